From an optimization exercise on the open Yosys and OpenROAD flow, aimed at small area, a short achievable clock period and few clock cycles; shortcuts taken in it are not production practice.
Only simulation tests tie the RTL to the original design; equivalence was not proved.
Order is by start time. A run may have started before the one above it ended, and the first run may already hold edits.
Not every run is shown, and edits may drop behaviour that the tests do not exercise.

## flow/design.v

```verilog
parameter [3:0] AluOp_Add  = 4'b0010;
parameter [3:0] AluOp_Sub  = 4'b0110;
parameter [3:0] AluOp_Lui  = 4'b0100;
parameter [3:0] AluOp_Sll  = 4'b0011;
parameter [3:0] AluOp_Or   = 4'b0001;
parameter [3:0] AluOp_Mul  = 4'b1000;
parameter [3:0] AluOp_Div  = 4'b1001;
parameter [3:0] AluOp_Mfhi = 4'b1110;
parameter [3:0] AluOp_Slt  = 4'b0111;
parameter [2:0] AluCtrl_R    = 3'b000;
parameter [2:0] AluCtrl_Lui  = 3'b001;
parameter [2:0] AluCtrl_Addi = 3'b010;
parameter [2:0] AluCtrl_Ori  = 3'b011;
parameter [2:0] AluCtrl_Beq  = 3'b100;
parameter [2:0] AluCtrl_Div  = 3'b101;
parameter [2:0] AluCtrl_Bne  = AluCtrl_Beq;
parameter [2:0] AluCtrl_J    = AluCtrl_Addi;
parameter [2:0] AluCtrl_Jal  = AluCtrl_Addi;
parameter [2:0] AluCtrl_Lw   = AluCtrl_Addi;
parameter [2:0] AluCtrl_Sw   = AluCtrl_Addi;
parameter [11:0] DP_R      = 12'b00_000001_00_01;
parameter [11:0] DP_Branch = 12'b10_110000_00_00;
parameter [11:0] DP_Add   = DP_R;
parameter [11:0] DP_Addi  = 12'b00_001010_00_01;
parameter [11:0] DP_Sub   = DP_R;
parameter [11:0] DP_Lui   = 12'b00_000110_00_01;
parameter [11:0] DP_Sll   = DP_R;
parameter [11:0] DP_Ori   = 12'b00_001110_00_01;
parameter [11:0] DP_Mul   = DP_R;
parameter [11:0] DP_Div   = 12'b00_010100_00_00;
parameter [11:0] DP_Mfhi  = DP_R;
parameter [11:0] DP_Slt   = DP_R;
parameter [11:0] DP_Beq   = DP_Branch;
parameter [11:0] DP_Bne   = DP_Branch;
parameter [11:0] DP_J     = 12'b01_101000_00_00;
parameter [11:0] DP_Jal   = 12'b01_101000_00_01;
parameter [11:0] DP_Jr    = 12'b11_100000_00_00;
parameter [11:0] DP_Lw    = 12'b00_001010_01_11;
parameter [11:0] DP_Sw    = 12'b00_001010_10_00;
parameter [5:0] Op_R  = 6'b000000;
parameter [5:0] Op_R2 = 6'b011100;
parameter [5:0] Op_Add  = Op_R; 
parameter [5:0] Op_Addi = 6'b001000; 
parameter [5:0] Op_Sub  = Op_R; 
parameter [5:0] Op_Lui  = 6'b001111; 
parameter [5:0] Op_Sll  = Op_R; 
parameter [5:0] Op_Ori  = 6'b001101; 
parameter [5:0] Op_Mul  = Op_R2; 
parameter [5:0] Op_Div  = Op_R; 
parameter [5:0] Op_Mfhi = Op_R; 
parameter [5:0] Op_Slt  = Op_R; 
parameter [5:0] Op_Beq  = 6'b000100; 
parameter [5:0] Op_Bne  = 6'b000101; 
parameter [5:0] Op_J    = 6'b000010; 
parameter [5:0] Op_Jal  = 6'b000011; 
parameter [5:0] Op_Jr   = Op_R; 
parameter [5:0] Op_Lw   = 6'b100011; 
parameter [5:0] Op_Sw   = 6'b101011; 
parameter [5:0] Funct_Add  = 6'b100000;
parameter [5:0] Funct_Sub  = 6'b100010;
parameter [5:0] Funct_Sll  = 6'b000000;
parameter [5:0] Funct_Mul  = 6'b000010;
parameter [5:0] Funct_Div  = 6'b011010;
parameter [5:0] Funct_Mfhi = 6'b010000;
parameter [5:0] Funct_Slt  = 6'b101010;
parameter [5:0] Funct_Jr   = 6'b001000;
`timescale 1ns / 1ps
module ADD (
    input [31:0] A,
    input [31:0] B,
    output[31:0] C
    );
    assign C = (A + B);
endmodule
`timescale 1ns / 1ps
module Mux2 #(parameter SIZE = 32)(
    input Sel,
    input [(SIZE-1):0] In0 , In1,
    output [(SIZE-1):0] Out
    );
    assign Out = (Sel) ? In1 : In0;
endmodule
`timescale 1ns / 1ps
module Mux4 #(parameter SIZE = 32)(
    input [1:0] Sel,
    input [(SIZE-1):0] In00 , In01, In10, In11,
    output reg [(SIZE-1):0] Out
    );
    always @(*) begin
      case (Sel)
        2'b00: Out <= In00;
        2'b01: Out <= In01;
        2'b10: Out <= In10;
        2'b11: Out <= In11;
      endcase
    end
endmodule
`timescale 1ns / 1ps
module Register (
    input Clock,
    input Reset,
    input Enable,
    input [31:0] In,
    output reg [31:0] Out
    );
    always @(posedge Clock) begin
      Out <= (Reset) ? 0 : ((Enable) ? In : Out);
    end
endmodule
`timescale 1ns / 1ps
module RegisterFile(
    input Clock,
    input Reset,
    input [4:0] ReadRg1, ReadRg2, WriteRg,
    input RegWrite,
    input [31:0] WriteData,
    output [31:0] ReadData1, ReadData2 
    );
    reg [31:0] registers [0:31];
    always @(negedge Clock) begin
            if (WriteRg != 0) 
                registers[WriteRg] <= RegWrite ? WriteData : registers[WriteRg];
    end
    assign ReadData1 = (ReadRg1 == 0) ? 32'b0 : registers[ReadRg1];
    assign ReadData2 = (ReadRg2 == 0) ? 32'b0 : registers[ReadRg2];
endmodule
`timescale 1ns / 1ps
module Extender (
        input SignExt,
        input [15:0] In,
        output [31:0] Out
    );
    wire signBit = In[15];
    assign Out = (SignExt) ? ((signBit) ? { 16'hFFFF, In } : { 16'b0 , In} ) : { 16'b0, In }; 
endmodule
`timescale 1ns / 1ps
module ALU (
    input Clock,
    input Reset,
    input [31:0] A,
    input [31:0] B,
    input [4:0] Shamt,
    input [3:0] ALUOp,
    output reg [31:0] ALUOut,
    output ZERO,
    output NEGATIVE,
    output reg CARRY,
    output OVERFLOW
    );
parameter [3:0] AluOp_Add  = 4'b0010;
parameter [3:0] AluOp_Sub  = 4'b0110;
parameter [3:0] AluOp_Lui  = 4'b0100;
parameter [3:0] AluOp_Sll  = 4'b0011;
parameter [3:0] AluOp_Or   = 4'b0001;
parameter [3:0] AluOp_Mul  = 4'b1000;
parameter [3:0] AluOp_Div  = 4'b1001;
parameter [3:0] AluOp_Mfhi = 4'b1110;
parameter [3:0] AluOp_Slt  = 4'b0111;
parameter [2:0] AluCtrl_R    = 3'b000;
parameter [2:0] AluCtrl_Lui  = 3'b001;
parameter [2:0] AluCtrl_Addi = 3'b010;
parameter [2:0] AluCtrl_Ori  = 3'b011;
parameter [2:0] AluCtrl_Beq  = 3'b100;
parameter [2:0] AluCtrl_Div  = 3'b101;
parameter [2:0] AluCtrl_Bne  = AluCtrl_Beq;
parameter [2:0] AluCtrl_J    = AluCtrl_Addi;
parameter [2:0] AluCtrl_Jal  = AluCtrl_Addi;
parameter [2:0] AluCtrl_Lw   = AluCtrl_Addi;
parameter [2:0] AluCtrl_Sw   = AluCtrl_Addi;
    reg [63:0] accumulator;
    wire [31:0] hi,lo;
    wire signed [31:0] As,Bs;
    wire signed [63:0] Mul_Result;
    wire signed [31:0] Quotient;
    wire signed [31:0] Remainder;
    assign hi = accumulator[63:32];
    assign lo = accumulator[31:0];
    assign As = A;
    assign Bs = B;
    assign Mul_Result = (As * Bs);
    assign Quotient = (As / Bs);
    assign Remainder = (As % Bs);
    always @(*) begin
        CARRY <= 1'b0;
        case (ALUOp)
            AluOp_Add:  {CARRY, ALUOut}      <= (A + B);
            AluOp_Sub:  ALUOut      <= (A - B);
            AluOp_Lui:  ALUOut      <= {B[15:0], 16'b0};
            AluOp_Sll:  ALUOut      <= B << Shamt;
            AluOp_Or:   ALUOut      <= (A | B);
            AluOp_Mul:  ALUOut      <= Mul_Result[31:0];
            AluOp_Mfhi: ALUOut      <= hi;
            AluOp_Slt:  ALUOut      <= (As < Bs) ? 32'b1 : 32'b0;
            default:    ALUOut      <= 32'b0;
        endcase
    end
    always @(posedge Clock) begin
        if (Reset) begin
            accumulator <= 64'b0;
        end
        else begin
            case (ALUOp)
                AluOp_Div: accumulator <= {Remainder, Quotient};
                default: accumulator <= accumulator;
            endcase
        end
    end
    assign ZERO = ~(|ALUOut);
    assign NEGATIVE = ( (A < B) && ALUOp == AluOp_Sub) ? 1 : 0;
    assign OVERFLOW = ({CARRY, ALUOut[31]} == 2'b01);
endmodule
`timescale 1ns / 1ps
module ALUControl (
    input [5:0] Funct,
    input [2:0] ALUCtrl,
    output reg [3:0] ALUOp
    );
parameter [3:0] AluOp_Add  = 4'b0010;
parameter [3:0] AluOp_Sub  = 4'b0110;
parameter [3:0] AluOp_Lui  = 4'b0100;
parameter [3:0] AluOp_Sll  = 4'b0011;
parameter [3:0] AluOp_Or   = 4'b0001;
parameter [3:0] AluOp_Mul  = 4'b1000;
parameter [3:0] AluOp_Div  = 4'b1001;
parameter [3:0] AluOp_Mfhi = 4'b1110;
parameter [3:0] AluOp_Slt  = 4'b0111;
parameter [2:0] AluCtrl_R    = 3'b000;
parameter [2:0] AluCtrl_Lui  = 3'b001;
parameter [2:0] AluCtrl_Addi = 3'b010;
parameter [2:0] AluCtrl_Ori  = 3'b011;
parameter [2:0] AluCtrl_Beq  = 3'b100;
parameter [2:0] AluCtrl_Div  = 3'b101;
parameter [2:0] AluCtrl_Bne  = AluCtrl_Beq;
parameter [2:0] AluCtrl_J    = AluCtrl_Addi;
parameter [2:0] AluCtrl_Jal  = AluCtrl_Addi;
parameter [2:0] AluCtrl_Lw   = AluCtrl_Addi;
parameter [2:0] AluCtrl_Sw   = AluCtrl_Addi;
parameter [5:0] Op_R  = 6'b000000;
parameter [5:0] Op_R2 = 6'b011100;
parameter [5:0] Op_Add  = Op_R; 
parameter [5:0] Op_Addi = 6'b001000; 
parameter [5:0] Op_Sub  = Op_R; 
parameter [5:0] Op_Lui  = 6'b001111; 
parameter [5:0] Op_Sll  = Op_R; 
parameter [5:0] Op_Ori  = 6'b001101; 
parameter [5:0] Op_Mul  = Op_R2; 
parameter [5:0] Op_Div  = Op_R; 
parameter [5:0] Op_Mfhi = Op_R; 
parameter [5:0] Op_Slt  = Op_R; 
parameter [5:0] Op_Beq  = 6'b000100; 
parameter [5:0] Op_Bne  = 6'b000101; 
parameter [5:0] Op_J    = 6'b000010; 
parameter [5:0] Op_Jal  = 6'b000011; 
parameter [5:0] Op_Jr   = Op_R; 
parameter [5:0] Op_Lw   = 6'b100011; 
parameter [5:0] Op_Sw   = 6'b101011; 
parameter [5:0] Funct_Add  = 6'b100000;
parameter [5:0] Funct_Sub  = 6'b100010;
parameter [5:0] Funct_Sll  = 6'b000000;
parameter [5:0] Funct_Mul  = 6'b000010;
parameter [5:0] Funct_Div  = 6'b011010;
parameter [5:0] Funct_Mfhi = 6'b010000;
parameter [5:0] Funct_Slt  = 6'b101010;
parameter [5:0] Funct_Jr   = 6'b001000;
    always @(*) begin
        case (ALUCtrl)
            AluCtrl_R: begin
                case (Funct)
                    Funct_Add : ALUOp <= AluOp_Add;
                    Funct_Sub : ALUOp <= AluOp_Sub;
                    Funct_Sll : ALUOp <= AluOp_Sll;
                    Funct_Mul : ALUOp <= AluOp_Mul;
                    Funct_Div : ALUOp <= AluOp_Add;
                    Funct_Mfhi: ALUOp <= AluOp_Mfhi;
                    Funct_Slt : ALUOp <= AluOp_Slt;
                    Funct_Jr  : ALUOp <= AluOp_Add;
                    default: ALUOp <= AluOp_Add;
                endcase
            end
            AluCtrl_Lui : ALUOp <= AluOp_Lui;
            AluCtrl_Addi: ALUOp <= AluOp_Add;
            AluCtrl_Ori : ALUOp <= AluOp_Or;
            AluCtrl_Div : ALUOp <= AluOp_Div;
            AluCtrl_Beq : ALUOp <= AluOp_Sub;
            AluCtrl_Bne : ALUOp <= AluOp_Sub;
            AluCtrl_J   : ALUOp <= AluOp_Add;
            AluCtrl_Jal : ALUOp <= AluOp_Add;
            AluCtrl_Lw  : ALUOp <= AluOp_Add;
            AluCtrl_Sw  : ALUOp <= AluOp_Add;
            default: ALUOp <= AluOp_Add;
        endcase
    end
endmodule
`timescale 1ns / 1ps
module ControlUnit (
    input [5:0] Opcode,
    input [5:0] Funct,
    input Cmp_RsRt,
    output IF_Flush,
    output SignExt,
    output [1:0] PCSrc,
    output NoDest,
    output [2:0] ALUCtrl,
    output ALUSrc,
    output RegDst,
    output MemWrite,
    output MemRead,
    output RegWrite,
    output Branch,
    output MemtoReg
    );
parameter [5:0] Op_R  = 6'b000000;
parameter [5:0] Op_R2 = 6'b011100;
parameter [5:0] Op_Add  = Op_R; 
parameter [5:0] Op_Addi = 6'b001000; 
parameter [5:0] Op_Sub  = Op_R; 
parameter [5:0] Op_Lui  = 6'b001111; 
parameter [5:0] Op_Sll  = Op_R; 
parameter [5:0] Op_Ori  = 6'b001101; 
parameter [5:0] Op_Mul  = Op_R2; 
parameter [5:0] Op_Div  = Op_R; 
parameter [5:0] Op_Mfhi = Op_R; 
parameter [5:0] Op_Slt  = Op_R; 
parameter [5:0] Op_Beq  = 6'b000100; 
parameter [5:0] Op_Bne  = 6'b000101; 
parameter [5:0] Op_J    = 6'b000010; 
parameter [5:0] Op_Jal  = 6'b000011; 
parameter [5:0] Op_Jr   = Op_R; 
parameter [5:0] Op_Lw   = 6'b100011; 
parameter [5:0] Op_Sw   = 6'b101011; 
parameter [5:0] Funct_Add  = 6'b100000;
parameter [5:0] Funct_Sub  = 6'b100010;
parameter [5:0] Funct_Sll  = 6'b000000;
parameter [5:0] Funct_Mul  = 6'b000010;
parameter [5:0] Funct_Div  = 6'b011010;
parameter [5:0] Funct_Mfhi = 6'b010000;
parameter [5:0] Funct_Slt  = 6'b101010;
parameter [5:0] Funct_Jr   = 6'b001000;
parameter [11:0] DP_R      = 12'b00_000001_00_01;
parameter [11:0] DP_Branch = 12'b10_110000_00_00;
parameter [11:0] DP_Add   = DP_R;
parameter [11:0] DP_Addi  = 12'b00_001010_00_01;
parameter [11:0] DP_Sub   = DP_R;
parameter [11:0] DP_Lui   = 12'b00_000110_00_01;
parameter [11:0] DP_Sll   = DP_R;
parameter [11:0] DP_Ori   = 12'b00_001110_00_01;
parameter [11:0] DP_Mul   = DP_R;
parameter [11:0] DP_Div   = 12'b00_010100_00_00;
parameter [11:0] DP_Mfhi  = DP_R;
parameter [11:0] DP_Slt   = DP_R;
parameter [11:0] DP_Beq   = DP_Branch;
parameter [11:0] DP_Bne   = DP_Branch;
parameter [11:0] DP_J     = 12'b01_101000_00_00;
parameter [11:0] DP_Jal   = 12'b01_101000_00_01;
parameter [11:0] DP_Jr    = 12'b11_100000_00_00;
parameter [11:0] DP_Lw    = 12'b00_001010_01_11;
parameter [11:0] DP_Sw    = 12'b00_001010_10_00;
    reg [11:0] datapath;
    assign PCSrc[0]     = datapath[10];
    assign NoDest       = datapath[9];
    assign ALUCtrl      = datapath[8:6];
    assign ALUSrc       = datapath[5];
    assign RegDst       = datapath[4];
    assign MemWrite     = datapath[3];
    assign MemRead      = datapath[2];
    assign MemtoReg     = datapath[1];
    assign RegWrite     = datapath[0];
    wire Branch_Eq, Branch_Neq;
    always @(*) begin
        case (Opcode)
            Op_R: begin
                case (Funct)
                    Funct_Add:  datapath <= DP_Add;
                    Funct_Sub:  datapath <= DP_Sub;
                    Funct_Sll:  datapath <= DP_Sll;
                    Funct_Div:  datapath <= DP_Div;
                    Funct_Mfhi: datapath <= DP_Mfhi;
                    Funct_Slt:  datapath <= DP_Slt;
                    Funct_Jr :  datapath <= DP_Jr;
                    default  :  datapath <= 12'b0;
                endcase
            end
            Op_R2: begin
                case (Funct)
                    Funct_Mul: datapath <= DP_Mul;
                    default:   datapath <= 12'b0;
                endcase
            end
            Op_Addi:  datapath <= DP_Addi;
            Op_Lui :  datapath <= DP_Lui;
            Op_Ori :  datapath <= DP_Ori;
            Op_Beq :  datapath <= DP_Beq;
            Op_Bne :  datapath <= DP_Bne;
            Op_J   :  datapath <= DP_J;
            Op_Jal :  datapath <= DP_Jal;
            Op_Lw  :  datapath <= DP_Lw;
            Op_Sw  :  datapath <= DP_Sw;
            default:  datapath <= 12'b0;
        endcase
    end
    assign Branch = (datapath[11] & ~datapath[10]);
    assign Branch_Eq  =  (~Opcode[3] & Opcode[2] & ~Opcode[1] & ~Opcode[0]) & Cmp_RsRt;
    assign Branch_Neq =  (~Opcode[3] & Opcode[2] & ~Opcode[1] &  Opcode[0]) & ~Cmp_RsRt;
    assign PCSrc[1] = (Branch) ? (Branch_Eq | Branch_Neq) : datapath[11];
    assign Jump = (~datapath[11] & datapath[10]);
    assign JumpReg = (datapath[11] & datapath[10]);
    assign IF_Flush = (Branch_Eq | Branch_Neq) | (Jump | JumpReg);
    assign SignExt = (Opcode[5:2] != 4'b0011);
endmodule
`timescale 1ns / 1ps
module ForwardingUnit(
    input MEMWB_MemToReg,
    input MEMWB_RegWrite,
    input EXMEM_RegWrite,
    input EXMEM_MemWrite,
    input [4:0] IDEX_RegRs,
    input [4:0] IDEX_RegRt,
    input [4:0] EXMEM_RegRd,
    input [4:0] MEMWB_RegRd,
    output [1:0] ForA,
    output [1:0] ForB,
    output ForC
);				
    wire IDEX_EQ_EXMEM_Rs = (IDEX_RegRs == EXMEM_RegRd);
    wire IDEX_EQ_EXMEM_Rt = (IDEX_RegRt == EXMEM_RegRd);
    wire IDEX_EQ_MEMWB_Rs = (IDEX_RegRs == MEMWB_RegRd);
    wire IDEX_EQ_MEMWB_Rt = (IDEX_RegRt == MEMWB_RegRd);
    wire EXMEM_EQ_MEMWB_Rd = (EXMEM_RegRd == MEMWB_RegRd);
    wire MEM_ForwardA = (EXMEM_RegWrite & EXMEM_RegRd != 0 & IDEX_EQ_EXMEM_Rs);
    wire MEM_ForwardB = (EXMEM_RegWrite & EXMEM_RegRd != 0 & IDEX_EQ_EXMEM_Rt);
    wire WB_ForwardA = (MEMWB_RegWrite & MEMWB_RegRd != 0 & !(MEM_ForwardA) & IDEX_EQ_MEMWB_Rs);
    wire WB_ForwardB = (MEMWB_RegWrite & MEMWB_RegRd != 0 & !(MEM_ForwardB) & IDEX_EQ_MEMWB_Rt);
    wire WB_ForwardC = (MEMWB_MemToReg & EXMEM_MemWrite & EXMEM_EQ_MEMWB_Rd);
    assign ForA = (MEM_ForwardA) ? 2'b10 : ( (WB_ForwardA) ? 2'b01 : 2'b00);
    assign ForB = (MEM_ForwardB) ? 2'b10 : ( (WB_ForwardB) ? 2'b01 : 2'b00);
    assign ForC = (WB_ForwardC) ? 1'b1 : 1'b0;
endmodule
`timescale 1ns / 1ps
module BranchForwardUnit(
    input EXMEM_RegWrite,
    input MEMWB_RegWrite,
    input [4:0] IFID_RegRs,
    input [4:0] IFID_RegRt,
    input [4:0] EXMEM_RegRd,
    input [4:0] MEMWB_RegRd,
    output [1:0] ForBranchA,
    output [1:0] ForBranchB
    );
    wire IFID_EQ_EXMEM_Rs = (IFID_RegRs == EXMEM_RegRd);
    wire IFID_EQ_EXMEM_Rt = (IFID_RegRt == EXMEM_RegRd);
    wire IFID_EQ_MEMWB_Rs = (IFID_RegRs == MEMWB_RegRd);
    wire IFID_EQ_MEMWB_Rt = (IFID_RegRt == MEMWB_RegRd);
    wire MEM_ForwardA = (EXMEM_RegWrite & EXMEM_RegRd != 0 & IFID_EQ_EXMEM_Rs);
    wire MEM_ForwardB = (EXMEM_RegWrite & EXMEM_RegRd != 0 & IFID_EQ_EXMEM_Rt);
    wire WB_ForwardA = (MEMWB_RegWrite & MEMWB_RegRd != 0 & IFID_EQ_MEMWB_Rs);
    wire WB_ForwardB = (MEMWB_RegWrite & MEMWB_RegRd != 0 & IFID_EQ_MEMWB_Rt);
    assign ForBranchA = (MEM_ForwardA) ? 2'b10 : ((WB_ForwardA) ? 2'b01 : 2'b00 );
    assign ForBranchB = (MEM_ForwardB) ? 2'b10 : ((WB_ForwardB) ? 2'b01 : 2'b00 );
endmodule
`timescale 1ns / 1ps
module HazardDetectionUnit(
    input IDEX_MemRead,
    input IDEX_RegWrite,
    input EXMEM_MemWrite,
    input EXMEM_MemRead,
    input MemWrite,
    input Branch,
    input [4:0] IDEX_DestReg,
    input [4:0] IFID_RegRs,
    input [4:0] IFID_RegRt,
    input [4:0] EXMEM_RegRd,
    output IFID_Write,
    output PCWrite,
    output HazZero
);
    wire IFID_EQ_IDEX_Rs = (IFID_RegRs == IDEX_DestReg);
    wire IFID_EQ_IDEX_Rt = (IFID_RegRt == IDEX_DestReg);
    wire IFID_EQ_EXMEM_Rs = (IFID_RegRs == EXMEM_RegRd);
    wire IFID_EQ_EXMEM_Rt = (IFID_RegRt == EXMEM_RegRd);
    wire Hazard_A = (IDEX_MemRead & IDEX_DestReg != 0 & (IFID_EQ_IDEX_Rs | (IFID_EQ_IDEX_Rt & !MemWrite)));
    wire Hazard_B = (Branch & IDEX_DestReg != 0 & (IDEX_RegWrite & (IFID_EQ_IDEX_Rs | IFID_EQ_IDEX_Rt)));
    wire Hazard_C = (Branch & EXMEM_RegRd != 0 & (EXMEM_MemRead & (IFID_EQ_EXMEM_Rs | IFID_EQ_EXMEM_Rt)));
    wire EXMEM_MemUsage = (EXMEM_MemWrite || EXMEM_MemRead);
    assign IFID_Write = (Hazard_A) ? 1'b0 : ( (Hazard_B) ? 1'b0 : ( (Hazard_C) ? 1'b0 : ( (EXMEM_MemUsage) ? 1'b0 : 1'b1)));
    assign PCWrite = (Hazard_A) ? 1'b0 : ( (Hazard_B) ? 1'b0 : ( (Hazard_C) ? 1'b0 : ( (EXMEM_MemUsage) ? 1'b0 : 1'b1)));
    assign HazZero = (Hazard_A) ? 1'b1 : ( (Hazard_B) ? 1'b1 : ( (Hazard_C) ? 1'b1 : ( (EXMEM_MemUsage) ? 1'b1 : 1'b0)));
endmodule
`timescale 1ns / 1ps
module IF_ID_Stage (
    input Clock,
    input Reset,
    input [31:0] IF_PCplus4,
    input [31:0] IF_Instruction,
    input IFDWrite,
    input IF_Flush,
    output reg[31:0] ID_Instruction,
    output reg[31:0] ID_PCplus4
    );
    always@(posedge Clock) begin
        ID_Instruction <= (Reset) ? 32'd0 : ((!IFDWrite) ? ID_Instruction : ((IF_Flush) ? 32'd0 : IF_Instruction)); 
        ID_PCplus4     <= (Reset) ? 32'd0 : ((!IFDWrite) ? ID_PCplus4     : ((IF_Flush) ? 32'd0 : IF_PCplus4    )); 
    end
endmodule
`timescale 1ns / 1ps
module ID_EX_Stage (
    input Clock,
    input Reset,
    input IDEXWrite,
    input ID_Flush,
    input ID_RegWrite,
    input ID_MemtoReg,
    input ID_MemRead,
    input ID_MemWrite,
    input ID_ALUSrc,
    input [2:0] ID_ALUCtrl,
    input ID_RegDst,
    input ID_NoDest,
    input [31:0] ID_PCplus4,
    input [31:0] ID_RsData,
    input [31:0] ID_RtData,
    input [31:0] ID_Immediate,
    input [4:0] ID_RsReg,
    input [4:0] ID_RtReg,
    input [4:0] ID_RdReg,
    input [31:0] ID_Instruction,
    output reg[31:0] EX_PCplus4,
    output reg[31:0] EX_RsData,
    output reg[31:0] EX_RtData,
    output reg[31:0] EX_Immediate,
    output reg[4:0] EX_RsReg,
    output reg[4:0] EX_RtReg,
    output reg[4:0] EX_RdReg,
    output reg EX_RegWrite,
    output reg EX_MemtoReg,
    output reg EX_MemRead,
    output reg EX_MemWrite,
    output reg EX_ALUSrc,
    output reg[2:0] EX_ALUCtrl,
    output reg EX_RegDst,
    output reg EX_NoDest,
    output reg [31:0] EX_Instruction
    );
    always@(posedge Clock) begin
        EX_PCplus4    <= (Reset) ? 32'd0 : ((!IDEXWrite) ? EX_PCplus4   : ((ID_Flush) ? 32'd0 : ID_PCplus4  )); 
        EX_RsData     <= (Reset) ? 32'd0 : ((!IDEXWrite) ? EX_RsData    : ((ID_Flush) ? 32'd0 : ID_RsData   )); 
        EX_RtData     <= (Reset) ? 32'd0 : ((!IDEXWrite) ? EX_RtData    : ((ID_Flush) ? 32'd0 : ID_RtData   )); 
        EX_Immediate  <= (Reset) ? 32'd0 : ((!IDEXWrite) ? EX_Immediate : ((ID_Flush) ? 32'd0 : ID_Immediate)); 
        EX_RsReg      <= (Reset) ? 5'd0  : ((!IDEXWrite) ? EX_RsReg     : ((ID_Flush) ?  5'd0 : ID_RsReg    )); 
        EX_RtReg      <= (Reset) ? 5'd0  : ((!IDEXWrite) ? EX_RtReg     : ((ID_Flush) ?  5'd0 : ID_RtReg    )); 
        EX_RdReg      <= (Reset) ? 5'd0  : ((!IDEXWrite) ? EX_RdReg     : ((ID_Flush) ?  5'd0 : ID_RdReg    )); 
        EX_RegWrite   <= (Reset) ? 1'd0  : ((!IDEXWrite) ? EX_RegWrite  : ((ID_Flush) ?  1'd0 : ID_RegWrite )); 
        EX_MemtoReg   <= (Reset) ? 1'd0  : ((!IDEXWrite) ? EX_MemtoReg  : ((ID_Flush) ?  1'd0 : ID_MemtoReg )); 
        EX_MemRead    <= (Reset) ? 1'd0  : ((!IDEXWrite) ? EX_MemRead   : ((ID_Flush) ?  1'd0 : ID_MemRead )); 
        EX_MemWrite   <= (Reset) ? 1'd0  : ((!IDEXWrite) ? EX_MemWrite  : ((ID_Flush) ?  1'd0 : ID_MemWrite )); 
        EX_ALUSrc     <= (Reset) ? 1'd0  : ((!IDEXWrite) ? EX_ALUSrc    : ((ID_Flush) ?  1'd0 : ID_ALUSrc )); 
        EX_ALUCtrl    <= (Reset) ? 3'd0  : ((!IDEXWrite) ? EX_ALUCtrl   : ((ID_Flush) ?  3'd0 : ID_ALUCtrl )); 
        EX_RegDst     <= (Reset) ? 1'd0  : ((!IDEXWrite) ? EX_RegDst    : ((ID_Flush) ?  1'd0 : ID_RegDst )); 
        EX_NoDest     <= (Reset) ? 1'd0  : ((!IDEXWrite) ? EX_NoDest    : ((ID_Flush) ?  1'd0 : ID_NoDest )); 
        EX_Instruction <= (Reset) ? 32'd0  : ((!IDEXWrite) ? EX_Instruction    : ((ID_Flush) ?  32'd0 : ID_Instruction )); 
    end
endmodule
`timescale 1ns / 1ps
module EX_MEM_Stage (
    input Clock,
    input Reset,
    input EXMEMWrite,
    input EX_Flush,
    input EX_RegWrite,
    input EX_MemtoReg,
    input EX_MemRead,
    input EX_MemWrite,
    input [31:0] EX_ALUOut,
    input [31:0] EX_RtData,
    input [4:0] EX_RdReg,
    input [31:0] EX_Instruction,
    output reg[31:0] MEM_ALUOut,
    output reg[31:0] MEM_RtData,
    output reg[4:0] MEM_RdReg,
    output reg MEM_RegWrite,
    output reg MEM_MemtoReg,
    output reg MEM_MemRead,
    output reg MEM_MemWrite,
    output reg [31:0] MEM_Instruction
    );
    always@(posedge Clock) begin
        MEM_ALUOut    <= (Reset) ? 32'd0 : ((!EXMEMWrite) ? MEM_ALUOut   : ((EX_Flush) ? 32'd0 : EX_ALUOut  )); 
        MEM_RtData    <= (Reset) ? 32'd0 : ((!EXMEMWrite) ? MEM_RtData   : ((EX_Flush) ? 32'd0 : EX_RtData  )); 
        MEM_RdReg     <= (Reset) ?  5'd0 : ((!EXMEMWrite) ? MEM_RdReg    : ((EX_Flush) ?  5'd0 : EX_RdReg   )); 
        MEM_RegWrite  <= (Reset) ?  1'd0 : ((!EXMEMWrite) ? MEM_RegWrite : ((EX_Flush) ?  1'd0 : EX_RegWrite   )); 
        MEM_MemtoReg  <= (Reset) ?  1'd0 : ((!EXMEMWrite) ? MEM_MemtoReg : ((EX_Flush) ?  1'd0 : EX_MemtoReg   )); 
        MEM_MemRead   <= (Reset) ?  1'd0 : ((!EXMEMWrite) ? MEM_MemRead  : ((EX_Flush) ?  1'd0 : EX_MemRead   )); 
        MEM_MemWrite  <= (Reset) ?  1'd0 : ((!EXMEMWrite) ? MEM_MemWrite : ((EX_Flush) ?  1'd0 : EX_MemWrite   )); 
        MEM_Instruction  <= (Reset) ?  32'd0 : ((!EXMEMWrite) ? MEM_Instruction : ((EX_Flush) ?  32'd0 : EX_Instruction   )); 
    end
endmodule
`timescale 1ns / 1ps
module MEM_WB_Stage (
    input Clock,
    input Reset,
    input MEMWBWrite,
    input MEM_Flush,
    input MEM_RegWrite,
    input MEM_MemtoReg,
    input [31:0] MEM_MemData,
    input [31:0] MEM_ALUOut,
    input [4:0] MEM_RdReg,
    input [31:0] MEM_Instruction,
    output reg[31:0] WB_MemData,
    output reg[31:0] WB_ALUOut,
    output reg[4:0] WB_RdReg,
    output reg WB_RegWrite,
    output reg WB_MemtoReg,
    output reg[31:0] WB_Instruction
    );
    always@(posedge Clock) begin
        WB_MemData    <= (Reset) ? 32'd0 : ((!MEMWBWrite) ? WB_MemData   : ((MEM_Flush) ? 32'd0 : MEM_MemData  )); 
        WB_ALUOut     <= (Reset) ? 32'd0 : ((!MEMWBWrite) ? WB_ALUOut    : ((MEM_Flush) ? 32'd0 : MEM_ALUOut  )); 
        WB_RdReg      <= (Reset) ?  5'd0 : ((!MEMWBWrite) ? WB_RdReg     : ((MEM_Flush) ?  5'd0 : MEM_RdReg   )); 
        WB_RegWrite   <= (Reset) ?  1'd0 : ((!MEMWBWrite) ? WB_RegWrite  : ((MEM_Flush) ?  1'd0 : MEM_RegWrite   )); 
        WB_MemtoReg   <= (Reset) ?  1'd0 : ((!MEMWBWrite) ? WB_MemtoReg  : ((MEM_Flush) ?  1'd0 : MEM_MemtoReg   )); 
        WB_Instruction   <= (Reset) ?  32'd0 : ((!MEMWBWrite) ? WB_Instruction  : ((MEM_Flush) ?  32'd0 : MEM_Instruction   )); 
    end
endmodule
`timescale 1ns / 1ps
module IF_Block (
    input Clock,
    input Reset,
    input [1:0] ID_PCSrc,
    input [31:0] ID_JumpAddr, ID_BranchAddr, ID_JrRsData,
    input MEM_MemRead, MEM_MemWrite,
    input [31:0] MEM_ALUOut, MEM_RtData, WB_WriteData,
    input [31:0] Mem_ReadData,
    input IF_ForC, IF_Write, IF_PCWrite, IF_Flush,
    output [31:0] Mem_Address,
    output [31:0] Mem_WriteData,
    output [31:0] ID_Instruction,
    output [31:0] ID_PCplus4
    );
    wire [31:0] IF_PCIn, IF_PCOut, IF_PCplus4;
    wire IF_IorD = (MEM_MemRead | MEM_MemWrite);
    Register PC (
        .Clock(Clock),
        .Reset(Reset),
        .Enable(IF_PCWrite),
        .In(IF_PCIn),
        .Out(IF_PCOut)
    );
    ADD Add_PC_4 (
        .A(IF_PCOut),
        .B(32'h00000004),
        .C(IF_PCplus4)
    );
    Mux4 #(.SIZE(32)) PCSrc_Mux (
        .Sel(ID_PCSrc),
        .In00(IF_PCplus4),
        .In01(ID_JumpAddr),
        .In10(ID_BranchAddr),
        .In11(ID_JrRsData),
        .Out(IF_PCIn)
    );
    Mux2 #(.SIZE(32)) IorD_Mux (
        .Sel(IF_IorD),
        .In0(IF_PCOut),
        .In1(MEM_ALUOut),
        .Out(Mem_Address)
    );
    Mux2 #(.SIZE(32)) ForwardC_Mux (
        .Sel(IF_ForC),
        .In0(MEM_RtData),
        .In1(WB_WriteData),
        .Out(Mem_WriteData)
    );
    IF_ID_Stage IfId (
        .Clock(Clock),
        .Reset(Reset),
        .IF_PCplus4(IF_PCplus4),
        .IF_Instruction(Mem_ReadData),
        .IFDWrite(IF_Write),
        .IF_Flush(IF_Flush),
        .ID_Instruction(ID_Instruction),
        .ID_PCplus4(ID_PCplus4)
    );
endmodule
`timescale 1ns / 1ps
module ID_Block (
    input Clock,
    input Reset,
    input [31:0] ID_Instruction, ID_PCplus4, WB_WriteData, MEM_ALUOut,
    input [1:0] ForBranchA, ForBranchB,
    input HazZero, WB_RegWrite,
    input [4:0] WB_DestReg,
    output [31:0] ID_BranchAddr, ID_JumpAddr, ID_JrRsData,
    output [1:0] ID_PCSrc,
    output IF_Flush, Branch,
    output [31:0] EX_PCplus4, EX_RsData, EX_RtData, EX_Immediate,
    output [4:0] EX_RsReg, EX_RtReg, EX_RdReg,
    output EX_RegWrite, EX_MemtoReg, EX_MemRead, EX_MemWrite, EX_ALUSrc,
    output [2:0] EX_ALUCtrl,
    output EX_RegDst, EX_NoDest,
    output [31:0] EX_Instruction,
    output [4:0] ID_RsReg, ID_RtReg,
    output MemWrite
    );
    wire [5:0] ID_Opcode     = ID_Instruction[31:26];
    wire [4:0] ID_Rs         = ID_Instruction[25:21];
    wire [4:0] ID_Rt         = ID_Instruction[20:16];
    wire [4:0] ID_Rd         = ID_Instruction[15:11];
    wire [5:0] ID_Funct      = ID_Instruction[5:0];
    wire [15:0] ID_Immediate  = ID_Instruction[15:0];
    wire SignExt;
    wire [31:0] ID_ExtImmediate;
    wire [31:0] ID_RsData, ID_RtData, ID_RsDataEnd, ID_RtDataEnd;
    wire ID_NoDest;
    wire [2:0] ID_ALUCtrl;
    wire ID_ALUSrc, ID_RegDst, ID_MemWrite, ID_MemRead; 
    wire ID_RegWrite, ID_MemtoReg;
    wire [9:0] pipelineSignals = {ID_NoDest,ID_ALUCtrl,ID_ALUSrc,ID_RegDst,ID_MemWrite,ID_MemRead,ID_MemtoReg,ID_RegWrite};
    wire [9:0] pipelineSignalsEnd;
    wire ID_NoDestEnd   = pipelineSignalsEnd[9];
    wire [2:0] ID_ALUCtrlEnd  = pipelineSignalsEnd[8:6];
    wire ID_ALUSrcEnd   = pipelineSignalsEnd[5];
    wire ID_RegDstEnd   = pipelineSignalsEnd[4];
    wire ID_MemWriteEnd = pipelineSignalsEnd[3];
    wire ID_MemReadEnd  = pipelineSignalsEnd[2];
    wire ID_MemtoRegEnd = pipelineSignalsEnd[1];
    wire ID_RegWriteEnd = pipelineSignalsEnd[0];
    assign ID_JrRsData = ID_RsDataEnd;
    assign ID_JumpAddr = {4'b0000, ID_Instruction[25:0], 2'b00};
    assign ID_RsReg = ID_Rs;
    assign ID_RtReg = ID_Rt;
    assign MemWrite = ID_MemWrite;
    wire Cmp_RsRt = (ID_RsDataEnd == ID_RtDataEnd);
    ADD branchAdd (
        .A(ID_PCplus4),
        .B({ID_ExtImmediate[29:0],2'b00}),
        .C(ID_BranchAddr)
    );
    ControlUnit ctrlu (
        .Opcode(ID_Opcode),
        .Funct(ID_Funct),
        .Cmp_RsRt(Cmp_RsRt),
        .IF_Flush(IF_Flush),
        .SignExt(SignExt),
        .PCSrc(ID_PCSrc),
        .NoDest(ID_NoDest),
        .ALUCtrl(ID_ALUCtrl),
        .ALUSrc(ID_ALUSrc),
        .RegDst(ID_RegDst),
        .MemWrite(ID_MemWrite),
        .MemRead(ID_MemRead),
        .RegWrite(ID_RegWrite),
        .Branch(Branch),
        .MemtoReg(ID_MemtoReg)
    );
    Mux2 #(.SIZE(10)) stall_mux (
        .Sel(HazZero),
        .In0(pipelineSignals),
        .In1(10'b0),
        .Out(pipelineSignalsEnd)
    );
    Mux4 #(.SIZE(32)) forBranchA_Mux(
        .Sel(ForBranchA),
        .In00(ID_RsData),
        .In01(WB_WriteData),
        .In10(MEM_ALUOut),
        .In11(32'bx),
        .Out(ID_RsDataEnd)
    );
    Mux4 #(.SIZE(32)) forBranchB_Mux(
        .Sel(ForBranchB),
        .In00(ID_RtData),
        .In01(WB_WriteData),
        .In10(MEM_ALUOut),
        .In11(32'bx),
        .Out(ID_RtDataEnd)
    );
    RegisterFile registerFile(
        .Clock(Clock),
        .Reset(Reset),
        .ReadRg1(ID_Rs),
        .ReadRg2(ID_Rt),
        .WriteRg(WB_DestReg),
        .RegWrite(WB_RegWrite),
        .WriteData(WB_WriteData),
        .ReadData1(ID_RsData),
        .ReadData2(ID_RtData)
    );
    Extender ext (
        .SignExt(SignExt),
        .In(ID_Immediate),
        .Out(ID_ExtImmediate)
    );
    ID_EX_Stage IdEx(
        .Clock(Clock),
        .Reset(Reset),
        .IDEXWrite(1'b1),
        .ID_Flush(1'b0),
        .ID_RegWrite(ID_RegWriteEnd),
        .ID_MemtoReg(ID_MemtoRegEnd),
        .ID_MemRead(ID_MemReadEnd),
        .ID_MemWrite(ID_MemWriteEnd),
        .ID_ALUSrc(ID_ALUSrcEnd),
        .ID_ALUCtrl(ID_ALUCtrlEnd),
        .ID_RegDst(ID_RegDstEnd),
        .ID_NoDest(ID_NoDestEnd),
        .ID_PCplus4(ID_PCplus4),
        .ID_RsData(ID_RsDataEnd),
        .ID_RtData(ID_RtDataEnd),
        .ID_Immediate(ID_ExtImmediate),
        .ID_RsReg(ID_Rs),
        .ID_RtReg(ID_Rt),
        .ID_RdReg(ID_Rd),
        .ID_Instruction(ID_Instruction),
        .EX_PCplus4(EX_PCplus4),
        .EX_RsData(EX_RsData),
        .EX_RtData(EX_RtData),
        .EX_Immediate(EX_Immediate),
        .EX_RsReg(EX_RsReg),
        .EX_RtReg(EX_RtReg),
        .EX_RdReg(EX_RdReg),
        .EX_RegWrite(EX_RegWrite),
        .EX_MemtoReg(EX_MemtoReg),
        .EX_MemRead(EX_MemRead),
        .EX_MemWrite(EX_MemWrite),
        .EX_ALUSrc(EX_ALUSrc),
        .EX_ALUCtrl(EX_ALUCtrl),
        .EX_RegDst(EX_RegDst),
        .EX_NoDest(EX_NoDest),
        .EX_Instruction(EX_Instruction)
    );
endmodule
`timescale 1ns / 1ps
module EX_Block (
    input Clock,
    input Reset,
    input [31:0] EX_PCplus4, EX_RsData, EX_RtData, EX_Immediate, EX_Instruction,
    input [4:0] EX_RtReg, EX_RdReg,
    input  EX_RegWrite, EX_MemtoReg,
    input EX_MemRead, EX_MemWrite,
    input [2:0] EX_ALUCtrl,
    input EX_ALUSrc, EX_RegDst, EX_NoDest,
    input [1:0] ForA, ForB,
    input [31:0] WB_WriteData,
    output [31:0] MEM_ALUOut, MEM_RtData, MEM_Instruction,
    output [4:0] MEM_DestReg,
    output [4:0] EX_DestReg,
    output MEM_RegWrite, MEM_MemtoReg, MEM_MemRead, MEM_MemWrite,
    output ZERO, NEGATIVE, OVERFLOW, CARRY
    );
    wire [31:0] ALU_InA, ALU_InB_End, ALU_InB;
    wire [4:0] Shamt = EX_Immediate[10:6];
    wire [5:0] Funct = EX_Immediate[5:0];
    wire [3:0] ALUOp;
    wire [31:0] ALUOut, ALUOut_End;
    wire [4:0] DestReg, DestReg_End, LinkReg;
    wire [31:0] MEM_ALUOut_For;
    assign EX_DestReg = DestReg_End;
    assign MEM_ALUOut = MEM_ALUOut_For;
    Mux4 forA_Mux(
        .Sel(ForA),
        .In00(EX_RsData),
        .In01(WB_WriteData),
        .In10(MEM_ALUOut_For),
        .In11(32'bx),
        .Out(ALU_InA)
    );
    Mux4 forB_Mux(
        .Sel(ForB),
        .In00(EX_RtData),
        .In01(WB_WriteData),
        .In10(MEM_ALUOut_For),
        .In11(32'bx),
        .Out(ALU_InB)
    );
    Mux2 AluSrc_Mux(
        .Sel(EX_ALUSrc),
        .In0(ALU_InB),
        .In1(EX_Immediate),
        .Out(ALU_InB_End)
    );
    Mux2 aluOut_Mux(
        .Sel(EX_NoDest),
        .In0(ALUOut),
        .In1(EX_PCplus4),
        .Out(ALUOut_End)
    );
    Mux2 #(.SIZE(5)) RtRd_Mux (
        .Sel(EX_RegDst),
        .In0(EX_RtReg),
        .In1(EX_RdReg),
        .Out(DestReg)
    );
    Mux2 #(.SIZE(5)) link_Mux(
        .Sel(EX_RegWrite),
        .In0(5'b00000),
        .In1(5'b11111),
        .Out(LinkReg)
    );
    Mux2 #(.SIZE(5)) destReg_Mux (
        .Sel(EX_NoDest),
        .In0(DestReg),
        .In1(LinkReg),
        .Out(DestReg_End)
    );
    ALUControl aluCtrl(
        .Funct(Funct),
        .ALUCtrl(EX_ALUCtrl),
        .ALUOp(ALUOp)
    );
    ALU alu (
        .Clock(Clock),
        .Reset(Reset),
        .A(ALU_InA),
        .B(ALU_InB_End),
        .Shamt(Shamt),
        .ALUOp(ALUOp),
        .ALUOut(ALUOut),
        .ZERO(ZERO),
        .NEGATIVE(NEGATIVE),
        .CARRY(CARRY),
        .OVERFLOW(OVERFLOW)
    );
    EX_MEM_Stage ExMem (
        .Clock(Clock),
        .Reset(Reset),
        .EXMEMWrite(1'b1),
        .EX_Flush(1'b0),
        .EX_RegWrite(EX_RegWrite),
        .EX_MemtoReg(EX_MemtoReg),
        .EX_MemRead(EX_MemRead),
        .EX_MemWrite(EX_MemWrite),
        .EX_ALUOut(ALUOut_End),
        .EX_RtData(ALU_InB),
        .EX_RdReg(DestReg_End),
        .EX_Instruction(EX_Instruction),
        .MEM_ALUOut(MEM_ALUOut_For),
        .MEM_RtData(MEM_RtData),
        .MEM_RdReg(MEM_DestReg),
        .MEM_RegWrite(MEM_RegWrite),
        .MEM_MemtoReg(MEM_MemtoReg),
        .MEM_MemRead(MEM_MemRead),
        .MEM_MemWrite(MEM_MemWrite),
        .MEM_Instruction(MEM_Instruction)
    );
endmodule
`timescale 1ns / 1ps
module MEM_Block (
    input Clock,
    input Reset,
    input [31:0] MEM_ALUOut, MEM_RtData, MEM_Instruction,
    input [4:0] MEM_DestReg,
    input MEM_RegWrite, MEM_MemtoReg, 
    input MEM_MemRead, MEM_MemWrite, 
    input [31:0] Mem_ReadData,
    output [31:0] WB_MemData, WB_ALUOut, WB_Instruction,
    output [4:0] WB_DestReg,
    output WB_RegWrite, WB_MemtoReg
    );
    MEM_WB_Stage MemWb (
        .Clock(Clock),
        .Reset(Reset),
        .MEMWBWrite(1'b1),
        .MEM_Flush(1'b0),
        .MEM_RegWrite(MEM_RegWrite),
        .MEM_MemtoReg(MEM_MemtoReg),
        .MEM_MemData(Mem_ReadData),
        .MEM_ALUOut(MEM_ALUOut),
        .MEM_RdReg(MEM_DestReg),
        .MEM_Instruction(MEM_Instruction),
        .WB_MemData(WB_MemData),
        .WB_ALUOut(WB_ALUOut),
        .WB_RdReg(WB_DestReg),
        .WB_RegWrite(WB_RegWrite),
        .WB_MemtoReg(WB_MemtoReg),
        .WB_Instruction(WB_Instruction)
    );
endmodule
`timescale 1ns / 1ps
module WB_Block (
    input [31:0] WB_MemData, WB_ALUOut,
    input WB_MemtoReg,
    output [31:0] WB_WriteData
    );
    Mux2 MemtoReg_Mux(
        .Sel(WB_MemtoReg),
        .In0(WB_ALUOut),
        .In1(WB_MemData),
        .Out(WB_WriteData)
    );
endmodule
`timescale 1ns / 1ps
module Processor (
    input Clock,
    input Reset,
    input [31:0] Mem_DataIn,
    output [31:0] Mem_Address,
    output Mem_WriteEnable,
    output [31:0] Mem_DataOut
    );
    wire [31:0] Mem_ReadData = Mem_DataIn;
    wire HazZero, Branch;
    wire IF_ForC, IF_Write, IF_PCWrite, IF_Flush;
    wire [1:0] ID_PCSrc, ID_ForBranchA, ID_ForBranchB;
    wire [31:0] ID_JumpAddr, ID_BranchAddr, ID_JrRsData;
    wire [31:0] ID_Instruction, ID_PCplus4;
    wire [4:0] ID_RsReg, ID_RtReg;
    wire ID_MemWrite;
    wire [31:0] EX_PCplus4, EX_Immediate, EX_Instruction;
    wire [31:0] EX_RsData, EX_RtData;
    wire [4:0] EX_RsReg, EX_RtReg, EX_RdReg, EX_DestReg;
    wire EX_RegWrite, EX_ALUSrc, EX_MemRead, EX_MemWrite, EX_MemtoReg;
    wire EX_NoDest, EX_RegDst;
    wire [2:0] EX_ALUCtrl;
    wire [1:0] EX_ForA, EX_ForB;
    wire MEM_MemRead, MEM_MemWrite, MEM_RegWrite, MEM_MemtoReg;
    wire [31:0] MEM_ALUOut, MEM_RtData, MEM_Instruction;
    wire [4:0] MEM_DestReg;
    wire [31:0] WB_WriteData, WB_ALUOut, WB_Instruction, WB_MemData;
    wire WB_RegWrite, WB_MemtoReg;
    wire [4:0] WB_DestReg;
    wire ZERO, NEGATIVE, OVERFLOW, CARRY;
    assign Mem_WriteEnable = MEM_MemWrite;
    IF_Block ifblock(
        .Clock(Clock),
        .Reset(Reset),
        .ID_PCSrc(ID_PCSrc),
        .ID_JumpAddr(ID_JumpAddr),
        .ID_BranchAddr(ID_BranchAddr),
        .ID_JrRsData(ID_JrRsData),
        .MEM_MemRead(MEM_MemRead),
        .MEM_MemWrite(MEM_MemWrite),
        .MEM_ALUOut(MEM_ALUOut),
        .MEM_RtData(MEM_RtData),
        .WB_WriteData(WB_WriteData),
        .Mem_ReadData(Mem_ReadData),
        .IF_ForC(IF_ForC),
        .IF_Write(IF_Write),
        .IF_PCWrite(IF_PCWrite),
        .IF_Flush(IF_Flush),
        .Mem_Address(Mem_Address),
        .Mem_WriteData(Mem_DataOut),
        .ID_Instruction(ID_Instruction),
        .ID_PCplus4(ID_PCplus4)
    );
    ID_Block idblock(
        .Clock(Clock),
        .Reset(Reset),
        .ID_Instruction(ID_Instruction),
        .ID_PCplus4(ID_PCplus4),
        .WB_WriteData(WB_WriteData),
        .MEM_ALUOut(MEM_ALUOut),
        .ForBranchA(ID_ForBranchA),
        .ForBranchB(ID_ForBranchB),
        .HazZero(HazZero),
        .WB_RegWrite(WB_RegWrite),
        .WB_DestReg(WB_DestReg),
        .ID_BranchAddr(ID_BranchAddr),
        .ID_JumpAddr(ID_JumpAddr),
        .ID_JrRsData(ID_JrRsData),
        .ID_PCSrc(ID_PCSrc),
        .IF_Flush(IF_Flush),
        .Branch(Branch),
        .EX_PCplus4(EX_PCplus4),
        .EX_RsData(EX_RsData),
        .EX_RtData(EX_RtData),
        .EX_Immediate(EX_Immediate),
        .EX_RsReg(EX_RsReg),
        .EX_RtReg(EX_RtReg),
        .EX_RdReg(EX_RdReg),
        .EX_RegWrite(EX_RegWrite),
        .EX_MemtoReg(EX_MemtoReg),
        .EX_MemRead(EX_MemRead),
        .EX_MemWrite(EX_MemWrite),
        .EX_ALUSrc(EX_ALUSrc),
        .EX_ALUCtrl(EX_ALUCtrl),
        .EX_RegDst(EX_RegDst),
        .EX_NoDest(EX_NoDest),
        .EX_Instruction(EX_Instruction),
        .ID_RsReg(ID_RsReg),
        .ID_RtReg(ID_RtReg),
        .MemWrite(ID_MemWrite)
    );
    EX_Block exblock(
        .Clock(Clock),
        .Reset(Reset),
        .EX_PCplus4(EX_PCplus4),
        .EX_RsData(EX_RsData),
        .EX_RtData(EX_RtData),
        .EX_Immediate(EX_Immediate),
        .EX_Instruction(EX_Instruction),
        .EX_RtReg(EX_RtReg),
        .EX_RdReg(EX_RdReg),
        .EX_RegWrite(EX_RegWrite),
        .EX_MemtoReg(EX_MemtoReg),
        .EX_MemRead(EX_MemRead),
        .EX_MemWrite(EX_MemWrite),
        .EX_ALUCtrl(EX_ALUCtrl),
        .EX_ALUSrc(EX_ALUSrc),
        .EX_RegDst(EX_RegDst),
        .EX_NoDest(EX_NoDest),
        .ForA(EX_ForA),
        .ForB(EX_ForB),
        .WB_WriteData(WB_WriteData),
        .MEM_ALUOut(MEM_ALUOut),
        .MEM_RtData(MEM_RtData),
        .MEM_Instruction(MEM_Instruction),
        .MEM_DestReg(MEM_DestReg),
        .EX_DestReg(EX_DestReg),
        .MEM_RegWrite(MEM_RegWrite),
        .MEM_MemtoReg(MEM_MemtoReg),
        .MEM_MemRead(MEM_MemRead),
        .MEM_MemWrite(MEM_MemWrite),
        .ZERO(ZERO),
        .NEGATIVE(NEGATIVE),
        .OVERFLOW(OVERFLOW),
        .CARRY(CARRY)
    );
    MEM_Block memblock(
        .Clock(Clock),
        .Reset(Reset),
        .MEM_ALUOut(MEM_ALUOut),
        .MEM_RtData(MEM_RtData),
        .MEM_Instruction(MEM_Instruction),
        .MEM_DestReg(MEM_DestReg),
        .MEM_RegWrite(MEM_RegWrite),
        .MEM_MemtoReg(MEM_MemtoReg),
        .MEM_MemRead(MEM_MemRead),
        .MEM_MemWrite(MEM_MemWrite),
        .Mem_ReadData(Mem_ReadData),
        .WB_MemData(WB_MemData),
        .WB_ALUOut(WB_ALUOut),
        .WB_Instruction(WB_Instruction),
        .WB_DestReg(WB_DestReg),
        .WB_RegWrite(WB_RegWrite),
        .WB_MemtoReg(WB_MemtoReg)
    );
    WB_Block wbblock(
        .WB_MemData(WB_MemData),
        .WB_ALUOut(WB_ALUOut),
        .WB_MemtoReg(WB_MemtoReg),
        .WB_WriteData(WB_WriteData)
    );
    ForwardingUnit fu(
        .MEMWB_MemToReg(WB_MemtoReg),
        .MEMWB_RegWrite(WB_RegWrite),
        .EXMEM_RegWrite(MEM_RegWrite),
        .EXMEM_MemWrite(MEM_MemWrite),
        .IDEX_RegRs(EX_RsReg),
        .IDEX_RegRt(EX_RtReg),
        .EXMEM_RegRd(MEM_DestReg),
        .MEMWB_RegRd(WB_DestReg),
        .ForA(EX_ForA),
        .ForB(EX_ForB),
        .ForC(IF_ForC)
    );
    BranchForwardUnit bfu (
        .EXMEM_RegWrite(MEM_RegWrite),
        .MEMWB_RegWrite(WB_RegWrite),
        .IFID_RegRs(ID_RsReg),
        .IFID_RegRt(ID_RtReg),
        .EXMEM_RegRd(MEM_DestReg),
        .MEMWB_RegRd(WB_DestReg),
        .ForBranchA(ID_ForBranchA),
        .ForBranchB(ID_ForBranchB)
    );
    HazardDetectionUnit hdu (
        .IDEX_MemRead(EX_MemRead),
        .IDEX_RegWrite(EX_RegWrite),
        .EXMEM_MemWrite(MEM_MemWrite),
        .EXMEM_MemRead(MEM_MemRead),
        .MemWrite(ID_MemWrite),
        .Branch(Branch),
        .IDEX_DestReg(EX_DestReg),
        .IFID_RegRs(ID_RsReg),
        .IFID_RegRt(ID_RtReg),
        .EXMEM_RegRd(MEM_DestReg),
        .IFID_Write(IF_Write),
        .PCWrite(IF_PCWrite),
        .HazZero(HazZero)
    );
endmodule
```

## flow/run.sh

```bash
#!/bin/bash
# synth_recipe.tcl (not shown) runs the flow's synth.tcl, then flattens the netlist and writes it again
# the make line also repeats each setting of config.mk as NAME=value (left out here)
make -C /OpenROAD-flow-scripts/flow DESIGN_CONFIG=/design/flow/config.mk WORK_HOME=/design/flow/orfs CLKGATE_MAP_FILE= SYNTH_SCRIPT=/design/flow/synth_recipe.tcl finish
```

## flow/config.mk

```make
export PLATFORM = sky130hd
export DESIGN_NAME = Processor
export DESIGN_NICKNAME = Processor
export VERILOG_FILES = /design/flow/design.v
export SDC_FILE = /design/flow/constraint.sdc
export NUM_CORES = 4
export LEC_CHECK = 0
export CAP_MARGIN = 20
export CORE_MARGIN = 2
export CORE_UTILIZATION = 40
export SLEW_MARGIN = 20
```

## flow/constraint.sdc

```tcl
create_clock -name core_clock -period 125.0 [get_ports {Clock}]
set_input_delay 25.0000 -clock core_clock [delete_from_list [all_inputs] [get_ports {Clock}]]
set_output_delay 25.0000 -clock core_clock [all_outputs]
set_load 0.01 [all_outputs]
```

==> notes.md, run 1 <==
The worst setup path is launched from a flip-flop. In this run, synthesis inferred 1024 flip-flops with an integrated enable. Setup violations remaining at the end of the flow were counted as 0. In this run the tool buffered the top-level ports with 98 buffer cells. The number of instances on the worst hold path came out at 1. The post-synthesis cell count is 12300. The floorplan row count came out at 203. The worst setup path is of the flip-flop to flip-flop kind. The detailed-route DRC error count is 0. For this configuration, the core starts out at a cell density of 0.402. For this block, the initial DRC count from the detailed router was between 10000 and 15000. The sequential fraction of the synthesis area is 0.316. The period utilization came out at 0.888. The normalized max-slew margin came out at 0.134. The worst hold-check path type is flip-flop to flip-flop.

The worst path needs 111.05 ns of the cycle, external delays included. The final core utilization came out at 0.455. The cell taking the most area after synthesis is edfxtp_1. The sum of net half-perimeters after detailed placement came out at 376000 um. During I/O placement, the number of pins put on the boundary was 99. Clock tree synthesis found a total of about 1400 sinks. The final-report max-slew violation count is 0. The count of filler cells inserted in the layout is 29200. The total of max-cap violations came out at 0. Among all stages on the critical path, the largest delay is contributed by and4_1. The kind of end point of the critical path is a flip-flop. By area the synthesized netlist is led by edfxtp_1 (25%), mux4_2 (12%), ha_1 (8.2%). Setup repair after global routing left no endpoint under its margin.

After synthesis, the mean cell area works out to 10.0 um2. The buffer count from post-CTS setup fixing is 0. In the post-route analysis, the smallest setup slack over all paths is 13.95 ns. Compared with the post-synthesis result, the final layout area differs by 13.2%. The largest fanout on the critical path is 37. The post-detailed-route wirelength per cell is 30.5 um. In this run, synthesis produced a sequential element count of 1428. After detailed routing, the total wire length is 535000 um. The global route total overflow came out at 0. More flip-flops sit in one register than any other, and that register is idblock.registerFile.registers. The tree is rooted in a clkbuf_16. For this run, the leading register cell type out of synthesis is edfxtp_1. Counting along the longest clock path gives a buffer depth of 3. The post-detailed-route count of antenna-violating nets came out at 0. After floorplanning, the core was sized to cover 0.306 mm2.

The die height is about 560 um. The number of cell instances on the worst register-to-register path came out at about 400. The routed layout has 110000 vias. Entering global routing, the biggest net connects between 100 and 150 pins. Once the clock tree was built, the resizer swapped 0 gates to a different size.

The worst path required time came out at between 100 and 150 ns. The clock slew seen by the registers of the worst setup and hold paths is about 0.070 ns. The largest incremental delay on the critical path came out at 0.91 ns. The slew at the pin closest to its max-slew limit came out at 1.29 ns.

The fraction of final layout cells with drive strength greater than 1 is 0.133. The H-tree was split into 4 levels. The via count of the first global-routing pass came out at 108000. Among the stages of the critical path, the cell type that occurs most often is o21a_1. The post-synthesis async set-or-reset flop share is 0. After synthesis, the most frequently instantiated cells are nand2_1 (1229), nor2_1 (1106), edfxtp_1 (1024).

The smallest hold slack came out at 0.455 ns. The data arrival time of the worst path came out at 111.79 ns. The run finished with no timing, DRC or antenna violations.

For this run, the total global-route usage over all layers was measured as 0.337. The initial antenna violation count was 31. Using the TritonRoute via totals, the vias-per-cell ratio works out to 6.27.

The full die area came out at around 0.31 mm2. At the later pin of the worst-skew pair, clock insertion delay measures 0.84 ns. The final estimated routing congestion in global placement is ~1.1.

The total number of yosys warnings is 13. In this run the horizontal extent of the chip is 559 um. The wire length of the first global-routing pass is 759000 um. The number of flip-flops in the largest register came out at 1024. The total number of nets in the final design is between 10000 and 15000. The number of distinct library cells after synthesis came out at 140. Of the post-synthesis cell area, the dominant cell type holds 0.250. Prior to clock tree synthesis, the placed netlist has a worst setup slack of 18.00 ns. The highest achievable clock rate came out at roughly 9.0 MHz.

The length of the first detailed-routing pass in iterations is 10. The cell area after technology mapping is 0.123 mm2. In the final timing run, aggregate negative setup slack is 0 ns. The number of buffers added by the clock tree synthesis step is 154. The library cell with the highest instance count after synthesis is nand2_1. The number of failing hold endpoints at the final stage came to 0. TritonCTS built the clock tree. After clock tree synthesis, the flow added hold-fix buffers numbering 0. Clock skew on the completed layout was measured at 0.0852 ns.
cells in the final DEF, fill, tap and decap left out, types with 55 or more instances in the layout:
master	instances
a211oi_1	81
a21o_1	179
a21oi_1	600
a221oi_1	57
a22oi_1	79
a31oi_1	143
and2_1	98
and3_1	73
buf_4	345
clkbuf_16	157
clkdlybuf4s50_1	97
dfxtp_1	390
edfxtp_1	1024
fa_1	412
ha_1	806
inv_1	1847
mux2_2	177
mux2i_1	130
mux4_2	641
nand2_1	1229
nand2b_1	94
nand3_1	205
nand4_1	109
nor2_1	1076
nor2b_1	211
nor3_1	279
nor4_1	85
o21a_1	173
o21ai_0	520
o21ai_1	56
o21bai_1	55
o31ai_1	72
or2_2	56
or3_1	90
xnor2_1	419
xor2_1	183
critical path: cells and delay by family, from the launching register on:
family,cells,cell delay (ns)
compound gates,216,57.85
fa+ha+maj,31,9.56
simple gates,118,32.90
buf+inv,23,5.88
flops,1,0.69
mux,9,3.67
metrics by stage:
| step | area [um2] | instances |
|---|---|---|
| global placement | 130000 | 16200 |
| global route | 139000 | 17500 |
| CTS | 139000 | 17500 |
| finish | 139000 | 17500 |
| floorplan | 123000 | 12300 |
| detailed placement | 130000 | 16200 |
worst paths after layout:
kind | start | end | slack (ns)
worst max-delay path | memblock.MemWb.WB_MemtoReg | exblock.alu.accumulator[59] | 13.95
worst min-delay path | idblock.IdEx.EX_PCplus4[3] | exblock.ExMem.MEM_ALUOut[3] | 0.45
worst max register to register | memblock.MemWb.WB_MemtoReg | exblock.alu.accumulator[59] | 13.95
worst min register to register | idblock.IdEx.EX_PCplus4[3] | exblock.ExMem.MEM_ALUOut[3] | 0.45
layout make-up:
type,count,area (um2),area share
diodes,27,67.6,0.000485
clock buffers,173,4090,0.0294
clock inverters,1130,5190,0.0373
inverters,845,3170,0.0228
multi-input cells,9374,78900,0.567
flip-flops and latches,1428,38900,0.279
well taps,4100,5130,0.0368
repair buffers,455,3760,0.0270
cells by family (layout without fill, tap and decap cells):
family	Yosys count	in the layout	synth area share
AOI/OAI and AO/OA	2729	2729	0.152
xor gates and xnor gates	619	619	0.0443
adders and majority gates	1218	1218	0.149
buffers and inverters	1524	2603	0.0488
DFF	1428	1428	0.316
muxes	952	952	0.145
other	1	59	0.0000305
and+or+nand+nor	3824	3824	0.146
metal layers:
| layer | vias up | track usage | wire length (um) |
|---|---|---|---|
| met4 | 18 | 0.264 | 47200 |
| met5 | - | 0 | 103 |
| met3 | 1747 | 0.0850 | 56200 |
| met1 | 53900 | 0.409 | 196000 |
| met2 | 6894 | 0.511 | 236000 |
| li1 | 47500 | - | - |
Testbench counts, summed over its fixed seeds: cycles 271,721.
Power of run 1 is not shown: default switching activity piles up to over one toggle a cycle in this logic, so the estimate is an artifact.
==> inputs of run 2 (changes only) <==
==> flow/design.v (replaced) <==
`timescale 1ns / 1ps
module Processor (
    input Clock,
    input Reset,
    input [31:0] Mem_DataIn,
    output [31:0] Mem_Address,
    output Mem_WriteEnable,
    output [31:0] Mem_DataOut
    );
    localparam DIVK = 4;                        
    localparam DIVN = 32 / DIVK;                
    reg  [31:0] mar;         
    reg         we;          
    reg  [31:0] dout;        
    reg         dcyc;        
    reg         ldp;         
    reg  [4:0]  ldrt;        
    reg  [31:0] ir;          
    reg         iv;          
    reg  [11:0] irpc;        
    reg  [30:0] hi;          
    reg         hineg;       
    reg  [31:0] dq;          
    reg  [31:0] dv;          
    reg         dcin;
    reg  [2:0]  dcnt;
    reg         dbusy;
    reg  [31:0] rf [1:31];
    assign Mem_Address     = mar;
    assign Mem_WriteEnable = we;
    assign Mem_DataOut     = dout;
    wire [5:0]  op  = ir[31:26];
    wire [4:0]  rs  = ir[25:21];
    wire [4:0]  rt  = ir[20:16];
    wire [4:0]  rd  = ir[15:11];
    wire [4:0]  sh  = ir[10:6];
    wire [5:0]  fn  = ir[5:0];
    wire [15:0] imm = ir[15:0];
    wire is_mem  = op[5];
    wire is_sw   = op[5] & op[3];
    wire is_lw   = op[5] & ~op[3];
    wire is_mul  = ~op[5] & op[4];
    wire is_imm  = ~op[5] & ~op[4] & op[3];
    wire is_addi = is_imm & ~op[0];
    wire is_lui  = is_imm & op[1] & op[0];
    wire is_ori  = is_imm & ~op[1] & op[0];
    wire is_j0   = ~op[5] & ~op[4] & ~op[3];
    wire is_br   = is_j0 & op[2];
    wire is_jmp  = is_j0 & ~op[2] & op[1];
    wire is_jal  = is_jmp & op[0];
    wire is_r    = is_j0 & ~op[2] & ~op[1];
    wire is_as   = is_r & fn[5];                
    wire is_slt  = is_as & fn[3];
    wire is_sub  = is_as & fn[1];
    wire is_div  = is_r & ~fn[5] & fn[4] & fn[3];
    wire is_mfhi = is_r & ~fn[5] & fn[4] & ~fn[3];
    wire is_jr   = is_r & ~fn[5] & ~fn[4] & fn[3];
    wire is_sll  = is_r & ~fn[5] & ~fn[4] & ~fn[3];
    wire stall = iv & is_r & ~fn[5] & fn[4] & dbusy;    
    wire ex    = iv & ~dcyc & ~stall;
    wire [31:0] A = (rs == 5'd0) ? 32'd0 : rf[rs];
    wire [31:0] B = (rt == 5'd0) ? 32'd0 : rf[rt];
    wire [31:0] simm = {{16{imm[15]}}, imm};
    wire        xzero = is_mfhi | is_div;
    wire [31:0] X = xzero ? 32'd0 : A;
    wire [31:0] Y = is_mfhi ? {1'b0, hi} :
                    is_div  ? A :
                    (is_imm | is_mem) ? simm : B;
    wire        sub = is_sub | (is_mfhi & hineg) | (is_div & A[31]);
    wire [31:0] sum = X + (Y ^ {32{sub}}) + {31'd0, sub};
    wire        lt  = (A[31] ^ B[31]) ? A[31] : sum[31];
    wire [31:0] mb   = is_sll ? (32'd1 << sh) : A;
    wire [31:0] prod = B * mb;
    wire [31:0] lg = is_lui ? {imm, 16'd0} : {A[31:16], A[15:0] | imm};
    wire [31:0] res = (is_mul | is_sll) ? prod :
                      is_imm ? (is_addi ? sum : lg) :
                      is_jal ? {18'd0, irpc, 2'b00} :
                      is_slt ? {31'd0, lt} : sum;
    wire        wr_ex = is_mul | is_imm | is_jal | (is_r & (fn[5] | ~fn[3]));
    wire [4:0]  dest  = (is_r | is_mul) ? rd : is_imm ? rt : 5'd31;
    wire        eq       = (A == B);
    wire        redirect = is_jmp | is_jr | (is_br & (eq ^ op[0]));
    wire [11:0] btarget  = irpc + imm[11:0];
    wire [11:0] target   = is_jmp ? ir[11:0] : is_jr ? A[13:2] : btarget;
    wire [11:0] seq      = mar[13:2] + 12'd1;
    wire        rf_we = dcyc ? ldp : (ex & wr_ex);
    wire [4:0]  rf_wa = dcyc ? ldrt : dest;
    wire [31:0] rf_wd = dcyc ? Mem_DataIn : res;
    integer i;
    always @(posedge Clock) begin
        for (i = 1; i < 32; i = i + 1)
            if (rf_we && rf_wa == i) rf[i] <= rf_wd;
    end
    always @(posedge Clock) begin
        if (Reset) begin
            mar  <= 32'd0;
            we   <= 1'b0;
            dcyc <= 1'b0;
            ldp  <= 1'b0;
            iv   <= 1'b0;
        end else if (dcyc) begin
            mar  <= {18'd0, irpc, 2'b00};
            we   <= 1'b0;
            dcyc <= 1'b0;
            ldp  <= 1'b0;
        end else if (!stall) begin
            ir   <= Mem_DataIn;
            irpc <= seq;
            iv   <= 1'b1;
            if (ex & is_mem) begin
                mar  <= sum;
                we   <= is_sw;
                dcyc <= 1'b1;
                ldp  <= is_lw;
            end else if (ex & redirect) begin
                mar  <= {18'd0, target, 2'b00};
                iv   <= 1'b0;
            end else begin
                mar  <= {18'd0, seq, 2'b00};
            end
        end
    end
    always @(posedge Clock) begin
        dout <= B;
        ldrt <= rt;
    end
    reg [30:0] r_n;
    reg [31:0] q_n;
    reg [32:0] t;
    integer k;
    always @(*) begin
        r_n = hi;
        q_n = dq;
        for (k = 0; k < DIVK; k = k + 1) begin
            t = {1'b0, r_n, q_n[31]} + {1'b1, dv} + {32'd0, dcin};
            r_n = t[32] ? {r_n[29:0], q_n[31]} : t[30:0];
            q_n = {q_n[30:0], 1'b0};
        end
    end
    always @(posedge Clock) begin
        if (Reset) begin
            hi    <= 31'd0;
            hineg <= 1'b0;
            dbusy <= 1'b0;
        end else if (ex & is_div) begin
            hi    <= 31'd0;
            hineg <= A[31];
            dq    <= sum;
            dv    <= B[31] ? B : ~B;
            dcin  <= ~B[31];
            dcnt  <= DIVN - 1;
            dbusy <= 1'b1;
        end else if (dbusy) begin
            hi    <= r_n;
            dq    <= q_n;
            dcnt  <= dcnt - 3'd1;
            if (dcnt == 3'd0) dbusy <= 1'b0;
        end
    end
endmodule
==> run 2 against run 1 <==
  * Via count is 32% lower
  * Flip-flop and latch count fell by 218
  * Core utilization is 0.37 points lower
  * Die area shrank 33%
==> notes.md, run 2 <==
The flow ran to the end and the layout has no timing, DRC or antenna violations. The via count of the first global-routing pass is 71800. The post-detailed-route wirelength per cell is 36.6 um.

In the synthesized netlist the dominant register cell turns out to be edfxtp_1. The layout-stage area growth over the synthesis result is 12.2%. The net count of the finished layout is 8759. In the synthesized netlist, the cells that appear most often are edfxtp_1 (1104), nand2_1 (818), inv_1 (623). In this run the number of H-tree levels came out at 4. The kind of end point of the critical path is a flip-flop. The startpoint identified for the worst register-to-register timing path is dv[0]. The quantity of I/O buffers inserted on ports is between 90 and 100.

The fraction of post-synthesis cell area in the top cell type by area came out at 0.402. At the placement stage, the worst setup path has a slack of 97.12 ns. Tracing the worst setup path back leads to its startpoint at Reset. The total number of yosys warnings is 34. The hold-fix buffer count after cts is 0. The wire length of the first global-routing pass came out at 548000 um. The die height is 458 um. The number of failing hold endpoints at the final stage is 0. The count of filler cells inserted in the layout is 18900.

Summed over all failing endpoints, the final setup total negative slack is 0 ns. The final-report max-slew violation count is 0. The highest achievable clock rate is approximately 37 MHz.

The setup violation total in the final timing report came out at 0. The floorplan row count is 166. The global route total overflow is 0. The worst hold-check path type is flip-flop to flip-flop. The first routing iteration left 14400 violations.

The post-detailed-routing wire length came out at 397000 um. The initial antenna violation count came out at 32. The sequential fraction of the synthesis area came out at 0.428.

Counting flops and latches in the post-synthesis netlist gives 1210. In the layout the commonest cells are edfxtp_1 (1104), nand2_1 (818), inv_1 (623). A synthesized cell averages just over 10 um2. The die is 458 um wide. The post-route non-filler standard cell count came out at 10800. The final route contains 75300 vias. The cell sitting at the root of the clock tree is a clkbuf_16. At the worst endpoint, the required time is 125.45 ns. The number of flip-flops in the largest register is 992. The library cell used most frequently in the layout, excluding fill and tap cells, is edfxtp_1. rf holds more flip-flops than any other register. TritonCTS built the clock tree.

In the final layout, the share of cells above drive strength 1 is 0.100. Once the clock tree was built, the resizer swapped 0 gates to a different size. The sum of net half-perimeters after detailed placement came out at ~250000 um. The average via count per standard cell came out at slightly below 7. The adder-cell share of the synthesized area came out at 0.146. In this run the worst path has a maximum fanout of 44. By area, the combinational part of the netlist is dominated by simple AND/OR/NAND/NOR gates. The initial utilization of the core area, before any placement, comes to 0.403. The smallest hold slack came out at 0.465 ns. The full die area is 0.210 mm2. 99 I/O pins were placed. The placeable core region came out at 0.205 mm2. The buffer count from post-CTS setup fixing came out at 0. Across the run, the number of max-cap violations was 0. At the pin with the least slew margin, the transition time is 1.30 ns.

The worst setup path category is input port to flip-flop. The basic-gate share of the synthesized area counting and, or, nand and nor cells is 0.186. The data arrival time of the worst path came out at 27.58 ns. For this design, the sink count on the clock tree is 1210. The period utilization is 0.217. The detailed-route DRC error count came out at 0. Across all setup checks in the final design, the least slack found is 97.87 ns. The worst clock skew on the final layout came out at 0.0875 ns. Setup repair after global routing left no endpoint under its margin.

Of all cell types, the one taking the most synthesized area is edfxtp_1. The area fraction in compound gates after synthesis came out at 0.133. The worst setup path is launched from an input port. In the global route stage, overall resource usage came out at 0.369. The number of enable-type register cells in the synthesized netlist is 1104. In this run the tightest slew margin relative to its limit is 0.134.

The number of cells in the design after placement came out at 10600. The cell area after technology mapping is 0.0824 mm2. The length of the first detailed-routing pass in iterations is 9.

Synthesis handed over a netlist of 8039 instances. The portion of netlist area occupied by mux cells is 0.0134. The insertion delay to the later sink of the worst-skew pair is 0.87 ns. Of all flip-flops after synthesis, the portion carrying an async set or reset was 0. The buffer levels on the longest clock path came out at 3.

After clock tree synthesis, the clock-pin slew on the worst setup and hold paths is 0.07 ns. edfxtp_1 is the most common cell in the netlist. The xor/xnor cell area share of the yosys netlist came out at 0.0345. The number of buffers added by the clock tree synthesis step came out at 138. By area the synthesized netlist is led by edfxtp_1 (40%), fa_1 (10%), ha_1 (4.5%). The final estimated routing congestion in global placement came out at 0.992. The post-layout minimum cycle time came out at about 27 ns.

The number of distinct library cells after synthesis came out at between 100 and 150. Entering global routing, the biggest net connects 108 pins. Once detail routing completed, the nets flagged for antenna violations numbered 0. The worst hold path begins at hineg.
[run 2: changes by cell type in the layout (fill, tap and decap cells not counted), moves of 332 or more]
cell     delta
mux4_2    -641
and3_1    +446
nand2_1   -411
ha_1      -513
nor2_1    -802
o21ai_0   -332
inv_1    -1224
nand3_1   +393
[run 2: critical path: stages]
cell and delay, ns:
clkdlybuf4s50_1 0.82, inv_1 0.71, nand2_1 0.11, buf_4 0.24, nor2_4 0.09, buf_4 0.53
[run 2: worst paths after layout]
kind / endpoint / cells past startpoint / slack [ns]
min reg2reg: hineg / 2 / 0.46
min: hineg / 2 / 0.46
max reg2reg: hi[17] / 56 / 109.45
max: ir[26] / 6 / 97.87
[run 2: layout make-up]
type	count	area (um2)	area share
antenna	31	77.6	0.000840
tap	2688	3360	0.0364
timing repair buffer	394	3310	0.0359
clock inverter	99	1150	0.0125
sequential	1210	35300	0.382
inverter	625	2350	0.0254
clock buffer	156	3540	0.0383
multi-input combinational	5645	43300	0.469
[run 2: kinds of logic after synthesis]
group | Yosys count
adder cells (fa/ha/maj) | 711
flip-flops | 1210
multiplexers | 100
AO/OA/AOI/OAI | 1536
other | 1
AND/OR/NAND/NOR | 2983
XOR/XNOR | 314
buffers and inverters | 1184
[run 2: through the flow]
stage	area [um2]	util
floorplan	82400	-
global placement	87400	0.427
detailed placement	87400	0.427
CTS	92100	0.450
global route	92300	0.451
finish	92400	0.452
[run 2: routing by layer]
layer	part of all wire	track usage	wire length [um]	vias to the layer above
met5	0.00056	0.00253	221	-
met2	0.41	0.525	162000	7164
met3	0.16	0.155	61900	2211
met1	0.33	0.428	131000	36500
li1	-	-	-	29400
met4	0.10	0.311	41600	24
Testbench counts for the RTL of run 2, summed over its fixed seeds: cycles 284,973.
Power of run 2 is left out for the same reason.
==> inputs of run 3 (changes only) <==
--- a/flow/design.v
+++ b/flow/design.v
@@ -1,4 +1,844 @@
 `timescale 1ns / 1ps
+module rf_dec (
+    input  [4:0]  a,
+    output [31:0] y
+    );
+    assign y = 32'd1 << a;
+endmodule
+module rf_sel (
+    input  [31:1]       s,       
+    input  [32*31-1:0]  d,       
+    output reg [31:0]   y
+    );
+    integer i;
+    always @(*) begin
+        y = 32'd0;
+        for (i = 1; i < 32; i = i + 1)
+            y = y | ({32{s[i]}} & d[32*(i-1) +: 32]);
+    end
+endmodule
+module mul32lo (input [31:0] a, input [31:0] b, output [31:0] p);
+    wire bo0, bt0, bn0;
+    assign bo0 = b[0] ^ 1'b0;
+    assign bt0 = (b[1] & ~b[0] & ~1'b0) | (~b[1] & b[0] & 1'b0);
+    assign bn0 = b[1] & ~(b[0] & 1'b0);
+    wire pp0_0 = ((bo0 & a[0]) | 1'b0) ^ bn0;
+    wire pp0_1 = ((bo0 & a[1]) | (bt0 & a[0])) ^ bn0;
+    wire pp0_2 = ((bo0 & a[2]) | (bt0 & a[1])) ^ bn0;
+    wire pp0_3 = ((bo0 & a[3]) | (bt0 & a[2])) ^ bn0;
+    wire pp0_4 = ((bo0 & a[4]) | (bt0 & a[3])) ^ bn0;
+    wire pp0_5 = ((bo0 & a[5]) | (bt0 & a[4])) ^ bn0;
+    wire pp0_6 = ((bo0 & a[6]) | (bt0 & a[5])) ^ bn0;
+    wire pp0_7 = ((bo0 & a[7]) | (bt0 & a[6])) ^ bn0;
+    wire pp0_8 = ((bo0 & a[8]) | (bt0 & a[7])) ^ bn0;
+    wire pp0_9 = ((bo0 & a[9]) | (bt0 & a[8])) ^ bn0;
+    wire pp0_10 = ((bo0 & a[10]) | (bt0 & a[9])) ^ bn0;
+    wire pp0_11 = ((bo0 & a[11]) | (bt0 & a[10])) ^ bn0;
+    wire pp0_12 = ((bo0 & a[12]) | (bt0 & a[11])) ^ bn0;
+    wire pp0_13 = ((bo0 & a[13]) | (bt0 & a[12])) ^ bn0;
+    wire pp0_14 = ((bo0 & a[14]) | (bt0 & a[13])) ^ bn0;
+    wire pp0_15 = ((bo0 & a[15]) | (bt0 & a[14])) ^ bn0;
+    wire pp0_16 = ((bo0 & a[16]) | (bt0 & a[15])) ^ bn0;
+    wire pp0_17 = ((bo0 & a[17]) | (bt0 & a[16])) ^ bn0;
+    wire pp0_18 = ((bo0 & a[18]) | (bt0 & a[17])) ^ bn0;
+    wire pp0_19 = ((bo0 & a[19]) | (bt0 & a[18])) ^ bn0;
+    wire pp0_20 = ((bo0 & a[20]) | (bt0 & a[19])) ^ bn0;
+    wire pp0_21 = ((bo0 & a[21]) | (bt0 & a[20])) ^ bn0;
+    wire pp0_22 = ((bo0 & a[22]) | (bt0 & a[21])) ^ bn0;
+    wire pp0_23 = ((bo0 & a[23]) | (bt0 & a[22])) ^ bn0;
+    wire pp0_24 = ((bo0 & a[24]) | (bt0 & a[23])) ^ bn0;
+    wire pp0_25 = ((bo0 & a[25]) | (bt0 & a[24])) ^ bn0;
+    wire pp0_26 = ((bo0 & a[26]) | (bt0 & a[25])) ^ bn0;
+    wire pp0_27 = ((bo0 & a[27]) | (bt0 & a[26])) ^ bn0;
+    wire pp0_28 = ((bo0 & a[28]) | (bt0 & a[27])) ^ bn0;
+    wire pp0_29 = ((bo0 & a[29]) | (bt0 & a[28])) ^ bn0;
+    wire pp0_30 = ((bo0 & a[30]) | (bt0 & a[29])) ^ bn0;
+    wire pp0_31 = ((bo0 & a[31]) | (bt0 & a[30])) ^ bn0;
+    wire bo1, bt1, bn1;
+    assign bo1 = b[2] ^ b[1];
+    assign bt1 = (b[3] & ~b[2] & ~b[1]) | (~b[3] & b[2] & b[1]);
+    assign bn1 = b[3] & ~(b[2] & b[1]);
+    wire pp1_2 = ((bo1 & a[0]) | 1'b0) ^ bn1;
+    wire pp1_3 = ((bo1 & a[1]) | (bt1 & a[0])) ^ bn1;
+    wire pp1_4 = ((bo1 & a[2]) | (bt1 & a[1])) ^ bn1;
+    wire pp1_5 = ((bo1 & a[3]) | (bt1 & a[2])) ^ bn1;
+    wire pp1_6 = ((bo1 & a[4]) | (bt1 & a[3])) ^ bn1;
+    wire pp1_7 = ((bo1 & a[5]) | (bt1 & a[4])) ^ bn1;
+    wire pp1_8 = ((bo1 & a[6]) | (bt1 & a[5])) ^ bn1;
+    wire pp1_9 = ((bo1 & a[7]) | (bt1 & a[6])) ^ bn1;
+    wire pp1_10 = ((bo1 & a[8]) | (bt1 & a[7])) ^ bn1;
+    wire pp1_11 = ((bo1 & a[9]) | (bt1 & a[8])) ^ bn1;
+    wire pp1_12 = ((bo1 & a[10]) | (bt1 & a[9])) ^ bn1;
+    wire pp1_13 = ((bo1 & a[11]) | (bt1 & a[10])) ^ bn1;
+    wire pp1_14 = ((bo1 & a[12]) | (bt1 & a[11])) ^ bn1;
+    wire pp1_15 = ((bo1 & a[13]) | (bt1 & a[12])) ^ bn1;
+    wire pp1_16 = ((bo1 & a[14]) | (bt1 & a[13])) ^ bn1;
+    wire pp1_17 = ((bo1 & a[15]) | (bt1 & a[14])) ^ bn1;
+    wire pp1_18 = ((bo1 & a[16]) | (bt1 & a[15])) ^ bn1;
+    wire pp1_19 = ((bo1 & a[17]) | (bt1 & a[16])) ^ bn1;
+    wire pp1_20 = ((bo1 & a[18]) | (bt1 & a[17])) ^ bn1;
+    wire pp1_21 = ((bo1 & a[19]) | (bt1 & a[18])) ^ bn1;
+    wire pp1_22 = ((bo1 & a[20]) | (bt1 & a[19])) ^ bn1;
+    wire pp1_23 = ((bo1 & a[21]) | (bt1 & a[20])) ^ bn1;
+    wire pp1_24 = ((bo1 & a[22]) | (bt1 & a[21])) ^ bn1;
+    wire pp1_25 = ((bo1 & a[23]) | (bt1 & a[22])) ^ bn1;
+    wire pp1_26 = ((bo1 & a[24]) | (bt1 & a[23])) ^ bn1;
+    wire pp1_27 = ((bo1 & a[25]) | (bt1 & a[24])) ^ bn1;
+    wire pp1_28 = ((bo1 & a[26]) | (bt1 & a[25])) ^ bn1;
+    wire pp1_29 = ((bo1 & a[27]) | (bt1 & a[26])) ^ bn1;
+    wire pp1_30 = ((bo1 & a[28]) | (bt1 & a[27])) ^ bn1;
+    wire pp1_31 = ((bo1 & a[29]) | (bt1 & a[28])) ^ bn1;
+    wire bo2, bt2, bn2;
+    assign bo2 = b[4] ^ b[3];
+    assign bt2 = (b[5] & ~b[4] & ~b[3]) | (~b[5] & b[4] & b[3]);
+    assign bn2 = b[5] & ~(b[4] & b[3]);
+    wire pp2_4 = ((bo2 & a[0]) | 1'b0) ^ bn2;
+    wire pp2_5 = ((bo2 & a[1]) | (bt2 & a[0])) ^ bn2;
+    wire pp2_6 = ((bo2 & a[2]) | (bt2 & a[1])) ^ bn2;
+    wire pp2_7 = ((bo2 & a[3]) | (bt2 & a[2])) ^ bn2;
+    wire pp2_8 = ((bo2 & a[4]) | (bt2 & a[3])) ^ bn2;
+    wire pp2_9 = ((bo2 & a[5]) | (bt2 & a[4])) ^ bn2;
+    wire pp2_10 = ((bo2 & a[6]) | (bt2 & a[5])) ^ bn2;
+    wire pp2_11 = ((bo2 & a[7]) | (bt2 & a[6])) ^ bn2;
+    wire pp2_12 = ((bo2 & a[8]) | (bt2 & a[7])) ^ bn2;
+    wire pp2_13 = ((bo2 & a[9]) | (bt2 & a[8])) ^ bn2;
+    wire pp2_14 = ((bo2 & a[10]) | (bt2 & a[9])) ^ bn2;
+    wire pp2_15 = ((bo2 & a[11]) | (bt2 & a[10])) ^ bn2;
+    wire pp2_16 = ((bo2 & a[12]) | (bt2 & a[11])) ^ bn2;
+    wire pp2_17 = ((bo2 & a[13]) | (bt2 & a[12])) ^ bn2;
+    wire pp2_18 = ((bo2 & a[14]) | (bt2 & a[13])) ^ bn2;
+    wire pp2_19 = ((bo2 & a[15]) | (bt2 & a[14])) ^ bn2;
+    wire pp2_20 = ((bo2 & a[16]) | (bt2 & a[15])) ^ bn2;
+    wire pp2_21 = ((bo2 & a[17]) | (bt2 & a[16])) ^ bn2;
+    wire pp2_22 = ((bo2 & a[18]) | (bt2 & a[17])) ^ bn2;
+    wire pp2_23 = ((bo2 & a[19]) | (bt2 & a[18])) ^ bn2;
+    wire pp2_24 = ((bo2 & a[20]) | (bt2 & a[19])) ^ bn2;
+    wire pp2_25 = ((bo2 & a[21]) | (bt2 & a[20])) ^ bn2;
+    wire pp2_26 = ((bo2 & a[22]) | (bt2 & a[21])) ^ bn2;
+    wire pp2_27 = ((bo2 & a[23]) | (bt2 & a[22])) ^ bn2;
+    wire pp2_28 = ((bo2 & a[24]) | (bt2 & a[23])) ^ bn2;
+    wire pp2_29 = ((bo2 & a[25]) | (bt2 & a[24])) ^ bn2;
+    wire pp2_30 = ((bo2 & a[26]) | (bt2 & a[25])) ^ bn2;
+    wire pp2_31 = ((bo2 & a[27]) | (bt2 & a[26])) ^ bn2;
+    wire bo3, bt3, bn3;
+    assign bo3 = b[6] ^ b[5];
+    assign bt3 = (b[7] & ~b[6] & ~b[5]) | (~b[7] & b[6] & b[5]);
+    assign bn3 = b[7] & ~(b[6] & b[5]);
+    wire pp3_6 = ((bo3 & a[0]) | 1'b0) ^ bn3;
+    wire pp3_7 = ((bo3 & a[1]) | (bt3 & a[0])) ^ bn3;
+    wire pp3_8 = ((bo3 & a[2]) | (bt3 & a[1])) ^ bn3;
+    wire pp3_9 = ((bo3 & a[3]) | (bt3 & a[2])) ^ bn3;
+    wire pp3_10 = ((bo3 & a[4]) | (bt3 & a[3])) ^ bn3;
+    wire pp3_11 = ((bo3 & a[5]) | (bt3 & a[4])) ^ bn3;
+    wire pp3_12 = ((bo3 & a[6]) | (bt3 & a[5])) ^ bn3;
+    wire pp3_13 = ((bo3 & a[7]) | (bt3 & a[6])) ^ bn3;
+    wire pp3_14 = ((bo3 & a[8]) | (bt3 & a[7])) ^ bn3;
+    wire pp3_15 = ((bo3 & a[9]) | (bt3 & a[8])) ^ bn3;
+    wire pp3_16 = ((bo3 & a[10]) | (bt3 & a[9])) ^ bn3;
+    wire pp3_17 = ((bo3 & a[11]) | (bt3 & a[10])) ^ bn3;
+    wire pp3_18 = ((bo3 & a[12]) | (bt3 & a[11])) ^ bn3;
+    wire pp3_19 = ((bo3 & a[13]) | (bt3 & a[12])) ^ bn3;
+    wire pp3_20 = ((bo3 & a[14]) | (bt3 & a[13])) ^ bn3;
+    wire pp3_21 = ((bo3 & a[15]) | (bt3 & a[14])) ^ bn3;
+    wire pp3_22 = ((bo3 & a[16]) | (bt3 & a[15])) ^ bn3;
+    wire pp3_23 = ((bo3 & a[17]) | (bt3 & a[16])) ^ bn3;
+    wire pp3_24 = ((bo3 & a[18]) | (bt3 & a[17])) ^ bn3;
+    wire pp3_25 = ((bo3 & a[19]) | (bt3 & a[18])) ^ bn3;
+    wire pp3_26 = ((bo3 & a[20]) | (bt3 & a[19])) ^ bn3;
+    wire pp3_27 = ((bo3 & a[21]) | (bt3 & a[20])) ^ bn3;
+    wire pp3_28 = ((bo3 & a[22]) | (bt3 & a[21])) ^ bn3;
+    wire pp3_29 = ((bo3 & a[23]) | (bt3 & a[22])) ^ bn3;
+    wire pp3_30 = ((bo3 & a[24]) | (bt3 & a[23])) ^ bn3;
+    wire pp3_31 = ((bo3 & a[25]) | (bt3 & a[24])) ^ bn3;
+    wire bo4, bt4, bn4;
+    assign bo4 = b[8] ^ b[7];
+    assign bt4 = (b[9] & ~b[8] & ~b[7]) | (~b[9] & b[8] & b[7]);
+    assign bn4 = b[9] & ~(b[8] & b[7]);
+    wire pp4_8 = ((bo4 & a[0]) | 1'b0) ^ bn4;
+    wire pp4_9 = ((bo4 & a[1]) | (bt4 & a[0])) ^ bn4;
+    wire pp4_10 = ((bo4 & a[2]) | (bt4 & a[1])) ^ bn4;
+    wire pp4_11 = ((bo4 & a[3]) | (bt4 & a[2])) ^ bn4;
+    wire pp4_12 = ((bo4 & a[4]) | (bt4 & a[3])) ^ bn4;
+    wire pp4_13 = ((bo4 & a[5]) | (bt4 & a[4])) ^ bn4;
+    wire pp4_14 = ((bo4 & a[6]) | (bt4 & a[5])) ^ bn4;
+    wire pp4_15 = ((bo4 & a[7]) | (bt4 & a[6])) ^ bn4;
+    wire pp4_16 = ((bo4 & a[8]) | (bt4 & a[7])) ^ bn4;
+    wire pp4_17 = ((bo4 & a[9]) | (bt4 & a[8])) ^ bn4;
+    wire pp4_18 = ((bo4 & a[10]) | (bt4 & a[9])) ^ bn4;
+    wire pp4_19 = ((bo4 & a[11]) | (bt4 & a[10])) ^ bn4;
+    wire pp4_20 = ((bo4 & a[12]) | (bt4 & a[11])) ^ bn4;
+    wire pp4_21 = ((bo4 & a[13]) | (bt4 & a[12])) ^ bn4;
+    wire pp4_22 = ((bo4 & a[14]) | (bt4 & a[13])) ^ bn4;
+    wire pp4_23 = ((bo4 & a[15]) | (bt4 & a[14])) ^ bn4;
+    wire pp4_24 = ((bo4 & a[16]) | (bt4 & a[15])) ^ bn4;
+    wire pp4_25 = ((bo4 & a[17]) | (bt4 & a[16])) ^ bn4;
+    wire pp4_26 = ((bo4 & a[18]) | (bt4 & a[17])) ^ bn4;
+    wire pp4_27 = ((bo4 & a[19]) | (bt4 & a[18])) ^ bn4;
+    wire pp4_28 = ((bo4 & a[20]) | (bt4 & a[19])) ^ bn4;
+    wire pp4_29 = ((bo4 & a[21]) | (bt4 & a[20])) ^ bn4;
+    wire pp4_30 = ((bo4 & a[22]) | (bt4 & a[21])) ^ bn4;
+    wire pp4_31 = ((bo4 & a[23]) | (bt4 & a[22])) ^ bn4;
+    wire bo5, bt5, bn5;
+    assign bo5 = b[10] ^ b[9];
+    assign bt5 = (b[11] & ~b[10] & ~b[9]) | (~b[11] & b[10] & b[9]);
+    assign bn5 = b[11] & ~(b[10] & b[9]);
+    wire pp5_10 = ((bo5 & a[0]) | 1'b0) ^ bn5;
+    wire pp5_11 = ((bo5 & a[1]) | (bt5 & a[0])) ^ bn5;
+    wire pp5_12 = ((bo5 & a[2]) | (bt5 & a[1])) ^ bn5;
+    wire pp5_13 = ((bo5 & a[3]) | (bt5 & a[2])) ^ bn5;
+    wire pp5_14 = ((bo5 & a[4]) | (bt5 & a[3])) ^ bn5;
+    wire pp5_15 = ((bo5 & a[5]) | (bt5 & a[4])) ^ bn5;
+    wire pp5_16 = ((bo5 & a[6]) | (bt5 & a[5])) ^ bn5;
+    wire pp5_17 = ((bo5 & a[7]) | (bt5 & a[6])) ^ bn5;
+    wire pp5_18 = ((bo5 & a[8]) | (bt5 & a[7])) ^ bn5;
+    wire pp5_19 = ((bo5 & a[9]) | (bt5 & a[8])) ^ bn5;
+    wire pp5_20 = ((bo5 & a[10]) | (bt5 & a[9])) ^ bn5;
+    wire pp5_21 = ((bo5 & a[11]) | (bt5 & a[10])) ^ bn5;
+    wire pp5_22 = ((bo5 & a[12]) | (bt5 & a[11])) ^ bn5;
+    wire pp5_23 = ((bo5 & a[13]) | (bt5 & a[12])) ^ bn5;
+    wire pp5_24 = ((bo5 & a[14]) | (bt5 & a[13])) ^ bn5;
+    wire pp5_25 = ((bo5 & a[15]) | (bt5 & a[14])) ^ bn5;
+    wire pp5_26 = ((bo5 & a[16]) | (bt5 & a[15])) ^ bn5;
+    wire pp5_27 = ((bo5 & a[17]) | (bt5 & a[16])) ^ bn5;
+    wire pp5_28 = ((bo5 & a[18]) | (bt5 & a[17])) ^ bn5;
+    wire pp5_29 = ((bo5 & a[19]) | (bt5 & a[18])) ^ bn5;
+    wire pp5_30 = ((bo5 & a[20]) | (bt5 & a[19])) ^ bn5;
+    wire pp5_31 = ((bo5 & a[21]) | (bt5 & a[20])) ^ bn5;
+    wire bo6, bt6, bn6;
+    assign bo6 = b[12] ^ b[11];
+    assign bt6 = (b[13] & ~b[12] & ~b[11]) | (~b[13] & b[12] & b[11]);
+    assign bn6 = b[13] & ~(b[12] & b[11]);
+    wire pp6_12 = ((bo6 & a[0]) | 1'b0) ^ bn6;
+    wire pp6_13 = ((bo6 & a[1]) | (bt6 & a[0])) ^ bn6;
+    wire pp6_14 = ((bo6 & a[2]) | (bt6 & a[1])) ^ bn6;
+    wire pp6_15 = ((bo6 & a[3]) | (bt6 & a[2])) ^ bn6;
+    wire pp6_16 = ((bo6 & a[4]) | (bt6 & a[3])) ^ bn6;
+    wire pp6_17 = ((bo6 & a[5]) | (bt6 & a[4])) ^ bn6;
+    wire pp6_18 = ((bo6 & a[6]) | (bt6 & a[5])) ^ bn6;
+    wire pp6_19 = ((bo6 & a[7]) | (bt6 & a[6])) ^ bn6;
+    wire pp6_20 = ((bo6 & a[8]) | (bt6 & a[7])) ^ bn6;
+    wire pp6_21 = ((bo6 & a[9]) | (bt6 & a[8])) ^ bn6;
+    wire pp6_22 = ((bo6 & a[10]) | (bt6 & a[9])) ^ bn6;
+    wire pp6_23 = ((bo6 & a[11]) | (bt6 & a[10])) ^ bn6;
+    wire pp6_24 = ((bo6 & a[12]) | (bt6 & a[11])) ^ bn6;
+    wire pp6_25 = ((bo6 & a[13]) | (bt6 & a[12])) ^ bn6;
+    wire pp6_26 = ((bo6 & a[14]) | (bt6 & a[13])) ^ bn6;
+    wire pp6_27 = ((bo6 & a[15]) | (bt6 & a[14])) ^ bn6;
+    wire pp6_28 = ((bo6 & a[16]) | (bt6 & a[15])) ^ bn6;
+    wire pp6_29 = ((bo6 & a[17]) | (bt6 & a[16])) ^ bn6;
+    wire pp6_30 = ((bo6 & a[18]) | (bt6 & a[17])) ^ bn6;
+    wire pp6_31 = ((bo6 & a[19]) | (bt6 & a[18])) ^ bn6;
+    wire bo7, bt7, bn7;
+    assign bo7 = b[14] ^ b[13];
+    assign bt7 = (b[15] & ~b[14] & ~b[13]) | (~b[15] & b[14] & b[13]);
+    assign bn7 = b[15] & ~(b[14] & b[13]);
+    wire pp7_14 = ((bo7 & a[0]) | 1'b0) ^ bn7;
+    wire pp7_15 = ((bo7 & a[1]) | (bt7 & a[0])) ^ bn7;
+    wire pp7_16 = ((bo7 & a[2]) | (bt7 & a[1])) ^ bn7;
+    wire pp7_17 = ((bo7 & a[3]) | (bt7 & a[2])) ^ bn7;
+    wire pp7_18 = ((bo7 & a[4]) | (bt7 & a[3])) ^ bn7;
+    wire pp7_19 = ((bo7 & a[5]) | (bt7 & a[4])) ^ bn7;
+    wire pp7_20 = ((bo7 & a[6]) | (bt7 & a[5])) ^ bn7;
+    wire pp7_21 = ((bo7 & a[7]) | (bt7 & a[6])) ^ bn7;
+    wire pp7_22 = ((bo7 & a[8]) | (bt7 & a[7])) ^ bn7;
+    wire pp7_23 = ((bo7 & a[9]) | (bt7 & a[8])) ^ bn7;
+    wire pp7_24 = ((bo7 & a[10]) | (bt7 & a[9])) ^ bn7;
+    wire pp7_25 = ((bo7 & a[11]) | (bt7 & a[10])) ^ bn7;
+    wire pp7_26 = ((bo7 & a[12]) | (bt7 & a[11])) ^ bn7;
+    wire pp7_27 = ((bo7 & a[13]) | (bt7 & a[12])) ^ bn7;
+    wire pp7_28 = ((bo7 & a[14]) | (bt7 & a[13])) ^ bn7;
+    wire pp7_29 = ((bo7 & a[15]) | (bt7 & a[14])) ^ bn7;
+    wire pp7_30 = ((bo7 & a[16]) | (bt7 & a[15])) ^ bn7;
+    wire pp7_31 = ((bo7 & a[17]) | (bt7 & a[16])) ^ bn7;
+    wire bo8, bt8, bn8;
+    assign bo8 = b[16] ^ b[15];
+    assign bt8 = (b[17] & ~b[16] & ~b[15]) | (~b[17] & b[16] & b[15]);
+    assign bn8 = b[17] & ~(b[16] & b[15]);
+    wire pp8_16 = ((bo8 & a[0]) | 1'b0) ^ bn8;
+    wire pp8_17 = ((bo8 & a[1]) | (bt8 & a[0])) ^ bn8;
+    wire pp8_18 = ((bo8 & a[2]) | (bt8 & a[1])) ^ bn8;
+    wire pp8_19 = ((bo8 & a[3]) | (bt8 & a[2])) ^ bn8;
+    wire pp8_20 = ((bo8 & a[4]) | (bt8 & a[3])) ^ bn8;
+    wire pp8_21 = ((bo8 & a[5]) | (bt8 & a[4])) ^ bn8;
+    wire pp8_22 = ((bo8 & a[6]) | (bt8 & a[5])) ^ bn8;
+    wire pp8_23 = ((bo8 & a[7]) | (bt8 & a[6])) ^ bn8;
+    wire pp8_24 = ((bo8 & a[8]) | (bt8 & a[7])) ^ bn8;
+    wire pp8_25 = ((bo8 & a[9]) | (bt8 & a[8])) ^ bn8;
+    wire pp8_26 = ((bo8 & a[10]) | (bt8 & a[9])) ^ bn8;
+    wire pp8_27 = ((bo8 & a[11]) | (bt8 & a[10])) ^ bn8;
+    wire pp8_28 = ((bo8 & a[12]) | (bt8 & a[11])) ^ bn8;
+    wire pp8_29 = ((bo8 & a[13]) | (bt8 & a[12])) ^ bn8;
+    wire pp8_30 = ((bo8 & a[14]) | (bt8 & a[13])) ^ bn8;
+    wire pp8_31 = ((bo8 & a[15]) | (bt8 & a[14])) ^ bn8;
+    wire bo9, bt9, bn9;
+    assign bo9 = b[18] ^ b[17];
+    assign bt9 = (b[19] & ~b[18] & ~b[17]) | (~b[19] & b[18] & b[17]);
+    assign bn9 = b[19] & ~(b[18] & b[17]);
+    wire pp9_18 = ((bo9 & a[0]) | 1'b0) ^ bn9;
+    wire pp9_19 = ((bo9 & a[1]) | (bt9 & a[0])) ^ bn9;
+    wire pp9_20 = ((bo9 & a[2]) | (bt9 & a[1])) ^ bn9;
+    wire pp9_21 = ((bo9 & a[3]) | (bt9 & a[2])) ^ bn9;
+    wire pp9_22 = ((bo9 & a[4]) | (bt9 & a[3])) ^ bn9;
+    wire pp9_23 = ((bo9 & a[5]) | (bt9 & a[4])) ^ bn9;
+    wire pp9_24 = ((bo9 & a[6]) | (bt9 & a[5])) ^ bn9;
+    wire pp9_25 = ((bo9 & a[7]) | (bt9 & a[6])) ^ bn9;
+    wire pp9_26 = ((bo9 & a[8]) | (bt9 & a[7])) ^ bn9;
+    wire pp9_27 = ((bo9 & a[9]) | (bt9 & a[8])) ^ bn9;
+    wire pp9_28 = ((bo9 & a[10]) | (bt9 & a[9])) ^ bn9;
+    wire pp9_29 = ((bo9 & a[11]) | (bt9 & a[10])) ^ bn9;
+    wire pp9_30 = ((bo9 & a[12]) | (bt9 & a[11])) ^ bn9;
+    wire pp9_31 = ((bo9 & a[13]) | (bt9 & a[12])) ^ bn9;
+    wire bo10, bt10, bn10;
+    assign bo10 = b[20] ^ b[19];
+    assign bt10 = (b[21] & ~b[20] & ~b[19]) | (~b[21] & b[20] & b[19]);
+    assign bn10 = b[21] & ~(b[20] & b[19]);
+    wire pp10_20 = ((bo10 & a[0]) | 1'b0) ^ bn10;
+    wire pp10_21 = ((bo10 & a[1]) | (bt10 & a[0])) ^ bn10;
+    wire pp10_22 = ((bo10 & a[2]) | (bt10 & a[1])) ^ bn10;
+    wire pp10_23 = ((bo10 & a[3]) | (bt10 & a[2])) ^ bn10;
+    wire pp10_24 = ((bo10 & a[4]) | (bt10 & a[3])) ^ bn10;
+    wire pp10_25 = ((bo10 & a[5]) | (bt10 & a[4])) ^ bn10;
+    wire pp10_26 = ((bo10 & a[6]) | (bt10 & a[5])) ^ bn10;
+    wire pp10_27 = ((bo10 & a[7]) | (bt10 & a[6])) ^ bn10;
+    wire pp10_28 = ((bo10 & a[8]) | (bt10 & a[7])) ^ bn10;
+    wire pp10_29 = ((bo10 & a[9]) | (bt10 & a[8])) ^ bn10;
+    wire pp10_30 = ((bo10 & a[10]) | (bt10 & a[9])) ^ bn10;
+    wire pp10_31 = ((bo10 & a[11]) | (bt10 & a[10])) ^ bn10;
+    wire bo11, bt11, bn11;
+    assign bo11 = b[22] ^ b[21];
+    assign bt11 = (b[23] & ~b[22] & ~b[21]) | (~b[23] & b[22] & b[21]);
+    assign bn11 = b[23] & ~(b[22] & b[21]);
+    wire pp11_22 = ((bo11 & a[0]) | 1'b0) ^ bn11;
+    wire pp11_23 = ((bo11 & a[1]) | (bt11 & a[0])) ^ bn11;
+    wire pp11_24 = ((bo11 & a[2]) | (bt11 & a[1])) ^ bn11;
+    wire pp11_25 = ((bo11 & a[3]) | (bt11 & a[2])) ^ bn11;
+    wire pp11_26 = ((bo11 & a[4]) | (bt11 & a[3])) ^ bn11;
+    wire pp11_27 = ((bo11 & a[5]) | (bt11 & a[4])) ^ bn11;
+    wire pp11_28 = ((bo11 & a[6]) | (bt11 & a[5])) ^ bn11;
+    wire pp11_29 = ((bo11 & a[7]) | (bt11 & a[6])) ^ bn11;
+    wire pp11_30 = ((bo11 & a[8]) | (bt11 & a[7])) ^ bn11;
+    wire pp11_31 = ((bo11 & a[9]) | (bt11 & a[8])) ^ bn11;
+    wire bo12, bt12, bn12;
+    assign bo12 = b[24] ^ b[23];
+    assign bt12 = (b[25] & ~b[24] & ~b[23]) | (~b[25] & b[24] & b[23]);
+    assign bn12 = b[25] & ~(b[24] & b[23]);
+    wire pp12_24 = ((bo12 & a[0]) | 1'b0) ^ bn12;
+    wire pp12_25 = ((bo12 & a[1]) | (bt12 & a[0])) ^ bn12;
+    wire pp12_26 = ((bo12 & a[2]) | (bt12 & a[1])) ^ bn12;
+    wire pp12_27 = ((bo12 & a[3]) | (bt12 & a[2])) ^ bn12;
+    wire pp12_28 = ((bo12 & a[4]) | (bt12 & a[3])) ^ bn12;
+    wire pp12_29 = ((bo12 & a[5]) | (bt12 & a[4])) ^ bn12;
+    wire pp12_30 = ((bo12 & a[6]) | (bt12 & a[5])) ^ bn12;
+    wire pp12_31 = ((bo12 & a[7]) | (bt12 & a[6])) ^ bn12;
+    wire bo13, bt13, bn13;
+    assign bo13 = b[26] ^ b[25];
+    assign bt13 = (b[27] & ~b[26] & ~b[25]) | (~b[27] & b[26] & b[25]);
+    assign bn13 = b[27] & ~(b[26] & b[25]);
+    wire pp13_26 = ((bo13 & a[0]) | 1'b0) ^ bn13;
+    wire pp13_27 = ((bo13 & a[1]) | (bt13 & a[0])) ^ bn13;
+    wire pp13_28 = ((bo13 & a[2]) | (bt13 & a[1])) ^ bn13;
+    wire pp13_29 = ((bo13 & a[3]) | (bt13 & a[2])) ^ bn13;
+    wire pp13_30 = ((bo13 & a[4]) | (bt13 & a[3])) ^ bn13;
+    wire pp13_31 = ((bo13 & a[5]) | (bt13 & a[4])) ^ bn13;
+    wire bo14, bt14, bn14;
+    assign bo14 = b[28] ^ b[27];
+    assign bt14 = (b[29] & ~b[28] & ~b[27]) | (~b[29] & b[28] & b[27]);
+    assign bn14 = b[29] & ~(b[28] & b[27]);
+    wire pp14_28 = ((bo14 & a[0]) | 1'b0) ^ bn14;
+    wire pp14_29 = ((bo14 & a[1]) | (bt14 & a[0])) ^ bn14;
+    wire pp14_30 = ((bo14 & a[2]) | (bt14 & a[1])) ^ bn14;
+    wire pp14_31 = ((bo14 & a[3]) | (bt14 & a[2])) ^ bn14;
+    wire bo15, bt15, bn15;
+    assign bo15 = b[30] ^ b[29];
+    assign bt15 = (b[31] & ~b[30] & ~b[29]) | (~b[31] & b[30] & b[29]);
+    assign bn15 = b[31] & ~(b[30] & b[29]);
+    wire pp15_30 = ((bo15 & a[0]) | 1'b0) ^ bn15;
+    wire pp15_31 = ((bo15 & a[1]) | (bt15 & a[0])) ^ bn15;
+    wire s0 = pp0_24 ^ pp1_24;
+    wire c0 = pp0_24 & pp1_24;
+    wire s1 = pp0_25 ^ pp1_25;
+    wire c1 = pp0_25 & pp1_25;
+    wire s2 = pp0_26 ^ pp1_26 ^ pp2_26;
+    wire c2 = (pp0_26 & pp1_26) | (pp0_26 & pp2_26) | (pp1_26 & pp2_26);
+    wire s3 = pp3_26 ^ pp4_26;
+    wire c3 = pp3_26 & pp4_26;
+    wire s4 = pp0_27 ^ pp1_27 ^ pp2_27;
+    wire c4 = (pp0_27 & pp1_27) | (pp0_27 & pp2_27) | (pp1_27 & pp2_27);
+    wire s5 = pp3_27 ^ pp4_27;
+    wire c5 = pp3_27 & pp4_27;
+    wire s6 = pp0_28 ^ pp1_28 ^ pp2_28;
+    wire c6 = (pp0_28 & pp1_28) | (pp0_28 & pp2_28) | (pp1_28 & pp2_28);
+    wire s7 = pp3_28 ^ pp4_28 ^ pp5_28;
+    wire c7 = (pp3_28 & pp4_28) | (pp3_28 & pp5_28) | (pp4_28 & pp5_28);
+    wire s8 = pp6_28 ^ pp7_28;
+    wire c8 = pp6_28 & pp7_28;
+    wire s9 = pp0_29 ^ pp1_29 ^ pp2_29;
+    wire c9 = (pp0_29 & pp1_29) | (pp0_29 & pp2_29) | (pp1_29 & pp2_29);
+    wire s10 = pp3_29 ^ pp4_29 ^ pp5_29;
+    wire c10 = (pp3_29 & pp4_29) | (pp3_29 & pp5_29) | (pp4_29 & pp5_29);
+    wire s11 = pp6_29 ^ pp7_29;
+    wire c11 = pp6_29 & pp7_29;
+    wire s12 = pp0_30 ^ pp1_30 ^ pp2_30;
+    wire c12 = (pp0_30 & pp1_30) | (pp0_30 & pp2_30) | (pp1_30 & pp2_30);
+    wire s13 = pp3_30 ^ pp4_30 ^ pp5_30;
+    wire c13 = (pp3_30 & pp4_30) | (pp3_30 & pp5_30) | (pp4_30 & pp5_30);
+    wire s14 = pp6_30 ^ pp7_30 ^ pp8_30;
+    wire c14 = (pp6_30 & pp7_30) | (pp6_30 & pp8_30) | (pp7_30 & pp8_30);
+    wire s15 = pp9_30 ^ pp10_30;
+    wire c15 = pp9_30 & pp10_30;
+    wire s16 = pp0_31 ^ pp1_31 ^ pp2_31;
+    wire c16 = (pp0_31 & pp1_31) | (pp0_31 & pp2_31) | (pp1_31 & pp2_31);
+    wire s17 = pp3_31 ^ pp4_31 ^ pp5_31;
+    wire c17 = (pp3_31 & pp4_31) | (pp3_31 & pp5_31) | (pp4_31 & pp5_31);
+    wire s18 = pp6_31 ^ pp7_31 ^ pp8_31;
+    wire c18 = (pp6_31 & pp7_31) | (pp6_31 & pp8_31) | (pp7_31 & pp8_31);
+    wire s19 = pp9_31 ^ pp10_31;
+    wire c19 = pp9_31 & pp10_31;
+    wire s20 = pp0_16 ^ pp1_16;
+    wire c20 = pp0_16 & pp1_16;
+    wire s21 = pp0_17 ^ pp1_17;
+    wire c21 = pp0_17 & pp1_17;
+    wire s22 = pp0_18 ^ pp1_18 ^ pp2_18;
+    wire c22 = (pp0_18 & pp1_18) | (pp0_18 & pp2_18) | (pp1_18 & pp2_18);
+    wire s23 = pp3_18 ^ pp4_18;
+    wire c23 = pp3_18 & pp4_18;
+    wire s24 = pp0_19 ^ pp1_19 ^ pp2_19;
+    wire c24 = (pp0_19 & pp1_19) | (pp0_19 & pp2_19) | (pp1_19 & pp2_19);
+    wire s25 = pp3_19 ^ pp4_19;
+    wire c25 = pp3_19 & pp4_19;
+    wire s26 = pp0_20 ^ pp1_20 ^ pp2_20;
+    wire c26 = (pp0_20 & pp1_20) | (pp0_20 & pp2_20) | (pp1_20 & pp2_20);
+    wire s27 = pp3_20 ^ pp4_20 ^ pp5_20;
+    wire c27 = (pp3_20 & pp4_20) | (pp3_20 & pp5_20) | (pp4_20 & pp5_20);
+    wire s28 = pp6_20 ^ pp7_20;
+    wire c28 = pp6_20 & pp7_20;
+    wire s29 = pp0_21 ^ pp1_21 ^ pp2_21;
+    wire c29 = (pp0_21 & pp1_21) | (pp0_21 & pp2_21) | (pp1_21 & pp2_21);
+    wire s30 = pp3_21 ^ pp4_21 ^ pp5_21;
+    wire c30 = (pp3_21 & pp4_21) | (pp3_21 & pp5_21) | (pp4_21 & pp5_21);
+    wire s31 = pp6_21 ^ pp7_21;
+    wire c31 = pp6_21 & pp7_21;
+    wire s32 = pp0_22 ^ pp1_22 ^ pp2_22;
+    wire c32 = (pp0_22 & pp1_22) | (pp0_22 & pp2_22) | (pp1_22 & pp2_22);
+    wire s33 = pp3_22 ^ pp4_22 ^ pp5_22;
+    wire c33 = (pp3_22 & pp4_22) | (pp3_22 & pp5_22) | (pp4_22 & pp5_22);
+    wire s34 = pp6_22 ^ pp7_22 ^ pp8_22;
+    wire c34 = (pp6_22 & pp7_22) | (pp6_22 & pp8_22) | (pp7_22 & pp8_22);
+    wire s35 = pp9_22 ^ pp10_22;
+    wire c35 = pp9_22 & pp10_22;
+    wire s36 = pp0_23 ^ pp1_23 ^ pp2_23;
+    wire c36 = (pp0_23 & pp1_23) | (pp0_23 & pp2_23) | (pp1_23 & pp2_23);
+    wire s37 = pp3_23 ^ pp4_23 ^ pp5_23;
+    wire c37 = (pp3_23 & pp4_23) | (pp3_23 & pp5_23) | (pp4_23 & pp5_23);
+    wire s38 = pp6_23 ^ pp7_23 ^ pp8_23;
+    wire c38 = (pp6_23 & pp7_23) | (pp6_23 & pp8_23) | (pp7_23 & pp8_23);
+    wire s39 = pp9_23 ^ pp10_23;
+    wire c39 = pp9_23 & pp10_23;
+    wire s40 = s0 ^ pp2_24 ^ pp3_24;
+    wire c40 = (s0 & pp2_24) | (s0 & pp3_24) | (pp2_24 & pp3_24);
+    wire s41 = pp4_24 ^ pp5_24 ^ pp6_24;
+    wire c41 = (pp4_24 & pp5_24) | (pp4_24 & pp6_24) | (pp5_24 & pp6_24);
+    wire s42 = pp7_24 ^ pp8_24 ^ pp9_24;
+    wire c42 = (pp7_24 & pp8_24) | (pp7_24 & pp9_24) | (pp8_24 & pp9_24);
+    wire s43 = pp10_24 ^ pp11_24 ^ pp12_24;
+    wire c43 = (pp10_24 & pp11_24) | (pp10_24 & pp12_24) | (pp11_24 & pp12_24);
+    wire s44 = c0 ^ s1 ^ pp2_25;
+    wire c44 = (c0 & s1) | (c0 & pp2_25) | (s1 & pp2_25);
+    wire s45 = pp3_25 ^ pp4_25 ^ pp5_25;
+    wire c45 = (pp3_25 & pp4_25) | (pp3_25 & pp5_25) | (pp4_25 & pp5_25);
+    wire s46 = pp6_25 ^ pp7_25 ^ pp8_25;
+    wire c46 = (pp6_25 & pp7_25) | (pp6_25 & pp8_25) | (pp7_25 & pp8_25);
+    wire s47 = pp9_25 ^ pp10_25 ^ pp11_25;
+    wire c47 = (pp9_25 & pp10_25) | (pp9_25 & pp11_25) | (pp10_25 & pp11_25);
+    wire s48 = c1 ^ s2 ^ s3;
+    wire c48 = (c1 & s2) | (c1 & s3) | (s2 & s3);
+    wire s49 = pp5_26 ^ pp6_26 ^ pp7_26;
+    wire c49 = (pp5_26 & pp6_26) | (pp5_26 & pp7_26) | (pp6_26 & pp7_26);
+    wire s50 = pp8_26 ^ pp9_26 ^ pp10_26;
+    wire c50 = (pp8_26 & pp9_26) | (pp8_26 & pp10_26) | (pp9_26 & pp10_26);
+    wire s51 = pp11_26 ^ pp12_26 ^ pp13_26;
+    wire c51 = (pp11_26 & pp12_26) | (pp11_26 & pp13_26) | (pp12_26 & pp13_26);
+    wire s52 = c2 ^ c3 ^ s4;
+    wire c52 = (c2 & c3) | (c2 & s4) | (c3 & s4);
+    wire s53 = s5 ^ pp5_27 ^ pp6_27;
+    wire c53 = (s5 & pp5_27) | (s5 & pp6_27) | (pp5_27 & pp6_27);
+    wire s54 = pp7_27 ^ pp8_27 ^ pp9_27;
+    wire c54 = (pp7_27 & pp8_27) | (pp7_27 & pp9_27) | (pp8_27 & pp9_27);
+    wire s55 = pp10_27 ^ pp11_27 ^ pp12_27;
+    wire c55 = (pp10_27 & pp11_27) | (pp10_27 & pp12_27) | (pp11_27 & pp12_27);
+    wire s56 = c4 ^ c5 ^ s6;
+    wire c56 = (c4 & c5) | (c4 & s6) | (c5 & s6);
+    wire s57 = s7 ^ s8 ^ pp8_28;
+    wire c57 = (s7 & s8) | (s7 & pp8_28) | (s8 & pp8_28);
+    wire s58 = pp9_28 ^ pp10_28 ^ pp11_28;
+    wire c58 = (pp9_28 & pp10_28) | (pp9_28 & pp11_28) | (pp10_28 & pp11_28);
+    wire s59 = pp12_28 ^ pp13_28 ^ pp14_28;
+    wire c59 = (pp12_28 & pp13_28) | (pp12_28 & pp14_28) | (pp13_28 & pp14_28);
+    wire s60 = c6 ^ c7 ^ c8;
+    wire c60 = (c6 & c7) | (c6 & c8) | (c7 & c8);
+    wire s61 = s9 ^ s10 ^ s11;
+    wire c61 = (s9 & s10) | (s9 & s11) | (s10 & s11);
+    wire s62 = pp8_29 ^ pp9_29 ^ pp10_29;
+    wire c62 = (pp8_29 & pp9_29) | (pp8_29 & pp10_29) | (pp9_29 & pp10_29);
+    wire s63 = pp11_29 ^ pp12_29 ^ pp13_29;
+    wire c63 = (pp11_29 & pp12_29) | (pp11_29 & pp13_29) | (pp12_29 & pp13_29);
+    wire s64 = c9 ^ c10 ^ c11;
+    wire c64 = (c9 & c10) | (c9 & c11) | (c10 & c11);
+    wire s65 = s12 ^ s13 ^ s14;
+    wire c65 = (s12 & s13) | (s12 & s14) | (s13 & s14);
+    wire s66 = s15 ^ pp11_30 ^ pp12_30;
+    wire c66 = (s15 & pp11_30) | (s15 & pp12_30) | (pp11_30 & pp12_30);
+    wire s67 = pp13_30 ^ pp14_30 ^ pp15_30;
+    wire c67 = (pp13_30 & pp14_30) | (pp13_30 & pp15_30) | (pp14_30 & pp15_30);
+    wire s68 = c12 ^ c13 ^ c14;
+    wire c68 = (c12 & c13) | (c12 & c14) | (c13 & c14);
+    wire s69 = c15 ^ s16 ^ s17;
+    wire c69 = (c15 & s16) | (c15 & s17) | (s16 & s17);
+    wire s70 = s18 ^ s19 ^ pp11_31;
+    wire c70 = (s18 & s19) | (s18 & pp11_31) | (s19 & pp11_31);
+    wire s71 = pp12_31 ^ pp13_31 ^ pp14_31;
+    wire c71 = (pp12_31 & pp13_31) | (pp12_31 & pp14_31) | (pp13_31 & pp14_31);
+    wire s72 = pp0_10 ^ pp1_10;
+    wire c72 = pp0_10 & pp1_10;
+    wire s73 = pp0_11 ^ pp1_11;
+    wire c73 = pp0_11 & pp1_11;
+    wire s74 = pp0_12 ^ pp1_12 ^ pp2_12;
+    wire c74 = (pp0_12 & pp1_12) | (pp0_12 & pp2_12) | (pp1_12 & pp2_12);
+    wire s75 = pp3_12 ^ pp4_12;
+    wire c75 = pp3_12 & pp4_12;
+    wire s76 = pp0_13 ^ pp1_13 ^ pp2_13;
+    wire c76 = (pp0_13 & pp1_13) | (pp0_13 & pp2_13) | (pp1_13 & pp2_13);
+    wire s77 = pp3_13 ^ pp4_13;
+    wire c77 = pp3_13 & pp4_13;
+    wire s78 = pp0_14 ^ pp1_14 ^ pp2_14;
+    wire c78 = (pp0_14 & pp1_14) | (pp0_14 & pp2_14) | (pp1_14 & pp2_14);
+    wire s79 = pp3_14 ^ pp4_14 ^ pp5_14;
+    wire c79 = (pp3_14 & pp4_14) | (pp3_14 & pp5_14) | (pp4_14 & pp5_14);
+    wire s80 = pp6_14 ^ pp7_14;
+    wire c80 = pp6_14 & pp7_14;
+    wire s81 = pp0_15 ^ pp1_15 ^ pp2_15;
+    wire c81 = (pp0_15 & pp1_15) | (pp0_15 & pp2_15) | (pp1_15 & pp2_15);
+    wire s82 = pp3_15 ^ pp4_15 ^ pp5_15;
+    wire c82 = (pp3_15 & pp4_15) | (pp3_15 & pp5_15) | (pp4_15 & pp5_15);
+    wire s83 = pp6_15 ^ pp7_15;
+    wire c83 = pp6_15 & pp7_15;
+    wire s84 = s20 ^ pp2_16 ^ pp3_16;
+    wire c84 = (s20 & pp2_16) | (s20 & pp3_16) | (pp2_16 & pp3_16);
+    wire s85 = pp4_16 ^ pp5_16 ^ pp6_16;
+    wire c85 = (pp4_16 & pp5_16) | (pp4_16 & pp6_16) | (pp5_16 & pp6_16);
+    wire s86 = pp7_16 ^ pp8_16 ^ bn8;
+    wire c86 = (pp7_16 & pp8_16) | (pp7_16 & bn8) | (pp8_16 & bn8);
+    wire s87 = c20 ^ s21 ^ pp2_17;
+    wire c87 = (c20 & s21) | (c20 & pp2_17) | (s21 & pp2_17);
+    wire s88 = pp3_17 ^ pp4_17 ^ pp5_17;
+    wire c88 = (pp3_17 & pp4_17) | (pp3_17 & pp5_17) | (pp4_17 & pp5_17);
+    wire s89 = pp6_17 ^ pp7_17 ^ pp8_17;
+    wire c89 = (pp6_17 & pp7_17) | (pp6_17 & pp8_17) | (pp7_17 & pp8_17);
+    wire s90 = c21 ^ s22 ^ s23;
+    wire c90 = (c21 & s22) | (c21 & s23) | (s22 & s23);
+    wire s91 = pp5_18 ^ pp6_18 ^ pp7_18;
+    wire c91 = (pp5_18 & pp6_18) | (pp5_18 & pp7_18) | (pp6_18 & pp7_18);
+    wire s92 = pp8_18 ^ pp9_18 ^ bn9;
+    wire c92 = (pp8_18 & pp9_18) | (pp8_18 & bn9) | (pp9_18 & bn9);
+    wire s93 = c22 ^ c23 ^ s24;
+    wire c93 = (c22 & c23) | (c22 & s24) | (c23 & s24);
+    wire s94 = s25 ^ pp5_19 ^ pp6_19;
+    wire c94 = (s25 & pp5_19) | (s25 & pp6_19) | (pp5_19 & pp6_19);
+    wire s95 = pp7_19 ^ pp8_19 ^ pp9_19;
+    wire c95 = (pp7_19 & pp8_19) | (pp7_19 & pp9_19) | (pp8_19 & pp9_19);
+    wire s96 = c24 ^ c25 ^ s26;
+    wire c96 = (c24 & c25) | (c24 & s26) | (c25 & s26);
+    wire s97 = s27 ^ s28 ^ pp8_20;
+    wire c97 = (s27 & s28) | (s27 & pp8_20) | (s28 & pp8_20);
+    wire s98 = pp9_20 ^ pp10_20 ^ bn10;
+    wire c98 = (pp9_20 & pp10_20) | (pp9_20 & bn10) | (pp10_20 & bn10);
+    wire s99 = c26 ^ c27 ^ c28;
+    wire c99 = (c26 & c27) | (c26 & c28) | (c27 & c28);
+    wire s100 = s29 ^ s30 ^ s31;
+    wire c100 = (s29 & s30) | (s29 & s31) | (s30 & s31);
+    wire s101 = pp8_21 ^ pp9_21 ^ pp10_21;
+    wire c101 = (pp8_21 & pp9_21) | (pp8_21 & pp10_21) | (pp9_21 & pp10_21);
+    wire s102 = c29 ^ c30 ^ c31;
+    wire c102 = (c29 & c30) | (c29 & c31) | (c30 & c31);
+    wire s103 = s32 ^ s33 ^ s34;
+    wire c103 = (s32 & s33) | (s32 & s34) | (s33 & s34);
+    wire s104 = s35 ^ pp11_22 ^ bn11;
+    wire c104 = (s35 & pp11_22) | (s35 & bn11) | (pp11_22 & bn11);
+    wire s105 = c32 ^ c33 ^ c34;
+    wire c105 = (c32 & c33) | (c32 & c34) | (c33 & c34);
+    wire s106 = c35 ^ s36 ^ s37;
+    wire c106 = (c35 & s36) | (c35 & s37) | (s36 & s37);
+    wire s107 = s38 ^ s39 ^ pp11_23;
+    wire c107 = (s38 & s39) | (s38 & pp11_23) | (s39 & pp11_23);
+    wire s108 = c36 ^ c37 ^ c38;
+    wire c108 = (c36 & c37) | (c36 & c38) | (c37 & c38);
+    wire s109 = c39 ^ s40 ^ s41;
+    wire c109 = (c39 & s40) | (c39 & s41) | (s40 & s41);
+    wire s110 = s42 ^ s43 ^ bn12;
+    wire c110 = (s42 & s43) | (s42 & bn12) | (s43 & bn12);
+    wire s111 = c40 ^ c41 ^ c42;
+    wire c111 = (c40 & c41) | (c40 & c42) | (c41 & c42);
+    wire s112 = c43 ^ s44 ^ s45;
+    wire c112 = (c43 & s44) | (c43 & s45) | (s44 & s45);
+    wire s113 = s46 ^ s47 ^ pp12_25;
+    wire c113 = (s46 & s47) | (s46 & pp12_25) | (s47 & pp12_25);
+    wire s114 = c44 ^ c45 ^ c46;
+    wire c114 = (c44 & c45) | (c44 & c46) | (c45 & c46);
+    wire s115 = c47 ^ s48 ^ s49;
+    wire c115 = (c47 & s48) | (c47 & s49) | (s48 & s49);
+    wire s116 = s50 ^ s51 ^ bn13;
+    wire c116 = (s50 & s51) | (s50 & bn13) | (s51 & bn13);
+    wire s117 = c48 ^ c49 ^ c50;
+    wire c117 = (c48 & c49) | (c48 & c50) | (c49 & c50);
+    wire s118 = c51 ^ s52 ^ s53;
+    wire c118 = (c51 & s52) | (c51 & s53) | (s52 & s53);
+    wire s119 = s54 ^ s55 ^ pp13_27;
+    wire c119 = (s54 & s55) | (s54 & pp13_27) | (s55 & pp13_27);
+    wire s120 = c52 ^ c53 ^ c54;
+    wire c120 = (c52 & c53) | (c52 & c54) | (c53 & c54);
+    wire s121 = c55 ^ s56 ^ s57;
+    wire c121 = (c55 & s56) | (c55 & s57) | (s56 & s57);
+    wire s122 = s58 ^ s59 ^ bn14;
+    wire c122 = (s58 & s59) | (s58 & bn14) | (s59 & bn14);
+    wire s123 = c56 ^ c57 ^ c58;
+    wire c123 = (c56 & c57) | (c56 & c58) | (c57 & c58);
+    wire s124 = c59 ^ s60 ^ s61;
+    wire c124 = (c59 & s60) | (c59 & s61) | (s60 & s61);
+    wire s125 = s62 ^ s63 ^ pp14_29;
+    wire c125 = (s62 & s63) | (s62 & pp14_29) | (s63 & pp14_29);
+    wire s126 = c60 ^ c61 ^ c62;
+    wire c126 = (c60 & c61) | (c60 & c62) | (c61 & c62);
+    wire s127 = c63 ^ s64 ^ s65;
+    wire c127 = (c63 & s64) | (c63 & s65) | (s64 & s65);
+    wire s128 = s66 ^ s67 ^ bn15;
+    wire c128 = (s66 & s67) | (s66 & bn15) | (s67 & bn15);
+    wire s129 = c64 ^ c65 ^ c66;
+    wire c129 = (c64 & c65) | (c64 & c66) | (c65 & c66);
+    wire s130 = c67 ^ s68 ^ s69;
+    wire c130 = (c67 & s68) | (c67 & s69) | (s68 & s69);
+    wire s131 = s70 ^ s71 ^ pp15_31;
+    wire c131 = (s70 & s71) | (s70 & pp15_31) | (s71 & pp15_31);
+    wire s132 = pp0_6 ^ pp1_6;
+    wire c132 = pp0_6 & pp1_6;
+    wire s133 = pp0_7 ^ pp1_7;
+    wire c133 = pp0_7 & pp1_7;
+    wire s134 = pp0_8 ^ pp1_8 ^ pp2_8;
+    wire c134 = (pp0_8 & pp1_8) | (pp0_8 & pp2_8) | (pp1_8 & pp2_8);
+    wire s135 = pp3_8 ^ pp4_8;
+    wire c135 = pp3_8 & pp4_8;
+    wire s136 = pp0_9 ^ pp1_9 ^ pp2_9;
+    wire c136 = (pp0_9 & pp1_9) | (pp0_9 & pp2_9) | (pp1_9 & pp2_9);
+    wire s137 = pp3_9 ^ pp4_9;
+    wire c137 = pp3_9 & pp4_9;
+    wire s138 = s72 ^ pp2_10 ^ pp3_10;
+    wire c138 = (s72 & pp2_10) | (s72 & pp3_10) | (pp2_10 & pp3_10);
+    wire s139 = pp4_10 ^ pp5_10 ^ bn5;
+    wire c139 = (pp4_10 & pp5_10) | (pp4_10 & bn5) | (pp5_10 & bn5);
+    wire s140 = c72 ^ s73 ^ pp2_11;
+    wire c140 = (c72 & s73) | (c72 & pp2_11) | (s73 & pp2_11);
+    wire s141 = pp3_11 ^ pp4_11 ^ pp5_11;
+    wire c141 = (pp3_11 & pp4_11) | (pp3_11 & pp5_11) | (pp4_11 & pp5_11);
+    wire s142 = c73 ^ s74 ^ s75;
+    wire c142 = (c73 & s74) | (c73 & s75) | (s74 & s75);
+    wire s143 = pp5_12 ^ pp6_12 ^ bn6;
+    wire c143 = (pp5_12 & pp6_12) | (pp5_12 & bn6) | (pp6_12 & bn6);
+    wire s144 = c74 ^ c75 ^ s76;
+    wire c144 = (c74 & c75) | (c74 & s76) | (c75 & s76);
+    wire s145 = s77 ^ pp5_13 ^ pp6_13;
+    wire c145 = (s77 & pp5_13) | (s77 & pp6_13) | (pp5_13 & pp6_13);
+    wire s146 = c76 ^ c77 ^ s78;
+    wire c146 = (c76 & c77) | (c76 & s78) | (c77 & s78);
+    wire s147 = s79 ^ s80 ^ bn7;
+    wire c147 = (s79 & s80) | (s79 & bn7) | (s80 & bn7);
+    wire s148 = c78 ^ c79 ^ c80;
+    wire c148 = (c78 & c79) | (c78 & c80) | (c79 & c80);
+    wire s149 = s81 ^ s82 ^ s83;
+    wire c149 = (s81 & s82) | (s81 & s83) | (s82 & s83);
+    wire s150 = c81 ^ c82 ^ c83;
+    wire c150 = (c81 & c82) | (c81 & c83) | (c82 & c83);
+    wire s151 = s84 ^ s85 ^ s86;
+    wire c151 = (s84 & s85) | (s84 & s86) | (s85 & s86);
+    wire s152 = c84 ^ c85 ^ c86;
+    wire c152 = (c84 & c85) | (c84 & c86) | (c85 & c86);
+    wire s153 = s87 ^ s88 ^ s89;
+    wire c153 = (s87 & s88) | (s87 & s89) | (s88 & s89);
+    wire s154 = c87 ^ c88 ^ c89;
+    wire c154 = (c87 & c88) | (c87 & c89) | (c88 & c89);
+    wire s155 = s90 ^ s91 ^ s92;
+    wire c155 = (s90 & s91) | (s90 & s92) | (s91 & s92);
+    wire s156 = c90 ^ c91 ^ c92;
+    wire c156 = (c90 & c91) | (c90 & c92) | (c91 & c92);
+    wire s157 = s93 ^ s94 ^ s95;
+    wire c157 = (s93 & s94) | (s93 & s95) | (s94 & s95);
+    wire s158 = c93 ^ c94 ^ c95;
+    wire c158 = (c93 & c94) | (c93 & c95) | (c94 & c95);
+    wire s159 = s96 ^ s97 ^ s98;
+    wire c159 = (s96 & s97) | (s96 & s98) | (s97 & s98);
+    wire s160 = c96 ^ c97 ^ c98;
+    wire c160 = (c96 & c97) | (c96 & c98) | (c97 & c98);
+    wire s161 = s99 ^ s100 ^ s101;
+    wire c161 = (s99 & s100) | (s99 & s101) | (s100 & s101);
+    wire s162 = c99 ^ c100 ^ c101;
+    wire c162 = (c99 & c100) | (c99 & c101) | (c100 & c101);
+    wire s163 = s102 ^ s103 ^ s104;
+    wire c163 = (s102 & s103) | (s102 & s104) | (s103 & s104);
+    wire s164 = c102 ^ c103 ^ c104;
+    wire c164 = (c102 & c103) | (c102 & c104) | (c103 & c104);
+    wire s165 = s105 ^ s106 ^ s107;
+    wire c165 = (s105 & s106) | (s105 & s107) | (s106 & s107);
+    wire s166 = c105 ^ c106 ^ c107;
+    wire c166 = (c105 & c106) | (c105 & c107) | (c106 & c107);
+    wire s167 = s108 ^ s109 ^ s110;
+    wire c167 = (s108 & s109) | (s108 & s110) | (s109 & s110);
+    wire s168 = c108 ^ c109 ^ c110;
+    wire c168 = (c108 & c109) | (c108 & c110) | (c109 & c110);
+    wire s169 = s111 ^ s112 ^ s113;
+    wire c169 = (s111 & s112) | (s111 & s113) | (s112 & s113);
+    wire s170 = c111 ^ c112 ^ c113;
+    wire c170 = (c111 & c112) | (c111 & c113) | (c112 & c113);
+    wire s171 = s114 ^ s115 ^ s116;
+    wire c171 = (s114 & s115) | (s114 & s116) | (s115 & s116);
+    wire s172 = c114 ^ c115 ^ c116;
+    wire c172 = (c114 & c115) | (c114 & c116) | (c115 & c116);
+    wire s173 = s117 ^ s118 ^ s119;
+    wire c173 = (s117 & s118) | (s117 & s119) | (s118 & s119);
+    wire s174 = c117 ^ c118 ^ c119;
+    wire c174 = (c117 & c118) | (c117 & c119) | (c118 & c119);
+    wire s175 = s120 ^ s121 ^ s122;
+    wire c175 = (s120 & s121) | (s120 & s122) | (s121 & s122);
+    wire s176 = c120 ^ c121 ^ c122;
+    wire c176 = (c120 & c121) | (c120 & c122) | (c121 & c122);
+    wire s177 = s123 ^ s124 ^ s125;
+    wire c177 = (s123 & s124) | (s123 & s125) | (s124 & s125);
+    wire s178 = c123 ^ c124 ^ c125;
+    wire c178 = (c123 & c124) | (c123 & c125) | (c124 & c125);
+    wire s179 = s126 ^ s127 ^ s128;
+    wire c179 = (s126 & s127) | (s126 & s128) | (s127 & s128);
+    wire s180 = c126 ^ c127 ^ c128;
+    wire c180 = (c126 & c127) | (c126 & c128) | (c127 & c128);
+    wire s181 = s129 ^ s130 ^ s131;
+    wire c181 = (s129 & s130) | (s129 & s131) | (s130 & s131);
+    wire s182 = pp0_4 ^ pp1_4;
+    wire c182 = pp0_4 & pp1_4;
+    wire s183 = pp0_5 ^ pp1_5;
+    wire c183 = pp0_5 & pp1_5;
+    wire s184 = s132 ^ pp2_6 ^ pp3_6;
+    wire c184 = (s132 & pp2_6) | (s132 & pp3_6) | (pp2_6 & pp3_6);
+    wire s185 = c132 ^ s133 ^ pp2_7;
+    wire c185 = (c132 & s133) | (c132 & pp2_7) | (s133 & pp2_7);
+    wire s186 = c133 ^ s134 ^ s135;
+    wire c186 = (c133 & s134) | (c133 & s135) | (s134 & s135);
+    wire s187 = c134 ^ c135 ^ s136;
+    wire c187 = (c134 & c135) | (c134 & s136) | (c135 & s136);
+    wire s188 = c136 ^ c137 ^ s138;
+    wire c188 = (c136 & c137) | (c136 & s138) | (c137 & s138);
+    wire s189 = c138 ^ c139 ^ s140;
+    wire c189 = (c138 & c139) | (c138 & s140) | (c139 & s140);
+    wire s190 = c140 ^ c141 ^ s142;
+    wire c190 = (c140 & c141) | (c140 & s142) | (c141 & s142);
+    wire s191 = c142 ^ c143 ^ s144;
+    wire c191 = (c142 & c143) | (c142 & s144) | (c143 & s144);
+    wire s192 = c144 ^ c145 ^ s146;
+    wire c192 = (c144 & c145) | (c144 & s146) | (c145 & s146);
+    wire s193 = c146 ^ c147 ^ s148;
+    wire c193 = (c146 & c147) | (c146 & s148) | (c147 & s148);
+    wire s194 = c148 ^ c149 ^ s150;
+    wire c194 = (c148 & c149) | (c148 & s150) | (c149 & s150);
+    wire s195 = c150 ^ c151 ^ s152;
+    wire c195 = (c150 & c151) | (c150 & s152) | (c151 & s152);
+    wire s196 = c152 ^ c153 ^ s154;
+    wire c196 = (c152 & c153) | (c152 & s154) | (c153 & s154);
+    wire s197 = c154 ^ c155 ^ s156;
+    wire c197 = (c154 & c155) | (c154 & s156) | (c155 & s156);
+    wire s198 = c156 ^ c157 ^ s158;
+    wire c198 = (c156 & c157) | (c156 & s158) | (c157 & s158);
+    wire s199 = c158 ^ c159 ^ s160;
+    wire c199 = (c158 & c159) | (c158 & s160) | (c159 & s160);
+    wire s200 = c160 ^ c161 ^ s162;
+    wire c200 = (c160 & c161) | (c160 & s162) | (c161 & s162);
+    wire s201 = c162 ^ c163 ^ s164;
+    wire c201 = (c162 & c163) | (c162 & s164) | (c163 & s164);
+    wire s202 = c164 ^ c165 ^ s166;
+    wire c202 = (c164 & c165) | (c164 & s166) | (c165 & s166);
+    wire s203 = c166 ^ c167 ^ s168;
+    wire c203 = (c166 & c167) | (c166 & s168) | (c167 & s168);
+    wire s204 = c168 ^ c169 ^ s170;
+    wire c204 = (c168 & c169) | (c168 & s170) | (c169 & s170);
+    wire s205 = c170 ^ c171 ^ s172;
+    wire c205 = (c170 & c171) | (c170 & s172) | (c171 & s172);
+    wire s206 = c172 ^ c173 ^ s174;
+    wire c206 = (c172 & c173) | (c172 & s174) | (c173 & s174);
+    wire s207 = c174 ^ c175 ^ s176;
+    wire c207 = (c174 & c175) | (c174 & s176) | (c175 & s176);
+    wire s208 = c176 ^ c177 ^ s178;
+    wire c208 = (c176 & c177) | (c176 & s178) | (c177 & s178);
+    wire s209 = c178 ^ c179 ^ s180;
+    wire c209 = (c178 & c179) | (c178 & s180) | (c179 & s180);
+    wire s210 = pp0_2 ^ pp1_2;
+    wire c210 = pp0_2 & pp1_2;
+    wire s211 = pp0_3 ^ pp1_3;
+    wire c211 = pp0_3 & pp1_3;
+    wire s212 = s182 ^ pp2_4 ^ bn2;
+    wire c212 = (s182 & pp2_4) | (s182 & bn2) | (pp2_4 & bn2);
+    wire s213 = c182 ^ s183 ^ pp2_5;
+    wire c213 = (c182 & s183) | (c182 & pp2_5) | (s183 & pp2_5);
+    wire s214 = c183 ^ s184 ^ bn3;
+    wire c214 = (c183 & s184) | (c183 & bn3) | (s184 & bn3);
+    wire s215 = c184 ^ s185 ^ pp3_7;
+    wire c215 = (c184 & s185) | (c184 & pp3_7) | (s185 & pp3_7);
+    wire s216 = c185 ^ s186 ^ bn4;
+    wire c216 = (c185 & s186) | (c185 & bn4) | (s186 & bn4);
+    wire s217 = c186 ^ s187 ^ s137;
+    wire c217 = (c186 & s187) | (c186 & s137) | (s187 & s137);
+    wire s218 = c187 ^ s188 ^ s139;
+    wire c218 = (c187 & s188) | (c187 & s139) | (s188 & s139);
+    wire s219 = c188 ^ s189 ^ s141;
+    wire c219 = (c188 & s189) | (c188 & s141) | (s189 & s141);
+    wire s220 = c189 ^ s190 ^ s143;
+    wire c220 = (c189 & s190) | (c189 & s143) | (s190 & s143);
+    wire s221 = c190 ^ s191 ^ s145;
+    wire c221 = (c190 & s191) | (c190 & s145) | (s191 & s145);
+    wire s222 = c191 ^ s192 ^ s147;
+    wire c222 = (c191 & s192) | (c191 & s147) | (s192 & s147);
+    wire s223 = c192 ^ s193 ^ s149;
+    wire c223 = (c192 & s193) | (c192 & s149) | (s193 & s149);
+    wire s224 = c193 ^ s194 ^ s151;
+    wire c224 = (c193 & s194) | (c193 & s151) | (s194 & s151);
+    wire s225 = c194 ^ s195 ^ s153;
+    wire c225 = (c194 & s195) | (c194 & s153) | (s195 & s153);
+    wire s226 = c195 ^ s196 ^ s155;
+    wire c226 = (c195 & s196) | (c195 & s155) | (s196 & s155);
+    wire s227 = c196 ^ s197 ^ s157;
+    wire c227 = (c196 & s197) | (c196 & s157) | (s197 & s157);
+    wire s228 = c197 ^ s198 ^ s159;
+    wire c228 = (c197 & s198) | (c197 & s159) | (s198 & s159);
+    wire s229 = c198 ^ s199 ^ s161;
+    wire c229 = (c198 & s199) | (c198 & s161) | (s199 & s161);
+    wire s230 = c199 ^ s200 ^ s163;
+    wire c230 = (c199 & s200) | (c199 & s163) | (s200 & s163);
+    wire s231 = c200 ^ s201 ^ s165;
+    wire c231 = (c200 & s201) | (c200 & s165) | (s201 & s165);
+    wire s232 = c201 ^ s202 ^ s167;
+    wire c232 = (c201 & s202) | (c201 & s167) | (s202 & s167);
+    wire s233 = c202 ^ s203 ^ s169;
+    wire c233 = (c202 & s203) | (c202 & s169) | (s203 & s169);
+    wire s234 = c203 ^ s204 ^ s171;
+    wire c234 = (c203 & s204) | (c203 & s171) | (s204 & s171);
+    wire s235 = c204 ^ s205 ^ s173;
+    wire c235 = (c204 & s205) | (c204 & s173) | (s205 & s173);
+    wire s236 = c205 ^ s206 ^ s175;
+    wire c236 = (c205 & s206) | (c205 & s175) | (s206 & s175);
+    wire s237 = c206 ^ s207 ^ s177;
+    wire c237 = (c206 & s207) | (c206 & s177) | (s207 & s177);
+    wire s238 = c207 ^ s208 ^ s179;
+    wire c238 = (c207 & s208) | (c207 & s179) | (s208 & s179);
+    wire s239 = c208 ^ s209 ^ s181;
+    wire c239 = (c208 & s209) | (c208 & s181) | (s209 & s181);
+    wire [31:0] ra = {c238 , c237 , c236 , c235 , c234 , c233 , c232 , c231 , c230 , c229 , c228 , c227 , c226 , c225 , c224 , c223 , c222 , c221 , c220 , c219 , c218 , c217 , c216 , c215 , c214 , c213 , c212 , c211 , c210 , s210 , pp0_1 , pp0_0};
+    wire [31:0] rb = {s239 , s238 , s237 , s236 , s235 , s234 , s233 , s232 , s231 , s230 , s229 , s228 , s227 , s226 , s225 , s224 , s223 , s222 , s221 , s220 , s219 , s218 , s217 , s216 , s215 , s214 , s213 , s212 , s211 , bn1 , 1'b0 , bn0};
+    assign p = ra + rb;
+endmodule
+`timescale 1ns / 1ps
 module Processor (
     input Clock,
     input Reset,
@@ -26,6 +866,7 @@
     reg  [2:0]  dcnt;
     reg         dbusy;
     reg  [31:0] rf [1:31];
+    reg         rst;         
     assign Mem_Address     = mar;
     assign Mem_WriteEnable = we;
     assign Mem_DataOut     = dout;
@@ -58,8 +899,19 @@
     wire is_sll  = is_r & ~fn[5] & ~fn[4] & ~fn[3];
     wire stall = iv & is_r & ~fn[5] & fn[4] & dbusy;    
     wire ex    = iv & ~dcyc & ~stall;
-    wire [31:0] A = (rs == 5'd0) ? 32'd0 : rf[rs];
-    wire [31:0] B = (rt == 5'd0) ? 32'd0 : rf[rt];
+    wire [32*31-1:0] rflat;
+    genvar g;
+    generate
+        for (g = 1; g < 32; g = g + 1) begin : rfl
+            assign rflat[32*(g-1) +: 32] = rf[g];
+        end
+    endgenerate
+    wire [31:0] sela, selb;
+    wire [31:0] A, B;
+    rf_dec deca (.a(rs), .y(sela));
+    rf_dec decb (.a(rt), .y(selb));
+    rf_sel rda  (.s(sela[31:1]), .d(rflat), .y(A));
+    rf_sel rdb  (.s(selb[31:1]), .d(rflat), .y(B));
     wire [31:0] simm = {{16{imm[15]}}, imm};
     wire        xzero = is_mfhi | is_div;
     wire [31:0] X = xzero ? 32'd0 : A;
@@ -70,7 +922,8 @@
     wire [31:0] sum = X + (Y ^ {32{sub}}) + {31'd0, sub};
     wire        lt  = (A[31] ^ B[31]) ? A[31] : sum[31];
     wire [31:0] mb   = is_sll ? (32'd1 << sh) : A;
-    wire [31:0] prod = B * mb;
+    wire [31:0] prod;
+    mul32lo mul (.a(B), .b(mb), .p(prod));
     wire [31:0] lg = is_lui ? {imm, 16'd0} : {A[31:16], A[15:0] | imm};
     wire [31:0] res = (is_mul | is_sll) ? prod :
                       is_imm ? (is_addi ? sum : lg) :
@@ -91,8 +944,9 @@
         for (i = 1; i < 32; i = i + 1)
             if (rf_we && rf_wa == i) rf[i] <= rf_wd;
     end
+    always @(posedge Clock) rst <= Reset;
     always @(posedge Clock) begin
-        if (Reset) begin
+        if (rst) begin
             mar  <= 32'd0;
             we   <= 1'b0;
             dcyc <= 1'b0;
@@ -137,8 +991,9 @@
             q_n = {q_n[30:0], 1'b0};
         end
     end
+    wire [32:0] t0 = {1'b0, dq} + {1'b1, dv} + {32'd0, dcin};
     always @(posedge Clock) begin
-        if (Reset) begin
+        if (rst) begin
             hi    <= 31'd0;
             hineg <= 1'b0;
             dbusy <= 1'b0;
@@ -150,6 +1005,9 @@
             dcin  <= ~B[31];
             dcnt  <= DIVN - 1;
             dbusy <= 1'b1;
+        end else if (dbusy && dcnt == DIVN - 1 && t0[32]) begin
+            hi    <= dq[30:0];
+            dbusy <= 1'b0;
         end else if (dbusy) begin
             hi    <= r_n;
             dq    <= q_n;
==> run 3 against run 2 <==
  * Critical path depth down 5
  * Non-clock buffer count shrank 53
  * Via count is 14% lower
  * Still clean on timing, DRC and antenna
  * Hold slack got worse by 0.0046 ns
  * Critical path type is now flip-flop to output pin
  * Fmax is 1.0% higher
  * Flip-flop and latch count grew 1
  * Clock skew is 0.023 ns lower
  * First-iteration DRC count fell by 3.1%
  * Die area down 10%
==> notes.md, run 3 <==
After clock tree synthesis, the clock-pin slew on the worst setup and hold paths is 0.06 ns. The number of distinct library cells after synthesis is 100. In this run, post-CTS repair resized a total of 0 instances. The period utilization came out at 0.215. The worst hold-check path type is flip-flop to flip-flop. The number of enable-type register cells in the synthesized netlist is approximately 1100.

The hold-fix buffer count after cts is 0. For the final database, setup skew stands at 0.0648 ns. The HPWL after detailed placement is ~210000 um. The average via count per standard cell came out at between 7 and 8.

The fraction of final layout cells with drive strength greater than 1 is 0.0972. The total number of nets in the final design came out at between 7000 and 8000. The via count of the first global-routing pass is approximately 60000.

After synthesis, the cell types taking the most area are edfxtp_1 (45%), a22oi_1 (6.8%), fa_1 (5.4%). The length of the first detailed-routing pass in iterations came out at 10. The quantity of I/O buffers inserted on ports came out at 98. Of the synthesized area, sequential elements account for 0.478. The placeable core region came out at approximately 0.18 mm2. The post-synthesis async set-or-reset flop share came out at 0. The count of vias placed by the detailed router came out at 65100. The post-detailed-route count of antenna-violating nets came out at 0. The post-detailed-routing wire length is 358000 um. The effective utilization at floorplan is 0.403. In this run the vertical extent of the chip is 434 um. The number of H-tree levels came out at 4. Data on the critical path is required at its endpoint by 100.00 ns. The final-report max-slew violation count came to 0. The first global-routing pass estimated roughly 490000 um of wire.

The number of placed I/O pins came out at roughly 100. Based on the critical path, the design can be clocked at up to 37.2 MHz. The global-route usage over all layers is 0.372. The count of state elements after synthesis came out at ~1200. In this run the cell area of the synthesized design comes to 0.0739 mm2.

The flow ran to the end and the layout has no timing, DRC or antenna violations. The detailed-route DRC error count is 0. The floorplan row count is 157. Yosys instantiated no cell more often than edfxtp_1.

By count the netlist is led by edfxtp_1 (1104), a22oi_1 (673), clkbuf_1 (414). The CTS tree is built. More flip-flops sit in one register than any other, and that register is rf.

The post-synthesis cell count is 6679. Entering global routing, the biggest net connects 67 pins. The final estimated routing congestion in global placement came out at 0.995. The die covers 0.188 mm2. The largest fanout on the critical path is 6. The setup violation total in the final timing report came out at 0. Summed over all instances, the cell type with the most area after synthesis is edfxtp_1. After the first detailed-routing iteration, the DRC count stood at 14000. The buffer count from post-CTS setup fixing is 0. Of the post-synthesis cell area, the dominant cell type holds 0.449. After detailed routing, the average wire length per cell comes to 38.8 um. STA classifies the critical path startpoint as a flip-flop. The setup TNS is 0 ns. The setup path with the least slack is of type flip-flop to output pin.

For the pin with the worst max-slew slack, the measured transition is 1.32 ns. The mean post-synth cell area came out at about 11 um2. The clock reaches the later pin of the worst-skew pair after 0.83 ns. The most used flip-flop cell after synthesis is edfxtp_1.

The data arrival time of the worst path came out at around 1.9 ns. The cell family contributing the most delay on the critical path is buffers and inverters. The cell at the root of the clock tree is clkbuf_16. Setup repair after global routing left no endpoint under its margin. The die is between 400 and 500 um wide. The TritonCTS sink count is 1211. The kind of end point of the critical path is an output pin. Relative to the synthesized area, the layout overhead comes to 12.9%. Summed over all layers, the global routing overflow is 0. The clock passes through at most 3 buffers. The register with the most flip-flops in the layout has 992 of them.

The post-layout minimum cycle time came out at 26.85 ns. The most common cell after layout, fill and taps aside is edfxtp_1. The number of failing hold endpoints at the final stage came to 0.

TritonCTS created 132 clock buffers. The initial antenna violation count is 18. The total of max-cap violations came out at 0. The normalized max-slew margin came out at 0.116. The library cells used most frequently in the layout, excluding fill and tap cells, are edfxtp_1 (1104), a22oi_1 (673), xnor2_1 (383). The critical path goes through clkdlybuf4s50_1. The largest incremental delay on the critical path came out at ~0.58 ns. The total number of yosys warnings came out at 3.

The count of buffer and inverter cells on the critical path came out at 1. On the critical path, the stage with the largest delay is an instance of clkdlybuf4s50_1.
run 3: cell types whose count changed after synthesis, moves of 76 or more:
cell       previous run  this run
buf_2               131        14
nand4_1             199       110
xnor2_1             195       385
nand2_1             818       349
a22oi_1             168       673
a22o_1               63       218
inv_1               623       272
a221oi_1             55       232
o21ai_0             202       278
fa_1                418       199
and3_1              522        21
a2111oi_0           154         5
nand3_1             599       157
run 3: cell families (layout without fill, tap and decap cells):
family          count (synthesis)  after routing  synth area share
other cells                     1              8         0.0000507
compound gates               2131           2131             0.209
fa+ha+maj                     474            474             0.100
mux                            85             85            0.0119
flops                        1211           1211             0.478
simple gates                 1420           1420            0.0932
buf+inv                       791            852            0.0408
xor+xnor                      566            566            0.0672
run 3: path summary, 6_finish.rpt:
path / slack, ns / to / startpoint / depth (start not counted)
max: 98.15 / Mem_Address[8] / mar[8] / 1
min: 0.46 / we / we / 2
max reg2reg: 103.73 / hi[2] / dv[0] / 95
min reg2reg: 0.46 / we / we / 2
run 3: area by class of cell:
type | count | area, um2
antenna | 7 | 17.5
clock buffer | 145 | 3380
clock inverter | 90 | 1060
fill | 16700 | 99800
inverter | 276 | 1040
multi-input combinational | 4677 | 36700
sequential | 1211 | 35300
tap | 2464 | 3080
timing repair buffer | 341 | 2850
run 3: per-layer routing:
| metal | vias to the layer above | global-route usage | routed length (um) |
|---|---|---|---|
| li1 | 25500 | - | - |
| met1 | 31600 | 0.437 | 118000 |
| met2 | 6067 | 0.529 | 146000 |
| met3 | 1841 | 0.164 | 59200 |
| met4 | 16 | 0.293 | 34900 |
| met5 | - | 0.00286 | 368 |
run 3: per-stage QoR:
| stage | hold WS [ns] | cell area, um2 | std cells | setup WS (ns) | util |
|---|---|---|---|---|---|
| final | 0.460 | 83400 | 9211 | 98.15 | 0.455 |
| after floorplan | 0.343 | 73900 | 6679 | 98.27 | - |
| after global routing | 0.501 | 83400 | 9206 | 98.11 | 0.455 |
| after CTS | 0.468 | 83200 | 9200 | 98.13 | 0.454 |
| after detailed placement | 0.459 | 78700 | 8965 | 97.67 | 0.430 |
| after global placement | 0.450 | 78700 | 8965 | 97.78 | 0.430 |
Testbench counts for the RTL of run 3, summed over its fixed seeds: cycles 270,652.
Power of run 3 is left out for the same reason.
==> inputs of run 4 (changes only) <==
--- a/flow/config.mk
+++ b/flow/config.mk
@@ -8,4 +8,6 @@
 export CAP_MARGIN = 20
 export CORE_MARGIN = 2
 export CORE_UTILIZATION = 40
+export CTS_CLUSTER_DIAMETER = 120
+export CTS_CLUSTER_SIZE = 20
 export SLEW_MARGIN = 20
==> run 4 against run 3 <==
  * Die area is the same
  * Hold slack gained 0.0035 ns
  * Cell count shrank 1.4%
  * Highest routed layer unchanged
  * Critical endpoint is now rf[17][23]
  * Cell area shrank 2.7%
==> notes.md, run 4 <==
The flow ran to the end and the layout has no timing, DRC or antenna violations. The slew at the pin closest to its max-slew limit is 1.29 ns. The fraction of final layout cells with drive strength greater than 1 is 0.0817.

The insertion delay to the later sink of the worst-skew pair is roughly 0.79 ns. At the worst endpoint, the arrival time is 27.10 ns. The post-detailed-route wirelength per cell came out at 39.2 um.

The sum of net half-perimeters after detailed placement is 213000 um. By instance count, the leading cell after synthesis is edfxtp_1. Of the available clock period, the critical path in the final layout requires 0.214. In the layout the commonest cells are edfxtp_1 (1104), a22oi_1 (673), xnor2_1 (385).

The final route contains ~65000 vias. The final-report max-slew violation count came out at 0. The post-detailed-route count of antenna-violating nets came out at 0. Entering global routing, the biggest net connects 67 pins. STA puts the critical path data required time at 125.29 ns. The worst setup path is of the input port to flip-flop kind. The overall die width came out at 434 um. The path class of the tightest hold or removal check is flip-flop to flip-flop. The mean post-synth cell area is 11.1 um2.

The sequential fraction of the synthesis area is 0.478. In this run, the number of DRC markers left after iteration 0 of detailed routing was 14000. The number of H-tree levels came out at 3. The clock slew seen by the registers of the worst setup and hold paths came out at 0.08 ns.

The most common cell after layout, fill and taps aside is edfxtp_1. The commonest cells after synthesis are edfxtp_1 (1104), a22oi_1 (673), clkbuf_1 (414). The final estimated routing congestion in global placement is about 1.0. The global-route usage over all layers is 0.370. Summed over all failing endpoints, the final setup total negative slack is 0 ns.

The initial antenna violation count is 26. The buffer levels on the longest clock path came out at 3. The worst setup path is launched from an input port.

The quantity of I/O buffers inserted on ports is 98. In this run, synthesis produced a sequential element count of 1211. The worst clock skew on the final layout is 0.111 ns. Synthesis handed over a netlist of 6679 instances. The normalized max-slew margin is 0.134.

The via count of the first global-routing pass came out at 61300. The post-detailed-routing wire length came out at 356000 um. The die height is 434 um.

The number of placed I/O pins is slightly below 100. The first global-routing pass estimated 487000 um of wire. The largest total area in the synthesized netlist belongs to edfxtp_1. CTS placed an instance of clkbuf_16 at the clock tree root. The total number of yosys warnings is 3.

The total number of nets in the final design is 7087. The effective utilization at floorplan came out at 0.403. The layout-stage area growth over the synthesis result came out at 9.88%. By area the synthesized netlist is led by edfxtp_1 (45%), a22oi_1 (6.8%), fa_1 (5.4%).

The number of resized instances in the post-cts repair step came out at 0. The post-synthesis async set-or-reset flop share came out at 0. The register with the most flip-flops in the final layout is rf. The fraction of post-synthesis cell area in the top cell type by area came out at 0.449. For this run, the detailed router's first-pass iteration total came to 13.

The kind of end point of the critical path is a flip-flop. The synthesized design contains 1104 enable-type register cells. In the routed design, unresolved DRC markers number 0. The largest fanout on the critical path came out at 31.

The post-layout minimum cycle time came out at roughly 27 ns. The register with the most flip-flops in the layout has 992 of them. Static timing analysis puts the maximum clock frequency at 37.3 MHz. Setup repair after global routing left no endpoint under its margin. The floorplan has 157 rows.

The buffer count from post-CTS setup fixing is 0. The TritonCTS sink count came out at 1211. After floorplanning, the core was sized to cover 0.183 mm2. The number of failing hold endpoints at the final stage is 0.

Clock tree synthesis inserted a total of 74 buffers. The setup violation total in the final timing report came out at 0. The die covers 0.188 mm2. The global route total overflow is 0.

The cell area after technology mapping is 0.0739 mm2. TritonCTS built the clock tree. The total of max-cap violations is 0.

The number of distinct library cells after synthesis came out at 100. In the synthesized netlist the dominant register cell turns out to be edfxtp_1. The average via count per standard cell came out at 7.18.

The hold-fix buffer count after cts came out at 0.
==> run 4: cell counts after synthesis <==
Identical to the previous run, type by type.
==> run 4: kinds of logic after synthesis <==
kind of cell	share of synthesized area
xor gates and xnor gates	0.0672
DFF	0.478
and+or+nand+nor	0.0932
AOI/OAI and AO/OA	0.209
muxes	0.0119
adders and majority gates	0.100
other	0.0000507
buffers and inverters	0.0408
==> run 4: critical path, stage by stage <==
cell and delay, ns:
clkdlybuf4s50_1 0.68, a222oi_1 0.79, inv_1 0.60
==> run 4: stage by stage <==
stage / std cells / utilization / hold slack (ns) / instance area [um2] / setup slack, ns
3_3_place_gp: 8965 / 0.430 / 0.450 / 78700 / 97.78
6_report: 9085 / 0.443 / 0.464 / 81200 / 98.20
4_1_cts: 9071 / 0.442 / 0.471 / 81000 / 98.19
5_1_grt: 9074 / 0.443 / 0.505 / 81200 / 98.17
2_1_floorplan: 6679 / - / 0.343 / 73900 / 98.27
3_5_place_dp: 8965 / 0.430 / 0.459 / 78700 / 97.67
==> run 4: final timing paths <==
kind	from	endpoint	slack [ns]	cells past startpoint
setup / recovery	Mem_DataIn[23]	rf[17][23]	98.20	3
hold / removal	we	we	0.46	2
setup reg to reg	dv[0]	hi[2]	103.79	95
hold reg to reg	we	we	0.46	2
==> run 4: layout make-up <==
| type | count | area (um2) |
|---|---|---|
| Fill cell | 16900 | 102000 |
| Multi-Input combinational cell | 4677 | 36700 |
| Sequential cell | 1211 | 35300 |
| Tap cell | 2464 | 3080 |
| Timing Repair Buffer | 339 | 2810 |
| Clock buffer | 91 | 1930 |
| Inverter | 276 | 1040 |
| Clock inverter | 15 | 310 |
| Antenna cell | 12 | 30.0 |
==> run 4: layer usage <==
metal / track usage / vias up / wire, um
met5: 0 / - / 251
met4: 0.282 / 24 / 34000
met3: 0.151 / 1896 / 57300
met2: 0.534 / 6242 / 147000
met1: 0.438 / 31700 / 118000
li1: - / 25400 / -
Power of run 4 is left out for the same reason.
==> inputs of run 5 (changes only) <==
--- a/flow/design.v
+++ b/flow/design.v
@@ -1,4 +1,50 @@
 `timescale 1ns / 1ps
+module add_bk #(parameter W = 32) (
+    input  [W-1:0] a,
+    input  [W-1:0] b,
+    input          ci,
+    output [W-1:0] s,
+    output         co
+    );
+    localparam integer TOPL = 64;    
+    reg [W:0] g, p;          
+    integer l, i;
+    always @(*) begin
+        g = {a & b, ci};
+        p = {a ^ b, 1'b0};
+        for (l = 1; l <= W; l = l * 2)
+            for (i = 2 * l - 1; i <= W; i = i + 2 * l) begin
+                g[i] = g[i] | (p[i] & g[i - l]);
+                p[i] = p[i] & p[i - l];
+            end
+        for (l = TOPL; l >= 1; l = l / 2)
+            for (i = 3 * l - 1; i <= W; i = i + 2 * l) begin
+                g[i] = g[i] | (p[i] & g[i - l]);
+                p[i] = p[i] & p[i - l];
+            end
+    end
+    assign s  = a ^ b ^ g[W-1:0];
+    assign co = g[W];
+endmodule
+module add_rc #(parameter W = 32) (
+    input  [W-1:0] a,
+    input  [W-1:0] b,
+    input          ci,
+    output [W-1:0] s,
+    output         co
+    );
+    wire [W:0] c;
+    assign c[0] = ci;
+    genvar k;
+    generate
+        for (k = 0; k < W; k = k + 1) begin : rc
+            assign s[k]   = a[k] ^ b[k] ^ c[k];
+            assign c[k+1] = (a[k] & b[k]) | (c[k] & (a[k] ^ b[k]));
+        end
+    endgenerate
+    assign co = c[W];
+endmodule
+`timescale 1ns / 1ps
 module rf_dec (
     input  [4:0]  a,
     output [31:0] y
@@ -847,8 +893,6 @@
     output Mem_WriteEnable,
     output [31:0] Mem_DataOut
     );
-    localparam DIVK = 4;                        
-    localparam DIVN = 32 / DIVK;                
     reg  [31:0] mar;         
     reg         we;          
     reg  [31:0] dout;        
@@ -858,13 +902,12 @@
     reg  [31:0] ir;          
     reg         iv;          
     reg  [11:0] irpc;        
-    reg  [30:0] hi;          
+    reg  [31:0] hi;          
     reg         hineg;       
-    reg  [31:0] dq;          
-    reg  [31:0] dv;          
-    reg         dcin;
-    reg  [2:0]  dcnt;
-    reg         dbusy;
+    reg  [32:0] dd;          
+    reg  [4:0]  dcnt;        
+    reg         dodd;        
+    wire        dbusy = (dcnt != 5'd0);
     reg  [31:0] rf [1:31];
     reg         rst;         
     assign Mem_Address     = mar;
@@ -915,15 +958,33 @@
     wire [31:0] simm = {{16{imm[15]}}, imm};
     wire        xzero = is_mfhi | is_div;
     wire [31:0] X = xzero ? 32'd0 : A;
-    wire [31:0] Y = is_mfhi ? {1'b0, hi} :
+    wire [31:0] Y = is_mfhi ? hi :
                     is_div  ? A :
                     (is_imm | is_mem) ? simm : B;
     wire        sub = is_sub | (is_mfhi & hineg) | (is_div & A[31]);
     wire [31:0] sum = X + (Y ^ {32{sub}}) + {31'd0, sub};
     wire        lt  = (A[31] ^ B[31]) ? A[31] : sum[31];
-    wire [31:0] mb   = is_sll ? (32'd1 << sh) : A;
+    wire [31:0] xa = A ^ {32{A[31]}};
+    wire [31:0] xb = B ^ {32{B[31]}};
+    reg  [5:0]  ca, cb;
+    integer n;
+    always @(*) begin
+        ca = 6'd32;
+        cb = 6'd32;
+        for (n = 0; n < 32; n = n + 1) begin
+            if (xa[n]) ca = 6'd31 - n;
+            if (xb[n]) cb = 6'd31 - n;
+        end
+    end
+    wire [6:0]  kd   = {1'b0, cb} - {1'b0, ca} + 7'd1;
+    wire [5:0]  k    = kd[6] ? 6'd0 : kd[5:0];   
+    wire [31:0] babs = xb + {31'd0, B[31]};      
+    wire [32:0] bsh  = {1'b0, babs} << k;
+    wire [4:0]  shamt = is_div ? k[4:0] : sh;
+    wire [31:0] mb    = (is_sll | is_div) ? ((32'd1 << shamt) & {32{~(is_div & k[5])}}) : A;
+    wire [31:0] ma    = is_div ? babs : B;
     wire [31:0] prod;
-    mul32lo mul (.a(B), .b(mb), .p(prod));
+    mul32lo mul (.a(ma), .b(mb), .p(prod));
     wire [31:0] lg = is_lui ? {imm, 16'd0} : {A[31:16], A[15:0] | imm};
     wire [31:0] res = (is_mul | is_sll) ? prod :
                       is_imm ? (is_addi ? sum : lg) :
@@ -978,41 +1039,27 @@
         dout <= B;
         ldrt <= rt;
     end
-    reg [30:0] r_n;
-    reg [31:0] q_n;
-    reg [32:0] t;
-    integer k;
-    always @(*) begin
-        r_n = hi;
-        q_n = dq;
-        for (k = 0; k < DIVK; k = k + 1) begin
-            t = {1'b0, r_n, q_n[31]} + {1'b1, dv} + {32'd0, dcin};
-            r_n = t[32] ? {r_n[29:0], q_n[31]} : t[30:0];
-            q_n = {q_n[30:0], 1'b0};
-        end
-    end
-    wire [32:0] t0 = {1'b0, dq} + {1'b1, dv} + {32'd0, dcin};
+    wire [33:0] t1, t2;
+    wire        t1co, t2co;
+    add_bk #(34) dst1 (.a({2'b0, hi}), .b({1'b1, ~dd}), .ci(1'b1), .s(t1), .co(t1co));
+    wire [31:0] r1 = t1[33] ? hi : t1[31:0];
+    add_rc #(34) dst2 (.a({2'b0, r1}), .b({2'b11, ~dd[32:1]}), .ci(1'b1), .s(t2), .co(t2co));
+    wire [31:0] r2 = t2[33] ? r1 : t2[31:0];
     always @(posedge Clock) begin
         if (rst) begin
-            hi    <= 31'd0;
+            hi    <= 32'd0;
             hineg <= 1'b0;
-            dbusy <= 1'b0;
+            dcnt  <= 5'd0;
         end else if (ex & is_div) begin
-            hi    <= 31'd0;
+            hi    <= sum;                        
             hineg <= A[31];
-            dq    <= sum;
-            dv    <= B[31] ? B : ~B;
-            dcin  <= ~B[31];
-            dcnt  <= DIVN - 1;
-            dbusy <= 1'b1;
-        end else if (dbusy && dcnt == DIVN - 1 && t0[32]) begin
-            hi    <= dq[30:0];
-            dbusy <= 1'b0;
+            dd    <= {bsh[32], prod};            
+            dcnt  <= k[5:1] + 5'd1;              
+            dodd  <= ~k[0];
         end else if (dbusy) begin
-            hi    <= r_n;
-            dq    <= q_n;
-            dcnt  <= dcnt - 3'd1;
-            if (dcnt == 3'd0) dbusy <= 1'b0;
+            hi    <= (dcnt == 5'd1 && dodd) ? r1 : r2;
+            dd    <= {2'b0, dd[32:2]};
+            dcnt  <= dcnt - 5'd1;
         end
     end
 endmodule
--- a/flow/config.mk
+++ b/flow/config.mk
@@ -11,3 +11,4 @@
 export CTS_CLUSTER_DIAMETER = 120
 export CTS_CLUSTER_SIZE = 20
 export SLEW_MARGIN = 20
+export SYNTH_HIERARCHICAL = 1
==> run 5 against run 4 <==
  * Still clean
  * Synthesized cell count grew 0.43%
  * Via count shrank 3.4%
  * Die area shrank 0.54%
  * Critical path depth shrank 2
  * Cell count grew 0.52%
  * Non-clock buffer count grew 27
  * Synthesized area shrank 0.54%
  * Fmax is essentially flat
  * Worst setup slack gained 0.019 ns
  * Critical path type is now flip-flop to output pin
  * Highest routed layer unchanged
==> notes.md, run 5 <==
The cell type of the slowest stage on the worst timing path is clkdlybuf4s50_1. The post-route standard cell area excluding fillers came out at 0.0808 mm2. Counting flops per register, the top entry is rf. The average via count per standard cell is 6.89. The reg-to-reg setup timing slack came out at about 110 ns. Setup repair after global routing left no endpoint under its margin.

The total number of yosys warnings came out at 10. The post-detailed-route wirelength per cell is ~35 um. The count of buffers added on input and output ports is 98. Entering global routing, the biggest net connects 73 pins. The overall die width came out at 433 um. The path with the worst hold slack has its endpoint at hineg. The floorplan step defined a core boundary enclosing between 0.15 and 0.2 mm2. The post-detailed-route count of antenna-violating nets is 0. Along the worst hold path, the cell count comes to 2.

At the worst endpoint, the required time is around 100 ns. The post-detailed-routing wire length is around 320000 um. The sum of met2 wire segment lengths after detailed routing is roughly 140000 um. The period utilization is 0.214. The top cell types in the final layout, fill and taps aside, are edfxtp_1 (1070), a22oi_1 (1022), inv_1 (382). The global-route usage over all layers came out at 0.336. The worst setup path category is flip-flop to output pin. The number of resized instances in the post-cts repair step came out at 0. The effective utilization at floorplan is 0.402. The CTS tree is built. The normalized max-slew margin is 0.164. The worst clock skew on the final layout is about 0.079 ns. The initial antenna violation count was 13. The tree is rooted in a clkbuf_16. The mean post-synth cell area came out at 11.0 um2.

The layout-stage area growth over the synthesis result is 9.88%. Summing every instance area after synthesis gives 0.0735 mm2. The fraction of final layout cells with drive strength greater than 1 came out at 0.0990. Data on the critical path arrives at its endpoint at 1.78 ns. The number of clock buffers added by TritonCTS is 71. After technology mapping, the gate count stands at 6708. The most common cell after layout, fill and taps aside is edfxtp_1. The worst hold path belongs to the class flip-flop to flip-flop.

The wire length of the first global-routing pass came out at 446000 um. The insertion delay to the later sink of the worst-skew pair came out at 0.76 ns. The first TritonRoute pass finished after 8 iterations.

For this run, design rule violations remaining after detail routing come to 0. The floorplan row count is between 150 and 200. The number of cell instances on the worst register-to-register path came out at 52. The total overflow left after global routing is 0. The via count of the first global-routing pass came to approximately 60000.

The run finished with no timing, DRC or antenna violations. The post-route non-filler standard cell count is approximately 9000. STA classifies the critical path startpoint as a flip-flop. The total of max-cap violations came out at 0.

The highest achievable clock rate is 37.3 MHz. The largest incremental delay on the critical path is between 0.5 and 0.6 ns. The number of DRC markers in iteration 0 is 10600. The count of vias placed by the detailed router came out at 63000. The total number of nets in the final design is just over 7000. The die height is 433 um. The met1 routed wirelength after detailed routing is about 110000 um. The floorplan step defined a die boundary enclosing 0.187 mm2. The slew at the pin closest to its max-slew limit is approximately 1.2 ns. In this run the critical register-to-register path is captured at rf[5][31]. The kind of end point of the critical path is an output pin. The number of setup buffers added after CTS is 0. The number of flip-flops in the largest register came out at 992. The worst register-to-register path begins at ir[20].

The post-layout minimum cycle time is ~27 ns. The number of cells in the design after placement came out at around 9000. Detailed placement ended at an HPWL of 203000 um. The cell family contributing the most delay on the critical path is buffers and inverters. Setup violations remaining at the end of the flow were counted as 0.

The H-tree was split into 3 levels. The number of placed I/O pins is a little under 100. The hold-fix buffer count after cts came out at 0. The buffer levels on the longest clock path is 3. The count of buffer and inverter cells on the critical path came out at 1. The routed design uses 48500 um of met3 wire. The largest fanout on the critical path came out at 6. Routed signal wires occupy layers up through met5. The TritonCTS sink count came out at 1182. The placed instances occupy a cell area of 0.0784 mm2. The final-report max-slew violation count came to 0. The number of failing hold endpoints at the final stage is 0. At the end of routability-driven placement, the weighted congestion stood at 0.977. The setup TNS came out at 0 ns. The signal on the critical path passes through clkdlybuf4s50_1. In the final layout, the registers with the most flip-flops are rf x992, dd x33.

The clock slew seen by the registers of the worst setup and hold paths came out at ~0.11 ns. The worst hold path begins at hineg.
-- run 5: worst max path at each step --
stage | depth (start not counted) | start | end | slack (ns)
3_3_place_gp | 3 | Mem_DataIn[30] | rf[12][30] | 98.02
4_1_cts | 1 | mar[2] | Mem_Address[2] | 98.19
6_report | 1 | mar[10] | Mem_Address[10] | 98.22
3_5_place_dp | 3 | Mem_DataIn[30] | rf[12][30] | 97.91
2_1_floorplan | 3 | Mem_DataIn[9] | rf[10][9] | 98.52
5_1_grt | 1 | mar[2] | Mem_Address[2] | 98.16
-- run 5: metrics by stage --
step	hold slack [ns]	setup WS, ns	utilization
2_1_floorplan	0.418	98.52	-
3_3_place_gp	0.440	98.02	0.429
3_5_place_dp	0.445	97.91	0.429
4_1_cts	0.459	98.19	0.440
5_1_grt	0.483	98.16	0.442
6_report	0.458	98.22	0.442
-- run 5: cell type report --
cell class,count,area (um2)
clock inverter,12,210
clock buffer,94,1890
multi-input combinational,4619,36700
tap,2464,3080
antenna,10,25.0
sequential,1182,34400
timing repair buffer,366,3070
fill,16800,102000
inverter,385,1450
-- run 5: metal layers --
metal  track usage  vias up
li1              -    25300
met1         0.402    31000
met2         0.496     5279
met3         0.134     1357
met4         0.228        8
met5             0        -
-- run 5: tightest hold or removal path, cell delays in order (launching register included) --
cell     delay [ns]
dfxtp_1        0.32
nand2_1        0.05
a21oi_1        0.05
Testbench counts for the RTL of run 5, summed over its fixed seeds: cycles 270,798.
Power of run 5 is left out for the same reason.
==> inputs of run 6 (changes only) <==
--- a/flow/design.v
+++ b/flow/design.v
@@ -962,7 +962,9 @@
                     is_div  ? A :
                     (is_imm | is_mem) ? simm : B;
     wire        sub = is_sub | (is_mfhi & hineg) | (is_div & A[31]);
-    wire [31:0] sum = X + (Y ^ {32{sub}}) + {31'd0, sub};
+    wire [31:0] sum;
+    wire        sum_co;
+    add_rc #(32) alu_add (.a(X), .b(Y ^ {32{sub}}), .ci(sub), .s(sum), .co(sum_co));
     wire        lt  = (A[31] ^ B[31]) ? A[31] : sum[31];
     wire [31:0] xa = A ^ {32{A[31]}};
     wire [31:0] xb = B ^ {32{B[31]}};
==> flow/flow/run.sh (new file) <==
#!/bin/bash
# Own layout flow: the standard layout (standard.sh), with one extra step
# after placement: flow/resize.tcl sizes the buffers that ORFS puts on the
# ports, the flip-flops that drive the output buffers and the high-fanout
# gates right behind the input buffers (cell swaps and re-legalization only;
# the constraints are untouched). Each tool's output goes to its own log here.
set -euo pipefail
R=orfs/results/${FLOW_PLATFORM}/Processor/base
bash standard.sh place > std_place.log 2>&1
cp "$R/3_place.odb" "$R/3_place_unsized.odb"
IN_ODB="$R/3_place_unsized.odb" OUT_ODB="$R/3_place.odb" \
    openroad -exit flow/resize.tcl > resize.log 2>&1
bash standard.sh finish > std_finish.log 2>&1
==> flow/flow/resize.tcl (new file) <==
# Port-path sizing on the placed design (no timing constraint is changed):
#  - port buffers inserted by buffer_ports get a regular buffer (buf_2);
#  - flip-flops that drive an output buffer get drive strength 2;
#  - gates within 3 levels of an input buffer that drive 8 or more pins
#    get the strongest drive of the same cell.
# Then the placement is legalized again.
read_db $::env(IN_ODB)
set db [ord::get_db]
set block [ord::get_db_block]
set pfx sky130_fd_sc_hd__

proc stronger {m} {
  global db pfx
  set name [$m getName]
  if {![regexp {^(.*)_([0-9]+)$} $name -> base drv]} { return "" }
  foreach d {4 2} {
    if {$d <= $drv} { continue }
    set c [$db findMaster "${base}_$d"]
    if {$c != "NULL" && $c != ""} { return $c }
  }
  return ""
}
proc out_net {inst} {
  foreach it [$inst getITerms] {
    if {[$it isOutputSignal]} { return [$it getNet] }
  }
  return "NULL"
}
proc fanout {net} {
  set n 0
  foreach it [$net getITerms] { if {[$it isInputSignal]} { incr n } }
  return $n
}

set buf2 [$db findMaster ${pfx}buf_2]
set dff2 [$db findMaster ${pfx}dfxtp_2]
set nb 0; set nf 0; set ng 0
set inbufs {}
foreach inst [$block getInsts] {
  set name [$inst getName]
  set m [[$inst getMaster] getName]
  if {![string match "*buf*" $m]} { continue }
  if {[string match "output*" $name]} {
    $inst swapMaster $buf2; incr nb
    foreach it [$inst getITerms] {
      if {[$it isInputSignal] && [$it getNet] != "NULL"} {
        foreach d [[$it getNet] getITerms] {
          if {[$d isOutputSignal]} {
            set di [$d getInst]
            if {[[$di getMaster] getName] == "${pfx}dfxtp_1"} { $di swapMaster $dff2; incr nf }
          }
        }
      }
    }
  } elseif {[string match "input*" $name]} {
    $inst swapMaster $buf2; incr nb
    lappend inbufs $inst
  }
}
# forward cone of the input buffers, 3 levels
set front $inbufs
set seen [dict create]
for {set lvl 0} {$lvl < 4} {incr lvl} {
  set next {}
  foreach inst $front {
    set net [out_net $inst]
    if {$net == "NULL"} { continue }
    if {$lvl > 0 && [fanout $net] >= 8} {
      set c [stronger [$inst getMaster]]
      if {$c != ""} { $inst swapMaster $c; incr ng }
    }
    foreach it [$net getITerms] {
      if {![$it isInputSignal]} { continue }
      set s [$it getInst]
      if {[[$s getMaster] isSequential]} { continue }
      set sn [$s getName]
      if {[dict exists $seen $sn]} { continue }
      dict set seen $sn 1
      lappend next $s
    }
  }
  set front $next
}
puts "resized $nb port buffers, $nf output flip-flops, $ng input-cone gates"
detailed_placement
check_placement
write_db $::env(OUT_ODB)
==> flow/standard.sh (new file) <==
#!/bin/bash
# synth_recipe.tcl (not shown) runs the flow's synth.tcl, then flattens the netlist and writes it again
# the make line also repeats each setting of config.mk as NAME=value (left out here)
make -C /OpenROAD-flow-scripts/flow DESIGN_CONFIG=/design/flow/config.mk WORK_HOME=/design/flow/orfs CLKGATE_MAP_FILE= SYNTH_SCRIPT=/design/flow/synth_recipe.tcl "${@:-finish}"
removed: flow/run.sh
==> run 6 against run 5 <==
  * Core utilization about the same
  * Global-route usage up 0.16 points
  * Critical endpoint is now Mem_Address[2]
  * Via count fell by 2.0%
  * Register-to-register slack got worse by 0.23 ns
  * Fmax rose by 1.9%
  * Critical path type unchanged
  * Cell area shrank 1.3%
  * Non-clock buffer count up 17
  * Worst setup slack better by 0.49 ns
  * Highest routed layer unchanged
  * Count of clock-buffer cells in the layout shrank 1
  * Still clean
  * Synthesized cell count fell by 2.3%
==> notes.md, run 6 <==
The run finished with no timing, DRC or antenna violations. The insertion delay to the later sink of the worst-skew pair came out at 0.75 ns. The worst hold path begins at hineg. The tree built by TritonCTS fans out to 1182 sinks.

The worst register-to-register path has a setup slack of 105.79 ns. Grouping stages by cell kind, the critical path spends the most delay in flip-flops. The post-detailed-route count of antenna-violating nets came out at 0. CTS placed an instance of clkbuf_16 at the clock tree root. The average via count per standard cell came out at slightly below 7. For this block, the initial DRC count from the detailed router was 11100.

The count of filler cells inserted in the layout came out at 16800. During I/O placement, the number of pins put on the boundary was 99. The full die area came out at 0.185 mm2. On the critical path, the stage with the largest delay is an instance of dfxtp_2.

The worst clock skew on the final layout came out at 0.0823 ns. More flip-flops sit in one register than any other, and that register is rf. In the layout the commonest cells are edfxtp_1 (1070), a22oi_1 (1036), inv_1 (378). The total of max-cap violations came out at 0. The largest registers in the layout are rf x992, dd x33. The effective utilization at floorplan came out at 0.403. The path class of the tightest hold or removal check is flip-flop to flip-flop. The initialized floorplan defines 156 standard-cell rows. Setup repair after global routing left no endpoint under its margin. TritonCTS built the clock tree. The number of flip-flops in the largest register is 992. The worst setup path is captured at an output pin. The endpoint identified for the worst register-to-register timing path is rf[8][0].

The total number of yosys warnings is 10. The worst setup path is launched from a flip-flop. Once the clock tree was built, the resizer swapped 0 gates to a different size. The total number of nets in the final design came out at 6928. The via count of the first global-routing pass came out at 58600. In the global route stage, overall resource usage came out at 0.337. The number of cell instances on the worst register-to-register path is 56. The wire length of the first global-routing pass came out at 444000 um. The cell depth of the worst setup path came out at 1.

The period utilization is 0.210. The hold-fix buffer count after cts is 0. The clock slew seen by the registers of the worst setup and hold paths came out at 0.11 ns.

The normalized max-slew margin came out at 0.176. The fraction of final layout cells with drive strength greater than 1 is 0.131. The length of the first detailed-routing pass in iterations came out at 9. The cell area after technology mapping is 0.0728 mm2. Setup violations remaining at the end of the flow were counted as 0. The highest achievable clock rate is 38.0 MHz.

The worst register-to-register path begins at ir[25]. The number of failing hold endpoints at the final stage is 0. The critical path ends at Mem_Address[2]. The buffer count from post-CTS setup fixing came out at 0. After global routing the overflow that remains totals 0. CTS built an H-tree with a depth of 3.

The final estimated routing congestion in global placement came out at 0.954. The sum of net half-perimeters after detailed placement is 199000 um. The worst path required time came out at 100.00 ns. The most common cell after layout, fill and taps aside is edfxtp_1.

Traced cell by cell, the critical path runs through buf_2. In this run the deepest clock path goes through 3 buffers. The layout-stage area growth over the synthesis result is 9.54%.

Tracing the worst setup path back leads to its startpoint at mar[2]. The placeable core region is around 0.18 mm2. The largest fanout on the critical path is 7. The slew at the pin closest to its max-slew limit came out at roughly 1.2 ns. The post-layout minimum cycle time came out at 26.29 ns. The post-detailed-route wirelength per cell came out at around 36 um. The largest incremental delay on the critical path is around 0.41 ns.

The number of buffers added by the clock tree synthesis step came out at 73. The final-report max-slew violation count is 0. The count of buffer and inverter cells on the critical path came out at 1. The post-synthesis cell count is 6556. Data on the critical path arrives at its endpoint at 1.29 ns. The die height came out at ~430 um.

The maximum number of pins on one net before global-route repair is between 70 and 80. The initial antenna violation count is 10. The quantity of I/O buffers inserted on ports is 98. The post-detailed-routing wire length came out at ~320000 um. The die is between 400 and 500 um wide. In the routed design, unresolved DRC markers number 0. The mean post-synth cell area is 11.1 um2.

The count of vias placed by the detailed router is a little over 60000. The setup TNS is 0 ns. The critical path is of the flip-flop to output pin type.
## run 6: cell count changes in the layout (fill, tap and decap cells not counted), sizes merged, moves of 27 or more
| cell | before | now |
|---|---|---|
| clkdlybuf4s50 | 98 | 0 |
| ha | 164 | 134 |
| fa | 244 | 275 |
| buf | 268 | 383 |
| o211ai | 46 | 14 |
| a21o | 56 | 29 |
## run 6: layout make-up
type                    instances  area [um2]  share of cell area
flip-flops and latches       1182       34500               0.432
inverters                     379        1420              0.0178
well taps                    2370        2970              0.0372
diodes                         12        30.0            0.000377
multi-input cells            4466       35900               0.451
clock inverters                16         333             0.00417
repair buffers                383        2700              0.0339
clock buffers                  93        1900              0.0238
## run 6: worst register-to-register path: cells and delay by family (launching register included)
family / cells / cell delay, ns
adders and majority gates: 33 / 12.89
and+or+nand+nor: 7 / 1.83
AOI/OAI and AO/OA: 6 / 1.59
buffers and inverters: 7 / 1.41
muxes: 2 / 0.58
DFF: 1 / 0.43
xor gates and xnor gates: 1 / 0.23
## run 6: worst min path at each step
stage,slack [ns],depth (start not counted),end
after floorplan,0.42,0,ldrt[2]
after global placement,0.44,2,hineg
after detailed placement,0.44,2,hineg
after CTS,0.46,2,hineg
after global routing,0.48,2,hineg
final,0.46,2,hineg
## run 6: stage by stage
step | setup slack [ns] | utilization | area, um2 | instances | hold slack, ns
6_report | 98.71 | 0.441 | 79700 | 8901 | 0.462
5_1_grt | 98.67 | 0.441 | 79700 | 8889 | 0.478
4_1_cts | 98.68 | 0.441 | 79700 | 8888 | 0.457
3_5_place_dp | 98.36 | 0.430 | 77700 | 8779 | 0.444
3_3_place_gp | 98.37 | 0.430 | 77700 | 8777 | 0.439
2_1_floorplan | 98.90 | - | 72800 | 6563 | 0.418
## run 6: layer usage
| metal | up-vias | GRT usage | wire [um] |
|---|---|---|---|
| met5 | - | 0 | 39 |
| met4 | 6 | 0.243 | 28000 |
| met3 | 1351 | 0.120 | 46300 |
| met2 | 5192 | 0.502 | 137000 |
| met1 | 30500 | 0.405 | 111000 |
| li1 | 24600 | - | - |
Testbench counts for the RTL of run 6, summed over its fixed seeds: cycles 270,798.
Power of run 6 is left out for the same reason.
==> inputs of run 7 (changes only) <==
==> flow/run.sh (new file) <==
#!/bin/bash
# synth_recipe.tcl (not shown) runs the flow's synth.tcl, then flattens the netlist and writes it again
# the make line also repeats each setting of config.mk as NAME=value (left out here)
make -C /OpenROAD-flow-scripts/flow DESIGN_CONFIG=/design/flow/config.mk WORK_HOME=/design/flow/orfs CLKGATE_MAP_FILE= SYNTH_SCRIPT=/design/flow/synth_recipe.tcl finish
removed: flow/flow/run.sh
removed: flow/flow/resize.tcl
removed: flow/standard.sh
==> run 7 against run 6 <==
  * Sequential share of layout area shrank 0.24 points
  * Synthesized area is the same
  * Register-to-register slack lost 0.07 ns
  * Via count grew 0.12%
  * Count of clock-buffer cells in the layout shrank 6
  * Critical path type unchanged
  * Highest routed layer unchanged
  * First-iteration DRC count grew 1.9%
==> notes.md, run 7 <==
The flow ran to the end and the layout has no timing, DRC or antenna violations. The slew at the pin closest to its max-slew limit is 1.24 ns. The TritonCTS sink count is 1182. In the final layout, the share of cells above drive strength 1 is 0.106. The post-detailed-routing wire length came out at 322000 um. For this run, the number of Yosys warnings is 10. The setup TNS is 0 ns. The total number of nets in the final design is slightly below 7000. After floorplanning, the core was divided into between 150 and 200 placement rows.

The global-route usage over all layers came out at 0.337. The via count of the first global-routing pass is 58400. STA classifies the critical path endpoint as an output pin. The cell type of the slowest stage on the worst timing path is clkdlybuf4s50_1. The data arrival time of the worst path came out at 1.79 ns. TritonCTS built the clock tree. Counting both buffers and inverters, the worst setup path holds a total of 1. The full die area is 0.185 mm2. The cell family contributing the most delay on the critical path is buffers and inverters.

STA classifies the critical path startpoint as a flip-flop. The worst setup path category is flip-flop to output pin. The post-synthesis cell count is 6556. The register name with the most flops is rf. After floorplanning, the core was sized to cover 0.181 mm2. The quantity of I/O buffers inserted on ports came out at 98. The effective utilization at floorplan came out at 0.403. The post-detailed-route count of antenna-violating nets came out at 0. In this run, the number of DRC markers left after iteration 0 of detailed routing was 11300. Leaving out fill and tap cells, the most frequent cells in the layout are edfxtp_1 (1070), a22oi_1 (1036), inv_1 (378). The register area came out at 0.0344 mm2.

Counting I/O delays and the setup requirement, the final critical path takes 26.79 ns. The first detailed-routing pass took 12 iterations. The worst hold-check path type is flip-flop to flip-flop. The largest registers in the layout are rf x992, dd x33. The setup violation total in the final timing report came out at 0. The worst clock skew on the final layout came out at ~0.086 ns. The number of buffers added by the clock tree synthesis step is 71. The worst path required time came out at 100.00 ns.

Setup repair after global routing left no endpoint under its margin. The library cell used most frequently in the layout, excluding fill and tap cells, is edfxtp_1. For this design the top-level I/O count stands at 99. The buffer levels on the longest clock path is 3.

Of the available clock period, the critical path in the final layout requires 0.214. The mean post-synth cell area is 11.1 um2. The total of max-cap violations came out at 0. The maximum number of pins on one net before global-route repair came out at 72. The buffer count from post-CTS setup fixing came out at 0. The final estimated routing congestion in global placement came out at 0.954.

In this design, the stage delay of the slowest critical-path cell is just under 0.6 ns. The initial antenna violation count was 10. The total area of multi-input combinational cells is 0.0359 mm2. The HPWL after detailed placement is 199000 um. The number of H-tree levels is 3.

The wire length of the first global-routing pass is about 440000 um. The total overflow left after global routing is 0. The largest fanout on the critical path came out at 7.

The final-report max-slew violation count is 0. Walking the worst path, the cells encountered are clkdlybuf4s50_1. The clock slew seen by the registers of the worst setup and hold paths is 0.10 ns. Based on the critical path, the design can be clocked at up to 37.3 MHz.

Compared with the post-synthesis result, the final layout area differs by 9.89%. The die height came out at 431 um. The hold-fix buffer count after cts is 0. After clock tree synthesis, the repair step resized 0 gates. The register with the most flip-flops in the layout has 992 of them. The insertion delay to the later sink of the worst-skew pair is 0.76 ns. The overall die width came out at approximately 430 um. The post-detailed-route wirelength per cell came out at around 36 um.

The cell area after technology mapping is 0.0728 mm2. The average via count per standard cell came out at just under 7. Headroom to the max-slew limit came out at 0.173. The detailed-route DRC error count is 0.

The count of filler cells inserted in the layout is 16700. Detailed routing inserted a total of roughly 60000 vias. The cell at the root of the clock tree is clkbuf_16. The number of failing hold endpoints at the final stage came to 0.
==> run 7: path summary, 6_finish.rpt <==
path	startpoint	to	slack, ns	cells past startpoint
worst max-delay path	mar[9]	Mem_Address[9]	98.21	1
worst min-delay path	hineg	hineg	0.46	2
worst max register to register	ir[25]	rf[29][0]	105.72	56
worst min register to register	hineg	hineg	0.46	2
==> run 7: cell type report <==
type,instances,share of cell area
diodes,10,0.000313
clock buffers,87,0.0230
flip-flops and latches,1182,0.430
multi-input cells,4466,0.449
repair buffers,382,0.0398
clock inverters,14,0.00336
inverters,379,0.0178
well taps,2370,0.0371
==> run 7: metrics by stage <==
step / area [um2] / cells / setup WS, ns / hold slack [ns] / util
3_3_place_gp: 77700 / 8777 / 98.37 / 0.439 / 0.430
5_1_grt: 80000 / 8882 / 98.14 / 0.477 / 0.443
3_5_place_dp: 77700 / 8779 / 98.36 / 0.444 / 0.430
4_1_cts: 79800 / 8880 / 98.19 / 0.457 / 0.442
6_report: 80000 / 8890 / 98.21 / 0.461 / 0.443
2_1_floorplan: 72800 / 6563 / 98.90 / 0.418 / -
==> run 7: tightest hold or removal path: stages (launching register included) <==
cell	delay [ns]
dfxtp_1	0.32
nand2_1	0.05
a21oi_1	0.05
==> run 7: per-layer routing <==
layer / global-route usage / vias up / wire, um
li1: - / 24600 / -
met1: 0.403 / 30400 / 110000
met2: 0.503 / 5255 / 137000
met3: 0.121 / 1430 / 46200
met4: 0.240 / 8 / 28200
met5: 0.00286 / - / 92
Power of run 7 is left out for the same reason.
==> inputs of run 8 (changes only) <==
--- a/flow/design.v
+++ b/flow/design.v
@@ -44,6 +44,21 @@
     endgenerate
     assign co = c[W];
 endmodule
+module inc_rc #(parameter W = 32) (
+    input  [W-1:0] a,
+    input          ci,
+    output [W-1:0] s
+    );
+    wire [W:0] c;
+    assign c[0] = ci;
+    genvar k;
+    generate
+        for (k = 0; k < W; k = k + 1) begin : rc
+            assign s[k]   = a[k] ^ c[k];
+            assign c[k+1] = a[k] & c[k];
+        end
+    endgenerate
+endmodule
 `timescale 1ns / 1ps
 module rf_dec (
     input  [4:0]  a,
@@ -980,7 +995,8 @@
     end
     wire [6:0]  kd   = {1'b0, cb} - {1'b0, ca} + 7'd1;
     wire [5:0]  k    = kd[6] ? 6'd0 : kd[5:0];   
-    wire [31:0] babs = xb + {31'd0, B[31]};      
+    wire [31:0] babs;                            
+    inc_rc #(32) babs_inc (.a(xb), .ci(B[31]), .s(babs));
     wire [32:0] bsh  = {1'b0, babs} << k;
     wire [4:0]  shamt = is_div ? k[4:0] : sh;
     wire [31:0] mb    = (is_sll | is_div) ? ((32'd1 << shamt) & {32{~(is_div & k[5])}}) : A;
@@ -996,9 +1012,12 @@
     wire [4:0]  dest  = (is_r | is_mul) ? rd : is_imm ? rt : 5'd31;
     wire        eq       = (A == B);
     wire        redirect = is_jmp | is_jr | (is_br & (eq ^ op[0]));
-    wire [11:0] btarget  = irpc + imm[11:0];
+    wire [11:0] btarget;
+    wire        btarget_co;
+    add_rc #(12) badd (.a(irpc), .b(imm[11:0]), .ci(1'b0), .s(btarget), .co(btarget_co));
     wire [11:0] target   = is_jmp ? ir[11:0] : is_jr ? A[13:2] : btarget;
-    wire [11:0] seq      = mar[13:2] + 12'd1;
+    wire [11:0] seq;
+    inc_rc #(12) pcinc (.a(mar[13:2]), .ci(1'b1), .s(seq));
     wire        rf_we = dcyc ? ldp : (ex & wr_ex);
     wire [4:0]  rf_wa = dcyc ? ldrt : dest;
     wire [31:0] rf_wd = dcyc ? Mem_DataIn : res;
==> flow/flow/run.sh (new file) <==
#!/bin/bash
# Own layout flow: the standard layout (standard.sh), with one extra step
# after placement: flow/resize.tcl sizes the buffers that ORFS puts on the
# ports, the flip-flops that drive the output buffers and the high-fanout
# gates right behind the input buffers (cell swaps and re-legalization only;
# the constraints are untouched). Each tool's output goes to its own log here.
set -euo pipefail
R=orfs/results/${FLOW_PLATFORM}/Processor/base
bash standard.sh place > std_place.log 2>&1
cp "$R/3_place.odb" "$R/3_place_unsized.odb"
IN_ODB="$R/3_place_unsized.odb" OUT_ODB="$R/3_place.odb" \
    openroad -exit flow/resize.tcl > resize.log 2>&1
bash standard.sh finish > std_finish.log 2>&1
==> flow/flow/resize.tcl: back to that of run 6 <==
==> flow/standard.sh (new file) <==
#!/bin/bash
# synth_recipe.tcl (not shown) runs the flow's synth.tcl, then flattens the netlist and writes it again
# the make line also repeats each setting of config.mk as NAME=value (left out here)
make -C /OpenROAD-flow-scripts/flow DESIGN_CONFIG=/design/flow/config.mk WORK_HOME=/design/flow/orfs CLKGATE_MAP_FILE= SYNTH_SCRIPT=/design/flow/synth_recipe.tcl "${@:-finish}"
removed: flow/run.sh
==> run 8 against run 7 <==
  * Still clean
  * Via count fell by 2.4%
  * Core utilization shrank 0.31 points
  * Critical path depth is the same
  * Fmax up 2.0%
  * Critical endpoint is now Mem_Address[12]
  * Largest cell class unchanged
==> notes.md, run 8 <==
The overall die width came out at between 400 and 500 um. The largest registers in the layout are rf x992, dd x33. Counting I/O delays and the setup requirement, the final critical path takes 26.27 ns. The setup TNS came out at 0 ns.

At the end of routability-driven placement, the weighted congestion stood at 0.974. The setup violation total in the final timing report is 0. The count of buffer and inverter cells on the critical path is 1. Setup repair after global routing left no endpoint under its margin. The via count of the first global-routing pass came out at 56700. The hold-fix buffer count after cts came out at 0.

The total number of yosys warnings is 10. The effective utilization at floorplan came out at 0.402. Synthesis produced a netlist whose cell count is 6294. The detailed-route DRC error count is 0. The total number of nets in the final design came out at 6743. The top cell types in the final layout, fill and taps aside, are edfxtp_1 (1070), a22oi_1 (1034), nand2_1 (427).

The H-tree generated during clock tree synthesis spans 3 levels. The die covers 0.182 mm2. The flow ran to the end and the layout has no timing, DRC or antenna violations. Headroom to the max-slew limit came out at 0.194.

TritonCTS built the clock tree. Port buffering added 98 buffers. The average via count per standard cell is slightly below 7.

The synthesized netlist occupies a cell area of 0.0716 mm2. The number of failing hold endpoints at the final stage is 0. The period utilization is 0.210. The worst hold path belongs to the class flip-flop to flip-flop. The largest incremental delay on the critical path came out at approximately 0.38 ns. The post-detailed-routing wire length is 320000 um. The global-route usage over all layers is 0.343. In this run the remaining antenna-violating nets after routing total 0. The mean post-synth cell area came out at 11.4 um2.

The worst path required time is 100.00 ns. In this run, CTS created clock tree buffers numbering 71. For the final database, setup skew stands at 0.102 ns. The post-detailed-route wirelength per cell is 37.0 um. The sum of net half-perimeters after detailed placement is 197000 um.

The buffer levels on the longest clock path came out at 3. The final-report max-slew violation count is 0. The register with the most flip-flops in the final layout is rf. The slew at the pin closest to its max-slew limit is between 1 and 1.5 ns. The slowest stage of the critical path belongs to the cell dfxtp_2.

The number of placed I/O pins came out at 99. The largest fanout on the critical path is 3. The maximum number of pins on one net before global-route repair came out at 102. The insertion delay to the later sink of the worst-skew pair is 0.77 ns. Max-cap violations in this run came to 0. The routed layout has about 60000 vias. Walking the worst path, the cells encountered are buf_2. The die height came out at 427 um. The initial antenna violation count came to 22.

The cell family contributing the most delay on the critical path is flip-flops. In the final layout, the share of cells above drive strength 1 is 0.136. The buffer count from post-CTS setup fixing is 0.

The highest achievable clock rate came out at ~38 MHz. The number of resized instances in the post-cts repair step is 0. Leaving out fill and tap cells, the most frequent cell in the layout is edfxtp_1.

The cell sitting at the root of the clock tree is a clkbuf_16. After clock tree synthesis, the clock-pin slew on the worst setup and hold paths is about 0.10 ns. The data arrival time of the worst path came out at roughly 1.3 ns. The wire length of the first global-routing pass is approximately 440000 um. The first routing iteration left 11400 violations. The length of the first detailed-routing pass in iterations is 8. The clock net in this run drives a total of between 1000 and 1500 sinks. Relative to the synthesized area, the layout overhead comes to 9.34%. The worst setup path is captured at an output pin. STA classifies the critical path startpoint as a flip-flop. The number of flip-flops in the largest register came out at 992. The critical path in this run is classified as flip-flop to output pin. The core region is 0.178 mm2.

For this run the aggregate overflow at the end of global routing stands at 0. The initialized floorplan defines 155 standard-cell rows.
## run 8: changes by cell type in the layout (fill, tap and decap cells not counted), moves of 46 or more
cell and change:
a21oi_1 -46, buf_2 +98, clkdlybuf4s50_1 -98, dfxtp_1 -65, dfxtp_2 +65, nand2_1 +77
nor2_1 -86, xnor2_1 -62
## run 8: routing by layer
metal  wire (um)  global-route usage  up-vias
met1      108000               0.404    29700
met5         219             0.00556        -
li1            -                   -    23800
met3       50800               0.153     1420
met4       26500               0.229       12
met2      135000               0.501     5256
## run 8: worst paths after layout
| path | end | start | cells past startpoint | slack, ns |
|---|---|---|---|---|
| max | Mem_Address[12] | mar[12] | 1 | 98.73 |
| min reg2reg | hineg | hineg | 2 | 0.50 |
| min | hineg | hineg | 2 | 0.50 |
| max reg2reg | rf[2][0] | ir[25] | 53 | 106.18 |
## run 8: layout make-up
class | count | area [um2]
diodes | 18 | 45.0
clock buffers | 93 | 1860
clock inverters | 14 | 269
fillers | 16400 | 99900
inverters | 370 | 1390
multi-input cells | 4253 | 34700
flip-flops and latches | 1182 | 34500
well taps | 2355 | 2950
repair buffers | 383 | 2670
## run 8: worst register-to-register path: cells and delay by family (launching register included)
kind	cells	cell delay, ns
fa+ha+maj	33	12.95
simple gates	6	1.91
compound gates	6	1.55
buf+inv	6	1.11
mux	2	0.54
flops	1	0.49
## run 8: metrics by stage
step | area (um2) | worst slack (ns) | std cells | util | hold slack, ns
detailed placement | 76400 | 98.36 | 8542 | 0.429 | 0.474
floorplan | 71700 | 98.90 | 6304 | - | 0.418
finish | 78300 | 98.73 | 8668 | 0.439 | 0.497
global route | 78300 | 98.68 | 8652 | 0.439 | 0.511
CTS | 78300 | 98.69 | 8649 | 0.439 | 0.489
global placement | 76300 | 98.25 | 8540 | 0.428 | 0.469
Testbench counts for the RTL of run 8, summed over its fixed seeds: cycles 270,798.
Power of run 8 is left out for the same reason.
==> inputs of run 9 (changes only) <==
--- a/flow/design.v
+++ b/flow/design.v
@@ -1018,6 +1018,14 @@
     wire [11:0] target   = is_jmp ? ir[11:0] : is_jr ? A[13:2] : btarget;
     wire [11:0] seq;
     inc_rc #(12) pcinc (.a(mar[13:2]), .ci(1'b1), .s(seq));
+    reg  [11:0] btag, btgt;
+    reg         bval;
+    wire [11:0] pseq   = dcyc ? irpc : seq;
+    wire        bhit   = bval & (btag == pseq);
+    wire [11:0] pnext  = bhit ? btgt : pseq;
+    wire        is_ctrl = is_br | is_jmp | is_jr;
+    wire [11:0] succ   = redirect ? target : irpc;
+    wire        mispred = is_ctrl & (mar[13:2] != succ);
     wire        rf_we = dcyc ? ldp : (ex & wr_ex);
     wire [4:0]  rf_wa = dcyc ? ldrt : dest;
     wire [31:0] rf_wd = dcyc ? Mem_DataIn : res;
@@ -1035,7 +1043,7 @@
             ldp  <= 1'b0;
             iv   <= 1'b0;
         end else if (dcyc) begin
-            mar  <= {18'd0, irpc, 2'b00};
+            mar  <= {18'd0, pnext, 2'b00};
             we   <= 1'b0;
             dcyc <= 1'b0;
             ldp  <= 1'b0;
@@ -1048,11 +1056,24 @@
                 we   <= is_sw;
                 dcyc <= 1'b1;
                 ldp  <= is_lw;
-            end else if (ex & redirect) begin
-                mar  <= {18'd0, target, 2'b00};
+            end else if (ex & mispred) begin
+                mar  <= {18'd0, succ, 2'b00};
                 iv   <= 1'b0;
             end else begin
-                mar  <= {18'd0, seq, 2'b00};
+                mar  <= {18'd0, pnext, 2'b00};
+            end
+        end
+    end
+    always @(posedge Clock) begin
+        if (rst) begin
+            bval <= 1'b0;
+        end else if (ex & is_ctrl) begin
+            if (redirect & (target < irpc)) begin
+                btag <= irpc;
+                btgt <= target;
+                bval <= 1'b1;
+            end else if (mispred & ~redirect) begin
+                bval <= 1'b0;                    
             end
         end
     end
==> run 9 against run 8 <==
  * Flip-flop and latch count grew 25
  * Count of clock-buffer cells in the layout is 1 higher
  * Synthesized area rose by 2.2%
  * Critical path type unchanged
  * First-iteration DRC count shrank 1.9%
  * Largest cell class unchanged
  * Core utilization fell by 0.20 points
  * Synthesized cell count grew 2.1%
  * Global-route usage barely moved
  * Fmax hardly changed
  * Hold slack got worse by 0.030 ns
  * Highest routed layer unchanged
==> notes.md, run 9 <==
After clock tree synthesis, the setup repair step added 0 buffers. The run finished with no timing, DRC or antenna violations. The total of max-cap violations came out at 0. Traced cell by cell, the critical path runs through buf_2. The slowest stage of the critical path belongs to the cell dfxtp_2. The total number of yosys warnings came out at 10. The register name with the most flops is rf. The post-detailed-routing wire length came out at around 330000 um. Once the clock tree was built, the resizer swapped 0 gates to a different size.

The largest incremental delay on the critical path is ~0.38 ns. The wire length of the first global-routing pass is 448000 um. The sum of net half-perimeters after detailed placement came out at 204000 um. TritonCTS built the clock tree.

Dividing the detail-routed wire length by the instance count gives ~37 um. The initial antenna violation count is 19. The final-report max-slew violation count came out at 0. The final estimated routing congestion in global placement is 0.960. The placeable core region came out at 0.182 mm2.

The quantity of I/O buffers inserted on ports is 98. The number of buffers added by the clock tree synthesis step is 73. The worst setup path is of the flip-flop to output pin kind.

The full die area is 0.186 mm2. Hold repair after CTS inserted 0 buffers. The global route total overflow is 0.

The count of filler cells inserted in the layout came out at 16800. Leaving out fill and tap cells, the most frequent cell in the layout is edfxtp_1. The post-layout minimum cycle time came out at 26.26 ns. The count of vias placed by the detailed router came out at around 61000. The worst register-to-register path begins at ir[23]. Clock tree synthesis selected as its root buffer the cell clkbuf_16. The buffer levels on the longest clock path came out at 3. The mean post-synth cell area came out at 11.4 um2. The number of instances on the worst hold path came out at 2. The reg-to-reg setup timing slack is 106.10 ns. For the worst flop-to-flop path, the logic depth is 55. The insertion delay to the later sink of the worst-skew pair is roughly 0.76 ns. The normalized max-slew margin is 0.187. For this run, the total global-route usage over all layers was measured as 0.342. The initial utilization of the core area, before any placement, comes to 0.401.

The length of the first detailed-routing pass in iterations came out at 10. The library cells used most frequently in the layout, excluding fill and tap cells, are edfxtp_1 (1094), a22oi_1 (1033), nand2_1 (434). Static timing analysis puts the maximum clock frequency at 38.1 MHz. The detailed router finished its first iteration with around 11000 violations. The maximum number of pins on one net before global-route repair came out at 75. The overall die width is 432 um. The TritonCTS sink count is between 1000 and 1500. The cell family contributing the most delay on the critical path is flip-flops. After detailed routing, the number of remaining DRC violations is 0.

The period utilization came out at 0.210. The count of nets left with antenna violations once routing finished came out at 0. The largest fanout on the critical path came out at 4. The slew at the pin closest to its max-slew limit came out at 1.22 ns. In the final layout, the registers with the most flip-flops are rf x992, dd x33.

The via count of the first global-routing pass came out at 58300. The floorplan row count is 157. The worst clock skew on the final layout came out at 0.0843 ns. STA classifies the critical path startpoint as a flip-flop. The destination of the worst register-to-register timing path is rf[22][0]. The count of buffer and inverter cells on the critical path came out at 1. STA classifies the critical path endpoint as an output pin. The number of failing hold endpoints at the final stage came out at 0. The startpoint of the worst hold path is hineg. The data arrival time of the worst path came out at approximately 1.3 ns.

The post-synthesis cell count is 6427. The tightest min-delay check is of the flip-flop to flip-flop type. The clock slew seen by the registers of the worst setup and hold paths is 0.09 ns. The setup TNS came out at 0 ns. The die height came out at between 400 and 500 um. The layout-stage area growth over the synthesis result came out at 9.03%. The number of H-tree levels came out at 3. The worst path required time came out at 100.00 ns. The cell area that synthesis handed to floorplanning was 0.0732 mm2. The net count of the finished layout is roughly 7000. Using the TritonRoute via totals, the vias-per-cell ratio works out to 6.93. Setup repair after global routing left no endpoint under its margin. For this design the top-level I/O count stands at 99. The register area came out at 0.0352 mm2. The fraction of final layout cells with drive strength greater than 1 is 0.136.

The setup violation total in the final timing report is 0. The number of flip-flops in the largest register came out at 992. The total area of multi-input combinational cells came out at 0.0354 mm2.

The worst hold path terminates at hineg.
run 9: final cells by class:
cell class | instances | area share
Antenna cell | 13 | 0.000407
Clock buffer | 94 | 0.0241
Clock inverter | 15 | 0.00265
Inverter | 379 | 0.0178
Multi-Input combinational cell | 4347 | 0.444
Sequential cell | 1207 | 0.441
Tap cell | 2385 | 0.0374
Timing Repair Buffer | 374 | 0.0332
run 9: metrics by stage:
stage          hold slack (ns)  instances  utilization  worst slack (ns)  cell area (um2)
6_report                 0.467       8814        0.437             98.74            79800
2_1_floorplan            0.418       6437            -             98.90            73300
3_3_place_gp             0.446       8690        0.427             98.37            77900
5_1_grt                  0.480       8801        0.437             98.71            79800
4_1_cts                  0.469       8799        0.437             98.71            79800
3_5_place_dp             0.456       8690        0.427             98.38            77900
run 9: worst max path at each step:
stage / start / endpoint / slack [ns] / cells past startpoint
floorplan: Mem_DataIn[10] / rf[10][10] / 98.90 / 2
global placement: Mem_DataIn[31] / rf[14][31] / 98.37 / 3
detailed placement: Mem_DataIn[17] / rf[16][17] / 98.38 / 3
CTS: mar[10] / Mem_Address[10] / 98.71 / 1
global route: mar[13] / Mem_Address[13] / 98.71 / 1
finish: mar[10] / Mem_Address[10] / 98.74 / 1
run 9: metal layers:
| layer | vias up | wire length, um | GRT usage | part of all wire |
|---|---|---|---|---|
| met5 | - | 137 | 0 | 0.00042 |
| met4 | 20 | 26500 | 0.233 | 0.081 |
| met3 | 1405 | 49700 | 0.139 | 0.15 |
| met2 | 5186 | 140000 | 0.509 | 0.43 |
| met1 | 30200 | 111000 | 0.405 | 0.34 |
| li1 | 24300 | - | - | - |
Testbench counts for the RTL of run 9, summed over its fixed seeds: cycles 264,703.
Power of run 9 is left out for the same reason.

[static timing again, ports no longer ideal]
The results above use ideal ports. As a check the final layouts listed here were re-extracted and re-timed, cells and wires unchanged. Step 1 (the two cells are an assumption about what drives the block):
set clk [get_ports {Clock}]
set_driving_cell -lib_cell sky130_fd_sc_hd__clkbuf_16 $clk
set_driving_cell -lib_cell sky130_fd_sc_hd__buf_2 [delete_from_list [all_inputs] $clk]
Step 2 moves the port delays by t, midway between the first and last clock arrival at a register: inputs arrive t later, outputs are due t later. That takes back most of the time a late clock gives input paths. a / b / c = ideal / step 1 / step 2; a / b = the first two.
| run | t (ns) | setup WS [ns] | hold slack, ns | worst register clock-pin slew, ns | pins driven straight from the clock port |
|---|---|---|---|---|---|
| run 2 | 0.909 | 97.874 / 97.901 / 96.992 | 0.465 / 0.465 / 0.465 | 0.07 / 0.07 | 1 |
| run 3 | 0.879 | 98.149 / 98.065 / 97.516 | 0.460 / 0.460 / 0.460 | 0.07 / 0.07 | 1 |
| run 4 | 0.821 | 98.197 / 98.121 / 97.439 | 0.464 / 0.464 / 0.464 | 0.10 / 0.10 | 1 |
| run 5 | 0.792 | 98.216 / 98.139 / 97.983 | 0.458 / 0.458 / 0.458 | 0.11 / 0.11 | 1 |
| run 6 | 0.797 | 98.705 / 98.617 / 98.766 | 0.462 / 0.462 / 0.462 | 0.11 / 0.11 | 1 |
| run 7 | 0.808 | 98.207 / 98.117 / 98.204 | 0.461 / 0.461 / 0.461 | 0.10 / 0.10 | 1 |
| run 8 | 0.816 | 98.726 / 98.631 / 98.770 | 0.497 / 0.497 / 0.497 | 0.10 / 0.10 | 1 |
| run 9 | 0.794 | 98.740 / 98.661 / 98.393 | 0.467 / 0.467 / 0.467 | 0.11 / 0.11 | 1 |
After both steps setup and hold are still met in every run listed. The setup slack of run 2, which loses most, moves by +0.027 ns with the drivers and by -0.882 ns with both steps.
